Background: an optimization exercise with open tools, aiming at small area and a short achievable clock period. Do not read the settings as production practice.
The RTL was checked by simulation tests, not by an equivalence proof against the original design.
Runs are listed by start time; runs that overlapped did not see each other's results, and the first one shown may already differ from the original design.
The series may have gaps, and a smaller design here may also do less where the tests do not look.
No activity file was given, so power comes from the tool's default toggle rates.

===== design/flow/config.mk =====
export PLATFORM = sky130hd
export DESIGN_NAME = top_module
export DESIGN_NICKNAME = top_module
export VERILOG_FILES = /design/flow/design.v
export SDC_FILE = /design/flow/constraint.sdc
export NUM_CORES = 4
export LEC_CHECK = 0
export CAP_MARGIN = 20
export CORE_MARGIN = 2
export CORE_UTILIZATION = 45
export PLACE_DENSITY = 0.6
export SETUP_SLACK_MARGIN = 0.5
export SLEW_MARGIN = 20

===== design/flow/constraint.sdc =====
create_clock -name core_clock -period 16.0 [get_ports {clk}]
set_input_delay 3.2000 -clock core_clock [delete_from_list [all_inputs] [get_ports {clk}]]
set_output_delay 3.2000 -clock core_clock [all_outputs]
set_load 0.01 [all_outputs]

===== design/flow/design.v =====
module ALU (
    input [31:0] SRCA,SCRB,
    input [2:0] ALUControl,
    output zero,
    output reg signed [31:0] ALUResult
);
always @(*) begin
          ALUResult=0; 
case (ALUControl)
    3'b000 : 
        ALUResult = SRCA & SCRB; 
    3'b001 : 
        ALUResult = SRCA | SCRB; 
    3'b010 : 
        ALUResult = SRCA + SCRB; 
    3'b110 : 
        ALUResult = SRCA - SCRB; 
    3'b111 : 
        ALUResult = (SRCA < SCRB) ? 1:0; 
    default:
        ALUResult=0; 
endcase
end
assign zero = (ALUResult==0) ? 1:0;
endmodule
module ALU_Decoder (
    input [5:0] Funct,
    input [1:0] ALUOp,
    output reg [2:0] ALUControl
);
always @(*) begin
    ALUControl=3'b000;
    casex (ALUOp)
       2'b00 : 
       ALUControl=3'b010;
       2'bx1:
       ALUControl=3'b110;
       2'b1x:
       begin
        case (Funct)
              6'b100000 :
              ALUControl=3'b010;
               6'b100010 :
              ALUControl=3'b110;
               6'b100100 :
              ALUControl=3'b000;
               6'b100101 :
              ALUControl=3'b001;
               6'b101010 :
              ALUControl=3'b111;
            default: 
              ALUControl=3'b000;
        endcase
       end
        default: 
         ALUControl=3'b000;
    endcase
end
endmodule
module main_decoder (
    input [5:0] Opcode,
    output reg MemtoReg,MemWrite,Branch,ALUSrc,RegDst,RegWrite,jump,
    output reg [1:0] ALUOp
);
always@(*)
begin
    RegWrite=0;
     RegDst=0;
     ALUSrc=0;
     Branch=0;
     MemWrite=0;
     MemtoReg=0;
     ALUOp=2'b00;
     jump=0;
case (Opcode)
   6'b0 :
   begin
     RegWrite=1;
     RegDst=1;
     ALUSrc=0;
     Branch=0;
     MemWrite=0;
     MemtoReg=0;
     ALUOp=2'b10;
   end 
   6'b100011 :
   begin
     RegWrite=1;
     RegDst=0;
     ALUSrc=1;
     Branch=0;
     MemWrite=0;
     MemtoReg=1;
     ALUOp=2'b00;
   end 
   6'b101011 :
   begin
     RegWrite=0;
     RegDst=0;
     ALUSrc=1;
     Branch=0;
     MemWrite=1;
     MemtoReg=0;
     ALUOp=2'b00;
   end 
   6'b000100:
   begin
     RegWrite=0;
     RegDst=0;
     ALUSrc=0;
     Branch=1;
     MemWrite=0;
     MemtoReg=0;
     ALUOp=2'b01;
   end 
   6'b001000 :
   begin
     RegWrite=1;
     RegDst=0;
     ALUSrc=1;
     Branch=0;
     MemWrite=0;
     MemtoReg=0;
     ALUOp=2'b00;
   end 
   6'b000010 :
   begin
     RegWrite=0;
     RegDst=0;
     ALUSrc=0;
     Branch=0;
     MemWrite=0;
     MemtoReg=0;
     ALUOp=2'b00;
     jump=1;
   end 
    default: 
     begin
     RegWrite=0;
     RegDst=0;
     ALUSrc=0;
     Branch=0;
     MemWrite=0;
     MemtoReg=0;
     ALUOp=2'b00;
     jump=0;
   end 
endcase
end
endmodule
module Contol_unit (
    input [5:0] Opcode,
    input [5:0] Funct,
    output  MemtoReg,MemWrite,Branch,ALUSrc,RegDst,RegWrite,jump,
    output  [2:0] ALUControl
);
wire [1:0] ALUOp;
main_decoder u1 (Opcode,MemtoReg,MemWrite,Branch,ALUSrc,RegDst,RegWrite,jump,ALUOp);
ALU_Decoder u2 (Funct,ALUOp,ALUControl);
endmodule
module mux2to1
#(parameter  N = 32 )(
    input [N-1 : 0] A,B,
    input sel,
    output reg [N-1 :0] OUT
);
always @(*) begin
    if(sel)
    OUT=B;
    else
    OUT=A;
end
endmodule
module sign_extend (
  input [15:0] in,
  output [31:0] out  
);
assign out = {{16{in[15]}},in};
endmodule
module Register_File(
input [4:0] A1,A2,A3,
input [31:0] WD3,
input WE3,clk,rst_n,
output reg [31:0] RD1,RD2
);
reg [31:0] Reg_MEM [1:31];
integer i;
always@(posedge clk , negedge rst_n)
begin
if(rst_n==0)
begin
 for(i=1;i<32;i=i+1)
begin
Reg_MEM[i]<=0;
end
end
else if (WE3 && A3!=0)
    Reg_MEM [A3]<= WD3;
end
always @(*) begin
    RD1=(A1==0) ? 32'd0 : Reg_MEM[A1];
    RD2=(A2==0) ? 32'd0 : Reg_MEM[A2];
end
endmodule
module Data_Memory (
input [31:0] A, WD,
input WE ,clk,rst_n,
output reg [31:0] RD
);
reg [31:0] DATA_MEM [0:31];
integer i;
always @(posedge clk , negedge rst_n) begin
 if(rst_n==0)
begin
 for(i=0;i<32;i=i+1)
begin
DATA_MEM[i]<=0;
end
end
else if (WE)
DATA_MEM[A[4:0]]<= WD;
end
always @(*) begin
    RD=DATA_MEM[A[4:0]];
end
endmodule
module PC_FF (
    input [31:0] PC_next,
    input rst_n,clk,
    output reg [31:0] PC
);
always @(posedge clk ,negedge rst_n) begin
    if(!rst_n)
    PC <= 0;
    else
    PC<=PC_next;
end
endmodule
module pcplus4 (
    input [31:0] pc,
    output reg [31:0] pc_plus4
);
always @(*) begin
    pc_plus4= pc +4;
end
endmodule
module pcbranch(
    input [31:0] A,B,
    output reg [31:0] S
);
reg [31:0] Ax4;
always @(*) begin
    Ax4 = A<<2;
    S= Ax4+B;
end
endmodule
module PCJump (
    input [3:0] up,
    input [25:0] down,
    output [31:0] out
);
    wire [27:0] down_mod;
    assign down_mod = down << 2;
    assign out = {up,down_mod};
endmodule
module top_module (
    input clk,rst_n,
    input [31:0] instr,
    output [31:0] pc,
    output signed [31:0] result
);
wire [31:0] PC,SRCA,SRCB,SRCB_reg,SignImm,ALUResult,ReadData,PC_next,PC_plus4,PC_Branch,PC_Jump,PC_notjump;
wire MemtoReg,MemWrite,Branch,ALUSrc,RegDst,RegWrite,zero,jump;
wire [2:0] ALUControl;
wire [4:0] WriteReg;
assign pc = PC;
Contol_unit u2 (instr [31:26], instr [5:0] , MemtoReg,MemWrite,Branch,ALUSrc,RegDst,RegWrite,jump,ALUControl);
mux2to1 #(.N(5)) u3 (instr[20:16],instr[15:11],RegDst,WriteReg);
Register_File u4 (instr[25:21],instr[20:16],WriteReg,result,RegWrite,clk,rst_n,SRCA,SRCB_reg);
sign_extend u5 (instr[15:0],SignImm);
mux2to1 u6 (SRCB_reg,SignImm,ALUSrc,SRCB);
ALU u7 (SRCA,SRCB,ALUControl,zero,ALUResult);
Data_Memory u8 (ALUResult,SRCB_reg,MemWrite,clk,rst_n,ReadData);
mux2to1 u9 (ALUResult,ReadData,MemtoReg,result);
PC_FF u10 (PC_next,rst_n,clk,PC);
pcplus4 u11 (PC,PC_plus4);
pcbranch u12 (SignImm,PC_plus4,PC_Branch);
mux2to1 u13 (PC_plus4,PC_Branch,(zero & Branch),PC_notjump);
mux2to1 u14 (PC_notjump,PC_Jump,jump,PC_next);
PCJump u15 (PC_plus4[31:28],instr[25:0],PC_Jump);
endmodule

===== design/flow/run.sh =====
#!/bin/bash
# synth_recipe.tcl (not shown) runs the flow's synth.tcl, then flattens the netlist and writes it again
# the make line also repeats each setting of config.mk as NAME=value (left out here)
make -C /OpenROAD-flow-scripts/flow DESIGN_CONFIG=/design/flow/config.mk WORK_HOME=/design/flow/orfs CLKGATE_MAP_FILE= SYNTH_SCRIPT=/design/flow/synth_recipe.tcl finish

==> results of run 1 <==
==> registers in the layout, indices dropped and copies added (netlist names) <==
name and count:
u4.Reg_MEM 992, u10.PC 30, u8.DATA_MEM 1024
==> metal layers <==
layer | share of wire [%] | vias up
li1 | - | 37210
met5 | 0.087 | -
met4 | 6.5 | 56
met3 | 15 | 2109
met2 | 39 | 8169
met1 | 39 | 48390
==> per-stage QoR <==
stage / hold WS [ns] / instances / util [%] / worst slack, ns
floorplan: 0.4538 / 10020 / - / 3.368
global placement: 0.4684 / 12850 / 48.99 / 0.5516
detailed placement: 0.4754 / 12850 / 49.01 / 0.4748
CTS: 0.4895 / 13250 / 52.23 / 0.5064
global route: 0.5094 / 13280 / 52.40 / 0.5259
finish: 0.4923 / 13300 / 52.42 / 0.3212
==> final timing paths <==
path / slack [ns] / cells after the start / endpoint
max: 0.32 / 26 / result[20]
min: 0.49 / 1 / u8.DATA_MEM[28][2]
max reg2reg: 7.60 / 23 / u10.PC[29]
min reg2reg: 0.49 / 1 / u8.DATA_MEM[28][2]
max in group asynchronous: 10.47 / 5 / u8.DATA_MEM[28][0]
min in group asynchronous: 2.27 / 1 / u4.Reg_MEM[22][27]
==> cell type report <==
cell class              instances  area (µm²)
clock buffers                 310        6192
repair buffers                776        7142
diodes                         21       52.55
inverters                     134       503.0
fillers                     20240      108400
clock inverters                86        1122
well taps                    3009        3765
flip-flops and latches       2046       51200
multi-input cells            6915       49390
==> report_power, final <==
| group | internal, mW | leakage [nW] | switching, mW | total [mW] |
|---|---|---|---|---|
| logic | 0.376 | 22.3 | 0.950 | 1.33 |
| clock network | 3.03 | 3.60 | 2.27 | 5.30 |
| registers | 5.23 | 28.5 | 0.0687 | 5.30 |
| total | 8.64 | 54.4 | 3.29 | 11.9 |
==> cell usage in the layout, fill, tap and decap left out, types with 30 or more instances in the layout <==
cell             count
clkbuf_8            37
mux2_2            1168
a31oi_1             39
nand3_1            236
o21ai_0            974
buf_12              82
nor2b_1             39
and3_1              38
a21o_1              30
ha_1               126
dfrtp_1           2046
a21oi_1            300
a211oi_1            45
nand2_1           1276
nor2_1             258
clkinv_2            43
clkbuf_16          219
nand4_1            128
buf_4              594
nor3_1             130
a222oi_1            77
inv_1              134
mux2i_1             83
a221oi_1           265
clkbuf_1            54
nor4_1              32
a22oi_1            575
xnor2_1             44
nor2_4              66
o31ai_1             51
clkdlybuf4s50_1     92
a22o_1             268
==> timing repair <==
item                       in CTS  in global routing
pin swaps                       0                  8
hold endpoints to repair        0                  0
resized for setup               1                  3
setup buffers                   0                 27
setup endpoints to repair       1                  8
==> kinds of logic after synthesis <==
family	synth area share, %
AND/OR/NAND/NOR	10.45
adder cells (fa/ha/maj)	1.585
XOR/XNOR	0.5429
AO/OA/AOI/OAI	20.10
other	0.003632
buffers and inverters	4.107
flip-flops	49.59
multiplexers	13.63
==> worst max-delay path: cells and delay by family <==
kind,cells,cell delay (ns)
and+or+nand+nor,10,3.42
AOI/OAI and AO/OA,9,3.03
buffers and inverters,6,2.24
adders and majority gates,1,0.51
==> metrics.md, run 1 <==
| Metric | Value |
|---|---|
| Post-DP Area | 111,600 µm² |
| Vias per cell | 7.214 |
| DR pass1 iterations | 14 |
| Worst setup path start | instr[17] |
| Ys flop type | dfrtp_1 |
| Max incr delay on CP | 0.96 ns |
| Grt met3 use | 17.32% |
| Worst skew pair latency | 0.93 ns |
| CP required | 12.80 ns |
| Syn Inst Count | 10,020 |
| Fin crit share | 97.99% |
| Port Buf Inserts | 95 |
| Critical path startpoint category | input pin |
| Tot GR Track Use | 43.79% |
| Post-synth top area cell | dfrtp_1 |
| Synth Area per Inst | 10.30 µm² |
| Slew Limit Fails | 0 |
| Fin. Hold Viols | 0 |
| Most Used Layer, Global Route | met1 |
| Core area | 227,700 µm² |
| Maximum number of pins on one net before global-route repair | 194 |
| Synth Cell Area | 103,300 µm² |
| Power per Cell Area | 99.90 nW/µm² |
| RSZ-0062 raised after global routing | false |
| Leading post-synthesis cells by cell area | dfrtp_1 (50%), mux2_2 (13%), nand2_1 (4.8%), o21ai_0 (4.7%), a22oi_1 (4.2%) |
| Layout cells sized above 1 | 24.12% |
| Post-layout min period | 15.68 ns |
| Number of synthesized flops with an enable pin | 0 |
| Total Power | 11.92 mW |
| WS Path Type | input pin to output port |
| Highest Clock Rate | 63.78 MHz |
| Leak | 54.37 nW |
| Worst-path clk slew | 0.06 ns |
| Worst-Margin Slew | 1.306 ns |
| Die area | 233,300 µm² |
| Post-DP HPWL | 335.5 mm |
| Most frequent CP cell | buf_4 |
| Slew Limit Headroom | 12.91% |
| Max-Cap Viols | 0 |
| Clock sink count | 2,046 |
| Post-synthesis sequential area ratio | 49.59% |
| Clock root buffer master | clkbuf_16 |
| Yosys top cell area share | 49.59% |
| CTS tree | yes |
| Hold buffers post-CTS | 0 |
| CP arrival | 12.48 ns |
| Die Y-Extent | 483.0 µm |
| Setup crit end kind | output port |
| Crit-path slowest cell | nor2_4 |
| Via count | 95,930 |
| Starting Density | 45.34% |
| Initial antenna violation count | 27 |
| Fin Clk Skew | 0.03834 ns |
| Top Ports | 98 |
| Async set or reset register ratio after synthesis | 100.0% |
| CTS buffer count | 216 |
| DR iter-0 viols | 17,240 |
| Hold Path Class | register to register |
| Met2 GRT Util | 59.04% |
| Fin area | 119,400 µm² |
| Yosys warnings | 12 |
| Max Buffers Root-to-Sink | 3 |
| Status | no timing/DRC/antenna violations |
| # DRC | 0 |
| Final Setup Violations | 0 |
| Vias in the first global route | 90,720 |
| Htree depth | 4 |
| Fin Setup TNS | 0 ns |
| Die width | 483.0 µm |
| WL final | 526.2 mm |
| Hold path startpoint | u8.DATA_MEM[28][2] |
| Area delta synth->final | 15.61% |
| Yosys cell types | 115 |
| Top cells by count, synth | dfrtp_1 (2,046), nand2_1 (1,312), mux2_2 (1,168) |
| Met1 Resource Use GR | 60.14% |
| WL per Instance | 39.57 µm |
| Global-route wire length before repair | 727.4 mm |
| Routed Antenna Nets | 0 |
| Maximum vdd drop | 97.61 µV |
| Final Wtd Congestion | 1.029 |
| Count leader, synth | dfrtp_1 |
| Row Count | 175 |
| GRT Residual Overflow | 0 |
| CP Max Fanout | 15 |
| R2R Path Start | u4.Reg_MEM[26][0] |
| #FFs+latches synth | 2,046 |
| Final net count | 10,250 |
==> run 2: changes to the inputs <==
==> design/flow/design.v (replaced) <==
module ALU (
    input  [31:0] A,
    input  [31:0] B,
    input         sub,       
    input         op_and,
    input         op_or,
    input         op_add,    
    input         op_slt,
    output [31:0] Y,
    output        eq
);
    wire [32:0] s = {1'b0, A} + {1'b0, B ^ {32{sub}}} + {32'd0, sub};
    wire        lt = ~s[32];
    assign Y = ({32{op_and}} & (A & B))
             | ({32{op_or}}  & (A | B))
             | ({32{op_add}} & s[31:0])
             | {31'd0, op_slt & lt};
    assign eq = (A == B);
endmodule
module aoi222 (input a1, b1, a2, b2, a3, b3, output y);
    assign y = ~((a1 & b1) | (a2 & b2) | (a3 & b3));
endmodule
module aoi22 (input a1, b1, a2, b2, output y);
    assign y = ~((a1 & b1) | (a2 & b2));
endmodule
module onehot_mux32 (input [31:0] sel, input [31:0] d, output y);
    wire [10:0] n;
    genvar i;
    generate
        for (i = 0; i < 10; i = i + 1) begin : g
            aoi222 u (.a1(sel[3*i]), .b1(d[3*i]), .a2(sel[3*i+1]), .b2(d[3*i+1]),
                      .a3(sel[3*i+2]), .b3(d[3*i+2]), .y(n[i]));
        end
    endgenerate
    aoi22 u10 (.a1(sel[30]), .b1(d[30]), .a2(sel[31]), .b2(d[31]), .y(n[10]));
    assign y = ~&n[3:0] | ~&n[7:4] | ~&n[10:8];
endmodule
module top_module (
    input clk,rst_n,
    input [31:0] instr,
    output [31:0] pc,
    output signed [31:0] result
);
    wire [5:0] op    = instr[31:26];
    wire [4:0] rs    = instr[25:21];
    wire [4:0] rt    = instr[20:16];
    wire [4:0] rd    = instr[15:11];
    wire [5:0] funct = instr[5:0];
    wire [31:0] imm  = {{16{instr[15]}}, instr[15:0]};
    wire is_r    = (op == 6'b000000);
    wire is_lw   = (op == 6'b100011);
    wire is_sw   = (op == 6'b101011);
    wire is_beq  = (op == 6'b000100);
    wire is_addi = (op == 6'b001000);
    wire is_j    = (op == 6'b000010);
    wire f_add = (funct == 6'b100000);
    wire f_sub = (funct == 6'b100010);
    wire f_or  = (funct == 6'b100101);
    wire f_slt = (funct == 6'b101010);
    wire r_and = is_r & ~(f_add | f_sub | f_or | f_slt);
    wire r_or  = is_r & f_or;
    wire r_slt = is_r & f_slt;
    wire sub    = is_beq | (is_r & (f_sub | f_slt));
    wire op_add = ~is_r | f_add | f_sub;
    wire alusrc = is_lw | is_sw | is_addi;
    reg  [29:0] PC;            
    assign pc = {PC, 2'b00};
    wire [4:0]  wreg     = is_r ? rd : rt;
    wire        regwrite = is_r | is_lw | is_addi;
    wire [31:0] rwe      = (32'd1 << wreg) & {32{regwrite}} & 32'hFFFF_FFFE;
    reg  [31:0] rvalid;
    always @(posedge clk or negedge rst_n)
        if (!rst_n) rvalid <= 32'd0;
        else        rvalid <= rvalid | rwe;
    wire [31:0] sel1 = (32'd1 << rs) & rvalid & 32'hFFFF_FFFE;
    wire [31:0] sel2 = (32'd1 << rt) & rvalid & 32'hFFFF_FFFE;
    wire [31:0] rq [0:31];
    assign rq[0] = 32'd0;
    genvar i, b;
    generate
        for (i = 1; i < 32; i = i + 1) begin : r
            reg [31:0] d;
            always @(posedge clk)
                if (rwe[i]) d <= result;
            assign rq[i] = d;
        end
    endgenerate
    wire [31:0] RD1, RD2;
    wire [4:0]  maddr = RD1[4:0] + instr[4:0];
    wire [31:0] mdec  = 32'd1 << maddr;
    wire [31:0] mwe   = mdec & {32{is_sw}};
    reg  [31:0] mvalid;
    always @(posedge clk or negedge rst_n)
        if (!rst_n) mvalid <= 32'd0;
        else        mvalid <= mvalid | mwe;
    wire [31:0] msel = mdec & mvalid;
    wire [31:0] mq [0:31];
    generate
        for (i = 0; i < 32; i = i + 1) begin : m
            reg [31:0] d;
            always @(posedge clk)
                if (mwe[i]) d <= RD2;
            assign mq[i] = d;
        end
    endgenerate
    wire [31:0] mrd;
    generate
        for (b = 0; b < 32; b = b + 1) begin : rp
            wire [31:0] rcol, mcol;
            for (i = 0; i < 32; i = i + 1) begin : c
                assign rcol[i] = rq[i][b];
                assign mcol[i] = mq[i][b];
            end
            onehot_mux32 p1 (.sel(sel1), .d(rcol), .y(RD1[b]));
            onehot_mux32 p2 (.sel(sel2), .d(rcol), .y(RD2[b]));
            onehot_mux32 p3 (.sel(msel), .d(mcol), .y(mrd[b]));
        end
    endgenerate
    wire [31:0] srcb = alusrc ? imm : RD2;
    wire [31:0] alu_y;
    wire        eq;
    ALU alu (.A(RD1), .B(srcb), .sub(sub), .op_and(r_and), .op_or(r_or),
             .op_add(op_add), .op_slt(r_slt), .Y(alu_y), .eq(eq));
    assign result = is_lw ? mrd : alu_y;
    wire [29:0] pc4  = PC + 30'd1;
    wire [29:0] pcbr = PC + imm[29:0] + 30'd1;
    wire        take = is_beq & eq;
    wire [29:0] pcn  = is_j ? {pc4[29:26], instr[25:0]} : (take ? pcbr : pc4);
    always @(posedge clk or negedge rst_n)
        if (!rst_n) PC <= 30'd0;
        else        PC <= pcn;
endmodule
--- a/design/flow/config.mk
+++ b/design/flow/config.mk
@@ -11,3 +11,4 @@
 export PLACE_DENSITY = 0.6
 export SETUP_SLACK_MARGIN = 0.5
 export SLEW_MARGIN = 20
+export SYNTH_HIERARCHICAL = 1
==> metrics.md, run 2 <==
| Metric | Value |
|---|---|
| Status | no timing/DRC/antenna violations |
| Port Buf Inserts | 95 (unchanged) |
| Power per Cell Area | 131.9 nW/µm² (+32%) |
| Util after Layout | 52.43% (about the same) |
| Top Registers | m.d x1024, r.d x992, mvalid x32 |
| Combinational fraction of design power | 12.6% (+1.5 points) |
| Starting Density | 45.20% (-0.14 points) |
| Hold buffers post-CTS | 0 (unchanged) |
| WL final | 310.2 mm (-41%) |
| Post-synth top area cell | edfxtp_1 |
| Worst-path clk slew | 0.06 ns (about the same) |
| Area delta synth->final | 16.00% |
| RSZ-0062 raised after global routing | false |
| Worst-Margin Slew | 1.100 ns (-0.2062 ns) |
| Setup Fix Bufs, Post-CTS | 0 (unchanged) |
| Register share of total power | 50.3% (+5.8 points) |
| Clock sink count | 2,109 (+3.1%) |
| DR iter-0 viols | 13,140 (-24%) |
| Fin Setup TNS | 0 ns (unchanged) |
| Max Buffers Root-to-Sink | 3 (unchanged) |
| Core area | 187,600 µm² (-18%) |
| Leak | 32.87 nW (-40%) |
| Global-route wire length before repair | 425.8 mm (-41%) |
| Die width | 438.1 µm (-9.3%) |
| CP required | 12.80 ns (about the same) |
| Setup crit end kind | output port |
| Hold Path Class | register to register |
| Area of the multi-input gates | 22,410 µm² (-55%) |
| Maximum number of pins on one net before global-route repair | 63 (-68%) |
| Ys flop type | edfxtp_1 |
| Maximum vdd drop | 107.2 µV (+9.9%) |
| Final Wtd Congestion | 0.9995 (-2.9%) |
| Fillers | 15,030 (-26%) |
| # DRC | 0 (unchanged) |
| Count leader, synth | edfxtp_1 |
| Yosys warnings | 7 (-5) |
| Yosys top cell area share | 71.39% (+22 points) |
| Post-layout min period | 15.02 ns (-0.6632 ns) |
| GRT Residual Overflow | 0 (unchanged) |
| Switch share | 25.94% (-1.6 points) |
| Top reg by flops | m.d |
| Fin. Hold Viols | 0 (unchanged) |
| Internal Power | 9.608 mW (+11%) |
| Top Ports | 98 (unchanged) |
| Number of synthesized flops with an enable pin | 2,016 (+2,016) |
| Vias in the first global route | 55,410 (-39%) |
| Leading post-synthesis cells by cell area | edfxtp_1 (71%), a222oi_1 (11%), dfrtp_1 (2.7%), ha_1 (2.0%), nand4_1 (1.5%) |
| Clock power share | 37.1% (-7.3 points) |
| Highest Clock Rate | 66.60 MHz (+4.4%) |
| Leading cell type in the layout, fill and taps excluded | edfxtp_1 |
| Post-DP HPWL | 195.9 mm (-42%) |
| Yosys cell types | 74 (-36%) |
| #FFs+latches synth | 2,109 (+3.1%) |
| Vias per cell | 7.171 (-0.60%) |
| CP arrival | 11.82 ns (-0.66 ns) |
| Row Count | 159 (-9.1%) |
| Die area | 191,900 µm² (-18%) |
| CTS tree | yes |
| Post-synthesis sequential area ratio | 74.14% (+25 points) |
| Synth Area per Inst | 17.40 µm² (+69%) |
| Syn Inst Count | 4,873 (-51%) |
| Max reg flops | 1,024 (unchanged) |
| Async set or reset register ratio after synthesis | 4.410% (-96 points) |
| Top cells by count, synth | edfxtp_1 (2,016), a222oi_1 (960), nand4_1 (207) |
| Initial antenna violation count | 28 (+3.7%) |
| Slew Limit Fails | 0 (unchanged) |
| Htree depth | 4 (unchanged) |
| CP Max Fanout | 32 (+17) |
| Synth Cell Area | 84,790 µm² (-18%) |
| Die Y-Extent | 438.1 µm (-9.3%) |
| Worst skew pair latency | 0.89 ns (-0.04 ns) |
| WL per Instance | 37.87 µm (-4.3%) |
| Final Setup Violations | 0 (unchanged) |
| Routed Antenna Nets | 0 (unchanged) |
| Commonest non-fill, non-tap cells in the layout | edfxtp_1 (2,016), a222oi_1 (960), buf_4 (261), nand4_1 (207), clkbuf_16 (202) |
| FF/Latch Area | 62,870 µm² (+23%) |
| Post-cts sizing count | 0 (-1) |
| Tot GR Track Use | 31.42% (-12 points) |
| CTS buffer count | 202 (-6.5%) |
| Slew Limit Headroom | 26.66% (+14 points) |
| Min Hold Slack | 0.4591 ns (-0.03314 ns) |
| Fin Clk Skew | 0.05636 ns (+0.01802 ns) |
| Clock root buffer master | clkbuf_16 |
| Via count | 58,740 (-39%) |
| DR pass1 iterations | 11 (-3) |
| Critical path startpoint category | input pin |
| WS Path Type | input pin to output port |
| Final net count | 5,687 (-45%) |
| Layout cells sized above 1 | 15.19% (-8.9 points) |
| Net switching power | 3.366 mW (+2.4%) |
| Fin crit share | 93.85% (-4.1 points) |
| Max-Cap Viols | 0 (unchanged) |
[run 2: cell types whose count changed in the layout (fill, tap and decap cells not counted), sizes merged, moves of 189 or more]
cell,previous run,this run
a21oi,341,82
a221oi,267,4
a222oi,77,960
a22o,268,0
a22oi,577,96
buf,684,264
dfrtp,2046,93
edfxtp,0,2016
mux2,1174,46
nand2,1314,130
nor2,332,143
o21ai,1011,55
[run 2: final timing paths]
path | startpoint | endpoint | cells past startpoint | slack [ns]
hold reg to reg | mvalid[14] | mvalid[14] | 1 | 0.46
min in group asynchronous | rst_n | rvalid[13] | 1 | 2.28
setup reg to reg | rvalid[27] | r[13].d[19] | 17 | 8.37
hold / removal | mvalid[14] | mvalid[14] | 1 | 0.46
max in group asynchronous | rst_n | mvalid[16] | 2 | 12.34
setup / recovery | instr[25] | result[15] | 20 | 0.98
[run 2: per-stage QoR]
step,instances,power (mW),setup slack (ns),area [µm²]
final,8191,12.97,0.9845,98360
after global routing,8182,13.31,1.016,98340
after CTS,8178,12.96,1.337,98320
after detailed placement,7804,8.228,1.365,91690
after global placement,7802,8.205,1.237,91640
after floorplan,5002,7.398,4.346,85280
[run 2: critical path: stages]
cell	delay, ns
clkdlybuf4s50_1	0.73
and3_1	0.38
and3_1	0.46
buf_4	0.37
a222oi_1	0.46
nand4_1	0.34
or3_1	0.62
ha_1	0.42
nor2b_1	0.15
o21ai_0	0.15
nand2b_1	0.13
xnor2_1	0.31
nor2_1	0.25
and3_1	0.43
buf_4	0.34
a222oi_1	0.48
nand4_1	0.60
or3_1	0.65
mux2_2	0.57
clkdlybuf4s50_1	0.66
[run 2: area by class of cell]
class | count | share of cell area (%)
Multi-Input combinational cell | 2755 | 22.78
Antenna cell | 13 | 0.03307
Clock inverter | 121 | 1.366
Sequential cell | 2109 | 63.91
Clock buffer | 253 | 5.374
Timing Repair Buffer | 358 | 3.025
Tap cell | 2495 | 3.174
Inverter | 87 | 0.3320
[run 2: logic make-up after synthesis]
kind of cell,share of synthesized area (%)
adder cells (fa/ha/maj),2.092
other,0.004422
AND/OR/NAND/NOR,6.261
AO/OA/AOI/OAI,15.00
buffers and inverters,0.6389
multiplexers,0.6935
XOR/XNOR,1.167
flip-flops,74.14
[run 2: power groups by stage]
stage	clock [mW]	combinational, mW	sequential (mW)
after global routing	5.07	1.72	6.52
after CTS	4.84	1.60	6.52
final	4.81	1.64	6.52
after global placement	0	1.57	6.63
after detailed placement	0	1.59	6.63
after floorplan	0	0.782	6.62
[run 2: modules after synthesis, one instance, submodules excluded]
module,times used,flops+latches,cells inside
top_module,1,2109,2923
aoi222,960,0,1
onehot_mux32,96,0,4
ALU,1,0,510
aoi22,96,0,1
[run 2: routing by layer]
metal  GRT usage [%]  part of all wire [%]
met1           40.14                    35
met2           48.29                    45
met3           7.967                    13
met4           19.29                   7.4
met5               0                 0.042
==> run 3: changes to the inputs <==
==> design/flow/design.v (replaced) <==
module ALU (
    input  [31:0] A,
    input  [31:0] RD2,
    input  [31:0] imm,
    input  [31:0] mrd,
    input         alusrc,
    input         sub,
    input         c_mem,
    input         c_add,
    input         c_and,
    input         c_or,
    input         c_slt,
    output [31:0] result,
    output [31:0] wdata,
    output        eq
);
    wire bx0;
    wire b0;
    wire x0;
    wire g0;
    wire o0;
    wire bx1;
    wire b1;
    wire x1;
    wire g1;
    wire o1;
    wire bx2;
    wire b2;
    wire x2;
    wire g2;
    wire o2;
    wire bx3;
    wire b3;
    wire x3;
    wire g3;
    wire o3;
    wire bx4;
    wire b4;
    wire x4;
    wire g4;
    wire o4;
    wire bx5;
    wire b5;
    wire x5;
    wire g5;
    wire o5;
    wire bx6;
    wire b6;
    wire x6;
    wire g6;
    wire o6;
    wire bx7;
    wire b7;
    wire x7;
    wire g7;
    wire o7;
    wire bx8;
    wire b8;
    wire x8;
    wire g8;
    wire o8;
    wire bx9;
    wire b9;
    wire x9;
    wire g9;
    wire o9;
    wire bx10;
    wire b10;
    wire x10;
    wire g10;
    wire o10;
    wire bx11;
    wire b11;
    wire x11;
    wire g11;
    wire o11;
    wire bx12;
    wire b12;
    wire x12;
    wire g12;
    wire o12;
    wire bx13;
    wire b13;
    wire x13;
    wire g13;
    wire o13;
    wire bx14;
    wire b14;
    wire x14;
    wire g14;
    wire o14;
    wire bx15;
    wire b15;
    wire x15;
    wire g15;
    wire o15;
    wire bx16;
    wire b16;
    wire x16;
    wire g16;
    wire o16;
    wire bx17;
    wire b17;
    wire x17;
    wire g17;
    wire o17;
    wire bx18;
    wire b18;
    wire x18;
    wire g18;
    wire o18;
    wire bx19;
    wire b19;
    wire x19;
    wire g19;
    wire o19;
    wire bx20;
    wire b20;
    wire x20;
    wire g20;
    wire o20;
    wire bx21;
    wire b21;
    wire x21;
    wire g21;
    wire o21;
    wire bx22;
    wire b22;
    wire x22;
    wire g22;
    wire o22;
    wire bx23;
    wire b23;
    wire x23;
    wire g23;
    wire o23;
    wire bx24;
    wire b24;
    wire x24;
    wire g24;
    wire o24;
    wire bx25;
    wire b25;
    wire x25;
    wire g25;
    wire o25;
    wire bx26;
    wire b26;
    wire x26;
    wire g26;
    wire o26;
    wire bx27;
    wire b27;
    wire x27;
    wire g27;
    wire o27;
    wire bx28;
    wire b28;
    wire x28;
    wire g28;
    wire o28;
    wire bx29;
    wire b29;
    wire x29;
    wire g29;
    wire o29;
    wire bx30;
    wire b30;
    wire x30;
    wire g30;
    wire o30;
    wire bx31;
    wire b31;
    wire x31;
    wire g31;
    wire o31;
    wire gc0;
    wire i_gc0;
    wire G1_1;
    wire P1_1;
    wire G1_2;
    wire P1_2;
    wire G1_3;
    wire P1_3;
    wire G1_4;
    wire P1_4;
    wire G1_5;
    wire P1_5;
    wire G1_6;
    wire P1_6;
    wire G1_7;
    wire P1_7;
    wire G1_8;
    wire P1_8;
    wire G1_9;
    wire P1_9;
    wire G1_10;
    wire P1_10;
    wire G1_11;
    wire P1_11;
    wire G1_12;
    wire P1_12;
    wire G1_13;
    wire P1_13;
    wire G1_14;
    wire P1_14;
    wire G1_15;
    wire P1_15;
    wire G1_16;
    wire P1_16;
    wire G1_17;
    wire P1_17;
    wire G1_18;
    wire P1_18;
    wire G1_19;
    wire P1_19;
    wire G1_20;
    wire P1_20;
    wire G1_21;
    wire P1_21;
    wire G1_22;
    wire P1_22;
    wire G1_23;
    wire P1_23;
    wire G1_24;
    wire P1_24;
    wire G1_25;
    wire P1_25;
    wire G1_26;
    wire P1_26;
    wire G1_27;
    wire P1_27;
    wire G1_28;
    wire P1_28;
    wire G1_29;
    wire P1_29;
    wire G1_30;
    wire P1_30;
    wire G1_31;
    wire P1_31;
    wire G2_2;
    wire G2_3;
    wire P2_3;
    wire G2_4;
    wire P2_4;
    wire G2_5;
    wire P2_5;
    wire G2_6;
    wire P2_6;
    wire G2_7;
    wire P2_7;
    wire G2_8;
    wire P2_8;
    wire G2_9;
    wire P2_9;
    wire G2_10;
    wire P2_10;
    wire G2_11;
    wire P2_11;
    wire G2_12;
    wire P2_12;
    wire G2_13;
    wire P2_13;
    wire G2_14;
    wire P2_14;
    wire G2_15;
    wire P2_15;
    wire G2_16;
    wire P2_16;
    wire G2_17;
    wire P2_17;
    wire G2_18;
    wire P2_18;
    wire G2_19;
    wire P2_19;
    wire G2_20;
    wire P2_20;
    wire G2_21;
    wire P2_21;
    wire G2_22;
    wire P2_22;
    wire G2_23;
    wire P2_23;
    wire G2_24;
    wire P2_24;
    wire G2_25;
    wire P2_25;
    wire G2_26;
    wire P2_26;
    wire G2_27;
    wire P2_27;
    wire G2_28;
    wire P2_28;
    wire G2_29;
    wire P2_29;
    wire G2_30;
    wire P2_30;
    wire G2_31;
    wire P2_31;
    wire G3_4;
    wire i_G1_1;
    wire G3_5;
    wire G3_6;
    wire G3_7;
    wire P3_7;
    wire G3_8;
    wire P3_8;
    wire G3_9;
    wire P3_9;
    wire G3_10;
    wire P3_10;
    wire G3_11;
    wire P3_11;
    wire G3_12;
    wire P3_12;
    wire G3_13;
    wire P3_13;
    wire G3_14;
    wire P3_14;
    wire G3_15;
    wire P3_15;
    wire G3_16;
    wire P3_16;
    wire G3_17;
    wire P3_17;
    wire G3_18;
    wire P3_18;
    wire G3_19;
    wire P3_19;
    wire G3_20;
    wire P3_20;
    wire G3_21;
    wire P3_21;
    wire G3_22;
    wire P3_22;
    wire G3_23;
    wire P3_23;
    wire G3_24;
    wire P3_24;
    wire G3_25;
    wire P3_25;
    wire G3_26;
    wire P3_26;
    wire G3_27;
    wire P3_27;
    wire G3_28;
    wire P3_28;
    wire G3_29;
    wire P3_29;
    wire G3_30;
    wire P3_30;
    wire G3_31;
    wire P3_31;
    wire G4_8;
    wire G4_9;
    wire i_G2_2;
    wire G4_10;
    wire i_G2_3;
    wire G4_11;
    wire G4_12;
    wire G4_13;
    wire G4_14;
    wire G4_15;
    wire P4_15;
    wire G4_16;
    wire P4_16;
    wire G4_17;
    wire P4_17;
    wire G4_18;
    wire P4_18;
    wire G4_19;
    wire P4_19;
    wire G4_20;
    wire P4_20;
    wire G4_21;
    wire P4_21;
    wire G4_22;
    wire P4_22;
    wire G4_23;
    wire P4_23;
    wire G4_24;
    wire P4_24;
    wire G4_25;
    wire P4_25;
    wire G4_26;
    wire P4_26;
    wire G4_27;
    wire P4_27;
    wire G4_28;
    wire P4_28;
    wire G4_29;
    wire P4_29;
    wire G4_30;
    wire P4_30;
    wire G4_31;
    wire P4_31;
    wire G5_16;
    wire G5_17;
    wire G5_18;
    wire G5_19;
    wire i_G3_4;
    wire G5_20;
    wire i_G3_5;
    wire G5_21;
    wire i_G3_6;
    wire G5_22;
    wire i_G3_7;
    wire G5_23;
    wire G5_24;
    wire G5_25;
    wire G5_26;
    wire G5_27;
    wire G5_28;
    wire G5_29;
    wire G5_30;
    wire G5_31;
    wire P5_31;
    wire s0;
    wire s1;
    wire s2;
    wire s3;
    wire s4;
    wire s5;
    wire s6;
    wire s7;
    wire s8;
    wire s9;
    wire s10;
    wire s11;
    wire s12;
    wire s13;
    wire s14;
    wire s15;
    wire s16;
    wire s17;
    wire s18;
    wire s19;
    wire s20;
    wire s21;
    wire s22;
    wire s23;
    wire s24;
    wire s25;
    wire s26;
    wire s27;
    wire s28;
    wire s29;
    wire s30;
    wire s31;
    wire lt;
    wire nm0;
    wire na0;
    wire ne0;
    wire nl0;
    wire nm1;
    wire na1;
    wire ne1;
    wire nm2;
    wire na2;
    wire ne2;
    wire nm3;
    wire na3;
    wire ne3;
    wire nm4;
    wire na4;
    wire ne4;
    wire nm5;
    wire na5;
    wire ne5;
    wire nm6;
    wire na6;
    wire ne6;
    wire nm7;
    wire na7;
    wire ne7;
    wire nm8;
    wire na8;
    wire ne8;
    wire nm9;
    wire na9;
    wire ne9;
    wire nm10;
    wire na10;
    wire ne10;
    wire nm11;
    wire na11;
    wire ne11;
    wire nm12;
    wire na12;
    wire ne12;
    wire nm13;
    wire na13;
    wire ne13;
    wire nm14;
    wire na14;
    wire ne14;
    wire nm15;
    wire na15;
    wire ne15;
    wire nm16;
    wire na16;
    wire ne16;
    wire nm17;
    wire na17;
    wire ne17;
    wire nm18;
    wire na18;
    wire ne18;
    wire nm19;
    wire na19;
    wire ne19;
    wire nm20;
    wire na20;
    wire ne20;
    wire nm21;
    wire na21;
    wire ne21;
    wire nm22;
    wire na22;
    wire ne22;
    wire nm23;
    wire na23;
    wire ne23;
    wire nm24;
    wire na24;
    wire ne24;
    wire nm25;
    wire na25;
    wire ne25;
    wire nm26;
    wire na26;
    wire ne26;
    wire nm27;
    wire na27;
    wire ne27;
    wire nm28;
    wire na28;
    wire ne28;
    wire nm29;
    wire na29;
    wire ne29;
    wire nm30;
    wire na30;
    wire ne30;
    wire nm31;
    wire na31;
    wire ne31;
    xor2g u1 (.a(RD2[0]), .b(sub), .y(bx0));
    mux2g u2 (.a(bx0), .b(imm[0]), .s(alusrc), .y(b0));
    xor2g u3 (.a(A[0]), .b(b0), .y(x0));
    and2g u4 (.a(A[0]), .b(b0), .y(g0));
    or2g u5 (.a(A[0]), .b(b0), .y(o0));
    xor2g u6 (.a(RD2[1]), .b(sub), .y(bx1));
    mux2g u7 (.a(bx1), .b(imm[1]), .s(alusrc), .y(b1));
    xor2g u8 (.a(A[1]), .b(b1), .y(x1));
    and2g u9 (.a(A[1]), .b(b1), .y(g1));
    or2g u10 (.a(A[1]), .b(b1), .y(o1));
    xor2g u11 (.a(RD2[2]), .b(sub), .y(bx2));
    mux2g u12 (.a(bx2), .b(imm[2]), .s(alusrc), .y(b2));
    xor2g u13 (.a(A[2]), .b(b2), .y(x2));
    and2g u14 (.a(A[2]), .b(b2), .y(g2));
    or2g u15 (.a(A[2]), .b(b2), .y(o2));
    xor2g u16 (.a(RD2[3]), .b(sub), .y(bx3));
    mux2g u17 (.a(bx3), .b(imm[3]), .s(alusrc), .y(b3));
    xor2g u18 (.a(A[3]), .b(b3), .y(x3));
    and2g u19 (.a(A[3]), .b(b3), .y(g3));
    or2g u20 (.a(A[3]), .b(b3), .y(o3));
    xor2g u21 (.a(RD2[4]), .b(sub), .y(bx4));
    mux2g u22 (.a(bx4), .b(imm[4]), .s(alusrc), .y(b4));
    xor2g u23 (.a(A[4]), .b(b4), .y(x4));
    and2g u24 (.a(A[4]), .b(b4), .y(g4));
    or2g u25 (.a(A[4]), .b(b4), .y(o4));
    xor2g u26 (.a(RD2[5]), .b(sub), .y(bx5));
    mux2g u27 (.a(bx5), .b(imm[5]), .s(alusrc), .y(b5));
    xor2g u28 (.a(A[5]), .b(b5), .y(x5));
    and2g u29 (.a(A[5]), .b(b5), .y(g5));
    or2g u30 (.a(A[5]), .b(b5), .y(o5));
    xor2g u31 (.a(RD2[6]), .b(sub), .y(bx6));
    mux2g u32 (.a(bx6), .b(imm[6]), .s(alusrc), .y(b6));
    xor2g u33 (.a(A[6]), .b(b6), .y(x6));
    and2g u34 (.a(A[6]), .b(b6), .y(g6));
    or2g u35 (.a(A[6]), .b(b6), .y(o6));
    xor2g u36 (.a(RD2[7]), .b(sub), .y(bx7));
    mux2g u37 (.a(bx7), .b(imm[7]), .s(alusrc), .y(b7));
    xor2g u38 (.a(A[7]), .b(b7), .y(x7));
    and2g u39 (.a(A[7]), .b(b7), .y(g7));
    or2g u40 (.a(A[7]), .b(b7), .y(o7));
    xor2g u41 (.a(RD2[8]), .b(sub), .y(bx8));
    mux2g u42 (.a(bx8), .b(imm[8]), .s(alusrc), .y(b8));
    xor2g u43 (.a(A[8]), .b(b8), .y(x8));
    and2g u44 (.a(A[8]), .b(b8), .y(g8));
    or2g u45 (.a(A[8]), .b(b8), .y(o8));
    xor2g u46 (.a(RD2[9]), .b(sub), .y(bx9));
    mux2g u47 (.a(bx9), .b(imm[9]), .s(alusrc), .y(b9));
    xor2g u48 (.a(A[9]), .b(b9), .y(x9));
    and2g u49 (.a(A[9]), .b(b9), .y(g9));
    or2g u50 (.a(A[9]), .b(b9), .y(o9));
    xor2g u51 (.a(RD2[10]), .b(sub), .y(bx10));
    mux2g u52 (.a(bx10), .b(imm[10]), .s(alusrc), .y(b10));
    xor2g u53 (.a(A[10]), .b(b10), .y(x10));
    and2g u54 (.a(A[10]), .b(b10), .y(g10));
    or2g u55 (.a(A[10]), .b(b10), .y(o10));
    xor2g u56 (.a(RD2[11]), .b(sub), .y(bx11));
    mux2g u57 (.a(bx11), .b(imm[11]), .s(alusrc), .y(b11));
    xor2g u58 (.a(A[11]), .b(b11), .y(x11));
    and2g u59 (.a(A[11]), .b(b11), .y(g11));
    or2g u60 (.a(A[11]), .b(b11), .y(o11));
    xor2g u61 (.a(RD2[12]), .b(sub), .y(bx12));
    mux2g u62 (.a(bx12), .b(imm[12]), .s(alusrc), .y(b12));
    xor2g u63 (.a(A[12]), .b(b12), .y(x12));
    and2g u64 (.a(A[12]), .b(b12), .y(g12));
    or2g u65 (.a(A[12]), .b(b12), .y(o12));
    xor2g u66 (.a(RD2[13]), .b(sub), .y(bx13));
    mux2g u67 (.a(bx13), .b(imm[13]), .s(alusrc), .y(b13));
    xor2g u68 (.a(A[13]), .b(b13), .y(x13));
    and2g u69 (.a(A[13]), .b(b13), .y(g13));
    or2g u70 (.a(A[13]), .b(b13), .y(o13));
    xor2g u71 (.a(RD2[14]), .b(sub), .y(bx14));
    mux2g u72 (.a(bx14), .b(imm[14]), .s(alusrc), .y(b14));
    xor2g u73 (.a(A[14]), .b(b14), .y(x14));
    and2g u74 (.a(A[14]), .b(b14), .y(g14));
    or2g u75 (.a(A[14]), .b(b14), .y(o14));
    xor2g u76 (.a(RD2[15]), .b(sub), .y(bx15));
    mux2g u77 (.a(bx15), .b(imm[15]), .s(alusrc), .y(b15));
    xor2g u78 (.a(A[15]), .b(b15), .y(x15));
    and2g u79 (.a(A[15]), .b(b15), .y(g15));
    or2g u80 (.a(A[15]), .b(b15), .y(o15));
    xor2g u81 (.a(RD2[16]), .b(sub), .y(bx16));
    mux2g u82 (.a(bx16), .b(imm[16]), .s(alusrc), .y(b16));
    xor2g u83 (.a(A[16]), .b(b16), .y(x16));
    and2g u84 (.a(A[16]), .b(b16), .y(g16));
    or2g u85 (.a(A[16]), .b(b16), .y(o16));
    xor2g u86 (.a(RD2[17]), .b(sub), .y(bx17));
    mux2g u87 (.a(bx17), .b(imm[17]), .s(alusrc), .y(b17));
    xor2g u88 (.a(A[17]), .b(b17), .y(x17));
    and2g u89 (.a(A[17]), .b(b17), .y(g17));
    or2g u90 (.a(A[17]), .b(b17), .y(o17));
    xor2g u91 (.a(RD2[18]), .b(sub), .y(bx18));
    mux2g u92 (.a(bx18), .b(imm[18]), .s(alusrc), .y(b18));
    xor2g u93 (.a(A[18]), .b(b18), .y(x18));
    and2g u94 (.a(A[18]), .b(b18), .y(g18));
    or2g u95 (.a(A[18]), .b(b18), .y(o18));
    xor2g u96 (.a(RD2[19]), .b(sub), .y(bx19));
    mux2g u97 (.a(bx19), .b(imm[19]), .s(alusrc), .y(b19));
    xor2g u98 (.a(A[19]), .b(b19), .y(x19));
    and2g u99 (.a(A[19]), .b(b19), .y(g19));
    or2g u100 (.a(A[19]), .b(b19), .y(o19));
    xor2g u101 (.a(RD2[20]), .b(sub), .y(bx20));
    mux2g u102 (.a(bx20), .b(imm[20]), .s(alusrc), .y(b20));
    xor2g u103 (.a(A[20]), .b(b20), .y(x20));
    and2g u104 (.a(A[20]), .b(b20), .y(g20));
    or2g u105 (.a(A[20]), .b(b20), .y(o20));
    xor2g u106 (.a(RD2[21]), .b(sub), .y(bx21));
    mux2g u107 (.a(bx21), .b(imm[21]), .s(alusrc), .y(b21));
    xor2g u108 (.a(A[21]), .b(b21), .y(x21));
    and2g u109 (.a(A[21]), .b(b21), .y(g21));
    or2g u110 (.a(A[21]), .b(b21), .y(o21));
    xor2g u111 (.a(RD2[22]), .b(sub), .y(bx22));
    mux2g u112 (.a(bx22), .b(imm[22]), .s(alusrc), .y(b22));
    xor2g u113 (.a(A[22]), .b(b22), .y(x22));
    and2g u114 (.a(A[22]), .b(b22), .y(g22));
    or2g u115 (.a(A[22]), .b(b22), .y(o22));
    xor2g u116 (.a(RD2[23]), .b(sub), .y(bx23));
    mux2g u117 (.a(bx23), .b(imm[23]), .s(alusrc), .y(b23));
    xor2g u118 (.a(A[23]), .b(b23), .y(x23));
    and2g u119 (.a(A[23]), .b(b23), .y(g23));
    or2g u120 (.a(A[23]), .b(b23), .y(o23));
    xor2g u121 (.a(RD2[24]), .b(sub), .y(bx24));
    mux2g u122 (.a(bx24), .b(imm[24]), .s(alusrc), .y(b24));
    xor2g u123 (.a(A[24]), .b(b24), .y(x24));
    and2g u124 (.a(A[24]), .b(b24), .y(g24));
    or2g u125 (.a(A[24]), .b(b24), .y(o24));
    xor2g u126 (.a(RD2[25]), .b(sub), .y(bx25));
    mux2g u127 (.a(bx25), .b(imm[25]), .s(alusrc), .y(b25));
    xor2g u128 (.a(A[25]), .b(b25), .y(x25));
    and2g u129 (.a(A[25]), .b(b25), .y(g25));
    or2g u130 (.a(A[25]), .b(b25), .y(o25));
    xor2g u131 (.a(RD2[26]), .b(sub), .y(bx26));
    mux2g u132 (.a(bx26), .b(imm[26]), .s(alusrc), .y(b26));
    xor2g u133 (.a(A[26]), .b(b26), .y(x26));
    and2g u134 (.a(A[26]), .b(b26), .y(g26));
    or2g u135 (.a(A[26]), .b(b26), .y(o26));
    xor2g u136 (.a(RD2[27]), .b(sub), .y(bx27));
    mux2g u137 (.a(bx27), .b(imm[27]), .s(alusrc), .y(b27));
    xor2g u138 (.a(A[27]), .b(b27), .y(x27));
    and2g u139 (.a(A[27]), .b(b27), .y(g27));
    or2g u140 (.a(A[27]), .b(b27), .y(o27));
    xor2g u141 (.a(RD2[28]), .b(sub), .y(bx28));
    mux2g u142 (.a(bx28), .b(imm[28]), .s(alusrc), .y(b28));
    xor2g u143 (.a(A[28]), .b(b28), .y(x28));
    and2g u144 (.a(A[28]), .b(b28), .y(g28));
    or2g u145 (.a(A[28]), .b(b28), .y(o28));
    xor2g u146 (.a(RD2[29]), .b(sub), .y(bx29));
    mux2g u147 (.a(bx29), .b(imm[29]), .s(alusrc), .y(b29));
    xor2g u148 (.a(A[29]), .b(b29), .y(x29));
    and2g u149 (.a(A[29]), .b(b29), .y(g29));
    or2g u150 (.a(A[29]), .b(b29), .y(o29));
    xor2g u151 (.a(RD2[30]), .b(sub), .y(bx30));
    mux2g u152 (.a(bx30), .b(imm[30]), .s(alusrc), .y(b30));
    xor2g u153 (.a(A[30]), .b(b30), .y(x30));
    and2g u154 (.a(A[30]), .b(b30), .y(g30));
    or2g u155 (.a(A[30]), .b(b30), .y(o30));
    xor2g u156 (.a(RD2[31]), .b(sub), .y(bx31));
    mux2g u157 (.a(bx31), .b(imm[31]), .s(alusrc), .y(b31));
    xor2g u158 (.a(A[31]), .b(b31), .y(x31));
    and2g u159 (.a(A[31]), .b(b31), .y(g31));
    or2g u160 (.a(A[31]), .b(b31), .y(o31));
    aoi21g u161 (.a1(x0), .a2(sub), .b1(g0), .y(gc0));
    invg u162 (.a(gc0), .y(i_gc0));
    aoi21g u163 (.a1(x1), .a2(i_gc0), .b1(g1), .y(G1_1));
    nand2g u164 (.a(x1), .b(x0), .y(P1_1));
    aoi21g u165 (.a1(x2), .a2(g1), .b1(g2), .y(G1_2));
    nand2g u166 (.a(x2), .b(x1), .y(P1_2));
    aoi21g u167 (.a1(x3), .a2(g2), .b1(g3), .y(G1_3));
    nand2g u168 (.a(x3), .b(x2), .y(P1_3));
    aoi21g u169 (.a1(x4), .a2(g3), .b1(g4), .y(G1_4));
    nand2g u170 (.a(x4), .b(x3), .y(P1_4));
    aoi21g u171 (.a1(x5), .a2(g4), .b1(g5), .y(G1_5));
    nand2g u172 (.a(x5), .b(x4), .y(P1_5));
    aoi21g u173 (.a1(x6), .a2(g5), .b1(g6), .y(G1_6));
    nand2g u174 (.a(x6), .b(x5), .y(P1_6));
    aoi21g u175 (.a1(x7), .a2(g6), .b1(g7), .y(G1_7));
    nand2g u176 (.a(x7), .b(x6), .y(P1_7));
    aoi21g u177 (.a1(x8), .a2(g7), .b1(g8), .y(G1_8));
    nand2g u178 (.a(x8), .b(x7), .y(P1_8));
    aoi21g u179 (.a1(x9), .a2(g8), .b1(g9), .y(G1_9));
    nand2g u180 (.a(x9), .b(x8), .y(P1_9));
    aoi21g u181 (.a1(x10), .a2(g9), .b1(g10), .y(G1_10));
    nand2g u182 (.a(x10), .b(x9), .y(P1_10));
    aoi21g u183 (.a1(x11), .a2(g10), .b1(g11), .y(G1_11));
    nand2g u184 (.a(x11), .b(x10), .y(P1_11));
    aoi21g u185 (.a1(x12), .a2(g11), .b1(g12), .y(G1_12));
    nand2g u186 (.a(x12), .b(x11), .y(P1_12));
    aoi21g u187 (.a1(x13), .a2(g12), .b1(g13), .y(G1_13));
    nand2g u188 (.a(x13), .b(x12), .y(P1_13));
    aoi21g u189 (.a1(x14), .a2(g13), .b1(g14), .y(G1_14));
    nand2g u190 (.a(x14), .b(x13), .y(P1_14));
    aoi21g u191 (.a1(x15), .a2(g14), .b1(g15), .y(G1_15));
    nand2g u192 (.a(x15), .b(x14), .y(P1_15));
    aoi21g u193 (.a1(x16), .a2(g15), .b1(g16), .y(G1_16));
    nand2g u194 (.a(x16), .b(x15), .y(P1_16));
    aoi21g u195 (.a1(x17), .a2(g16), .b1(g17), .y(G1_17));
    nand2g u196 (.a(x17), .b(x16), .y(P1_17));
    aoi21g u197 (.a1(x18), .a2(g17), .b1(g18), .y(G1_18));
    nand2g u198 (.a(x18), .b(x17), .y(P1_18));
    aoi21g u199 (.a1(x19), .a2(g18), .b1(g19), .y(G1_19));
    nand2g u200 (.a(x19), .b(x18), .y(P1_19));
    aoi21g u201 (.a1(x20), .a2(g19), .b1(g20), .y(G1_20));
    nand2g u202 (.a(x20), .b(x19), .y(P1_20));
    aoi21g u203 (.a1(x21), .a2(g20), .b1(g21), .y(G1_21));
    nand2g u204 (.a(x21), .b(x20), .y(P1_21));
    aoi21g u205 (.a1(x22), .a2(g21), .b1(g22), .y(G1_22));
    nand2g u206 (.a(x22), .b(x21), .y(P1_22));
    aoi21g u207 (.a1(x23), .a2(g22), .b1(g23), .y(G1_23));
    nand2g u208 (.a(x23), .b(x22), .y(P1_23));
    aoi21g u209 (.a1(x24), .a2(g23), .b1(g24), .y(G1_24));
    nand2g u210 (.a(x24), .b(x23), .y(P1_24));
    aoi21g u211 (.a1(x25), .a2(g24), .b1(g25), .y(G1_25));
    nand2g u212 (.a(x25), .b(x24), .y(P1_25));
    aoi21g u213 (.a1(x26), .a2(g25), .b1(g26), .y(G1_26));
    nand2g u214 (.a(x26), .b(x25), .y(P1_26));
    aoi21g u215 (.a1(x27), .a2(g26), .b1(g27), .y(G1_27));
    nand2g u216 (.a(x27), .b(x26), .y(P1_27));
    aoi21g u217 (.a1(x28), .a2(g27), .b1(g28), .y(G1_28));
    nand2g u218 (.a(x28), .b(x27), .y(P1_28));
    aoi21g u219 (.a1(x29), .a2(g28), .b1(g29), .y(G1_29));
    nand2g u220 (.a(x29), .b(x28), .y(P1_29));
    aoi21g u221 (.a1(x30), .a2(g29), .b1(g30), .y(G1_30));
    nand2g u222 (.a(x30), .b(x29), .y(P1_30));
    aoi21g u223 (.a1(x31), .a2(g30), .b1(g31), .y(G1_31));
    nand2g u224 (.a(x31), .b(x30), .y(P1_31));
    oai21g u225 (.a1(P1_2), .a2(gc0), .b1(G1_2), .y(G2_2));
    oai21g u228 (.a1(P1_3), .a2(G1_1), .b1(G1_3), .y(G2_3));
    nor2g u229 (.a(P1_3), .b(P1_1), .y(P2_3));
    oai21g u230 (.a1(P1_4), .a2(G1_2), .b1(G1_4), .y(G2_4));
    nor2g u231 (.a(P1_4), .b(P1_2), .y(P2_4));
    oai21g u232 (.a1(P1_5), .a2(G1_3), .b1(G1_5), .y(G2_5));
    nor2g u233 (.a(P1_5), .b(P1_3), .y(P2_5));
    oai21g u234 (.a1(P1_6), .a2(G1_4), .b1(G1_6), .y(G2_6));
    nor2g u235 (.a(P1_6), .b(P1_4), .y(P2_6));
    oai21g u236 (.a1(P1_7), .a2(G1_5), .b1(G1_7), .y(G2_7));
    nor2g u237 (.a(P1_7), .b(P1_5), .y(P2_7));
    oai21g u238 (.a1(P1_8), .a2(G1_6), .b1(G1_8), .y(G2_8));
    nor2g u239 (.a(P1_8), .b(P1_6), .y(P2_8));
    oai21g u240 (.a1(P1_9), .a2(G1_7), .b1(G1_9), .y(G2_9));
    nor2g u241 (.a(P1_9), .b(P1_7), .y(P2_9));
    oai21g u242 (.a1(P1_10), .a2(G1_8), .b1(G1_10), .y(G2_10));
    nor2g u243 (.a(P1_10), .b(P1_8), .y(P2_10));
    oai21g u244 (.a1(P1_11), .a2(G1_9), .b1(G1_11), .y(G2_11));
    nor2g u245 (.a(P1_11), .b(P1_9), .y(P2_11));
    oai21g u246 (.a1(P1_12), .a2(G1_10), .b1(G1_12), .y(G2_12));
    nor2g u247 (.a(P1_12), .b(P1_10), .y(P2_12));
    oai21g u248 (.a1(P1_13), .a2(G1_11), .b1(G1_13), .y(G2_13));
    nor2g u249 (.a(P1_13), .b(P1_11), .y(P2_13));
    oai21g u250 (.a1(P1_14), .a2(G1_12), .b1(G1_14), .y(G2_14));
    nor2g u251 (.a(P1_14), .b(P1_12), .y(P2_14));
    oai21g u252 (.a1(P1_15), .a2(G1_13), .b1(G1_15), .y(G2_15));
    nor2g u253 (.a(P1_15), .b(P1_13), .y(P2_15));
    oai21g u254 (.a1(P1_16), .a2(G1_14), .b1(G1_16), .y(G2_16));
    nor2g u255 (.a(P1_16), .b(P1_14), .y(P2_16));
    oai21g u256 (.a1(P1_17), .a2(G1_15), .b1(G1_17), .y(G2_17));
    nor2g u257 (.a(P1_17), .b(P1_15), .y(P2_17));
    oai21g u258 (.a1(P1_18), .a2(G1_16), .b1(G1_18), .y(G2_18));
    nor2g u259 (.a(P1_18), .b(P1_16), .y(P2_18));
    oai21g u260 (.a1(P1_19), .a2(G1_17), .b1(G1_19), .y(G2_19));
    nor2g u261 (.a(P1_19), .b(P1_17), .y(P2_19));
    oai21g u262 (.a1(P1_20), .a2(G1_18), .b1(G1_20), .y(G2_20));
    nor2g u263 (.a(P1_20), .b(P1_18), .y(P2_20));
    oai21g u264 (.a1(P1_21), .a2(G1_19), .b1(G1_21), .y(G2_21));
    nor2g u265 (.a(P1_21), .b(P1_19), .y(P2_21));
    oai21g u266 (.a1(P1_22), .a2(G1_20), .b1(G1_22), .y(G2_22));
    nor2g u267 (.a(P1_22), .b(P1_20), .y(P2_22));
    oai21g u268 (.a1(P1_23), .a2(G1_21), .b1(G1_23), .y(G2_23));
    nor2g u269 (.a(P1_23), .b(P1_21), .y(P2_23));
    oai21g u270 (.a1(P1_24), .a2(G1_22), .b1(G1_24), .y(G2_24));
    nor2g u271 (.a(P1_24), .b(P1_22), .y(P2_24));
    oai21g u272 (.a1(P1_25), .a2(G1_23), .b1(G1_25), .y(G2_25));
    nor2g u273 (.a(P1_25), .b(P1_23), .y(P2_25));
    oai21g u274 (.a1(P1_26), .a2(G1_24), .b1(G1_26), .y(G2_26));
    nor2g u275 (.a(P1_26), .b(P1_24), .y(P2_26));
    oai21g u276 (.a1(P1_27), .a2(G1_25), .b1(G1_27), .y(G2_27));
    nor2g u277 (.a(P1_27), .b(P1_25), .y(P2_27));
    oai21g u278 (.a1(P1_28), .a2(G1_26), .b1(G1_28), .y(G2_28));
    nor2g u279 (.a(P1_28), .b(P1_26), .y(P2_28));
    oai21g u280 (.a1(P1_29), .a2(G1_27), .b1(G1_29), .y(G2_29));
    nor2g u281 (.a(P1_29), .b(P1_27), .y(P2_29));
    oai21g u282 (.a1(P1_30), .a2(G1_28), .b1(G1_30), .y(G2_30));
    nor2g u283 (.a(P1_30), .b(P1_28), .y(P2_30));
    oai21g u284 (.a1(P1_31), .a2(G1_29), .b1(G1_31), .y(G2_31));
    nor2g u285 (.a(P1_31), .b(P1_29), .y(P2_31));
    aoi21g u286 (.a1(P2_4), .a2(i_gc0), .b1(G2_4), .y(G3_4));
    invg u288 (.a(G1_1), .y(i_G1_1));
    aoi21g u289 (.a1(P2_5), .a2(i_G1_1), .b1(G2_5), .y(G3_5));
    aoi21g u292 (.a1(P2_6), .a2(G2_2), .b1(G2_6), .y(G3_6));
    aoi21g u294 (.a1(P2_7), .a2(G2_3), .b1(G2_7), .y(G3_7));
    nand2g u295 (.a(P2_7), .b(P2_3), .y(P3_7));
    aoi21g u296 (.a1(P2_8), .a2(G2_4), .b1(G2_8), .y(G3_8));
    nand2g u297 (.a(P2_8), .b(P2_4), .y(P3_8));
    aoi21g u298 (.a1(P2_9), .a2(G2_5), .b1(G2_9), .y(G3_9));
    nand2g u299 (.a(P2_9), .b(P2_5), .y(P3_9));
    aoi21g u300 (.a1(P2_10), .a2(G2_6), .b1(G2_10), .y(G3_10));
    nand2g u301 (.a(P2_10), .b(P2_6), .y(P3_10));
    aoi21g u302 (.a1(P2_11), .a2(G2_7), .b1(G2_11), .y(G3_11));
    nand2g u303 (.a(P2_11), .b(P2_7), .y(P3_11));
    aoi21g u304 (.a1(P2_12), .a2(G2_8), .b1(G2_12), .y(G3_12));
    nand2g u305 (.a(P2_12), .b(P2_8), .y(P3_12));
    aoi21g u306 (.a1(P2_13), .a2(G2_9), .b1(G2_13), .y(G3_13));
    nand2g u307 (.a(P2_13), .b(P2_9), .y(P3_13));
    aoi21g u308 (.a1(P2_14), .a2(G2_10), .b1(G2_14), .y(G3_14));
    nand2g u309 (.a(P2_14), .b(P2_10), .y(P3_14));
    aoi21g u310 (.a1(P2_15), .a2(G2_11), .b1(G2_15), .y(G3_15));
    nand2g u311 (.a(P2_15), .b(P2_11), .y(P3_15));
    aoi21g u312 (.a1(P2_16), .a2(G2_12), .b1(G2_16), .y(G3_16));
    nand2g u313 (.a(P2_16), .b(P2_12), .y(P3_16));
    aoi21g u314 (.a1(P2_17), .a2(G2_13), .b1(G2_17), .y(G3_17));
    nand2g u315 (.a(P2_17), .b(P2_13), .y(P3_17));
    aoi21g u316 (.a1(P2_18), .a2(G2_14), .b1(G2_18), .y(G3_18));
    nand2g u317 (.a(P2_18), .b(P2_14), .y(P3_18));
    aoi21g u318 (.a1(P2_19), .a2(G2_15), .b1(G2_19), .y(G3_19));
    nand2g u319 (.a(P2_19), .b(P2_15), .y(P3_19));
    aoi21g u320 (.a1(P2_20), .a2(G2_16), .b1(G2_20), .y(G3_20));
    nand2g u321 (.a(P2_20), .b(P2_16), .y(P3_20));
    aoi21g u322 (.a1(P2_21), .a2(G2_17), .b1(G2_21), .y(G3_21));
    nand2g u323 (.a(P2_21), .b(P2_17), .y(P3_21));
    aoi21g u324 (.a1(P2_22), .a2(G2_18), .b1(G2_22), .y(G3_22));
    nand2g u325 (.a(P2_22), .b(P2_18), .y(P3_22));
    aoi21g u326 (.a1(P2_23), .a2(G2_19), .b1(G2_23), .y(G3_23));
    nand2g u327 (.a(P2_23), .b(P2_19), .y(P3_23));
    aoi21g u328 (.a1(P2_24), .a2(G2_20), .b1(G2_24), .y(G3_24));
    nand2g u329 (.a(P2_24), .b(P2_20), .y(P3_24));
    aoi21g u330 (.a1(P2_25), .a2(G2_21), .b1(G2_25), .y(G3_25));
    nand2g u331 (.a(P2_25), .b(P2_21), .y(P3_25));
    aoi21g u332 (.a1(P2_26), .a2(G2_22), .b1(G2_26), .y(G3_26));
    nand2g u333 (.a(P2_26), .b(P2_22), .y(P3_26));
    aoi21g u334 (.a1(P2_27), .a2(G2_23), .b1(G2_27), .y(G3_27));
    nand2g u335 (.a(P2_27), .b(P2_23), .y(P3_27));
    aoi21g u336 (.a1(P2_28), .a2(G2_24), .b1(G2_28), .y(G3_28));
    nand2g u337 (.a(P2_28), .b(P2_24), .y(P3_28));
    aoi21g u338 (.a1(P2_29), .a2(G2_25), .b1(G2_29), .y(G3_29));
    nand2g u339 (.a(P2_29), .b(P2_25), .y(P3_29));
    aoi21g u340 (.a1(P2_30), .a2(G2_26), .b1(G2_30), .y(G3_30));
    nand2g u341 (.a(P2_30), .b(P2_26), .y(P3_30));
    aoi21g u342 (.a1(P2_31), .a2(G2_27), .b1(G2_31), .y(G3_31));
    nand2g u343 (.a(P2_31), .b(P2_27), .y(P3_31));
    oai21g u344 (.a1(P3_8), .a2(gc0), .b1(G3_8), .y(G4_8));
    oai21g u346 (.a1(P3_9), .a2(G1_1), .b1(G3_9), .y(G4_9));
    invg u348 (.a(G2_2), .y(i_G2_2));
    oai21g u349 (.a1(P3_10), .a2(i_G2_2), .b1(G3_10), .y(G4_10));
    invg u352 (.a(G2_3), .y(i_G2_3));
    oai21g u353 (.a1(P3_11), .a2(i_G2_3), .b1(G3_11), .y(G4_11));
    oai21g u356 (.a1(P3_12), .a2(G3_4), .b1(G3_12), .y(G4_12));
    oai21g u358 (.a1(P3_13), .a2(G3_5), .b1(G3_13), .y(G4_13));
    oai21g u360 (.a1(P3_14), .a2(G3_6), .b1(G3_14), .y(G4_14));
    oai21g u362 (.a1(P3_15), .a2(G3_7), .b1(G3_15), .y(G4_15));
    nor2g u363 (.a(P3_15), .b(P3_7), .y(P4_15));
    oai21g u364 (.a1(P3_16), .a2(G3_8), .b1(G3_16), .y(G4_16));
    nor2g u365 (.a(P3_16), .b(P3_8), .y(P4_16));
    oai21g u366 (.a1(P3_17), .a2(G3_9), .b1(G3_17), .y(G4_17));
    nor2g u367 (.a(P3_17), .b(P3_9), .y(P4_17));
    oai21g u368 (.a1(P3_18), .a2(G3_10), .b1(G3_18), .y(G4_18));
    nor2g u369 (.a(P3_18), .b(P3_10), .y(P4_18));
    oai21g u370 (.a1(P3_19), .a2(G3_11), .b1(G3_19), .y(G4_19));
    nor2g u371 (.a(P3_19), .b(P3_11), .y(P4_19));
    oai21g u372 (.a1(P3_20), .a2(G3_12), .b1(G3_20), .y(G4_20));
    nor2g u373 (.a(P3_20), .b(P3_12), .y(P4_20));
    oai21g u374 (.a1(P3_21), .a2(G3_13), .b1(G3_21), .y(G4_21));
    nor2g u375 (.a(P3_21), .b(P3_13), .y(P4_21));
    oai21g u376 (.a1(P3_22), .a2(G3_14), .b1(G3_22), .y(G4_22));
    nor2g u377 (.a(P3_22), .b(P3_14), .y(P4_22));
    oai21g u378 (.a1(P3_23), .a2(G3_15), .b1(G3_23), .y(G4_23));
    nor2g u379 (.a(P3_23), .b(P3_15), .y(P4_23));
    oai21g u380 (.a1(P3_24), .a2(G3_16), .b1(G3_24), .y(G4_24));
    nor2g u381 (.a(P3_24), .b(P3_16), .y(P4_24));
    oai21g u382 (.a1(P3_25), .a2(G3_17), .b1(G3_25), .y(G4_25));
    nor2g u383 (.a(P3_25), .b(P3_17), .y(P4_25));
    oai21g u384 (.a1(P3_26), .a2(G3_18), .b1(G3_26), .y(G4_26));
    nor2g u385 (.a(P3_26), .b(P3_18), .y(P4_26));
    oai21g u386 (.a1(P3_27), .a2(G3_19), .b1(G3_27), .y(G4_27));
    nor2g u387 (.a(P3_27), .b(P3_19), .y(P4_27));
    oai21g u388 (.a1(P3_28), .a2(G3_20), .b1(G3_28), .y(G4_28));
    nor2g u389 (.a(P3_28), .b(P3_20), .y(P4_28));
    oai21g u390 (.a1(P3_29), .a2(G3_21), .b1(G3_29), .y(G4_29));
    nor2g u391 (.a(P3_29), .b(P3_21), .y(P4_29));
    oai21g u392 (.a1(P3_30), .a2(G3_22), .b1(G3_30), .y(G4_30));
    nor2g u393 (.a(P3_30), .b(P3_22), .y(P4_30));
    oai21g u394 (.a1(P3_31), .a2(G3_23), .b1(G3_31), .y(G4_31));
    nor2g u395 (.a(P3_31), .b(P3_23), .y(P4_31));
    aoi21g u396 (.a1(P4_16), .a2(i_gc0), .b1(G4_16), .y(G5_16));
    aoi21g u398 (.a1(P4_17), .a2(i_G1_1), .b1(G4_17), .y(G5_17));
    aoi21g u400 (.a1(P4_18), .a2(G2_2), .b1(G4_18), .y(G5_18));
    aoi21g u402 (.a1(P4_19), .a2(G2_3), .b1(G4_19), .y(G5_19));
    invg u404 (.a(G3_4), .y(i_G3_4));
    aoi21g u405 (.a1(P4_20), .a2(i_G3_4), .b1(G4_20), .y(G5_20));
    invg u408 (.a(G3_5), .y(i_G3_5));
    aoi21g u409 (.a1(P4_21), .a2(i_G3_5), .b1(G4_21), .y(G5_21));
    invg u412 (.a(G3_6), .y(i_G3_6));
    aoi21g u413 (.a1(P4_22), .a2(i_G3_6), .b1(G4_22), .y(G5_22));
    invg u416 (.a(G3_7), .y(i_G3_7));
    aoi21g u417 (.a1(P4_23), .a2(i_G3_7), .b1(G4_23), .y(G5_23));
    aoi21g u420 (.a1(P4_24), .a2(G4_8), .b1(G4_24), .y(G5_24));
    aoi21g u422 (.a1(P4_25), .a2(G4_9), .b1(G4_25), .y(G5_25));
    aoi21g u424 (.a1(P4_26), .a2(G4_10), .b1(G4_26), .y(G5_26));
    aoi21g u426 (.a1(P4_27), .a2(G4_11), .b1(G4_27), .y(G5_27));
    aoi21g u428 (.a1(P4_28), .a2(G4_12), .b1(G4_28), .y(G5_28));
    aoi21g u430 (.a1(P4_29), .a2(G4_13), .b1(G4_29), .y(G5_29));
    aoi21g u432 (.a1(P4_30), .a2(G4_14), .b1(G4_30), .y(G5_30));
    aoi21g u434 (.a1(P4_31), .a2(G4_15), .b1(G4_31), .y(G5_31));
    nand2g u435 (.a(P4_31), .b(P4_15), .y(P5_31));
    xor2g u436 (.a(x0), .b(sub), .y(s0));
    xnor2g u437 (.a(x1), .b(gc0), .y(s1));
    xnor2g u438 (.a(x2), .b(G1_1), .y(s2));
    xor2g u439 (.a(x3), .b(G2_2), .y(s3));
    xor2g u440 (.a(x4), .b(G2_3), .y(s4));
    xnor2g u441 (.a(x5), .b(G3_4), .y(s5));
    xnor2g u442 (.a(x6), .b(G3_5), .y(s6));
    xnor2g u443 (.a(x7), .b(G3_6), .y(s7));
    xnor2g u444 (.a(x8), .b(G3_7), .y(s8));
    xor2g u445 (.a(x9), .b(G4_8), .y(s9));
    xor2g u446 (.a(x10), .b(G4_9), .y(s10));
    xor2g u447 (.a(x11), .b(G4_10), .y(s11));
    xor2g u448 (.a(x12), .b(G4_11), .y(s12));
    xor2g u449 (.a(x13), .b(G4_12), .y(s13));
    xor2g u450 (.a(x14), .b(G4_13), .y(s14));
    xor2g u451 (.a(x15), .b(G4_14), .y(s15));
    xor2g u452 (.a(x16), .b(G4_15), .y(s16));
    xnor2g u453 (.a(x17), .b(G5_16), .y(s17));
    xnor2g u454 (.a(x18), .b(G5_17), .y(s18));
    xnor2g u455 (.a(x19), .b(G5_18), .y(s19));
    xnor2g u456 (.a(x20), .b(G5_19), .y(s20));
    xnor2g u457 (.a(x21), .b(G5_20), .y(s21));
    xnor2g u458 (.a(x22), .b(G5_21), .y(s22));
    xnor2g u459 (.a(x23), .b(G5_22), .y(s23));
    xnor2g u460 (.a(x24), .b(G5_23), .y(s24));
    xnor2g u461 (.a(x25), .b(G5_24), .y(s25));
    xnor2g u462 (.a(x26), .b(G5_25), .y(s26));
    xnor2g u463 (.a(x27), .b(G5_26), .y(s27));
    xnor2g u464 (.a(x28), .b(G5_27), .y(s28));
    xnor2g u465 (.a(x29), .b(G5_28), .y(s29));
    xnor2g u466 (.a(x30), .b(G5_29), .y(s30));
    xnor2g u467 (.a(x31), .b(G5_30), .y(s31));
    assign eq = ~P5_31;
    assign lt = G5_31;
    nand2g u468 (.a(c_mem), .b(mrd[0]), .y(nm0));
    nand2g u469 (.a(c_add), .b(s0), .y(na0));
    aoi22g u470 (.a1(c_and), .b1(g0), .a2(c_or), .b2(o0), .y(ne0));
    nand2g u471 (.a(c_slt), .b(lt), .y(nl0));
    nand4g u472 (.a(nm0), .b(na0), .c(ne0), .d(nl0), .y(result[0]));
    nand4g u473 (.a(nm0), .b(na0), .c(ne0), .d(nl0), .y(wdata[0]));
    nand2g u474 (.a(c_mem), .b(mrd[1]), .y(nm1));
    nand2g u475 (.a(c_add), .b(s1), .y(na1));
    aoi22g u476 (.a1(c_and), .b1(g1), .a2(c_or), .b2(o1), .y(ne1));
    nand3g u477 (.a(nm1), .b(na1), .c(ne1), .y(result[1]));
    nand3g u478 (.a(nm1), .b(na1), .c(ne1), .y(wdata[1]));
    nand2g u479 (.a(c_mem), .b(mrd[2]), .y(nm2));
    nand2g u480 (.a(c_add), .b(s2), .y(na2));
    aoi22g u481 (.a1(c_and), .b1(g2), .a2(c_or), .b2(o2), .y(ne2));
    nand3g u482 (.a(nm2), .b(na2), .c(ne2), .y(result[2]));
    nand3g u483 (.a(nm2), .b(na2), .c(ne2), .y(wdata[2]));
    nand2g u484 (.a(c_mem), .b(mrd[3]), .y(nm3));
    nand2g u485 (.a(c_add), .b(s3), .y(na3));
    aoi22g u486 (.a1(c_and), .b1(g3), .a2(c_or), .b2(o3), .y(ne3));
    nand3g u487 (.a(nm3), .b(na3), .c(ne3), .y(result[3]));
    nand3g u488 (.a(nm3), .b(na3), .c(ne3), .y(wdata[3]));
    nand2g u489 (.a(c_mem), .b(mrd[4]), .y(nm4));
    nand2g u490 (.a(c_add), .b(s4), .y(na4));
    aoi22g u491 (.a1(c_and), .b1(g4), .a2(c_or), .b2(o4), .y(ne4));
    nand3g u492 (.a(nm4), .b(na4), .c(ne4), .y(result[4]));
    nand3g u493 (.a(nm4), .b(na4), .c(ne4), .y(wdata[4]));
    nand2g u494 (.a(c_mem), .b(mrd[5]), .y(nm5));
    nand2g u495 (.a(c_add), .b(s5), .y(na5));
    aoi22g u496 (.a1(c_and), .b1(g5), .a2(c_or), .b2(o5), .y(ne5));
    nand3g u497 (.a(nm5), .b(na5), .c(ne5), .y(result[5]));
    nand3g u498 (.a(nm5), .b(na5), .c(ne5), .y(wdata[5]));
    nand2g u499 (.a(c_mem), .b(mrd[6]), .y(nm6));
    nand2g u500 (.a(c_add), .b(s6), .y(na6));
    aoi22g u501 (.a1(c_and), .b1(g6), .a2(c_or), .b2(o6), .y(ne6));
    nand3g u502 (.a(nm6), .b(na6), .c(ne6), .y(result[6]));
    nand3g u503 (.a(nm6), .b(na6), .c(ne6), .y(wdata[6]));
    nand2g u504 (.a(c_mem), .b(mrd[7]), .y(nm7));
    nand2g u505 (.a(c_add), .b(s7), .y(na7));
    aoi22g u506 (.a1(c_and), .b1(g7), .a2(c_or), .b2(o7), .y(ne7));
    nand3g u507 (.a(nm7), .b(na7), .c(ne7), .y(result[7]));
    nand3g u508 (.a(nm7), .b(na7), .c(ne7), .y(wdata[7]));
    nand2g u509 (.a(c_mem), .b(mrd[8]), .y(nm8));
    nand2g u510 (.a(c_add), .b(s8), .y(na8));
    aoi22g u511 (.a1(c_and), .b1(g8), .a2(c_or), .b2(o8), .y(ne8));
    nand3g u512 (.a(nm8), .b(na8), .c(ne8), .y(result[8]));
    nand3g u513 (.a(nm8), .b(na8), .c(ne8), .y(wdata[8]));
    nand2g u514 (.a(c_mem), .b(mrd[9]), .y(nm9));
    nand2g u515 (.a(c_add), .b(s9), .y(na9));
    aoi22g u516 (.a1(c_and), .b1(g9), .a2(c_or), .b2(o9), .y(ne9));
    nand3g u517 (.a(nm9), .b(na9), .c(ne9), .y(result[9]));
    nand3g u518 (.a(nm9), .b(na9), .c(ne9), .y(wdata[9]));
    nand2g u519 (.a(c_mem), .b(mrd[10]), .y(nm10));
    nand2g u520 (.a(c_add), .b(s10), .y(na10));
    aoi22g u521 (.a1(c_and), .b1(g10), .a2(c_or), .b2(o10), .y(ne10));
    nand3g u522 (.a(nm10), .b(na10), .c(ne10), .y(result[10]));
    nand3g u523 (.a(nm10), .b(na10), .c(ne10), .y(wdata[10]));
    nand2g u524 (.a(c_mem), .b(mrd[11]), .y(nm11));
    nand2g u525 (.a(c_add), .b(s11), .y(na11));
    aoi22g u526 (.a1(c_and), .b1(g11), .a2(c_or), .b2(o11), .y(ne11));
    nand3g u527 (.a(nm11), .b(na11), .c(ne11), .y(result[11]));
    nand3g u528 (.a(nm11), .b(na11), .c(ne11), .y(wdata[11]));
    nand2g u529 (.a(c_mem), .b(mrd[12]), .y(nm12));
    nand2g u530 (.a(c_add), .b(s12), .y(na12));
    aoi22g u531 (.a1(c_and), .b1(g12), .a2(c_or), .b2(o12), .y(ne12));
    nand3g u532 (.a(nm12), .b(na12), .c(ne12), .y(result[12]));
    nand3g u533 (.a(nm12), .b(na12), .c(ne12), .y(wdata[12]));
    nand2g u534 (.a(c_mem), .b(mrd[13]), .y(nm13));
    nand2g u535 (.a(c_add), .b(s13), .y(na13));
    aoi22g u536 (.a1(c_and), .b1(g13), .a2(c_or), .b2(o13), .y(ne13));
    nand3g u537 (.a(nm13), .b(na13), .c(ne13), .y(result[13]));
    nand3g u538 (.a(nm13), .b(na13), .c(ne13), .y(wdata[13]));
    nand2g u539 (.a(c_mem), .b(mrd[14]), .y(nm14));
    nand2g u540 (.a(c_add), .b(s14), .y(na14));
    aoi22g u541 (.a1(c_and), .b1(g14), .a2(c_or), .b2(o14), .y(ne14));
    nand3g u542 (.a(nm14), .b(na14), .c(ne14), .y(result[14]));
    nand3g u543 (.a(nm14), .b(na14), .c(ne14), .y(wdata[14]));
    nand2g u544 (.a(c_mem), .b(mrd[15]), .y(nm15));
    nand2g u545 (.a(c_add), .b(s15), .y(na15));
    aoi22g u546 (.a1(c_and), .b1(g15), .a2(c_or), .b2(o15), .y(ne15));
    nand3g u547 (.a(nm15), .b(na15), .c(ne15), .y(result[15]));
    nand3g u548 (.a(nm15), .b(na15), .c(ne15), .y(wdata[15]));
    nand2g u549 (.a(c_mem), .b(mrd[16]), .y(nm16));
    nand2g u550 (.a(c_add), .b(s16), .y(na16));
    aoi22g u551 (.a1(c_and), .b1(g16), .a2(c_or), .b2(o16), .y(ne16));
    nand3g u552 (.a(nm16), .b(na16), .c(ne16), .y(result[16]));
    nand3g u553 (.a(nm16), .b(na16), .c(ne16), .y(wdata[16]));
    nand2g u554 (.a(c_mem), .b(mrd[17]), .y(nm17));
    nand2g u555 (.a(c_add), .b(s17), .y(na17));
    aoi22g u556 (.a1(c_and), .b1(g17), .a2(c_or), .b2(o17), .y(ne17));
    nand3g u557 (.a(nm17), .b(na17), .c(ne17), .y(result[17]));
    nand3g u558 (.a(nm17), .b(na17), .c(ne17), .y(wdata[17]));
    nand2g u559 (.a(c_mem), .b(mrd[18]), .y(nm18));
    nand2g u560 (.a(c_add), .b(s18), .y(na18));
    aoi22g u561 (.a1(c_and), .b1(g18), .a2(c_or), .b2(o18), .y(ne18));
    nand3g u562 (.a(nm18), .b(na18), .c(ne18), .y(result[18]));
    nand3g u563 (.a(nm18), .b(na18), .c(ne18), .y(wdata[18]));
    nand2g u564 (.a(c_mem), .b(mrd[19]), .y(nm19));
    nand2g u565 (.a(c_add), .b(s19), .y(na19));
    aoi22g u566 (.a1(c_and), .b1(g19), .a2(c_or), .b2(o19), .y(ne19));
    nand3g u567 (.a(nm19), .b(na19), .c(ne19), .y(result[19]));
    nand3g u568 (.a(nm19), .b(na19), .c(ne19), .y(wdata[19]));
    nand2g u569 (.a(c_mem), .b(mrd[20]), .y(nm20));
    nand2g u570 (.a(c_add), .b(s20), .y(na20));
    aoi22g u571 (.a1(c_and), .b1(g20), .a2(c_or), .b2(o20), .y(ne20));
    nand3g u572 (.a(nm20), .b(na20), .c(ne20), .y(result[20]));
    nand3g u573 (.a(nm20), .b(na20), .c(ne20), .y(wdata[20]));
    nand2g u574 (.a(c_mem), .b(mrd[21]), .y(nm21));
    nand2g u575 (.a(c_add), .b(s21), .y(na21));
    aoi22g u576 (.a1(c_and), .b1(g21), .a2(c_or), .b2(o21), .y(ne21));
    nand3g u577 (.a(nm21), .b(na21), .c(ne21), .y(result[21]));
    nand3g u578 (.a(nm21), .b(na21), .c(ne21), .y(wdata[21]));
    nand2g u579 (.a(c_mem), .b(mrd[22]), .y(nm22));
    nand2g u580 (.a(c_add), .b(s22), .y(na22));
    aoi22g u581 (.a1(c_and), .b1(g22), .a2(c_or), .b2(o22), .y(ne22));
    nand3g u582 (.a(nm22), .b(na22), .c(ne22), .y(result[22]));
    nand3g u583 (.a(nm22), .b(na22), .c(ne22), .y(wdata[22]));
    nand2g u584 (.a(c_mem), .b(mrd[23]), .y(nm23));
    nand2g u585 (.a(c_add), .b(s23), .y(na23));
    aoi22g u586 (.a1(c_and), .b1(g23), .a2(c_or), .b2(o23), .y(ne23));
    nand3g u587 (.a(nm23), .b(na23), .c(ne23), .y(result[23]));
    nand3g u588 (.a(nm23), .b(na23), .c(ne23), .y(wdata[23]));
    nand2g u589 (.a(c_mem), .b(mrd[24]), .y(nm24));
    nand2g u590 (.a(c_add), .b(s24), .y(na24));
    aoi22g u591 (.a1(c_and), .b1(g24), .a2(c_or), .b2(o24), .y(ne24));
    nand3g u592 (.a(nm24), .b(na24), .c(ne24), .y(result[24]));
    nand3g u593 (.a(nm24), .b(na24), .c(ne24), .y(wdata[24]));
    nand2g u594 (.a(c_mem), .b(mrd[25]), .y(nm25));
    nand2g u595 (.a(c_add), .b(s25), .y(na25));
    aoi22g u596 (.a1(c_and), .b1(g25), .a2(c_or), .b2(o25), .y(ne25));
    nand3g u597 (.a(nm25), .b(na25), .c(ne25), .y(result[25]));
    nand3g u598 (.a(nm25), .b(na25), .c(ne25), .y(wdata[25]));
    nand2g u599 (.a(c_mem), .b(mrd[26]), .y(nm26));
    nand2g u600 (.a(c_add), .b(s26), .y(na26));
    aoi22g u601 (.a1(c_and), .b1(g26), .a2(c_or), .b2(o26), .y(ne26));
    nand3g u602 (.a(nm26), .b(na26), .c(ne26), .y(result[26]));
    nand3g u603 (.a(nm26), .b(na26), .c(ne26), .y(wdata[26]));
    nand2g u604 (.a(c_mem), .b(mrd[27]), .y(nm27));
    nand2g u605 (.a(c_add), .b(s27), .y(na27));
    aoi22g u606 (.a1(c_and), .b1(g27), .a2(c_or), .b2(o27), .y(ne27));
    nand3g u607 (.a(nm27), .b(na27), .c(ne27), .y(result[27]));
    nand3g u608 (.a(nm27), .b(na27), .c(ne27), .y(wdata[27]));
    nand2g u609 (.a(c_mem), .b(mrd[28]), .y(nm28));
    nand2g u610 (.a(c_add), .b(s28), .y(na28));
    aoi22g u611 (.a1(c_and), .b1(g28), .a2(c_or), .b2(o28), .y(ne28));
    nand3g u612 (.a(nm28), .b(na28), .c(ne28), .y(result[28]));
    nand3g u613 (.a(nm28), .b(na28), .c(ne28), .y(wdata[28]));
    nand2g u614 (.a(c_mem), .b(mrd[29]), .y(nm29));
    nand2g u615 (.a(c_add), .b(s29), .y(na29));
    aoi22g u616 (.a1(c_and), .b1(g29), .a2(c_or), .b2(o29), .y(ne29));
    nand3g u617 (.a(nm29), .b(na29), .c(ne29), .y(result[29]));
    nand3g u618 (.a(nm29), .b(na29), .c(ne29), .y(wdata[29]));
    nand2g u619 (.a(c_mem), .b(mrd[30]), .y(nm30));
    nand2g u620 (.a(c_add), .b(s30), .y(na30));
    aoi22g u621 (.a1(c_and), .b1(g30), .a2(c_or), .b2(o30), .y(ne30));
    nand3g u622 (.a(nm30), .b(na30), .c(ne30), .y(result[30]));
    nand3g u623 (.a(nm30), .b(na30), .c(ne30), .y(wdata[30]));
    nand2g u624 (.a(c_mem), .b(mrd[31]), .y(nm31));
    nand2g u625 (.a(c_add), .b(s31), .y(na31));
    aoi22g u626 (.a1(c_and), .b1(g31), .a2(c_or), .b2(o31), .y(ne31));
    nand3g u627 (.a(nm31), .b(na31), .c(ne31), .y(result[31]));
    nand3g u628 (.a(nm31), .b(na31), .c(ne31), .y(wdata[31]));
endmodule
module aoi222 (input a1, b1, a2, b2, a3, b3, output y);
    assign y = ~((a1 & b1) | (a2 & b2) | (a3 & b3));
endmodule
module aoi22 (input a1, b1, a2, b2, output y);
    assign y = ~((a1 & b1) | (a2 & b2));
endmodule
module nand4g (input a, b, c, d, output y);
    assign y = ~(a & b & c & d);
endmodule
module nand2g (input a, b, output y);
    assign y = ~(a & b);
endmodule
module nor2g (input a, b, output y);
    assign y = ~(a | b);
endmodule
module and3g (input a, b, c, output y);
    assign y = a & b & c;
endmodule
module nand3g (input a, b, c, output y);
    assign y = ~(a & b & c);
endmodule
module invg (input a, output y);
    assign y = ~a;
endmodule
module and2g (input a, b, output y);
    assign y = a & b;
endmodule
module or2g (input a, b, output y);
    assign y = a | b;
endmodule
module xor2g (input a, b, output y);
    assign y = a ^ b;
endmodule
module xnor2g (input a, b, output y);
    assign y = ~(a ^ b);
endmodule
module mux2g (input a, b, s, output y);
    assign y = s ? b : a;
endmodule
module aoi21g (input a1, a2, b1, output y);
    assign y = ~((a1 & a2) | b1);
endmodule
module oai21g (input a1, a2, b1, output y);
    assign y = ~((a1 | a2) & b1);
endmodule
module aoi22g (input a1, b1, a2, b2, output y);
    assign y = ~((a1 & b1) | (a2 & b2));
endmodule
module ohtail (input [9:0] n, input nx, output y);
    wire h0, h1, t0, t1;
    nand4g u0 (.a(n[0]), .b(n[1]), .c(n[2]), .d(n[3]), .y(h0));
    nand4g u1 (.a(n[4]), .b(n[5]), .c(n[6]), .d(n[7]), .y(h1));
    nor2g  u2 (.a(h0), .b(h1), .y(t0));
    and3g  u3 (.a(n[8]), .b(n[9]), .c(nx), .y(t1));
    nand2g u4 (.a(t0), .b(t1), .y(y));
endmodule
module onehot_mux32 (input [31:0] sel, input [31:0] d, output y);
    wire [9:0] n;
    wire nx;
    genvar i;
    generate
        for (i = 0; i < 10; i = i + 1) begin : g
            aoi222 u (.a1(sel[3*i]), .b1(d[3*i]), .a2(sel[3*i+1]), .b2(d[3*i+1]),
                      .a3(sel[3*i+2]), .b3(d[3*i+2]), .y(n[i]));
        end
    endgenerate
    aoi22 ux (.a1(sel[30]), .b1(d[30]), .a2(sel[31]), .b2(d[31]), .y(nx));
    ohtail t (.n(n), .nx(nx), .y(y));
endmodule
module onehot_mux31 (input [31:1] sel, input [31:1] d, output y);
    wire [9:0] n;
    wire nx;
    genvar i;
    generate
        for (i = 0; i < 10; i = i + 1) begin : g
            aoi222 u (.a1(sel[3*i+1]), .b1(d[3*i+1]), .a2(sel[3*i+2]), .b2(d[3*i+2]),
                      .a3(sel[3*i+3]), .b3(d[3*i+3]), .y(n[i]));
        end
    endgenerate
    nand2g ux (.a(sel[31]), .b(d[31]), .y(nx));
    ohtail t (.n(n), .nx(nx), .y(y));
endmodule
module rsel (input [4:0] a, input [31:0] valid, output [31:0] sel);
    assign sel = (32'd1 << a) & valid & 32'hFFFF_FFFE;
endmodule
module maddr_dec (input [4:0] a, input [4:0] b, output [31:0] dec);
    wire [3:0] oa_lo = 4'd1 << a[1:0];
    wire [3:0] ob_lo = 4'd1 << b[1:0];
    wire [7:0] oa_hi = 8'd1 << a[4:2];
    wire [7:0] ob_hi = 8'd1 << b[4:2];
    reg  [3:0] lo;
    reg  [7:0] hi0;
    integer j, k;
    always @(*) begin
        for (k = 0; k < 4; k = k + 1) begin
            lo[k] = 1'b0;
            for (j = 0; j < 4; j = j + 1)
                lo[k] = lo[k] | (oa_lo[j] & ob_lo[(k - j + 4) % 4]);
        end
        for (k = 0; k < 8; k = k + 1) begin
            hi0[k] = 1'b0;
            for (j = 0; j < 8; j = j + 1)
                hi0[k] = hi0[k] | (oa_hi[j] & ob_hi[(k - j + 8) % 8]);
        end
    end
    wire       c2 = (a[1] & b[1]) | ((a[1] | b[1]) & a[0] & b[0]);
    wire [7:0] hi = c2 ? {hi0[6:0], hi0[7]} : hi0;
    genvar i;
    generate
        for (i = 0; i < 32; i = i + 1) begin : d
            assign dec[i] = lo[i % 4] & hi[i / 4];
        end
    endgenerate
endmodule
module top_module (
    input clk,rst_n,
    input [31:0] instr,
    output [31:0] pc,
    output signed [31:0] result
);
    wire [5:0] op    = instr[31:26];
    wire [4:0] rs    = instr[25:21];
    wire [4:0] rt    = instr[20:16];
    wire [4:0] rd    = instr[15:11];
    wire [5:0] funct = instr[5:0];
    wire [31:0] imm  = {{16{instr[15]}}, instr[15:0]};
    wire is_r    = (op == 6'b000000);
    wire is_lw   = (op == 6'b100011);
    wire is_sw   = (op == 6'b101011);
    wire is_beq  = (op == 6'b000100);
    wire is_addi = (op == 6'b001000);
    wire is_j    = (op == 6'b000010);
    wire f_add = (funct == 6'b100000);
    wire f_sub = (funct == 6'b100010);
    wire f_or  = (funct == 6'b100101);
    wire f_slt = (funct == 6'b101010);
    wire r_and = is_r & ~(f_add | f_sub | f_or | f_slt);
    wire r_or  = is_r & f_or;
    wire r_slt = is_r & f_slt;
    wire sub    = is_beq | (is_r & (f_sub | f_slt));
    wire op_add = ~is_r | f_add | f_sub;
    wire alusrc = is_lw | is_sw | is_addi;
    reg  [29:0] PC;            
    assign pc = {PC, 2'b00};
    genvar i, b;
    wire [4:0]  wreg     = is_r ? rd : rt;
    wire        regwrite = is_r | is_lw | is_addi;
    wire [31:0] rwe      = (32'd1 << wreg) & {32{regwrite}} & 32'hFFFF_FFFE;
    reg  [31:0] rvalid;
    always @(posedge clk or negedge rst_n)
        if (!rst_n) rvalid <= 32'd0;
        else        rvalid <= rvalid | rwe;
    wire [31:0] sel1, sel1a, sel2;
    rsel dec1  (.a(rs), .valid(rvalid), .sel(sel1));
    rsel dec1a (.a(rs), .valid(rvalid), .sel(sel1a));
    rsel dec2  (.a(rt), .valid(rvalid), .sel(sel2));
    wire [31:0] rq [0:31];
    assign rq[0] = 32'd0;
    generate
        for (i = 1; i < 32; i = i + 1) begin : r
            reg  [31:0] d;
            always @(posedge clk)
                if (rwe[i]) d <= wdata;
            assign rq[i] = d;
        end
    endgenerate
    wire [31:0] RD1, RD2;
    wire [31:0] mdec;
    maddr_dec mad (.a(RD1[4:0]), .b(instr[4:0]), .dec(mdec));
    wire [31:0] mwe   = mdec & {32{is_sw}};
    reg  [31:0] mvalid;
    always @(posedge clk or negedge rst_n)
        if (!rst_n) mvalid <= 32'd0;
        else        mvalid <= mvalid | mwe;
    wire [31:0] msel = mdec & mvalid;
    wire [31:0] mq [0:31];
    generate
        for (i = 0; i < 32; i = i + 1) begin : m
            reg  [31:0] d;
            always @(posedge clk)
                if (mwe[i]) d <= RD2;
            assign mq[i] = d;
        end
    endgenerate
    wire [31:0] mrd;
    generate
        for (b = 0; b < 32; b = b + 1) begin : rp
            wire [31:1] rcol;
            wire [31:0] mcol;
            for (i = 0; i < 32; i = i + 1) begin : c
                if (i > 0) assign rcol[i] = rq[i][b];
                assign mcol[i] = mq[i][b];
            end
            onehot_mux31 p1 (.sel(b < 5 ? sel1a[31:1] : sel1[31:1]), .d(rcol), .y(RD1[b]));
            onehot_mux31 p2 (.sel(sel2[31:1]), .d(rcol), .y(RD2[b]));
            onehot_mux32 p3 (.sel(msel), .d(mcol), .y(mrd[b]));
        end
    endgenerate
    wire [31:0] wdata;
    wire        eq;
    ALU alu (.A(RD1), .RD2(RD2), .imm(imm), .mrd(mrd), .alusrc(alusrc), .sub(sub),
             .c_mem(is_lw), .c_add(~is_lw & op_add), .c_and(r_and), .c_or(r_or),
             .c_slt(r_slt), .result(result), .wdata(wdata), .eq(eq));
    wire [29:0] pc4  = PC + 30'd1;
    wire [29:0] pcbr = PC + imm[29:0] + 30'd1;
    wire        take = is_beq & eq;
    wire [29:0] pcn  = is_j ? {pc4[29:26], instr[25:0]} : (take ? pcbr : pc4);
    always @(posedge clk or negedge rst_n)
        if (!rst_n) PC <= 30'd0;
        else        PC <= pcn;
endmodule
--- a/design/flow/config.mk
+++ b/design/flow/config.mk
@@ -7,8 +7,8 @@
 export LEC_CHECK = 0
 export CAP_MARGIN = 20
 export CORE_MARGIN = 2
-export CORE_UTILIZATION = 45
-export PLACE_DENSITY = 0.6
-export SETUP_SLACK_MARGIN = 0.5
+export CORE_UTILIZATION = 60
+export PLACE_DENSITY = 0.7
+export SETUP_SLACK_MARGIN = 5
 export SLEW_MARGIN = 20
 export SYNTH_HIERARCHICAL = 1
==> metrics.md, run 3 <==
| Metric | Value |
|---|---|
| Status | no timing/DRC/antenna violations |
| CP required | 12.80 ns (about the same) |
| Top Registers | m.d x1024, r.d x992, mvalid x32 |
| Final Setup Violations | 0 (unchanged) |
| Fin. Hold Viols | 0 (unchanged) |
| CTS tree | yes |
| Max Buffers Root-to-Sink | 3 (unchanged) |
| Critical path startpoint category | input pin |
| Crit-path slowest cell | a222oi_1 |
| WL per Instance | 39.60 µm (+4.6%) |
| Top Ports | 98 (unchanged) |
| Final Wtd Congestion | 0.9849 (-1.5%) |
| Maximum vdd drop | 104.2 µV (-2.8%) |
| Hold Path Class | register to register |
| Routed Antenna Nets | 0 (unchanged) |
| Global-route wire length before repair | 421.1 mm (-1.1%) |
| Worst-path clk slew | 0.06 ns (about the same) |
| Core area | 141,400 µm² (-25%) |
| Initial antenna violation count | 15 (-46%) |
| Vias per cell | 7.924 (+10%) |
| Fin crit share | 71.49% (-22 points) |
| Leading cell type in the layout, fill and taps excluded | edfxtp_1 |
| Setup crit end kind | output port |
| Final net count | 5,864 (+3.1%) |
| Clock root buffer master | clkbuf_16 |
| Worst-Margin Slew | 1.146 ns (+0.04582 ns) |
| Post-layout min period | 11.44 ns (-3.577 ns) |
| Hold buffers post-CTS | 0 (unchanged) |
| # DRC | 0 (unchanged) |
| Tot GR Track Use | 41.03% (+9.6 points) |
| Port Buf Inserts | 95 (unchanged) |
| Buffers plus inverters on the worst setup path | 8 (+4) |
| CP Max Fanout | 7 (-78%) |
| Htree depth | 4 (unchanged) |
| Max-Cap Viols | 0 (unchanged) |
| DP Cell Count | 7,305 (-6.4%) |
| CTS buffer count | 200 (-0.99%) |
| Commonest non-fill, non-tap cells in the layout | edfxtp_1 (2,016), a222oi_1 (960), nand2_1 (269), buf_4 (267), clkbuf_16 (212) |
| Syn Inst Count | 5,154 (+5.8%) |
| CP arrival | 8.24 ns (-3.58 ns) |
| Die width | 381.2 µm (-13%) |
| Synth Area per Inst | 16.56 µm² (-4.8%) |
| Total Power | 11.98 mW (-7.6%) |
| Maximum number of pins on one net before global-route repair | 54 (-14%) |
| DR iter-0 viols | 15,700 (+19%) |
| WL final | 311.7 mm (+0.50%) |
| Util after Layout | 72.52% (+20 points) |
| Die Y-Extent | 381.2 µm (-13%) |
| Fin Clk Skew | 0.05787 ns (+0.001514 ns) |
| WS Path Type | input pin to output port |
| Starting Density | 60.37% (+15 points) |
| Post-DP HPWL | 173.1 mm (-12%) |
| DR pass1 iterations | 17 (+6) |
| Max incr delay on CP | 0.49 ns (-0.24 ns) |
| Worst skew pair latency | 0.87 ns (-0.02 ns) |
| Min Hold Slack | 0.4616 ns (+0.002458 ns) |
| Max reg flops | 1,024 (unchanged) |
| Placement Setup Slack | 2.152 ns (+0.7870 ns) |
| Synth Cell Area | 85,380 µm² (+0.69%) |
| Slew Limit Headroom | 23.25% (-3.4 points) |
| Clock sink count | 2,109 (unchanged) |
| Post-DP Area | 90,460 µm² (-1.3%) |
| Layout cells sized above 1 | 24.10% (+8.9 points) |
| Leak | 34.85 nW (+6.0%) |
| Fin Setup TNS | 0 ns (unchanged) |
| Yosys warnings | 8 (+1) |
| Most frequent CP cell | buf_12 |
| Highest Clock Rate | 87.43 MHz (+31%) |
| Area delta synth->final | 20.12% |
| Final WS setup | 4.562 ns (+3.577 ns) |
| Delay-heaviest family, CP | simple AND/OR/NAND/NOR gates |
| RSZ-0062 raised after global routing | true |
| Power per Cell Area | 116.8 nW/µm² (-11%) |
| GRT Residual Overflow | 0 (unchanged) |
| Die area | 145,300 µm² (-24%) |
| Slew Limit Fails | 0 (unchanged) |
| Fin area | 102,600 µm² (+4.3%) |
| Via count | 62,380 (+6.2%) |
| Row Count | 138 (-13%) |
| Fillers | 8,804 (-41%) |
| Vias in the first global route | 58,210 (+5.0%) |
| Non-Filler Instances | 7,872 (-3.9%) |
| Top reg by flops | m.d |
## run 3: what timing repair did
action | in CTS | in global routing
resized for setup | 746 | 192
setup buffers | 82 | 64
endpoints found under the setup margin | 32 | 32
cloned | 22 | 13
pin swaps | 286 | 218
## run 3: final cells by class
type                       count  area, µm²  share of cell area [%]
sequential                  2109      62870                   61.30
multi-input combinational   2972      25170                   24.54
timing repair buffer         482       5326                   5.194
clock buffer                 252       5270                   5.139
tap                         1890       2365                   2.306
clock inverter               122       1403                   1.368
inverter                      34      127.6                  0.1244
antenna                       11      27.53                 0.02684
## run 3: worst reg2reg max path: stages (launching register included)
cell and delay, ns:
dfrtp_1 0.44, and3_4 0.19, buf_4 0.14, a222oi_1 0.36
nand4_1 0.35, nor2_4 0.32, nand2_8 0.12, xor2_2 0.23
and3_4 0.22, a22oi_2 0.29, nor2_1 0.11, and2_4 0.19
buf_12 0.16, buf_4 0.17, a222oi_1 0.40, nand4_1 0.37
nor2_4 0.38, nand2_1 0.12, nand2_1 0.13, nand3_2 0.84
## run 3: per-layer routing
layer | vias up | track usage, % | wire length, µm
met5 | - | 0 | 187
met4 | 12 | 23.09 | 20520
met3 | 1098 | 16.21 | 56320
met2 | 6153 | 57.98 | 132600
met1 | 30790 | 54.39 | 102100
li1 | 24320 | - | -
## run 3: worst paths after layout
path                       startpoint           to  slack (ns)  depth (start not counted)
max reg2reg                 rvalid[3]  r[28].d[15]        9.85                         19
min                        mvalid[26]   mvalid[26]        0.46                          1
max                         instr[21]   result[24]        4.56                         25
max in group asynchronous       rst_n   mvalid[14]       12.36                          2
min reg2reg                mvalid[26]   mvalid[26]        0.46                          1
min in group asynchronous       rst_n       PC[24]        2.41                          1
## run 3: power breakdown
part	leakage, nW	internal (mW)	switching [mW]
clock	3.21	2.68	2.11
combinational	11.6	0.331	0.654
sequential	20.0	6.14	0.0591
==> run 4: changes to the inputs <==
==> design/flow/flow/run.sh (new file) <==
#!/bin/bash
# Layout: the standard ORFS flow (standard.sh, unchanged synthesis),
# with these changes to how the layout is built:
#  - timing repair aims for 6 ns of setup slack instead of 5;
#  - ports are buffered with buf_4 cells (resizable within the buf family)
#    instead of the delay cell buffer_ports picks by default;
#  - clock tree synthesis adds no dummy loads;
#  - the clock tree is built from clkbuf_8 cells.
# make's full output goes to flow_make.log here; ORFS keeps each step's log
# under orfs/logs/.
set -euo pipefail
bash standard.sh \
  "SETUP_SLACK_MARGIN=6" \
  "BUFFER_PORTS_ARGS=-buffer_cell sky130_fd_sc_hd__buf_4" \
  "CTS_ARGS=-sink_clustering_enable -repair_clock_nets -dont_use_dummy_load -buf_list sky130_fd_sc_hd__clkbuf_8" \
  finish > flow_make.log 2>&1
==> design/flow/standard.sh (new file) <==
#!/bin/bash
# synth_recipe.tcl (not shown) runs the flow's synth.tcl, then flattens the netlist and writes it again
# the make line also repeats each setting of config.mk as NAME=value (left out here)
make -C /OpenROAD-flow-scripts/flow DESIGN_CONFIG=/design/flow/config.mk WORK_HOME=/design/flow/orfs CLKGATE_MAP_FILE= SYNTH_SCRIPT=/design/flow/synth_recipe.tcl "${@:-finish}"
--- a/design/flow/config.mk
+++ b/design/flow/config.mk
@@ -7,8 +7,8 @@
 export LEC_CHECK = 0
 export CAP_MARGIN = 20
 export CORE_MARGIN = 2
-export CORE_UTILIZATION = 60
-export PLACE_DENSITY = 0.7
+export CORE_UTILIZATION = 50
+export PLACE_DENSITY = 0.62
 export SETUP_SLACK_MARGIN = 5
 export SLEW_MARGIN = 20
 export SYNTH_HIERARCHICAL = 1
removed: design/flow/run.sh
==> metrics.md, run 4 <==
| Metric | Value |
|---|---|
| Power per Cell Area | 109.0 nW/µm² (-6.7%) |
| CTS buffer count | 351 (+76%) |
| Top Ports | 98 (unchanged) |
| CP required | 12.80 ns (about the same) |
| Combinational fraction of design power | 8.2% (about the same) |
| Synth Area per Inst | 16.56 µm² (unchanged) |
| Post-DP HPWL | 165.5 mm (-4.4%) |
| Htree depth | 5 (+1) |
| Max-Cap Viols | 0 (unchanged) |
| Fin crit share | 68.83% (-2.7 points) |
| Post-layout min period | 11.01 ns (-0.4251 ns) |
| WL per Instance | 36.65 µm (-7.5%) |
| Fin Setup TNS | 0 ns (unchanged) |
| Setup crit end kind | output port |
| Slew Limit Fails | 0 (unchanged) |
| Max Buffers Root-to-Sink | 4 (+1) |
| Routed Antenna Nets | 0 (unchanged) |
| Fin. Hold Viols | 0 (unchanged) |
| Via count | 59,910 (-4.0%) |
| RSZ-0062 raised after global routing | true |
| Final net count | 5,954 (+1.5%) |
| Core area | 169,500 µm² (+20%) |
| Util after Layout | 59.18% (-13 points) |
| Worst skew pair latency | 1.07 ns (+0.20 ns) |
| Hold Path Class | register to register |
| Vias in the first global route | 58,140 (-0.12%) |
| DR pass1 iterations | 14 (-3) |
| Row Count | 151 (+9.4%) |
| Fin Clk Skew | 0.1031 ns (+0.04526 ns) |
| Max reg flops | 1,024 (unchanged) |
| CP Max Fanout | 32 (+25) |
| Switch share | 23.35% (-0.25 points) |
| Final Setup Violations | 0 (unchanged) |
| Starting Density | 50.38% (-10 points) |
| Maximum vdd drop | 89.46 µV (-14%) |
| Net switching power | 2.553 mW (-9.7%) |
| Global-route wire length before repair | 410.5 mm (-2.5%) |
| DR iter-0 viols | 12,630 (-20%) |
| Commonest non-fill, non-tap cells in the layout | edfxtp_1 (2,016), a222oi_1 (960), clkbuf_8 (351), buf_4 (299), nand2_1 (269) |
| WL final | 297.2 mm (-4.7%) |
| Internal Power | 8.382 mW (-8.5%) |
| Port Buf Inserts | 95 (unchanged) |
| CP arrival | 7.81 ns (-0.43 ns) |
| Yosys warnings | 8 (unchanged) |
| Clock power share | 35.0% (-5.0 points) |
| # DRC | 0 (unchanged) |
| Synth Cell Area | 85,380 µm² (unchanged) |
| Leading cell type in the layout, fill and taps excluded | edfxtp_1 |
| Die area | 174,100 µm² (+20%) |
| Worst-Margin Slew | 1.190 ns (+0.04406 ns) |
| Top Registers | m.d x1024, r.d x992, mvalid x32 |
| Layout cells sized above 1 | 25.23% (+1.1 points) |
| Clock root buffer master | clkbuf_8 |
| Clock sink count | 2,109 (unchanged) |
| Area delta synth->final | 17.47% |
| Worst-path clk slew | 0.06 ns (about the same) |
| Top reg by flops | m.d |
| WS Path Type | input pin to output port |
| Die width | 417.2 µm (+9.4%) |
| GRT Residual Overflow | 0 (unchanged) |
| Slew Limit Headroom | 20.67% (-2.6 points) |
| Leak | 33.73 nW (-3.2%) |
| Die Y-Extent | 417.2 µm (+9.4%) |
| Maximum number of pins on one net before global-route repair | 51 (-5.6%) |
| Initial antenna violation count | 3 (-12) |
| Highest Clock Rate | 90.80 MHz (+3.9%) |
| Vias per cell | 7.386 (-6.8%) |
| Syn Inst Count | 5,154 (unchanged) |
| CTS tree | yes |
| Status | no timing/DRC/antenna violations |
| Final Wtd Congestion | 0.9956 (+1.1%) |
| Register share of total power | 56.8% (+5.1 points) |
| Tot GR Track Use | 32.89% (-8.1 points) |
| Critical path startpoint category | input pin |
[run 4: cell types whose count changed in the layout (fill, tap and decap cells not counted), moves of 16 or more]
cell,delta
clkbuf_8,+343
clkbuf_16,-204
clkdlybuf4s50_1,-51
clkbuf_1,-45
clkinv_1,-35
clkinv_2,-33
buf_4,+32
nand2_8,+21
bufinv_16,-20
nand3_2,+16
[run 4: path summary, 6_finish.rpt]
kind	cells past startpoint	end	startpoint	slack, ns
setup / recovery	21	result[20]	instr[23]	4.99
hold reg to reg	1	mvalid[22]	mvalid[22]	0.46
hold / removal	1	mvalid[22]	mvalid[22]	0.46
setup reg to reg	20	PC[15]	rvalid[10]	10.29
max in group asynchronous	2	rvalid[19]	rst_n	12.60
min in group asynchronous	1	PC[10]	rst_n	2.15
[run 4: per-stage QoR]
stage | instance area [µm²] | total power, mW | setup slack [ns] | cells | hold slack (ns)
6_report | 100300 | 10.93 | 4.987 | 8111 | 0.4564
5_1_grt | 100300 | 11.26 | 4.971 | 8108 | 0.4708
4_1_cts | 99580 | 10.94 | 5.231 | 8074 | 0.4575
3_3_place_gp | 90780 | 7.103 | 3.627 | 7608 | 0.4416
3_5_place_dp | 90830 | 7.114 | 3.642 | 7609 | 0.4446
2_1_floorplan | 85790 | 6.771 | 5.710 | 5155 | 0.4300
[run 4: critical path, stage by stage]
cell and delay, ns:
buf_6 0.15, nor2b_1 0.18, and3_4 0.21, a222oi_1 0.45, nand4_1 0.33, nor2_4 0.33
nand2_8 0.13, xnor2_4 0.20, buf_4 0.17, o211ai_1 0.21, a32oi_4 0.31, nor2_1 0.08
and2_1 0.19, buf_12 0.18, a222oi_1 0.49, nand4_1 0.19, nor2_2 0.17, nand2_1 0.09
nand2_1 0.14, nand3_4 0.14, buf_4 0.17
[run 4: metal layers]
metal	track usage [%]	up-vias	part of all wire, %
met1	42.55	30280	36
met2	53.29	4469	48
met3	7.021	885	11
met5	0	-	0
li1	-	24280	-
met4	15.39	0	5.1
[run 4: final cells by class]
| type | instances | area (µm²) |
|---|---|---|
| Clock buffer | 351 | 4831 |
| Multi-Input combinational cell | 2980 | 25230 |
| Antenna cell | 6 | 15.01 |
| Sequential cell | 2109 | 62870 |
| Tap cell | 2218 | 2775 |
| Fill cell | 12720 | 69180 |
| Inverter | 34 | 130.1 |
| Timing Repair Buffer | 413 | 4437 |
[run 4: power by group through the flow]
stage	logic, mW	registers, mW	clock network, mW
finish	0.902	6.21	3.82
global route	0.963	6.21	4.09
CTS	0.868	6.21	3.86
detailed placement	0.794	6.32	0
global placement	0.783	6.32	0
floorplan	0.463	6.31	0
[run 4: repair_timing]
action | 4_1_cts | 5_1_grt
resized for setup | 574 | 70
cloned | 31 | 9
hold buffers | 0 | 0
pin swaps | 252 | 148
setup endpoints to repair | 32 | 32
setup buffers | 83 | 22
==> run 5: changes to the inputs <==
==> design/flow/design.v (replaced) <==
module ALU (
    input  [31:0] A,
    input  [31:0] RD2,
    input  [31:0] imm,
    input  [31:0] mrd,
    input         alusrc,
    input         nalusrc,     
    input         sub,
    input         c_mem,
    input         c_add,
    input         c_and,
    input         c_or,
    input         c_slt,
    output [31:0] result,
    output [31:0] wdata,
    output        eq
);
    wire bx0;
    wire b0;
    wire x0;
    wire g0;
    wire o0;
    wire nbx0;
    wire nim0;
    wire bx1;
    wire b1;
    wire x1;
    wire g1;
    wire o1;
    wire nbx1;
    wire nim1;
    wire bx2;
    wire b2;
    wire x2;
    wire g2;
    wire o2;
    wire nbx2;
    wire nim2;
    wire bx3;
    wire b3;
    wire x3;
    wire g3;
    wire o3;
    wire nbx3;
    wire nim3;
    wire bx4;
    wire b4;
    wire x4;
    wire g4;
    wire o4;
    wire nbx4;
    wire nim4;
    wire bx5;
    wire b5;
    wire x5;
    wire g5;
    wire o5;
    wire nbx5;
    wire nim5;
    wire bx6;
    wire b6;
    wire x6;
    wire g6;
    wire o6;
    wire nbx6;
    wire nim6;
    wire bx7;
    wire b7;
    wire x7;
    wire g7;
    wire o7;
    wire nbx7;
    wire nim7;
    wire bx8;
    wire b8;
    wire x8;
    wire g8;
    wire o8;
    wire nbx8;
    wire nim8;
    wire bx9;
    wire b9;
    wire x9;
    wire g9;
    wire o9;
    wire nbx9;
    wire nim9;
    wire bx10;
    wire b10;
    wire x10;
    wire g10;
    wire o10;
    wire nbx10;
    wire nim10;
    wire bx11;
    wire b11;
    wire x11;
    wire g11;
    wire o11;
    wire nbx11;
    wire nim11;
    wire bx12;
    wire b12;
    wire x12;
    wire g12;
    wire o12;
    wire nbx12;
    wire nim12;
    wire bx13;
    wire b13;
    wire x13;
    wire g13;
    wire o13;
    wire nbx13;
    wire nim13;
    wire bx14;
    wire b14;
    wire x14;
    wire g14;
    wire o14;
    wire nbx14;
    wire nim14;
    wire bx15;
    wire b15;
    wire x15;
    wire g15;
    wire o15;
    wire nbx15;
    wire nim15;
    wire bx16;
    wire b16;
    wire x16;
    wire g16;
    wire o16;
    wire nbx16;
    wire nim16;
    wire bx17;
    wire b17;
    wire x17;
    wire g17;
    wire o17;
    wire nbx17;
    wire nim17;
    wire bx18;
    wire b18;
    wire x18;
    wire g18;
    wire o18;
    wire nbx18;
    wire nim18;
    wire bx19;
    wire b19;
    wire x19;
    wire g19;
    wire o19;
    wire nbx19;
    wire nim19;
    wire bx20;
    wire b20;
    wire x20;
    wire g20;
    wire o20;
    wire nbx20;
    wire nim20;
    wire bx21;
    wire b21;
    wire x21;
    wire g21;
    wire o21;
    wire nbx21;
    wire nim21;
    wire bx22;
    wire b22;
    wire x22;
    wire g22;
    wire o22;
    wire nbx22;
    wire nim22;
    wire bx23;
    wire b23;
    wire x23;
    wire g23;
    wire o23;
    wire nbx23;
    wire nim23;
    wire bx24;
    wire b24;
    wire x24;
    wire g24;
    wire o24;
    wire nbx24;
    wire nim24;
    wire bx25;
    wire b25;
    wire x25;
    wire g25;
    wire o25;
    wire nbx25;
    wire nim25;
    wire bx26;
    wire b26;
    wire x26;
    wire g26;
    wire o26;
    wire nbx26;
    wire nim26;
    wire bx27;
    wire b27;
    wire x27;
    wire g27;
    wire o27;
    wire nbx27;
    wire nim27;
    wire bx28;
    wire b28;
    wire x28;
    wire g28;
    wire o28;
    wire nbx28;
    wire nim28;
    wire bx29;
    wire b29;
    wire x29;
    wire g29;
    wire o29;
    wire nbx29;
    wire nim29;
    wire bx30;
    wire b30;
    wire x30;
    wire g30;
    wire o30;
    wire nbx30;
    wire nim30;
    wire bx31;
    wire b31;
    wire x31;
    wire g31;
    wire o31;
    wire nbx31;
    wire nim31;
    wire gc0;
    wire i_gc0;
    wire G1_1;
    wire P1_1;
    wire G1_2;
    wire P1_2;
    wire G1_3;
    wire P1_3;
    wire G1_4;
    wire P1_4;
    wire G1_5;
    wire P1_5;
    wire G1_6;
    wire P1_6;
    wire G1_7;
    wire P1_7;
    wire G1_8;
    wire P1_8;
    wire G1_9;
    wire P1_9;
    wire G1_10;
    wire P1_10;
    wire G1_11;
    wire P1_11;
    wire G1_12;
    wire P1_12;
    wire G1_13;
    wire P1_13;
    wire G1_14;
    wire P1_14;
    wire G1_15;
    wire P1_15;
    wire G1_16;
    wire P1_16;
    wire G1_17;
    wire P1_17;
    wire G1_18;
    wire P1_18;
    wire G1_19;
    wire P1_19;
    wire G1_20;
    wire P1_20;
    wire G1_21;
    wire P1_21;
    wire G1_22;
    wire P1_22;
    wire G1_23;
    wire P1_23;
    wire G1_24;
    wire P1_24;
    wire G1_25;
    wire P1_25;
    wire G1_26;
    wire P1_26;
    wire G1_27;
    wire P1_27;
    wire G1_28;
    wire P1_28;
    wire G1_29;
    wire P1_29;
    wire G1_30;
    wire P1_30;
    wire G1_31;
    wire P1_31;
    wire G2_2;
    wire G2_3;
    wire P2_3;
    wire G2_4;
    wire P2_4;
    wire G2_5;
    wire P2_5;
    wire G2_6;
    wire P2_6;
    wire G2_7;
    wire P2_7;
    wire G2_8;
    wire P2_8;
    wire G2_9;
    wire P2_9;
    wire G2_10;
    wire P2_10;
    wire G2_11;
    wire P2_11;
    wire G2_12;
    wire P2_12;
    wire G2_13;
    wire P2_13;
    wire G2_14;
    wire P2_14;
    wire G2_15;
    wire P2_15;
    wire G2_16;
    wire P2_16;
    wire G2_17;
    wire P2_17;
    wire G2_18;
    wire P2_18;
    wire G2_19;
    wire P2_19;
    wire G2_20;
    wire P2_20;
    wire G2_21;
    wire P2_21;
    wire G2_22;
    wire P2_22;
    wire G2_23;
    wire P2_23;
    wire G2_24;
    wire P2_24;
    wire G2_25;
    wire P2_25;
    wire G2_26;
    wire P2_26;
    wire G2_27;
    wire P2_27;
    wire G2_28;
    wire P2_28;
    wire G2_29;
    wire P2_29;
    wire G2_30;
    wire P2_30;
    wire G2_31;
    wire P2_31;
    wire G3_4;
    wire i_G1_1;
    wire G3_5;
    wire G3_6;
    wire G3_7;
    wire P3_7;
    wire G3_8;
    wire P3_8;
    wire G3_9;
    wire P3_9;
    wire G3_10;
    wire P3_10;
    wire G3_11;
    wire P3_11;
    wire G3_12;
    wire P3_12;
    wire G3_13;
    wire P3_13;
    wire G3_14;
    wire P3_14;
    wire G3_15;
    wire P3_15;
    wire G3_16;
    wire P3_16;
    wire G3_17;
    wire P3_17;
    wire G3_18;
    wire P3_18;
    wire G3_19;
    wire P3_19;
    wire G3_20;
    wire P3_20;
    wire G3_21;
    wire P3_21;
    wire G3_22;
    wire P3_22;
    wire G3_23;
    wire P3_23;
    wire G3_24;
    wire P3_24;
    wire G3_25;
    wire P3_25;
    wire G3_26;
    wire P3_26;
    wire G3_27;
    wire P3_27;
    wire G3_28;
    wire P3_28;
    wire G3_29;
    wire P3_29;
    wire G3_30;
    wire P3_30;
    wire G3_31;
    wire P3_31;
    wire G4_8;
    wire G4_9;
    wire i_G2_2;
    wire G4_10;
    wire i_G2_3;
    wire G4_11;
    wire G4_12;
    wire G4_13;
    wire G4_14;
    wire G4_15;
    wire P4_15;
    wire G4_16;
    wire P4_16;
    wire G4_17;
    wire P4_17;
    wire G4_18;
    wire P4_18;
    wire G4_19;
    wire P4_19;
    wire G4_20;
    wire P4_20;
    wire G4_21;
    wire P4_21;
    wire G4_22;
    wire P4_22;
    wire G4_23;
    wire P4_23;
    wire G4_24;
    wire P4_24;
    wire G4_25;
    wire P4_25;
    wire G4_26;
    wire P4_26;
    wire G4_27;
    wire P4_27;
    wire G4_28;
    wire P4_28;
    wire G4_29;
    wire P4_29;
    wire G4_30;
    wire P4_30;
    wire G4_31;
    wire P4_31;
    wire G5_16;
    wire G5_17;
    wire G5_18;
    wire G5_19;
    wire i_G3_4;
    wire G5_20;
    wire i_G3_5;
    wire G5_21;
    wire i_G3_6;
    wire G5_22;
    wire i_G3_7;
    wire G5_23;
    wire G5_24;
    wire G5_25;
    wire G5_26;
    wire G5_27;
    wire G5_28;
    wire G5_29;
    wire G5_30;
    wire G5_31;
    wire P5_31;
    wire s0;
    wire s1;
    wire s2;
    wire s3;
    wire s4;
    wire s5;
    wire s6;
    wire s7;
    wire s8;
    wire s9;
    wire s10;
    wire s11;
    wire s12;
    wire s13;
    wire s14;
    wire s15;
    wire s16;
    wire s17;
    wire s18;
    wire s19;
    wire s20;
    wire s21;
    wire s22;
    wire s23;
    wire s24;
    wire s25;
    wire s26;
    wire s27;
    wire s28;
    wire s29;
    wire s30;
    wire s31;
    wire lt;
    wire nm0;
    wire na0;
    wire ne0;
    wire nl0;
    wire nm1;
    wire na1;
    wire ne1;
    wire nm2;
    wire na2;
    wire ne2;
    wire nm3;
    wire na3;
    wire ne3;
    wire nm4;
    wire na4;
    wire ne4;
    wire nm5;
    wire na5;
    wire ne5;
    wire nm6;
    wire na6;
    wire ne6;
    wire nm7;
    wire na7;
    wire ne7;
    wire nm8;
    wire na8;
    wire ne8;
    wire nm9;
    wire na9;
    wire ne9;
    wire nm10;
    wire na10;
    wire ne10;
    wire nm11;
    wire na11;
    wire ne11;
    wire nm12;
    wire na12;
    wire ne12;
    wire nm13;
    wire na13;
    wire ne13;
    wire nm14;
    wire na14;
    wire ne14;
    wire nm15;
    wire na15;
    wire ne15;
    wire nm16;
    wire na16;
    wire ne16;
    wire nm17;
    wire na17;
    wire ne17;
    wire nm18;
    wire na18;
    wire ne18;
    wire nm19;
    wire na19;
    wire ne19;
    wire nm20;
    wire na20;
    wire ne20;
    wire nm21;
    wire na21;
    wire ne21;
    wire nm22;
    wire na22;
    wire ne22;
    wire nm23;
    wire na23;
    wire ne23;
    wire nm24;
    wire na24;
    wire ne24;
    wire nm25;
    wire na25;
    wire ne25;
    wire nm26;
    wire na26;
    wire ne26;
    wire nm27;
    wire na27;
    wire ne27;
    wire nm28;
    wire na28;
    wire ne28;
    wire nm29;
    wire na29;
    wire ne29;
    wire nm30;
    wire na30;
    wire ne30;
    wire nm31;
    wire na31;
    wire ne31;
    xor2g u1 (.a(RD2[0]), .b(sub), .y(bx0));
    nand2g u2 (.a(bx0), .b(nalusrc), .y(nbx0));
    nand2g u3 (.a(imm[0]), .b(alusrc), .y(nim0));
    nand2g u4 (.a(nbx0), .b(nim0), .y(b0));
    xor2g u5 (.a(A[0]), .b(b0), .y(x0));
    and2g u6 (.a(A[0]), .b(b0), .y(g0));
    or2g u7 (.a(A[0]), .b(b0), .y(o0));
    xor2g u8 (.a(RD2[1]), .b(sub), .y(bx1));
    nand2g u9 (.a(bx1), .b(nalusrc), .y(nbx1));
    nand2g u10 (.a(imm[1]), .b(alusrc), .y(nim1));
    nand2g u11 (.a(nbx1), .b(nim1), .y(b1));
    xor2g u12 (.a(A[1]), .b(b1), .y(x1));
    and2g u13 (.a(A[1]), .b(b1), .y(g1));
    or2g u14 (.a(A[1]), .b(b1), .y(o1));
    xor2g u15 (.a(RD2[2]), .b(sub), .y(bx2));
    nand2g u16 (.a(bx2), .b(nalusrc), .y(nbx2));
    nand2g u17 (.a(imm[2]), .b(alusrc), .y(nim2));
    nand2g u18 (.a(nbx2), .b(nim2), .y(b2));
    xor2g u19 (.a(A[2]), .b(b2), .y(x2));
    and2g u20 (.a(A[2]), .b(b2), .y(g2));
    or2g u21 (.a(A[2]), .b(b2), .y(o2));
    xor2g u22 (.a(RD2[3]), .b(sub), .y(bx3));
    nand2g u23 (.a(bx3), .b(nalusrc), .y(nbx3));
    nand2g u24 (.a(imm[3]), .b(alusrc), .y(nim3));
    nand2g u25 (.a(nbx3), .b(nim3), .y(b3));
    xor2g u26 (.a(A[3]), .b(b3), .y(x3));
    and2g u27 (.a(A[3]), .b(b3), .y(g3));
    or2g u28 (.a(A[3]), .b(b3), .y(o3));
    xor2g u29 (.a(RD2[4]), .b(sub), .y(bx4));
    nand2g u30 (.a(bx4), .b(nalusrc), .y(nbx4));
    nand2g u31 (.a(imm[4]), .b(alusrc), .y(nim4));
    nand2g u32 (.a(nbx4), .b(nim4), .y(b4));
    xor2g u33 (.a(A[4]), .b(b4), .y(x4));
    and2g u34 (.a(A[4]), .b(b4), .y(g4));
    or2g u35 (.a(A[4]), .b(b4), .y(o4));
    xor2g u36 (.a(RD2[5]), .b(sub), .y(bx5));
    nand2g u37 (.a(bx5), .b(nalusrc), .y(nbx5));
    nand2g u38 (.a(imm[5]), .b(alusrc), .y(nim5));
    nand2g u39 (.a(nbx5), .b(nim5), .y(b5));
    xor2g u40 (.a(A[5]), .b(b5), .y(x5));
    and2g u41 (.a(A[5]), .b(b5), .y(g5));
    or2g u42 (.a(A[5]), .b(b5), .y(o5));
    xor2g u43 (.a(RD2[6]), .b(sub), .y(bx6));
    nand2g u44 (.a(bx6), .b(nalusrc), .y(nbx6));
    nand2g u45 (.a(imm[6]), .b(alusrc), .y(nim6));
    nand2g u46 (.a(nbx6), .b(nim6), .y(b6));
    xor2g u47 (.a(A[6]), .b(b6), .y(x6));
    and2g u48 (.a(A[6]), .b(b6), .y(g6));
    or2g u49 (.a(A[6]), .b(b6), .y(o6));
    xor2g u50 (.a(RD2[7]), .b(sub), .y(bx7));
    nand2g u51 (.a(bx7), .b(nalusrc), .y(nbx7));
    nand2g u52 (.a(imm[7]), .b(alusrc), .y(nim7));
    nand2g u53 (.a(nbx7), .b(nim7), .y(b7));
    xor2g u54 (.a(A[7]), .b(b7), .y(x7));
    and2g u55 (.a(A[7]), .b(b7), .y(g7));
    or2g u56 (.a(A[7]), .b(b7), .y(o7));
    xor2g u57 (.a(RD2[8]), .b(sub), .y(bx8));
    nand2g u58 (.a(bx8), .b(nalusrc), .y(nbx8));
    nand2g u59 (.a(imm[8]), .b(alusrc), .y(nim8));
    nand2g u60 (.a(nbx8), .b(nim8), .y(b8));
    xor2g u61 (.a(A[8]), .b(b8), .y(x8));
    and2g u62 (.a(A[8]), .b(b8), .y(g8));
    or2g u63 (.a(A[8]), .b(b8), .y(o8));
    xor2g u64 (.a(RD2[9]), .b(sub), .y(bx9));
    nand2g u65 (.a(bx9), .b(nalusrc), .y(nbx9));
    nand2g u66 (.a(imm[9]), .b(alusrc), .y(nim9));
    nand2g u67 (.a(nbx9), .b(nim9), .y(b9));
    xor2g u68 (.a(A[9]), .b(b9), .y(x9));
    and2g u69 (.a(A[9]), .b(b9), .y(g9));
    or2g u70 (.a(A[9]), .b(b9), .y(o9));
    xor2g u71 (.a(RD2[10]), .b(sub), .y(bx10));
    nand2g u72 (.a(bx10), .b(nalusrc), .y(nbx10));
    nand2g u73 (.a(imm[10]), .b(alusrc), .y(nim10));
    nand2g u74 (.a(nbx10), .b(nim10), .y(b10));
    xor2g u75 (.a(A[10]), .b(b10), .y(x10));
    and2g u76 (.a(A[10]), .b(b10), .y(g10));
    or2g u77 (.a(A[10]), .b(b10), .y(o10));
    xor2g u78 (.a(RD2[11]), .b(sub), .y(bx11));
    nand2g u79 (.a(bx11), .b(nalusrc), .y(nbx11));
    nand2g u80 (.a(imm[11]), .b(alusrc), .y(nim11));
    nand2g u81 (.a(nbx11), .b(nim11), .y(b11));
    xor2g u82 (.a(A[11]), .b(b11), .y(x11));
    and2g u83 (.a(A[11]), .b(b11), .y(g11));
    or2g u84 (.a(A[11]), .b(b11), .y(o11));
    xor2g u85 (.a(RD2[12]), .b(sub), .y(bx12));
    nand2g u86 (.a(bx12), .b(nalusrc), .y(nbx12));
    nand2g u87 (.a(imm[12]), .b(alusrc), .y(nim12));
    nand2g u88 (.a(nbx12), .b(nim12), .y(b12));
    xor2g u89 (.a(A[12]), .b(b12), .y(x12));
    and2g u90 (.a(A[12]), .b(b12), .y(g12));
    or2g u91 (.a(A[12]), .b(b12), .y(o12));
    xor2g u92 (.a(RD2[13]), .b(sub), .y(bx13));
    nand2g u93 (.a(bx13), .b(nalusrc), .y(nbx13));
    nand2g u94 (.a(imm[13]), .b(alusrc), .y(nim13));
    nand2g u95 (.a(nbx13), .b(nim13), .y(b13));
    xor2g u96 (.a(A[13]), .b(b13), .y(x13));
    and2g u97 (.a(A[13]), .b(b13), .y(g13));
    or2g u98 (.a(A[13]), .b(b13), .y(o13));
    xor2g u99 (.a(RD2[14]), .b(sub), .y(bx14));
    nand2g u100 (.a(bx14), .b(nalusrc), .y(nbx14));
    nand2g u101 (.a(imm[14]), .b(alusrc), .y(nim14));
    nand2g u102 (.a(nbx14), .b(nim14), .y(b14));
    xor2g u103 (.a(A[14]), .b(b14), .y(x14));
    and2g u104 (.a(A[14]), .b(b14), .y(g14));
    or2g u105 (.a(A[14]), .b(b14), .y(o14));
    xor2g u106 (.a(RD2[15]), .b(sub), .y(bx15));
    nand2g u107 (.a(bx15), .b(nalusrc), .y(nbx15));
    nand2g u108 (.a(imm[15]), .b(alusrc), .y(nim15));
    nand2g u109 (.a(nbx15), .b(nim15), .y(b15));
    xor2g u110 (.a(A[15]), .b(b15), .y(x15));
    and2g u111 (.a(A[15]), .b(b15), .y(g15));
    or2g u112 (.a(A[15]), .b(b15), .y(o15));
    xor2g u113 (.a(RD2[16]), .b(sub), .y(bx16));
    nand2g u114 (.a(bx16), .b(nalusrc), .y(nbx16));
    nand2g u115 (.a(imm[16]), .b(alusrc), .y(nim16));
    nand2g u116 (.a(nbx16), .b(nim16), .y(b16));
    xor2g u117 (.a(A[16]), .b(b16), .y(x16));
    and2g u118 (.a(A[16]), .b(b16), .y(g16));
    or2g u119 (.a(A[16]), .b(b16), .y(o16));
    xor2g u120 (.a(RD2[17]), .b(sub), .y(bx17));
    nand2g u121 (.a(bx17), .b(nalusrc), .y(nbx17));
    nand2g u122 (.a(imm[17]), .b(alusrc), .y(nim17));
    nand2g u123 (.a(nbx17), .b(nim17), .y(b17));
    xor2g u124 (.a(A[17]), .b(b17), .y(x17));
    and2g u125 (.a(A[17]), .b(b17), .y(g17));
    or2g u126 (.a(A[17]), .b(b17), .y(o17));
    xor2g u127 (.a(RD2[18]), .b(sub), .y(bx18));
    nand2g u128 (.a(bx18), .b(nalusrc), .y(nbx18));
    nand2g u129 (.a(imm[18]), .b(alusrc), .y(nim18));
    nand2g u130 (.a(nbx18), .b(nim18), .y(b18));
    xor2g u131 (.a(A[18]), .b(b18), .y(x18));
    and2g u132 (.a(A[18]), .b(b18), .y(g18));
    or2g u133 (.a(A[18]), .b(b18), .y(o18));
    xor2g u134 (.a(RD2[19]), .b(sub), .y(bx19));
    nand2g u135 (.a(bx19), .b(nalusrc), .y(nbx19));
    nand2g u136 (.a(imm[19]), .b(alusrc), .y(nim19));
    nand2g u137 (.a(nbx19), .b(nim19), .y(b19));
    xor2g u138 (.a(A[19]), .b(b19), .y(x19));
    and2g u139 (.a(A[19]), .b(b19), .y(g19));
    or2g u140 (.a(A[19]), .b(b19), .y(o19));
    xor2g u141 (.a(RD2[20]), .b(sub), .y(bx20));
    nand2g u142 (.a(bx20), .b(nalusrc), .y(nbx20));
    nand2g u143 (.a(imm[20]), .b(alusrc), .y(nim20));
    nand2g u144 (.a(nbx20), .b(nim20), .y(b20));
    xor2g u145 (.a(A[20]), .b(b20), .y(x20));
    and2g u146 (.a(A[20]), .b(b20), .y(g20));
    or2g u147 (.a(A[20]), .b(b20), .y(o20));
    xor2g u148 (.a(RD2[21]), .b(sub), .y(bx21));
    nand2g u149 (.a(bx21), .b(nalusrc), .y(nbx21));
    nand2g u150 (.a(imm[21]), .b(alusrc), .y(nim21));
    nand2g u151 (.a(nbx21), .b(nim21), .y(b21));
    xor2g u152 (.a(A[21]), .b(b21), .y(x21));
    and2g u153 (.a(A[21]), .b(b21), .y(g21));
    or2g u154 (.a(A[21]), .b(b21), .y(o21));
    xor2g u155 (.a(RD2[22]), .b(sub), .y(bx22));
    nand2g u156 (.a(bx22), .b(nalusrc), .y(nbx22));
    nand2g u157 (.a(imm[22]), .b(alusrc), .y(nim22));
    nand2g u158 (.a(nbx22), .b(nim22), .y(b22));
    xor2g u159 (.a(A[22]), .b(b22), .y(x22));
    and2g u160 (.a(A[22]), .b(b22), .y(g22));
    or2g u161 (.a(A[22]), .b(b22), .y(o22));
    xor2g u162 (.a(RD2[23]), .b(sub), .y(bx23));
    nand2g u163 (.a(bx23), .b(nalusrc), .y(nbx23));
    nand2g u164 (.a(imm[23]), .b(alusrc), .y(nim23));
    nand2g u165 (.a(nbx23), .b(nim23), .y(b23));
    xor2g u166 (.a(A[23]), .b(b23), .y(x23));
    and2g u167 (.a(A[23]), .b(b23), .y(g23));
    or2g u168 (.a(A[23]), .b(b23), .y(o23));
    xor2g u169 (.a(RD2[24]), .b(sub), .y(bx24));
    nand2g u170 (.a(bx24), .b(nalusrc), .y(nbx24));
    nand2g u171 (.a(imm[24]), .b(alusrc), .y(nim24));
    nand2g u172 (.a(nbx24), .b(nim24), .y(b24));
    xor2g u173 (.a(A[24]), .b(b24), .y(x24));
    and2g u174 (.a(A[24]), .b(b24), .y(g24));
    or2g u175 (.a(A[24]), .b(b24), .y(o24));
    xor2g u176 (.a(RD2[25]), .b(sub), .y(bx25));
    nand2g u177 (.a(bx25), .b(nalusrc), .y(nbx25));
    nand2g u178 (.a(imm[25]), .b(alusrc), .y(nim25));
    nand2g u179 (.a(nbx25), .b(nim25), .y(b25));
    xor2g u180 (.a(A[25]), .b(b25), .y(x25));
    and2g u181 (.a(A[25]), .b(b25), .y(g25));
    or2g u182 (.a(A[25]), .b(b25), .y(o25));
    xor2g u183 (.a(RD2[26]), .b(sub), .y(bx26));
    nand2g u184 (.a(bx26), .b(nalusrc), .y(nbx26));
    nand2g u185 (.a(imm[26]), .b(alusrc), .y(nim26));
    nand2g u186 (.a(nbx26), .b(nim26), .y(b26));
    xor2g u187 (.a(A[26]), .b(b26), .y(x26));
    and2g u188 (.a(A[26]), .b(b26), .y(g26));
    or2g u189 (.a(A[26]), .b(b26), .y(o26));
    xor2g u190 (.a(RD2[27]), .b(sub), .y(bx27));
    nand2g u191 (.a(bx27), .b(nalusrc), .y(nbx27));
    nand2g u192 (.a(imm[27]), .b(alusrc), .y(nim27));
    nand2g u193 (.a(nbx27), .b(nim27), .y(b27));
    xor2g u194 (.a(A[27]), .b(b27), .y(x27));
    and2g u195 (.a(A[27]), .b(b27), .y(g27));
    or2g u196 (.a(A[27]), .b(b27), .y(o27));
    xor2g u197 (.a(RD2[28]), .b(sub), .y(bx28));
    nand2g u198 (.a(bx28), .b(nalusrc), .y(nbx28));
    nand2g u199 (.a(imm[28]), .b(alusrc), .y(nim28));
    nand2g u200 (.a(nbx28), .b(nim28), .y(b28));
    xor2g u201 (.a(A[28]), .b(b28), .y(x28));
    and2g u202 (.a(A[28]), .b(b28), .y(g28));
    or2g u203 (.a(A[28]), .b(b28), .y(o28));
    xor2g u204 (.a(RD2[29]), .b(sub), .y(bx29));
    nand2g u205 (.a(bx29), .b(nalusrc), .y(nbx29));
    nand2g u206 (.a(imm[29]), .b(alusrc), .y(nim29));
    nand2g u207 (.a(nbx29), .b(nim29), .y(b29));
    xor2g u208 (.a(A[29]), .b(b29), .y(x29));
    and2g u209 (.a(A[29]), .b(b29), .y(g29));
    or2g u210 (.a(A[29]), .b(b29), .y(o29));
    xor2g u211 (.a(RD2[30]), .b(sub), .y(bx30));
    nand2g u212 (.a(bx30), .b(nalusrc), .y(nbx30));
    nand2g u213 (.a(imm[30]), .b(alusrc), .y(nim30));
    nand2g u214 (.a(nbx30), .b(nim30), .y(b30));
    xor2g u215 (.a(A[30]), .b(b30), .y(x30));
    and2g u216 (.a(A[30]), .b(b30), .y(g30));
    or2g u217 (.a(A[30]), .b(b30), .y(o30));
    xor2g u218 (.a(RD2[31]), .b(sub), .y(bx31));
    nand2g u219 (.a(bx31), .b(nalusrc), .y(nbx31));
    nand2g u220 (.a(imm[31]), .b(alusrc), .y(nim31));
    nand2g u221 (.a(nbx31), .b(nim31), .y(b31));
    xor2g u222 (.a(A[31]), .b(b31), .y(x31));
    and2g u223 (.a(A[31]), .b(b31), .y(g31));
    or2g u224 (.a(A[31]), .b(b31), .y(o31));
    aoi21g u225 (.a1(x0), .a2(sub), .b1(g0), .y(gc0));
    invg u226 (.a(gc0), .y(i_gc0));
    aoi21g u227 (.a1(x1), .a2(i_gc0), .b1(g1), .y(G1_1));
    nand2g u228 (.a(x1), .b(x0), .y(P1_1));
    aoi21g u229 (.a1(x2), .a2(g1), .b1(g2), .y(G1_2));
    nand2g u230 (.a(x2), .b(x1), .y(P1_2));
    aoi21g u231 (.a1(x3), .a2(g2), .b1(g3), .y(G1_3));
    nand2g u232 (.a(x3), .b(x2), .y(P1_3));
    aoi21g u233 (.a1(x4), .a2(g3), .b1(g4), .y(G1_4));
    nand2g u234 (.a(x4), .b(x3), .y(P1_4));
    aoi21g u235 (.a1(x5), .a2(g4), .b1(g5), .y(G1_5));
    nand2g u236 (.a(x5), .b(x4), .y(P1_5));
    aoi21g u237 (.a1(x6), .a2(g5), .b1(g6), .y(G1_6));
    nand2g u238 (.a(x6), .b(x5), .y(P1_6));
    aoi21g u239 (.a1(x7), .a2(g6), .b1(g7), .y(G1_7));
    nand2g u240 (.a(x7), .b(x6), .y(P1_7));
    aoi21g u241 (.a1(x8), .a2(g7), .b1(g8), .y(G1_8));
    nand2g u242 (.a(x8), .b(x7), .y(P1_8));
    aoi21g u243 (.a1(x9), .a2(g8), .b1(g9), .y(G1_9));
    nand2g u244 (.a(x9), .b(x8), .y(P1_9));
    aoi21g u245 (.a1(x10), .a2(g9), .b1(g10), .y(G1_10));
    nand2g u246 (.a(x10), .b(x9), .y(P1_10));
    aoi21g u247 (.a1(x11), .a2(g10), .b1(g11), .y(G1_11));
    nand2g u248 (.a(x11), .b(x10), .y(P1_11));
    aoi21g u249 (.a1(x12), .a2(g11), .b1(g12), .y(G1_12));
    nand2g u250 (.a(x12), .b(x11), .y(P1_12));
    aoi21g u251 (.a1(x13), .a2(g12), .b1(g13), .y(G1_13));
    nand2g u252 (.a(x13), .b(x12), .y(P1_13));
    aoi21g u253 (.a1(x14), .a2(g13), .b1(g14), .y(G1_14));
    nand2g u254 (.a(x14), .b(x13), .y(P1_14));
    aoi21g u255 (.a1(x15), .a2(g14), .b1(g15), .y(G1_15));
    nand2g u256 (.a(x15), .b(x14), .y(P1_15));
    aoi21g u257 (.a1(x16), .a2(g15), .b1(g16), .y(G1_16));
    nand2g u258 (.a(x16), .b(x15), .y(P1_16));
    aoi21g u259 (.a1(x17), .a2(g16), .b1(g17), .y(G1_17));
    nand2g u260 (.a(x17), .b(x16), .y(P1_17));
    aoi21g u261 (.a1(x18), .a2(g17), .b1(g18), .y(G1_18));
    nand2g u262 (.a(x18), .b(x17), .y(P1_18));
    aoi21g u263 (.a1(x19), .a2(g18), .b1(g19), .y(G1_19));
    nand2g u264 (.a(x19), .b(x18), .y(P1_19));
    aoi21g u265 (.a1(x20), .a2(g19), .b1(g20), .y(G1_20));
    nand2g u266 (.a(x20), .b(x19), .y(P1_20));
    aoi21g u267 (.a1(x21), .a2(g20), .b1(g21), .y(G1_21));
    nand2g u268 (.a(x21), .b(x20), .y(P1_21));
    aoi21g u269 (.a1(x22), .a2(g21), .b1(g22), .y(G1_22));
    nand2g u270 (.a(x22), .b(x21), .y(P1_22));
    aoi21g u271 (.a1(x23), .a2(g22), .b1(g23), .y(G1_23));
    nand2g u272 (.a(x23), .b(x22), .y(P1_23));
    aoi21g u273 (.a1(x24), .a2(g23), .b1(g24), .y(G1_24));
    nand2g u274 (.a(x24), .b(x23), .y(P1_24));
    aoi21g u275 (.a1(x25), .a2(g24), .b1(g25), .y(G1_25));
    nand2g u276 (.a(x25), .b(x24), .y(P1_25));
    aoi21g u277 (.a1(x26), .a2(g25), .b1(g26), .y(G1_26));
    nand2g u278 (.a(x26), .b(x25), .y(P1_26));
    aoi21g u279 (.a1(x27), .a2(g26), .b1(g27), .y(G1_27));
    nand2g u280 (.a(x27), .b(x26), .y(P1_27));
    aoi21g u281 (.a1(x28), .a2(g27), .b1(g28), .y(G1_28));
    nand2g u282 (.a(x28), .b(x27), .y(P1_28));
    aoi21g u283 (.a1(x29), .a2(g28), .b1(g29), .y(G1_29));
    nand2g u284 (.a(x29), .b(x28), .y(P1_29));
    aoi21g u285 (.a1(x30), .a2(g29), .b1(g30), .y(G1_30));
    nand2g u286 (.a(x30), .b(x29), .y(P1_30));
    aoi21g u287 (.a1(x31), .a2(g30), .b1(g31), .y(G1_31));
    nand2g u288 (.a(x31), .b(x30), .y(P1_31));
    oai21g u289 (.a1(P1_2), .a2(gc0), .b1(G1_2), .y(G2_2));
    oai21g u292 (.a1(P1_3), .a2(G1_1), .b1(G1_3), .y(G2_3));
    nor2g u293 (.a(P1_3), .b(P1_1), .y(P2_3));
    oai21g u294 (.a1(P1_4), .a2(G1_2), .b1(G1_4), .y(G2_4));
    nor2g u295 (.a(P1_4), .b(P1_2), .y(P2_4));
    oai21g u296 (.a1(P1_5), .a2(G1_3), .b1(G1_5), .y(G2_5));
    nor2g u297 (.a(P1_5), .b(P1_3), .y(P2_5));
    oai21g u298 (.a1(P1_6), .a2(G1_4), .b1(G1_6), .y(G2_6));
    nor2g u299 (.a(P1_6), .b(P1_4), .y(P2_6));
    oai21g u300 (.a1(P1_7), .a2(G1_5), .b1(G1_7), .y(G2_7));
    nor2g u301 (.a(P1_7), .b(P1_5), .y(P2_7));
    oai21g u302 (.a1(P1_8), .a2(G1_6), .b1(G1_8), .y(G2_8));
    nor2g u303 (.a(P1_8), .b(P1_6), .y(P2_8));
    oai21g u304 (.a1(P1_9), .a2(G1_7), .b1(G1_9), .y(G2_9));
    nor2g u305 (.a(P1_9), .b(P1_7), .y(P2_9));
    oai21g u306 (.a1(P1_10), .a2(G1_8), .b1(G1_10), .y(G2_10));
    nor2g u307 (.a(P1_10), .b(P1_8), .y(P2_10));
    oai21g u308 (.a1(P1_11), .a2(G1_9), .b1(G1_11), .y(G2_11));
    nor2g u309 (.a(P1_11), .b(P1_9), .y(P2_11));
    oai21g u310 (.a1(P1_12), .a2(G1_10), .b1(G1_12), .y(G2_12));
    nor2g u311 (.a(P1_12), .b(P1_10), .y(P2_12));
    oai21g u312 (.a1(P1_13), .a2(G1_11), .b1(G1_13), .y(G2_13));
    nor2g u313 (.a(P1_13), .b(P1_11), .y(P2_13));
    oai21g u314 (.a1(P1_14), .a2(G1_12), .b1(G1_14), .y(G2_14));
    nor2g u315 (.a(P1_14), .b(P1_12), .y(P2_14));
    oai21g u316 (.a1(P1_15), .a2(G1_13), .b1(G1_15), .y(G2_15));
    nor2g u317 (.a(P1_15), .b(P1_13), .y(P2_15));
    oai21g u318 (.a1(P1_16), .a2(G1_14), .b1(G1_16), .y(G2_16));
    nor2g u319 (.a(P1_16), .b(P1_14), .y(P2_16));
    oai21g u320 (.a1(P1_17), .a2(G1_15), .b1(G1_17), .y(G2_17));
    nor2g u321 (.a(P1_17), .b(P1_15), .y(P2_17));
    oai21g u322 (.a1(P1_18), .a2(G1_16), .b1(G1_18), .y(G2_18));
    nor2g u323 (.a(P1_18), .b(P1_16), .y(P2_18));
    oai21g u324 (.a1(P1_19), .a2(G1_17), .b1(G1_19), .y(G2_19));
    nor2g u325 (.a(P1_19), .b(P1_17), .y(P2_19));
    oai21g u326 (.a1(P1_20), .a2(G1_18), .b1(G1_20), .y(G2_20));
    nor2g u327 (.a(P1_20), .b(P1_18), .y(P2_20));
    oai21g u328 (.a1(P1_21), .a2(G1_19), .b1(G1_21), .y(G2_21));
    nor2g u329 (.a(P1_21), .b(P1_19), .y(P2_21));
    oai21g u330 (.a1(P1_22), .a2(G1_20), .b1(G1_22), .y(G2_22));
    nor2g u331 (.a(P1_22), .b(P1_20), .y(P2_22));
    oai21g u332 (.a1(P1_23), .a2(G1_21), .b1(G1_23), .y(G2_23));
    nor2g u333 (.a(P1_23), .b(P1_21), .y(P2_23));
    oai21g u334 (.a1(P1_24), .a2(G1_22), .b1(G1_24), .y(G2_24));
    nor2g u335 (.a(P1_24), .b(P1_22), .y(P2_24));
    oai21g u336 (.a1(P1_25), .a2(G1_23), .b1(G1_25), .y(G2_25));
    nor2g u337 (.a(P1_25), .b(P1_23), .y(P2_25));
    oai21g u338 (.a1(P1_26), .a2(G1_24), .b1(G1_26), .y(G2_26));
    nor2g u339 (.a(P1_26), .b(P1_24), .y(P2_26));
    oai21g u340 (.a1(P1_27), .a2(G1_25), .b1(G1_27), .y(G2_27));
    nor2g u341 (.a(P1_27), .b(P1_25), .y(P2_27));
    oai21g u342 (.a1(P1_28), .a2(G1_26), .b1(G1_28), .y(G2_28));
    nor2g u343 (.a(P1_28), .b(P1_26), .y(P2_28));
    oai21g u344 (.a1(P1_29), .a2(G1_27), .b1(G1_29), .y(G2_29));
    nor2g u345 (.a(P1_29), .b(P1_27), .y(P2_29));
    oai21g u346 (.a1(P1_30), .a2(G1_28), .b1(G1_30), .y(G2_30));
    nor2g u347 (.a(P1_30), .b(P1_28), .y(P2_30));
    oai21g u348 (.a1(P1_31), .a2(G1_29), .b1(G1_31), .y(G2_31));
    nor2g u349 (.a(P1_31), .b(P1_29), .y(P2_31));
    aoi21g u350 (.a1(P2_4), .a2(i_gc0), .b1(G2_4), .y(G3_4));
    invg u352 (.a(G1_1), .y(i_G1_1));
    aoi21g u353 (.a1(P2_5), .a2(i_G1_1), .b1(G2_5), .y(G3_5));
    aoi21g u356 (.a1(P2_6), .a2(G2_2), .b1(G2_6), .y(G3_6));
    aoi21g u358 (.a1(P2_7), .a2(G2_3), .b1(G2_7), .y(G3_7));
    nand2g u359 (.a(P2_7), .b(P2_3), .y(P3_7));
    aoi21g u360 (.a1(P2_8), .a2(G2_4), .b1(G2_8), .y(G3_8));
    nand2g u361 (.a(P2_8), .b(P2_4), .y(P3_8));
    aoi21g u362 (.a1(P2_9), .a2(G2_5), .b1(G2_9), .y(G3_9));
    nand2g u363 (.a(P2_9), .b(P2_5), .y(P3_9));
    aoi21g u364 (.a1(P2_10), .a2(G2_6), .b1(G2_10), .y(G3_10));
    nand2g u365 (.a(P2_10), .b(P2_6), .y(P3_10));
    aoi21g u366 (.a1(P2_11), .a2(G2_7), .b1(G2_11), .y(G3_11));
    nand2g u367 (.a(P2_11), .b(P2_7), .y(P3_11));
    aoi21g u368 (.a1(P2_12), .a2(G2_8), .b1(G2_12), .y(G3_12));
    nand2g u369 (.a(P2_12), .b(P2_8), .y(P3_12));
    aoi21g u370 (.a1(P2_13), .a2(G2_9), .b1(G2_13), .y(G3_13));
    nand2g u371 (.a(P2_13), .b(P2_9), .y(P3_13));
    aoi21g u372 (.a1(P2_14), .a2(G2_10), .b1(G2_14), .y(G3_14));
    nand2g u373 (.a(P2_14), .b(P2_10), .y(P3_14));
    aoi21g u374 (.a1(P2_15), .a2(G2_11), .b1(G2_15), .y(G3_15));
    nand2g u375 (.a(P2_15), .b(P2_11), .y(P3_15));
    aoi21g u376 (.a1(P2_16), .a2(G2_12), .b1(G2_16), .y(G3_16));
    nand2g u377 (.a(P2_16), .b(P2_12), .y(P3_16));
    aoi21g u378 (.a1(P2_17), .a2(G2_13), .b1(G2_17), .y(G3_17));
    nand2g u379 (.a(P2_17), .b(P2_13), .y(P3_17));
    aoi21g u380 (.a1(P2_18), .a2(G2_14), .b1(G2_18), .y(G3_18));
    nand2g u381 (.a(P2_18), .b(P2_14), .y(P3_18));
    aoi21g u382 (.a1(P2_19), .a2(G2_15), .b1(G2_19), .y(G3_19));
    nand2g u383 (.a(P2_19), .b(P2_15), .y(P3_19));
    aoi21g u384 (.a1(P2_20), .a2(G2_16), .b1(G2_20), .y(G3_20));
    nand2g u385 (.a(P2_20), .b(P2_16), .y(P3_20));
    aoi21g u386 (.a1(P2_21), .a2(G2_17), .b1(G2_21), .y(G3_21));
    nand2g u387 (.a(P2_21), .b(P2_17), .y(P3_21));
    aoi21g u388 (.a1(P2_22), .a2(G2_18), .b1(G2_22), .y(G3_22));
    nand2g u389 (.a(P2_22), .b(P2_18), .y(P3_22));
    aoi21g u390 (.a1(P2_23), .a2(G2_19), .b1(G2_23), .y(G3_23));
    nand2g u391 (.a(P2_23), .b(P2_19), .y(P3_23));
    aoi21g u392 (.a1(P2_24), .a2(G2_20), .b1(G2_24), .y(G3_24));
    nand2g u393 (.a(P2_24), .b(P2_20), .y(P3_24));
    aoi21g u394 (.a1(P2_25), .a2(G2_21), .b1(G2_25), .y(G3_25));
    nand2g u395 (.a(P2_25), .b(P2_21), .y(P3_25));
    aoi21g u396 (.a1(P2_26), .a2(G2_22), .b1(G2_26), .y(G3_26));
    nand2g u397 (.a(P2_26), .b(P2_22), .y(P3_26));
    aoi21g u398 (.a1(P2_27), .a2(G2_23), .b1(G2_27), .y(G3_27));
    nand2g u399 (.a(P2_27), .b(P2_23), .y(P3_27));
    aoi21g u400 (.a1(P2_28), .a2(G2_24), .b1(G2_28), .y(G3_28));
    nand2g u401 (.a(P2_28), .b(P2_24), .y(P3_28));
    aoi21g u402 (.a1(P2_29), .a2(G2_25), .b1(G2_29), .y(G3_29));
    nand2g u403 (.a(P2_29), .b(P2_25), .y(P3_29));
    aoi21g u404 (.a1(P2_30), .a2(G2_26), .b1(G2_30), .y(G3_30));
    nand2g u405 (.a(P2_30), .b(P2_26), .y(P3_30));
    aoi21g u406 (.a1(P2_31), .a2(G2_27), .b1(G2_31), .y(G3_31));
    nand2g u407 (.a(P2_31), .b(P2_27), .y(P3_31));
    oai21g u408 (.a1(P3_8), .a2(gc0), .b1(G3_8), .y(G4_8));
    oai21g u410 (.a1(P3_9), .a2(G1_1), .b1(G3_9), .y(G4_9));
    invg u412 (.a(G2_2), .y(i_G2_2));
    oai21g u413 (.a1(P3_10), .a2(i_G2_2), .b1(G3_10), .y(G4_10));
    invg u416 (.a(G2_3), .y(i_G2_3));
    oai21g u417 (.a1(P3_11), .a2(i_G2_3), .b1(G3_11), .y(G4_11));
    oai21g u420 (.a1(P3_12), .a2(G3_4), .b1(G3_12), .y(G4_12));
    oai21g u422 (.a1(P3_13), .a2(G3_5), .b1(G3_13), .y(G4_13));
    oai21g u424 (.a1(P3_14), .a2(G3_6), .b1(G3_14), .y(G4_14));
    oai21g u426 (.a1(P3_15), .a2(G3_7), .b1(G3_15), .y(G4_15));
    nor2g u427 (.a(P3_15), .b(P3_7), .y(P4_15));
    oai21g u428 (.a1(P3_16), .a2(G3_8), .b1(G3_16), .y(G4_16));
    nor2g u429 (.a(P3_16), .b(P3_8), .y(P4_16));
    oai21g u430 (.a1(P3_17), .a2(G3_9), .b1(G3_17), .y(G4_17));
    nor2g u431 (.a(P3_17), .b(P3_9), .y(P4_17));
    oai21g u432 (.a1(P3_18), .a2(G3_10), .b1(G3_18), .y(G4_18));
    nor2g u433 (.a(P3_18), .b(P3_10), .y(P4_18));
    oai21g u434 (.a1(P3_19), .a2(G3_11), .b1(G3_19), .y(G4_19));
    nor2g u435 (.a(P3_19), .b(P3_11), .y(P4_19));
    oai21g u436 (.a1(P3_20), .a2(G3_12), .b1(G3_20), .y(G4_20));
    nor2g u437 (.a(P3_20), .b(P3_12), .y(P4_20));
    oai21g u438 (.a1(P3_21), .a2(G3_13), .b1(G3_21), .y(G4_21));
    nor2g u439 (.a(P3_21), .b(P3_13), .y(P4_21));
    oai21g u440 (.a1(P3_22), .a2(G3_14), .b1(G3_22), .y(G4_22));
    nor2g u441 (.a(P3_22), .b(P3_14), .y(P4_22));
    oai21g u442 (.a1(P3_23), .a2(G3_15), .b1(G3_23), .y(G4_23));
    nor2g u443 (.a(P3_23), .b(P3_15), .y(P4_23));
    oai21g u444 (.a1(P3_24), .a2(G3_16), .b1(G3_24), .y(G4_24));
    nor2g u445 (.a(P3_24), .b(P3_16), .y(P4_24));
    oai21g u446 (.a1(P3_25), .a2(G3_17), .b1(G3_25), .y(G4_25));
    nor2g u447 (.a(P3_25), .b(P3_17), .y(P4_25));
    oai21g u448 (.a1(P3_26), .a2(G3_18), .b1(G3_26), .y(G4_26));
    nor2g u449 (.a(P3_26), .b(P3_18), .y(P4_26));
    oai21g u450 (.a1(P3_27), .a2(G3_19), .b1(G3_27), .y(G4_27));
    nor2g u451 (.a(P3_27), .b(P3_19), .y(P4_27));
    oai21g u452 (.a1(P3_28), .a2(G3_20), .b1(G3_28), .y(G4_28));
    nor2g u453 (.a(P3_28), .b(P3_20), .y(P4_28));
    oai21g u454 (.a1(P3_29), .a2(G3_21), .b1(G3_29), .y(G4_29));
    nor2g u455 (.a(P3_29), .b(P3_21), .y(P4_29));
    oai21g u456 (.a1(P3_30), .a2(G3_22), .b1(G3_30), .y(G4_30));
    nor2g u457 (.a(P3_30), .b(P3_22), .y(P4_30));
    oai21g u458 (.a1(P3_31), .a2(G3_23), .b1(G3_31), .y(G4_31));
    nor2g u459 (.a(P3_31), .b(P3_23), .y(P4_31));
    aoi21g u460 (.a1(P4_16), .a2(i_gc0), .b1(G4_16), .y(G5_16));
    aoi21g u462 (.a1(P4_17), .a2(i_G1_1), .b1(G4_17), .y(G5_17));
    aoi21g u464 (.a1(P4_18), .a2(G2_2), .b1(G4_18), .y(G5_18));
    aoi21g u466 (.a1(P4_19), .a2(G2_3), .b1(G4_19), .y(G5_19));
    invg u468 (.a(G3_4), .y(i_G3_4));
    aoi21g u469 (.a1(P4_20), .a2(i_G3_4), .b1(G4_20), .y(G5_20));
    invg u472 (.a(G3_5), .y(i_G3_5));
    aoi21g u473 (.a1(P4_21), .a2(i_G3_5), .b1(G4_21), .y(G5_21));
    invg u476 (.a(G3_6), .y(i_G3_6));
    aoi21g u477 (.a1(P4_22), .a2(i_G3_6), .b1(G4_22), .y(G5_22));
    invg u480 (.a(G3_7), .y(i_G3_7));
    aoi21g u481 (.a1(P4_23), .a2(i_G3_7), .b1(G4_23), .y(G5_23));
    aoi21g u484 (.a1(P4_24), .a2(G4_8), .b1(G4_24), .y(G5_24));
    aoi21g u486 (.a1(P4_25), .a2(G4_9), .b1(G4_25), .y(G5_25));
    aoi21g u488 (.a1(P4_26), .a2(G4_10), .b1(G4_26), .y(G5_26));
    aoi21g u490 (.a1(P4_27), .a2(G4_11), .b1(G4_27), .y(G5_27));
    aoi21g u492 (.a1(P4_28), .a2(G4_12), .b1(G4_28), .y(G5_28));
    aoi21g u494 (.a1(P4_29), .a2(G4_13), .b1(G4_29), .y(G5_29));
    aoi21g u496 (.a1(P4_30), .a2(G4_14), .b1(G4_30), .y(G5_30));
    aoi21g u498 (.a1(P4_31), .a2(G4_15), .b1(G4_31), .y(G5_31));
    nand2g u499 (.a(P4_31), .b(P4_15), .y(P5_31));
    xor2g u500 (.a(x0), .b(sub), .y(s0));
    xnor2g u501 (.a(x1), .b(gc0), .y(s1));
    xnor2g u502 (.a(x2), .b(G1_1), .y(s2));
    xor2g u503 (.a(x3), .b(G2_2), .y(s3));
    xor2g u504 (.a(x4), .b(G2_3), .y(s4));
    xnor2g u505 (.a(x5), .b(G3_4), .y(s5));
    xnor2g u506 (.a(x6), .b(G3_5), .y(s6));
    xnor2g u507 (.a(x7), .b(G3_6), .y(s7));
    xnor2g u508 (.a(x8), .b(G3_7), .y(s8));
    xor2g u509 (.a(x9), .b(G4_8), .y(s9));
    xor2g u510 (.a(x10), .b(G4_9), .y(s10));
    xor2g u511 (.a(x11), .b(G4_10), .y(s11));
    xor2g u512 (.a(x12), .b(G4_11), .y(s12));
    xor2g u513 (.a(x13), .b(G4_12), .y(s13));
    xor2g u514 (.a(x14), .b(G4_13), .y(s14));
    xor2g u515 (.a(x15), .b(G4_14), .y(s15));
    xor2g u516 (.a(x16), .b(G4_15), .y(s16));
    xnor2g u517 (.a(x17), .b(G5_16), .y(s17));
    xnor2g u518 (.a(x18), .b(G5_17), .y(s18));
    xnor2g u519 (.a(x19), .b(G5_18), .y(s19));
    xnor2g u520 (.a(x20), .b(G5_19), .y(s20));
    xnor2g u521 (.a(x21), .b(G5_20), .y(s21));
    xnor2g u522 (.a(x22), .b(G5_21), .y(s22));
    xnor2g u523 (.a(x23), .b(G5_22), .y(s23));
    xnor2g u524 (.a(x24), .b(G5_23), .y(s24));
    xnor2g u525 (.a(x25), .b(G5_24), .y(s25));
    xnor2g u526 (.a(x26), .b(G5_25), .y(s26));
    xnor2g u527 (.a(x27), .b(G5_26), .y(s27));
    xnor2g u528 (.a(x28), .b(G5_27), .y(s28));
    xnor2g u529 (.a(x29), .b(G5_28), .y(s29));
    xnor2g u530 (.a(x30), .b(G5_29), .y(s30));
    xnor2g u531 (.a(x31), .b(G5_30), .y(s31));
    assign eq = ~P5_31;
    assign lt = G5_31;
    nand2g u532 (.a(c_mem), .b(mrd[0]), .y(nm0));
    nand2g u533 (.a(c_add), .b(s0), .y(na0));
    aoi22g u534 (.a1(c_and), .b1(g0), .a2(c_or), .b2(o0), .y(ne0));
    nand2g u535 (.a(c_slt), .b(lt), .y(nl0));
    nand4g u536 (.a(nm0), .b(na0), .c(ne0), .d(nl0), .y(result[0]));
    nand4g u537 (.a(nm0), .b(na0), .c(ne0), .d(nl0), .y(wdata[0]));
    nand2g u538 (.a(c_mem), .b(mrd[1]), .y(nm1));
    nand2g u539 (.a(c_add), .b(s1), .y(na1));
    aoi22g u540 (.a1(c_and), .b1(g1), .a2(c_or), .b2(o1), .y(ne1));
    nand3g u541 (.a(nm1), .b(na1), .c(ne1), .y(result[1]));
    nand3g u542 (.a(nm1), .b(na1), .c(ne1), .y(wdata[1]));
    nand2g u543 (.a(c_mem), .b(mrd[2]), .y(nm2));
    nand2g u544 (.a(c_add), .b(s2), .y(na2));
    aoi22g u545 (.a1(c_and), .b1(g2), .a2(c_or), .b2(o2), .y(ne2));
    nand3g u546 (.a(nm2), .b(na2), .c(ne2), .y(result[2]));
    nand3g u547 (.a(nm2), .b(na2), .c(ne2), .y(wdata[2]));
    nand2g u548 (.a(c_mem), .b(mrd[3]), .y(nm3));
    nand2g u549 (.a(c_add), .b(s3), .y(na3));
    aoi22g u550 (.a1(c_and), .b1(g3), .a2(c_or), .b2(o3), .y(ne3));
    nand3g u551 (.a(nm3), .b(na3), .c(ne3), .y(result[3]));
    nand3g u552 (.a(nm3), .b(na3), .c(ne3), .y(wdata[3]));
    nand2g u553 (.a(c_mem), .b(mrd[4]), .y(nm4));
    nand2g u554 (.a(c_add), .b(s4), .y(na4));
    aoi22g u555 (.a1(c_and), .b1(g4), .a2(c_or), .b2(o4), .y(ne4));
    nand3g u556 (.a(nm4), .b(na4), .c(ne4), .y(result[4]));
    nand3g u557 (.a(nm4), .b(na4), .c(ne4), .y(wdata[4]));
    nand2g u558 (.a(c_mem), .b(mrd[5]), .y(nm5));
    nand2g u559 (.a(c_add), .b(s5), .y(na5));
    aoi22g u560 (.a1(c_and), .b1(g5), .a2(c_or), .b2(o5), .y(ne5));
    nand3g u561 (.a(nm5), .b(na5), .c(ne5), .y(result[5]));
    nand3g u562 (.a(nm5), .b(na5), .c(ne5), .y(wdata[5]));
    nand2g u563 (.a(c_mem), .b(mrd[6]), .y(nm6));
    nand2g u564 (.a(c_add), .b(s6), .y(na6));
    aoi22g u565 (.a1(c_and), .b1(g6), .a2(c_or), .b2(o6), .y(ne6));
    nand3g u566 (.a(nm6), .b(na6), .c(ne6), .y(result[6]));
    nand3g u567 (.a(nm6), .b(na6), .c(ne6), .y(wdata[6]));
    nand2g u568 (.a(c_mem), .b(mrd[7]), .y(nm7));
    nand2g u569 (.a(c_add), .b(s7), .y(na7));
    aoi22g u570 (.a1(c_and), .b1(g7), .a2(c_or), .b2(o7), .y(ne7));
    nand3g u571 (.a(nm7), .b(na7), .c(ne7), .y(result[7]));
    nand3g u572 (.a(nm7), .b(na7), .c(ne7), .y(wdata[7]));
    nand2g u573 (.a(c_mem), .b(mrd[8]), .y(nm8));
    nand2g u574 (.a(c_add), .b(s8), .y(na8));
    aoi22g u575 (.a1(c_and), .b1(g8), .a2(c_or), .b2(o8), .y(ne8));
    nand3g u576 (.a(nm8), .b(na8), .c(ne8), .y(result[8]));
    nand3g u577 (.a(nm8), .b(na8), .c(ne8), .y(wdata[8]));
    nand2g u578 (.a(c_mem), .b(mrd[9]), .y(nm9));
    nand2g u579 (.a(c_add), .b(s9), .y(na9));
    aoi22g u580 (.a1(c_and), .b1(g9), .a2(c_or), .b2(o9), .y(ne9));
    nand3g u581 (.a(nm9), .b(na9), .c(ne9), .y(result[9]));
    nand3g u582 (.a(nm9), .b(na9), .c(ne9), .y(wdata[9]));
    nand2g u583 (.a(c_mem), .b(mrd[10]), .y(nm10));
    nand2g u584 (.a(c_add), .b(s10), .y(na10));
    aoi22g u585 (.a1(c_and), .b1(g10), .a2(c_or), .b2(o10), .y(ne10));
    nand3g u586 (.a(nm10), .b(na10), .c(ne10), .y(result[10]));
    nand3g u587 (.a(nm10), .b(na10), .c(ne10), .y(wdata[10]));
    nand2g u588 (.a(c_mem), .b(mrd[11]), .y(nm11));
    nand2g u589 (.a(c_add), .b(s11), .y(na11));
    aoi22g u590 (.a1(c_and), .b1(g11), .a2(c_or), .b2(o11), .y(ne11));
    nand3g u591 (.a(nm11), .b(na11), .c(ne11), .y(result[11]));
    nand3g u592 (.a(nm11), .b(na11), .c(ne11), .y(wdata[11]));
    nand2g u593 (.a(c_mem), .b(mrd[12]), .y(nm12));
    nand2g u594 (.a(c_add), .b(s12), .y(na12));
    aoi22g u595 (.a1(c_and), .b1(g12), .a2(c_or), .b2(o12), .y(ne12));
    nand3g u596 (.a(nm12), .b(na12), .c(ne12), .y(result[12]));
    nand3g u597 (.a(nm12), .b(na12), .c(ne12), .y(wdata[12]));
    nand2g u598 (.a(c_mem), .b(mrd[13]), .y(nm13));
    nand2g u599 (.a(c_add), .b(s13), .y(na13));
    aoi22g u600 (.a1(c_and), .b1(g13), .a2(c_or), .b2(o13), .y(ne13));
    nand3g u601 (.a(nm13), .b(na13), .c(ne13), .y(result[13]));
    nand3g u602 (.a(nm13), .b(na13), .c(ne13), .y(wdata[13]));
    nand2g u603 (.a(c_mem), .b(mrd[14]), .y(nm14));
    nand2g u604 (.a(c_add), .b(s14), .y(na14));
    aoi22g u605 (.a1(c_and), .b1(g14), .a2(c_or), .b2(o14), .y(ne14));
    nand3g u606 (.a(nm14), .b(na14), .c(ne14), .y(result[14]));
    nand3g u607 (.a(nm14), .b(na14), .c(ne14), .y(wdata[14]));
    nand2g u608 (.a(c_mem), .b(mrd[15]), .y(nm15));
    nand2g u609 (.a(c_add), .b(s15), .y(na15));
    aoi22g u610 (.a1(c_and), .b1(g15), .a2(c_or), .b2(o15), .y(ne15));
    nand3g u611 (.a(nm15), .b(na15), .c(ne15), .y(result[15]));
    nand3g u612 (.a(nm15), .b(na15), .c(ne15), .y(wdata[15]));
    nand2g u613 (.a(c_mem), .b(mrd[16]), .y(nm16));
    nand2g u614 (.a(c_add), .b(s16), .y(na16));
    aoi22g u615 (.a1(c_and), .b1(g16), .a2(c_or), .b2(o16), .y(ne16));
    nand3g u616 (.a(nm16), .b(na16), .c(ne16), .y(result[16]));
    nand3g u617 (.a(nm16), .b(na16), .c(ne16), .y(wdata[16]));
    nand2g u618 (.a(c_mem), .b(mrd[17]), .y(nm17));
    nand2g u619 (.a(c_add), .b(s17), .y(na17));
    aoi22g u620 (.a1(c_and), .b1(g17), .a2(c_or), .b2(o17), .y(ne17));
    nand3g u621 (.a(nm17), .b(na17), .c(ne17), .y(result[17]));
    nand3g u622 (.a(nm17), .b(na17), .c(ne17), .y(wdata[17]));
    nand2g u623 (.a(c_mem), .b(mrd[18]), .y(nm18));
    nand2g u624 (.a(c_add), .b(s18), .y(na18));
    aoi22g u625 (.a1(c_and), .b1(g18), .a2(c_or), .b2(o18), .y(ne18));
    nand3g u626 (.a(nm18), .b(na18), .c(ne18), .y(result[18]));
    nand3g u627 (.a(nm18), .b(na18), .c(ne18), .y(wdata[18]));
    nand2g u628 (.a(c_mem), .b(mrd[19]), .y(nm19));
    nand2g u629 (.a(c_add), .b(s19), .y(na19));
    aoi22g u630 (.a1(c_and), .b1(g19), .a2(c_or), .b2(o19), .y(ne19));
    nand3g u631 (.a(nm19), .b(na19), .c(ne19), .y(result[19]));
    nand3g u632 (.a(nm19), .b(na19), .c(ne19), .y(wdata[19]));
    nand2g u633 (.a(c_mem), .b(mrd[20]), .y(nm20));
    nand2g u634 (.a(c_add), .b(s20), .y(na20));
    aoi22g u635 (.a1(c_and), .b1(g20), .a2(c_or), .b2(o20), .y(ne20));
    nand3g u636 (.a(nm20), .b(na20), .c(ne20), .y(result[20]));
    nand3g u637 (.a(nm20), .b(na20), .c(ne20), .y(wdata[20]));
    nand2g u638 (.a(c_mem), .b(mrd[21]), .y(nm21));
    nand2g u639 (.a(c_add), .b(s21), .y(na21));
    aoi22g u640 (.a1(c_and), .b1(g21), .a2(c_or), .b2(o21), .y(ne21));
    nand3g u641 (.a(nm21), .b(na21), .c(ne21), .y(result[21]));
    nand3g u642 (.a(nm21), .b(na21), .c(ne21), .y(wdata[21]));
    nand2g u643 (.a(c_mem), .b(mrd[22]), .y(nm22));
    nand2g u644 (.a(c_add), .b(s22), .y(na22));
    aoi22g u645 (.a1(c_and), .b1(g22), .a2(c_or), .b2(o22), .y(ne22));
    nand3g u646 (.a(nm22), .b(na22), .c(ne22), .y(result[22]));
    nand3g u647 (.a(nm22), .b(na22), .c(ne22), .y(wdata[22]));
    nand2g u648 (.a(c_mem), .b(mrd[23]), .y(nm23));
    nand2g u649 (.a(c_add), .b(s23), .y(na23));
    aoi22g u650 (.a1(c_and), .b1(g23), .a2(c_or), .b2(o23), .y(ne23));
    nand3g u651 (.a(nm23), .b(na23), .c(ne23), .y(result[23]));
    nand3g u652 (.a(nm23), .b(na23), .c(ne23), .y(wdata[23]));
    nand2g u653 (.a(c_mem), .b(mrd[24]), .y(nm24));
    nand2g u654 (.a(c_add), .b(s24), .y(na24));
    aoi22g u655 (.a1(c_and), .b1(g24), .a2(c_or), .b2(o24), .y(ne24));
    nand3g u656 (.a(nm24), .b(na24), .c(ne24), .y(result[24]));
    nand3g u657 (.a(nm24), .b(na24), .c(ne24), .y(wdata[24]));
    nand2g u658 (.a(c_mem), .b(mrd[25]), .y(nm25));
    nand2g u659 (.a(c_add), .b(s25), .y(na25));
    aoi22g u660 (.a1(c_and), .b1(g25), .a2(c_or), .b2(o25), .y(ne25));
    nand3g u661 (.a(nm25), .b(na25), .c(ne25), .y(result[25]));
    nand3g u662 (.a(nm25), .b(na25), .c(ne25), .y(wdata[25]));
    nand2g u663 (.a(c_mem), .b(mrd[26]), .y(nm26));
    nand2g u664 (.a(c_add), .b(s26), .y(na26));
    aoi22g u665 (.a1(c_and), .b1(g26), .a2(c_or), .b2(o26), .y(ne26));
    nand3g u666 (.a(nm26), .b(na26), .c(ne26), .y(result[26]));
    nand3g u667 (.a(nm26), .b(na26), .c(ne26), .y(wdata[26]));
    nand2g u668 (.a(c_mem), .b(mrd[27]), .y(nm27));
    nand2g u669 (.a(c_add), .b(s27), .y(na27));
    aoi22g u670 (.a1(c_and), .b1(g27), .a2(c_or), .b2(o27), .y(ne27));
    nand3g u671 (.a(nm27), .b(na27), .c(ne27), .y(result[27]));
    nand3g u672 (.a(nm27), .b(na27), .c(ne27), .y(wdata[27]));
    nand2g u673 (.a(c_mem), .b(mrd[28]), .y(nm28));
    nand2g u674 (.a(c_add), .b(s28), .y(na28));
    aoi22g u675 (.a1(c_and), .b1(g28), .a2(c_or), .b2(o28), .y(ne28));
    nand3g u676 (.a(nm28), .b(na28), .c(ne28), .y(result[28]));
    nand3g u677 (.a(nm28), .b(na28), .c(ne28), .y(wdata[28]));
    nand2g u678 (.a(c_mem), .b(mrd[29]), .y(nm29));
    nand2g u679 (.a(c_add), .b(s29), .y(na29));
    aoi22g u680 (.a1(c_and), .b1(g29), .a2(c_or), .b2(o29), .y(ne29));
    nand3g u681 (.a(nm29), .b(na29), .c(ne29), .y(result[29]));
    nand3g u682 (.a(nm29), .b(na29), .c(ne29), .y(wdata[29]));
    nand2g u683 (.a(c_mem), .b(mrd[30]), .y(nm30));
    nand2g u684 (.a(c_add), .b(s30), .y(na30));
    aoi22g u685 (.a1(c_and), .b1(g30), .a2(c_or), .b2(o30), .y(ne30));
    nand3g u686 (.a(nm30), .b(na30), .c(ne30), .y(result[30]));
    nand3g u687 (.a(nm30), .b(na30), .c(ne30), .y(wdata[30]));
    nand2g u688 (.a(c_mem), .b(mrd[31]), .y(nm31));
    nand2g u689 (.a(c_add), .b(s31), .y(na31));
    aoi22g u690 (.a1(c_and), .b1(g31), .a2(c_or), .b2(o31), .y(ne31));
    nand3g u691 (.a(nm31), .b(na31), .c(ne31), .y(result[31]));
    nand3g u692 (.a(nm31), .b(na31), .c(ne31), .y(wdata[31]));
endmodule
module aoi222 (input a1, b1, a2, b2, a3, b3, output y);
    assign y = ~((a1 & b1) | (a2 & b2) | (a3 & b3));
endmodule
module aoi22 (input a1, b1, a2, b2, output y);
    assign y = ~((a1 & b1) | (a2 & b2));
endmodule
module nand4g (input a, b, c, d, output y);
    assign y = ~(a & b & c & d);
endmodule
module nand2g (input a, b, output y);
    assign y = ~(a & b);
endmodule
module nor2g (input a, b, output y);
    assign y = ~(a | b);
endmodule
module and3g (input a, b, c, output y);
    assign y = a & b & c;
endmodule
module nand3g (input a, b, c, output y);
    assign y = ~(a & b & c);
endmodule
module invg (input a, output y);
    assign y = ~a;
endmodule
module and2g (input a, b, output y);
    assign y = a & b;
endmodule
module or2g (input a, b, output y);
    assign y = a | b;
endmodule
module xor2g (input a, b, output y);
    assign y = a ^ b;
endmodule
module xnor2g (input a, b, output y);
    assign y = ~(a ^ b);
endmodule
module mux2g (input a, b, s, output y);
    assign y = s ? b : a;
endmodule
module aoi21g (input a1, a2, b1, output y);
    assign y = ~((a1 & a2) | b1);
endmodule
module oai21g (input a1, a2, b1, output y);
    assign y = ~((a1 | a2) & b1);
endmodule
module aoi22g (input a1, b1, a2, b2, output y);
    assign y = ~((a1 & b1) | (a2 & b2));
endmodule
module ohtail (input [9:0] n, input nx, output y);
    wire h0, h1, t0, t1;
    nand4g u0 (.a(n[0]), .b(n[1]), .c(n[2]), .d(n[3]), .y(h0));
    nand4g u1 (.a(n[4]), .b(n[5]), .c(n[6]), .d(n[7]), .y(h1));
    nor2g  u2 (.a(h0), .b(h1), .y(t0));
    and3g  u3 (.a(n[8]), .b(n[9]), .c(nx), .y(t1));
    nand2g u4 (.a(t0), .b(t1), .y(y));
endmodule
module onehot_mux32 (input [31:0] sel, input [31:0] d, output y);
    wire [9:0] n;
    wire nx;
    genvar i;
    generate
        for (i = 0; i < 10; i = i + 1) begin : g
            aoi222 u (.a1(sel[3*i]), .b1(d[3*i]), .a2(sel[3*i+1]), .b2(d[3*i+1]),
                      .a3(sel[3*i+2]), .b3(d[3*i+2]), .y(n[i]));
        end
    endgenerate
    aoi22 ux (.a1(sel[30]), .b1(d[30]), .a2(sel[31]), .b2(d[31]), .y(nx));
    ohtail t (.n(n), .nx(nx), .y(y));
endmodule
module onehot_mux31 (input [31:1] sel, input [31:1] d, output y);
    wire [9:0] n;
    wire nx;
    genvar i;
    generate
        for (i = 0; i < 10; i = i + 1) begin : g
            aoi222 u (.a1(sel[3*i+1]), .b1(d[3*i+1]), .a2(sel[3*i+2]), .b2(d[3*i+2]),
                      .a3(sel[3*i+3]), .b3(d[3*i+3]), .y(n[i]));
        end
    endgenerate
    nand2g ux (.a(sel[31]), .b(d[31]), .y(nx));
    ohtail t (.n(n), .nx(nx), .y(y));
endmodule
module rsel (input [4:0] a, input [31:0] valid, output [31:0] sel);
    assign sel = (32'd1 << a) & valid & 32'hFFFF_FFFE;
endmodule
module maddr_dec (input [4:0] a, input [4:0] b, output [31:0] dec);
    wire [3:0] oa_lo = 4'd1 << a[1:0];
    wire [3:0] ob_lo = 4'd1 << b[1:0];
    wire [7:0] oa_hi = 8'd1 << a[4:2];
    wire [7:0] ob_hi = 8'd1 << b[4:2];
    reg  [3:0] lo;
    reg  [7:0] hi0;
    integer j, k;
    always @(*) begin
        for (k = 0; k < 4; k = k + 1) begin
            lo[k] = 1'b0;
            for (j = 0; j < 4; j = j + 1)
                lo[k] = lo[k] | (oa_lo[j] & ob_lo[(k - j + 4) % 4]);
        end
        for (k = 0; k < 8; k = k + 1) begin
            hi0[k] = 1'b0;
            for (j = 0; j < 8; j = j + 1)
                hi0[k] = hi0[k] | (oa_hi[j] & ob_hi[(k - j + 8) % 8]);
        end
    end
    wire       c2 = (a[1] & b[1]) | ((a[1] | b[1]) & a[0] & b[0]);
    wire [7:0] hi = c2 ? {hi0[6:0], hi0[7]} : hi0;
    genvar i;
    generate
        for (i = 0; i < 32; i = i + 1) begin : d
            assign dec[i] = lo[i % 4] & hi[i / 4];
        end
    endgenerate
endmodule
module top_module (
    input clk,rst_n,
    input [31:0] instr,
    output [31:0] pc,
    output signed [31:0] result
);
    wire [5:0] op    = instr[31:26];
    wire [4:0] rs    = instr[25:21];
    wire [4:0] rt    = instr[20:16];
    wire [4:0] rd    = instr[15:11];
    wire [5:0] funct = instr[5:0];
    wire [31:0] imm  = {{16{instr[15]}}, instr[15:0]};
    wire is_r    = (op == 6'b000000);
    wire is_lw   = (op == 6'b100011);
    wire is_sw   = (op == 6'b101011);
    wire is_beq  = (op == 6'b000100);
    wire is_addi = (op == 6'b001000);
    wire is_j    = (op == 6'b000010);
    wire f_add = (funct == 6'b100000);
    wire f_sub = (funct == 6'b100010);
    wire f_or  = (funct == 6'b100101);
    wire f_slt = (funct == 6'b101010);
    wire r_and = is_r & ~(f_add | f_sub | f_or | f_slt);
    wire r_or  = is_r & f_or;
    wire r_slt = is_r & f_slt;
    wire sub    = is_beq | (is_r & (f_sub | f_slt));
    wire op_add = ~is_r | f_add | f_sub;
    wire alusrc = is_lw | is_sw | is_addi;
    reg  [29:0] PC;            
    assign pc = {PC, 2'b00};
    genvar i, b;
    wire [4:0]  wreg     = is_r ? rd : rt;
    wire        regwrite = is_r | is_lw | is_addi;
    wire [31:0] rwe      = (32'd1 << wreg) & {32{regwrite}} & 32'hFFFF_FFFE;
    reg  [31:0] rvalid;
    always @(posedge clk or negedge rst_n)
        if (!rst_n) rvalid <= 32'd0;
        else        rvalid <= rvalid | rwe;
    wire [31:0] sel1, sel1a, sel2;
    rsel dec1  (.a(rs), .valid(rvalid), .sel(sel1));
    rsel dec1a (.a(rs), .valid(rvalid), .sel(sel1a));
    rsel dec2  (.a(rt), .valid(rvalid), .sel(sel2));
    wire [31:0] rq [0:31];
    assign rq[0] = 32'd0;
    generate
        for (i = 1; i < 32; i = i + 1) begin : r
            reg  [31:0] d;
            always @(posedge clk)
                if (rwe[i]) d <= wdata;
            assign rq[i] = d;
        end
    endgenerate
    wire [31:0] RD1, RD2;
    wire [31:0] mdec;
    maddr_dec mad (.a(RD1[4:0]), .b(instr[4:0]), .dec(mdec));
    wire [31:0] mwe   = mdec & {32{is_sw}};
    reg  [31:0] mvalid;
    always @(posedge clk or negedge rst_n)
        if (!rst_n) mvalid <= 32'd0;
        else        mvalid <= mvalid | mwe;
    wire [31:0] msel = mdec & mvalid;
    wire [31:0] mq [0:31];
    generate
        for (i = 0; i < 32; i = i + 1) begin : m
            reg  [31:0] d;
            always @(posedge clk)
                if (mwe[i]) d <= RD2;
            assign mq[i] = d;
        end
    endgenerate
    wire [31:0] mrd;
    generate
        for (b = 0; b < 32; b = b + 1) begin : rp
            wire [31:1] rcol;
            wire [31:0] mcol;
            for (i = 0; i < 32; i = i + 1) begin : c
                if (i > 0) assign rcol[i] = rq[i][b];
                assign mcol[i] = mq[i][b];
            end
            onehot_mux31 p1 (.sel(b < 5 ? sel1a[31:1] : sel1[31:1]), .d(rcol), .y(RD1[b]));
            onehot_mux31 p2 (.sel(sel2[31:1]), .d(rcol), .y(RD2[b]));
            onehot_mux32 p3 (.sel(msel), .d(mcol), .y(mrd[b]));
        end
    endgenerate
    wire [31:0] wdata;
    wire        eq;
    ALU alu (.A(RD1), .RD2(RD2), .imm(imm), .mrd(mrd), .alusrc(alusrc), .nalusrc(~alusrc), .sub(sub),
             .c_mem(is_lw), .c_add(~is_lw & op_add), .c_and(r_and), .c_or(r_or),
             .c_slt(r_slt), .result(result), .wdata(wdata), .eq(eq));
    wire [29:0] pc4  = PC + 30'd1;
    wire [29:0] pcbr = PC + imm[29:0] + 30'd1;
    wire        take = is_beq & eq;
    wire [29:0] pcn  = is_j ? {pc4[29:26], instr[25:0]} : (take ? pcbr : pc4);
    always @(posedge clk or negedge rst_n)
        if (!rst_n) PC <= 30'd0;
        else        PC <= pcn;
endmodule
==> design/flow/flow/run.sh (replaced) <==
#!/bin/bash
# Layout: the standard ORFS flow (standard.sh, unchanged synthesis),
# with these changes to how the layout is built:
#  - timing repair aims for 6 ns of setup slack instead of 5;
#  - ports are buffered with buf_4 cells (resizable within the buf family)
#    instead of the delay cell buffer_ports picks by default;
#  - clock tree synthesis adds no dummy loads and clusters up to 20 flops
#    per clkbuf_16 leaf buffer.
# make's full output goes to flow_make.log here; ORFS keeps each step's log
# under orfs/logs/.
set -euo pipefail
bash standard.sh \
  "SETUP_SLACK_MARGIN=6" \
  "BUFFER_PORTS_ARGS=-buffer_cell sky130_fd_sc_hd__buf_4" \
  "CTS_ARGS=-sink_clustering_enable -repair_clock_nets -dont_use_dummy_load -buf_list sky130_fd_sc_hd__clkbuf_16 -sink_clustering_size 20 -sink_clustering_max_diameter 100" \
  finish > flow_make.log 2>&1
--- a/design/flow/config.mk
+++ b/design/flow/config.mk
@@ -6,9 +6,10 @@
 export NUM_CORES = 4
 export LEC_CHECK = 0
 export CAP_MARGIN = 20
+export CELL_PAD_IN_SITES_DETAIL_PLACEMENT = 1
 export CORE_MARGIN = 2
-export CORE_UTILIZATION = 50
-export PLACE_DENSITY = 0.62
+export CORE_UTILIZATION = 45
+export PLACE_DENSITY = 0.6
 export SETUP_SLACK_MARGIN = 5
 export SLEW_MARGIN = 20
 export SYNTH_HIERARCHICAL = 1
==> metrics.md, run 5 <==
| Metric | Value |
|---|---|
| Status | no timing/DRC/antenna violations |
| Fin. Hold Viols | 0 (unchanged) |
| Placement Setup Slack | 3.276 ns (-0.3669 ns) |
| Clock power share | 29.8% (-5.2 points) |
| Htree depth | 3 (-2) |
| Post-layout min period | 11.20 ns (+0.1841 ns) |
| CP required | 12.80 ns (about the same) |
| Delay-heaviest family, CP | simple AND/OR/NAND/NOR gates |
| Switch share | 23.62% (+0.27 points) |
| Clock sink count | 2,109 (unchanged) |
| Max Buffers Root-to-Sink | 3 (-1) |
| Initial antenna violation count | 6 (+3) |
| Min Hold Slack | 0.4649 ns (+0.008543 ns) |
| Die Y-Extent | 438.7 µm (+5.1%) |
| Power per Cell Area | 102.3 nW/µm² (-6.1%) |
| Commonest non-fill, non-tap cells in the layout | edfxtp_1 (2,016), a222oi_1 (960), nand2_1 (362), buf_4 (332), nand4_1 (202) |
| # DRC | 0 (unchanged) |
| Setup crit end kind | output port |
| Internal Power | 7.712 mW (-8.0%) |
| Total Power | 10.10 mW (-7.7%) |
| Fin Setup TNS | 0 ns (unchanged) |
| Crit-path cells | buf_12 -> buf_8 -> buf_4 -> nor2b_4 -> and3_4 -> a222oi_1 -> nand4_1 -> nor2_4 -> nand2_4 -> xor2_4 -> buf_4 -> nand2_1 -> a21oi_4 -> nor3_2 -> and2_4 -> buf_12 -> buf_16 -> a222oi_1 -> nand4_1 -> nor2_2 -> nand2_1 -> nand2_1 -> nand3_2 -> buf_4 |
| Critical path startpoint category | input pin |
| Area delta synth->final | 16.03% |
| Max incr delay on CP | 0.48 ns (about the same) |
| Final WS setup | 4.803 ns (-0.1841 ns) |
| Max-Cap Viols | 0 (unchanged) |
| Via count | 61,490 (+2.7%) |
| Buffers plus inverters on the worst setup path | 7 (+3) |
| Leak | 32.54 nW (-3.5%) |
| Worst setup path start | instr[21] |
| Net switching power | 2.385 mW (-6.6%) |
| WL final | 333.2 mm (+12%) |
| RSZ-0062 raised after global routing | true |
| Maximum number of pins on one net before global-route repair | 60 (+18%) |
| GRT Residual Overflow | 0 (unchanged) |
| Synth Cell Area | 85,030 µm² (-0.41%) |
| Clock root buffer master | clkbuf_16 |
| Core area | 187,800 µm² (+11%) |
| Slew Limit Fails | 0 (unchanged) |
| Flop2flop setup slack | 9.96 ns (-0.33 ns) |
| DR iter-0 viols | 12,550 (-0.61%) |
| Die area | 192,400 µm² (+11%) |
| Register share of total power | 61.4% (+4.6 points) |
| Non-Filler Instances | 8,217 (+1.3%) |
| Worst-Margin Slew | 1.201 ns (+0.01084 ns) |
| WL per Instance | 40.55 µm (+11%) |
| Routed Antenna Nets | 0 (unchanged) |
| Maximum vdd drop | 106.5 µV (+19%) |
| Fillers | 17,460 (+37%) |
| CTS tree | yes |
| Highest Clock Rate | 89.31 MHz (-1.6%) |
| Final net count | 5,783 (-2.9%) |
| Die width | 438.7 µm (+5.1%) |
| Tot GR Track Use | 33.51% (+0.62 points) |
| Leading cell type in the layout, fill and taps excluded | edfxtp_1 |
| Layout cells sized above 1 | 22.57% (-2.7 points) |
| Fin crit share | 69.98% (+1.2 points) |
| Hold path startpoint | mvalid[10] |
| Top Registers | m.d x1024, r.d x992, mvalid x32 |
| Hold Path Class | register to register |
| WS Path Type | input pin to output port |
| Top Ports | 98 (unchanged) |
| Top reg by flops | m.d |
| Global-route wire length before repair | 461.1 mm (+12%) |
| Fin Clk Skew | 0.08579 ns (-0.01734 ns) |
| Slew Limit Headroom | 19.33% (-1.3 points) |
| Util after Layout | 52.53% (-6.6 points) |
| Final Wtd Congestion | 0.9557 (-4.0%) |
| Hold buffers post-CTS | 0 (unchanged) |
| Port Buf Inserts | 95 (unchanged) |
| Final Setup Violations | 0 (unchanged) |
| Vias per cell | 7.484 (+1.3%) |
| Combinational fraction of design power | 8.8% (+0.6 points) |
| Vias in the first global route | 61,050 (+5.0%) |
| DR pass1 iterations | 13 (-1) |
| Worst-path clk slew | 0.08 ns (+0.02 ns) |
| Syn Inst Count | 5,159 (+0.097%) |
| DP Cell Count | 7,875 (+3.5%) |
| Post-DP HPWL | 179.9 mm (+8.7%) |
| Row Count | 159 (+5.3%) |
| CP arrival | 8.00 ns (+0.19 ns) |
| Post-DP Area | 90,360 µm² (-0.52%) |
| Max reg flops | 1,024 (unchanged) |
| Synth Area per Inst | 16.48 µm² (-0.50%) |
| Yosys warnings | 8 (unchanged) |
| CP Max Fanout | 8 (-75%) |
| R2R Path Start | rvalid[10] |
| Starting Density | 45.28% (-5.1 points) |
| CTS buffer count | 116 (-67%) |
| Fin area | 98,660 µm² (-1.6%) |
| Worst skew pair latency | 0.80 ns (-0.27 ns) |
| Crit-path slowest cell | a222oi_1 |
[run 5: layout make-up]
class                           count  area (µm²)  share of cell area [%]
Tap cell                         2495        3122                   3.164
Multi-Input combinational cell   3038       25240                   25.58
Sequential cell                  2109       62870                   63.72
Antenna cell                        6       15.01                 0.01522
Clock buffer                      116        2903                   2.942
Timing Repair Buffer              431        4424                   4.484
Inverter                           21       82.58                 0.08370
Timing Repair inverter              1       7.507                0.007609
[run 5: power groups by stage]
stage	sequential [mW]	clock (mW)	combinational, mW
final	6.20	3.01	0.887
after global routing	6.20	3.19	0.945
after CTS	6.20	3.01	0.845
after detailed placement	6.32	0	0.754
after global placement	6.31	0	0.731
after floorplan	6.30	0	0.433
[run 5: final timing paths]
| kind | endpoint | cells past startpoint |
|---|---|---|
| setup / recovery | result[2] | 24 |
| hold / removal | mvalid[10] | 1 |
| setup reg to reg | r[3].d[17] | 21 |
| hold reg to reg | mvalid[10] | 1 |
| max in group asynchronous | mvalid[25] | 2 |
| min in group asynchronous | PC[25] | 1 |
[run 5: metal layers]
layer | GRT usage, % | vias up | wire, µm
met4 | 20.34 | 4 | 24150
met3 | 5.289 | 1049 | 35270
met1 | 42.13 | 31790 | 115900
li1 | - | 23980 | -
met5 | 0 | - | 21
met2 | 54.77 | 4674 | 157900
[run 5: worst register-to-register path: cells and delay by family, from the launching register on]
family                 cells  cell delay, ns
AO/OA/AOI/OAI              4            1.39
XOR/XNOR                   1            0.26
buffers and inverters      5            0.70
flip-flops                 1            0.64
AND/OR/NAND/NOR           11            2.56
[run 5: repair_timing]
item / in CTS / in global routing
pin swaps: 282 / 124
gates cloned: 62 / 4
gates resized for setup: 614 / 80
setup buffers: 120 / 34
endpoints found under the setup margin: 32 / 32
==> run 6: changes to the inputs <==
--- a/design/flow/design.v
+++ b/design/flow/design.v
@@ -1353,10 +1353,38 @@
     nand2g ux (.a(sel[31]), .b(d[31]), .y(nx));
     ohtail t (.n(n), .nx(nx), .y(y));
 endmodule
+module or8 (input [7:0] s, input [7:0] d, output y);
+    assign y = |(s & d);
+endmodule
+module or7 (input [6:0] s, input [6:0] d, output y);
+    assign y = |(s & d);
+endmodule
+module onehot_mux32f (input [31:0] sel, input [31:0] d, output y);
+    wire [3:0] h;
+    wire [1:0] t;
+    or8    g0 (.s(sel[7:0]),   .d(d[7:0]),   .y(h[0]));
+    or8    g1 (.s(sel[15:8]),  .d(d[15:8]),  .y(h[1]));
+    or8    g2 (.s(sel[23:16]), .d(d[23:16]), .y(h[2]));
+    or8    g3 (.s(sel[31:24]), .d(d[31:24]), .y(h[3]));
+    nor2g  u0 (.a(h[0]), .b(h[1]), .y(t[0]));
+    nor2g  u1 (.a(h[2]), .b(h[3]), .y(t[1]));
+    nand2g u2 (.a(t[0]), .b(t[1]), .y(y));
+endmodule
+module onehot_mux31f (input [31:1] sel, input [31:1] d, output y);
+    wire [3:0] h;
+    wire [1:0] t;
+    or8    g0 (.s(sel[8:1]),   .d(d[8:1]),   .y(h[0]));
+    or8    g1 (.s(sel[16:9]),  .d(d[16:9]),  .y(h[1]));
+    or8    g2 (.s(sel[24:17]), .d(d[24:17]), .y(h[2]));
+    or7    g3 (.s(sel[31:25]), .d(d[31:25]), .y(h[3]));
+    nor2g  u0 (.a(h[0]), .b(h[1]), .y(t[0]));
+    nor2g  u1 (.a(h[2]), .b(h[3]), .y(t[1]));
+    nand2g u2 (.a(t[0]), .b(t[1]), .y(y));
+endmodule
 module rsel (input [4:0] a, input [31:0] valid, output [31:0] sel);
     assign sel = (32'd1 << a) & valid & 32'hFFFF_FFFE;
 endmodule
-module maddr_dec (input [4:0] a, input [4:0] b, output [31:0] dec);
+module maddr_dec (input [4:0] a, input [4:0] b, input [31:0] valid, output [31:0] dec);
     wire [3:0] oa_lo = 4'd1 << a[1:0];
     wire [3:0] ob_lo = 4'd1 << b[1:0];
     wire [7:0] oa_hi = 8'd1 << a[4:2];
@@ -1381,7 +1409,7 @@
     genvar i;
     generate
         for (i = 0; i < 32; i = i + 1) begin : d
-            assign dec[i] = lo[i % 4] & hi[i / 4];
+            assign dec[i] = lo[i % 4] & hi[i / 4] & valid[i];
         end
     endgenerate
 endmodule
@@ -1438,14 +1466,15 @@
         end
     endgenerate
     wire [31:0] RD1, RD2;
-    wire [31:0] mdec;
-    maddr_dec mad (.a(RD1[4:0]), .b(instr[4:0]), .dec(mdec));
-    wire [31:0] mwe   = mdec & {32{is_sw}};
+    wire [31:0] mdec, msel;
     reg  [31:0] mvalid;
+    maddr_dec mad (.a(RD1[4:0]), .b(instr[4:0]), .valid(mvalid), .dec(msel));
+    wire [4:0]  waddr = RD1[4:0] + instr[4:0];
+    assign mdec = 32'd1 << waddr;
+    wire [31:0] mwe   = mdec & {32{is_sw}};
     always @(posedge clk or negedge rst_n)
         if (!rst_n) mvalid <= 32'd0;
         else        mvalid <= mvalid | mwe;
-    wire [31:0] msel = mdec & mvalid;
     wire [31:0] mq [0:31];
     generate
         for (i = 0; i < 32; i = i + 1) begin : m
@@ -1464,9 +1493,9 @@
                 if (i > 0) assign rcol[i] = rq[i][b];
                 assign mcol[i] = mq[i][b];
             end
-            onehot_mux31 p1 (.sel(b < 5 ? sel1a[31:1] : sel1[31:1]), .d(rcol), .y(RD1[b]));
+            onehot_mux31f p1 (.sel(b < 5 ? sel1a[31:1] : sel1[31:1]), .d(rcol), .y(RD1[b]));
             onehot_mux31 p2 (.sel(sel2[31:1]), .d(rcol), .y(RD2[b]));
-            onehot_mux32 p3 (.sel(msel), .d(mcol), .y(mrd[b]));
+            onehot_mux32f p3 (.sel(msel), .d(mcol), .y(mrd[b]));
         end
     endgenerate
     wire [31:0] wdata;
==> design/flow/flow/run.sh (replaced) <==
#!/bin/bash
# Layout: the standard ORFS flow (standard.sh, unchanged synthesis),
# with these changes to how the layout is built:
#  - timing repair aims for 6 ns of setup slack instead of 5;
#  - ports are buffered with buf_4 cells (resizable within the buf family)
#    instead of the delay cell buffer_ports picks by default;
#  - clock tree synthesis adds no dummy loads;
#  - the clock tree is built from clkbuf_8 cells.
# make's full output goes to flow_make.log here; ORFS keeps each step's log
# under orfs/logs/.
set -euo pipefail
bash standard.sh \
  "SETUP_SLACK_MARGIN=6" \
  "BUFFER_PORTS_ARGS=-buffer_cell sky130_fd_sc_hd__buf_4" \
  "CTS_ARGS=-sink_clustering_enable -repair_clock_nets -dont_use_dummy_load -buf_list sky130_fd_sc_hd__clkbuf_8" \
  finish > flow_make.log 2>&1
==> design/flow/config.mk (replaced) <==
export PLATFORM = sky130hd
export DESIGN_NAME = top_module
export DESIGN_NICKNAME = top_module
export VERILOG_FILES = /design/flow/design.v
export SDC_FILE = /design/flow/constraint.sdc
export NUM_CORES = 4
export LEC_CHECK = 0
export CAP_MARGIN = 20
export CORE_MARGIN = 2
export CORE_UTILIZATION = 50
export PLACE_DENSITY = 0.62
export SETUP_SLACK_MARGIN = 5
export SLEW_MARGIN = 20
export SYNTH_HIERARCHICAL = 1
==> metrics.md, run 6 <==
| Metric | Value |
|---|---|
| Internal Power | 8.450 mW (+9.6%) |
| Top Registers | m.d x1024, r.d x992, mvalid x32 |
| Initial antenna violation count | 6 (unchanged) |
| Die area | 175,500 µm² (-8.8%) |
| Row Count | 152 (-4.4%) |
| R2R Path Start | rvalid[13] |
| Area of the multi-input gates | 26,960 µm² (+6.8%) |
| Max reg flops | 1,024 (unchanged) |
| Max Buffers Root-to-Sink | 4 (+1) |
| Routed Antenna Nets | 0 (unchanged) |
| WL per Instance | 35.79 µm (-12%) |
| Post-DP HPWL | 179.3 mm (-0.38%) |
| Clock power share | 35.1% (+5.3 points) |
| Synth Area per Inst | 15.46 µm² (-6.2%) |
| Worst-path clk slew | 0.05 ns (-0.03 ns) |
| WL final | 313.6 mm (-5.9%) |
| Leading cell type in the layout, fill and taps excluded | edfxtp_1 |
| Fin Clk Skew | 0.1024 ns (+0.01656 ns) |
| DR iter-0 viols | 10,970 (-13%) |
| DR pass1 iterations | 14 (+1) |
| CP arrival | 7.81 ns (-0.19 ns) |
| Combinational fraction of design power | 8.8% (about the same) |
| Flop2flop setup slack | 7.90 ns (-2.06 ns) |
| Vias in the first global route | 60,250 (-1.3%) |
| Slew Limit Headroom | 29.71% (+10 points) |
| Maximum vdd drop | 95.88 µV (-10%) |
| Yosys warnings | 8 (unchanged) |
| Maximum number of pins on one net before global-route repair | 58 (-3.3%) |
| Die width | 418.9 µm (-4.5%) |
| Final Wtd Congestion | 1.004 (+5.0%) |
| WS Path Type | input pin to output port |
| Synth Cell Area | 86,090 µm² (+1.2%) |
| Worst-Margin Slew | 1.054 ns (-0.1464 ns) |
| Highest Clock Rate | 90.85 MHz (+1.7%) |
| Vias per cell | 7.192 (-3.9%) |
| Post-DP Area | 91,860 µm² (+1.7%) |
| Worst Setup EP | result[27] |
| Hold Path Class | register to register |
| Layout cells sized above 1 | 25.75% (+3.2 points) |
| Hold path startpoint | mvalid[4] |
| Fin. Hold Viols | 0 (unchanged) |
| Hold buffers post-CTS | 0 (unchanged) |
| Register share of total power | 56.1% (-5.3 points) |
| Top Ports | 98 (unchanged) |
| Tot GR Track Use | 34.49% (+0.97 points) |
| Leak | 35.28 nW (+8.4%) |
| Setup crit end kind | output port |
| Switch share | 23.57% (-0.053 points) |
| Global-route wire length before repair | 433.0 mm (-6.1%) |
| Core area | 171,400 µm² (-8.8%) |
| CTS tree | yes |
| Htree depth | 5 (+2) |
| Net switching power | 2.605 mW (+9.3%) |
| Final Setup Violations | 0 (unchanged) |
| Fillers | 12,800 (-27%) |
| Worst skew pair latency | 1.09 ns (+0.29 ns) |
| Worst setup path start | instr[19] |
| Power per Cell Area | 106.9 nW/µm² (+4.5%) |
| Commonest non-fill, non-tap cells in the layout | edfxtp_1 (2,016), a22oi_1 (943), clkbuf_8 (355), a222oi_1 (352), buf_4 (343) |
| # DRC | 0 (unchanged) |
| FF/Latch Area | 62,870 µm² (unchanged) |
| Final net count | 6,515 (+13%) |
| Clock sink count | 2,109 (unchanged) |
| Syn Inst Count | 5,568 (+7.9%) |
| Clock root buffer master | clkbuf_8 |
| RSZ-0062 raised after global routing | true |
| CP required | 12.80 ns (about the same) |
| Port Buf Inserts | 95 (unchanged) |
| Post-layout min period | 11.01 ns (-0.1905 ns) |
| Area delta synth->final | 20.10% |
| R2R Path End | r[5].d[3] |
| GRT Residual Overflow | 0 (unchanged) |
| Starting Density | 50.24% (+5.0 points) |
| Status | no timing/DRC/antenna violations |
| Max-Cap Viols | 0 (unchanged) |
| CP Max Fanout | 7 (-1) |
| Critical path startpoint category | input pin |
| Fin area | 103,400 µm² (+4.8%) |
| Fin Setup TNS | 0 ns (unchanged) |
| Die Y-Extent | 418.9 µm (-4.5%) |
| Via count | 63,010 (+2.5%) |
| Fin crit share | 68.79% (-1.2 points) |
| Worst R2R Path Depth | 53 (+150%) |
| CTS buffer count | 354 (+210%) |
| Top reg by flops | m.d |
| Slew Limit Fails | 0 (unchanged) |
==> run 6: changes by cell type in the layout (fill, tap and decap cells not counted), moves of 29 or more <==
| cell | before | now |
|---|---|---|
| clkbuf_16 | 120 | 4 |
| a22oi_1 | 0 | 943 |
| nand4_1 | 202 | 298 |
| and3_1 | 151 | 68 |
| nor2_4 | 76 | 124 |
| buf_6 | 27 | 89 |
| nand2_2 | 39 | 68 |
| and3_2 | 23 | 54 |
| a222oi_1 | 960 | 352 |
| and2_2 | 47 | 6 |
| clkbuf_8 | 1 | 355 |
| and3_4 | 61 | 24 |
| nand2_1 | 362 | 328 |
| nor2_1 | 111 | 150 |
==> run 6: how the worst min path moves through the flow <==
stage          depth (start not counted)    endpoint
2_1_floorplan                          1  mvalid[15]
3_3_place_gp                           1  mvalid[31]
3_5_place_dp                           1  mvalid[21]
4_1_cts                                1   mvalid[6]
5_1_grt                                1   mvalid[4]
6_report                               1   mvalid[4]
==> run 6: final cells by class <==
type / count / area share [%]
Inverter: 27 / 0.09802
Clock buffer: 354 / 4.712
Antenna cell: 9 / 0.02178
Tap cell: 2310 / 2.795
Sequential cell: 2109 / 60.80
Multi-Input combinational cell: 3421 / 26.08
Timing Repair Buffer: 532 / 5.494
==> run 6: power groups by stage <==
stage,clock [mW],combinational (mW),sequential [mW]
finish,3.88,0.975,6.20
global route,4.13,1.03,6.20
floorplan,0,0.434,6.31
detailed placement,0,0.775,6.31
CTS,3.91,0.907,6.20
global placement,0,0.760,6.31
==> run 6: critical path, cell delays in order <==
cell and delay (ns):
buf_12 0.12, and3b_2 0.25, and3_4 0.23, buf_12 0.17, a222oi_1 0.93, nand4_1 0.26
nor2_2 0.26, nand2_2 0.11, buf_12 0.13, xor2_1 0.14, nand2_1 0.14, nand2_4 0.08
xor2_4 0.16, buf_12 0.14, a21oi_4 0.24, o21ai_4 0.11, a21oi_2 0.18, buf_4 0.14
o21ai_4 0.06, a21oi_2 0.15, xnor2_1 0.16, nand2_1 0.15, nand3_4 0.15, buf_6 0.13
==> run 6: per-layer routing <==
layer | wire length, µm | track usage (%) | vias up
li1 | - | - | 25350
met1 | 112500 | 44.67 | 31650
met2 | 144600 | 54.32 | 4927
met3 | 38180 | 8.575 | 1082
met4 | 18250 | 17.23 | 2
met5 | 52 | 0 | -
==> run 6: through the flow <==
step / instances / utilization [%] / total power, mW / hold slack, ns / worst slack [ns]
5_1_grt: 8760 / 60.34 / 11.37 / 0.4740 / 4.968
3_5_place_dp: 8148 / 53.61 / 7.085 / 0.4467 / 3.788
2_1_floorplan: 5569 / - / 6.740 / 0.4302 / 6.002
3_3_place_gp: 8145 / 53.57 / 7.072 / 0.4427 / 3.890
6_report: 8762 / 60.34 / 11.05 / 0.4566 / 4.993
4_1_cts: 8689 / 59.54 / 11.02 / 0.4608 / 5.378
==> run 6: repair_timing <==
item | 4_1_cts | 5_1_grt
pin swaps | 224 | 121
setup endpoints to repair | 32 | 63
setup buffers | 167 | 56
gates resized for setup | 759 | 162
gates cloned | 20 | 8
==> run 7: changes to the inputs <==
--- a/design/flow/design.v
+++ b/design/flow/design.v
@@ -1353,34 +1353,6 @@
     nand2g ux (.a(sel[31]), .b(d[31]), .y(nx));
     ohtail t (.n(n), .nx(nx), .y(y));
 endmodule
-module or8 (input [7:0] s, input [7:0] d, output y);
-    assign y = |(s & d);
-endmodule
-module or7 (input [6:0] s, input [6:0] d, output y);
-    assign y = |(s & d);
-endmodule
-module onehot_mux32f (input [31:0] sel, input [31:0] d, output y);
-    wire [3:0] h;
-    wire [1:0] t;
-    or8    g0 (.s(sel[7:0]),   .d(d[7:0]),   .y(h[0]));
-    or8    g1 (.s(sel[15:8]),  .d(d[15:8]),  .y(h[1]));
-    or8    g2 (.s(sel[23:16]), .d(d[23:16]), .y(h[2]));
-    or8    g3 (.s(sel[31:24]), .d(d[31:24]), .y(h[3]));
-    nor2g  u0 (.a(h[0]), .b(h[1]), .y(t[0]));
-    nor2g  u1 (.a(h[2]), .b(h[3]), .y(t[1]));
-    nand2g u2 (.a(t[0]), .b(t[1]), .y(y));
-endmodule
-module onehot_mux31f (input [31:1] sel, input [31:1] d, output y);
-    wire [3:0] h;
-    wire [1:0] t;
-    or8    g0 (.s(sel[8:1]),   .d(d[8:1]),   .y(h[0]));
-    or8    g1 (.s(sel[16:9]),  .d(d[16:9]),  .y(h[1]));
-    or8    g2 (.s(sel[24:17]), .d(d[24:17]), .y(h[2]));
-    or7    g3 (.s(sel[31:25]), .d(d[31:25]), .y(h[3]));
-    nor2g  u0 (.a(h[0]), .b(h[1]), .y(t[0]));
-    nor2g  u1 (.a(h[2]), .b(h[3]), .y(t[1]));
-    nand2g u2 (.a(t[0]), .b(t[1]), .y(y));
-endmodule
 module rsel (input [4:0] a, input [31:0] valid, output [31:0] sel);
     assign sel = (32'd1 << a) & valid & 32'hFFFF_FFFE;
 endmodule
@@ -1493,9 +1465,9 @@
                 if (i > 0) assign rcol[i] = rq[i][b];
                 assign mcol[i] = mq[i][b];
             end
-            onehot_mux31f p1 (.sel(b < 5 ? sel1a[31:1] : sel1[31:1]), .d(rcol), .y(RD1[b]));
+            onehot_mux31 p1 (.sel(b < 5 ? sel1a[31:1] : sel1[31:1]), .d(rcol), .y(RD1[b]));
             onehot_mux31 p2 (.sel(sel2[31:1]), .d(rcol), .y(RD2[b]));
-            onehot_mux32f p3 (.sel(msel), .d(mcol), .y(mrd[b]));
+            onehot_mux32 p3 (.sel(msel), .d(mcol), .y(mrd[b]));
         end
     endgenerate
     wire [31:0] wdata;
==> design/flow/flow/run.sh (replaced) <==
#!/bin/bash
# Layout: the standard ORFS flow (standard.sh, unchanged synthesis),
# with these changes to how the layout is built:
#  - timing repair aims for 6 ns of setup slack instead of 5;
#  - ports are buffered with buf_4 cells (resizable within the buf family)
#    instead of the delay cell buffer_ports picks by default;
#  - clock tree synthesis adds no dummy loads and clusters up to 20 flops
#    per clkbuf_16 leaf buffer.
# make's full output goes to flow_make.log here; ORFS keeps each step's log
# under orfs/logs/.
set -euo pipefail
bash standard.sh \
  "SETUP_SLACK_MARGIN=6" \
  "BUFFER_PORTS_ARGS=-buffer_cell sky130_fd_sc_hd__buf_4" \
  "CTS_ARGS=-sink_clustering_enable -repair_clock_nets -dont_use_dummy_load -buf_list sky130_fd_sc_hd__clkbuf_16 -sink_clustering_size 20 -sink_clustering_max_diameter 100" \
  finish > flow_make.log 2>&1
==> metrics.md, run 7 <==
| Metric | Value |
|---|---|
| Status | no timing/DRC/antenna violations |
| Fin Setup TNS | 0 ns (unchanged) |
| Placement Setup Slack | 3.783 ns (-0.004500 ns) |
| Die area | 173,100 µm² (-1.4%) |
| Fin crit share | 67.68% (-1.1 points) |
| Final WS setup | 5.171 ns (+0.1776 ns) |
| Vias in the first global route | 56,160 (-6.8%) |
| Final Wtd Congestion | 0.9843 (-1.9%) |
| WS Path Type | input pin to output port |
| Initial antenna violation count | 4 (-2) |
| Setup crit end kind | output port |
| CP arrival | 7.63 ns (-0.18 ns) |
| Leak | 33.04 nW (-6.3%) |
| Synth Area per Inst | 16.48 µm² (+6.6%) |
| Crit-path slowest cell | a222oi_1 |
| Slew Limit Fails | 0 (unchanged) |
| Yosys warnings | 8 (unchanged) |
| CP required | 12.80 ns (about the same) |
| Post-DP HPWL | 161.4 mm (-10%) |
| Syn Inst Count | 5,152 (-7.5%) |
| Worst-Margin Slew | 1.131 ns (+0.07652 ns) |
| FF/Latch Area | 62,870 µm² (unchanged) |
| Row Count | 151 (-0.66%) |
| GRT Residual Overflow | 0 (unchanged) |
| Non-Filler Instances | 7,944 (-9.3%) |
| Tot GR Track Use | 32.41% (-2.1 points) |
| Die Y-Extent | 416.0 µm (-0.69%) |
| Total Power | 10.00 mW (-9.5%) |
| DP Cell Count | 7,604 (-6.7%) |
| Die width | 416.0 µm (-0.69%) |
| Maximum number of pins on one net before global-route repair | 62 (+6.9%) |
| Min Hold Slack | 0.4717 ns (+0.01511 ns) |
| Clock sink count | 2,109 (unchanged) |
| Max reg flops | 1,024 (unchanged) |
| Slew Limit Headroom | 24.40% (-5.3 points) |
| Area of the multi-input gates | 25,410 µm² (-5.7%) |
| Htree depth | 3 (-2) |
| Area delta synth->final | 16.23% |
| WL per Instance | 37.15 µm (+3.8%) |
| Synth Cell Area | 84,890 µm² (-1.4%) |
| Post-layout min period | 10.83 ns (-0.1776 ns) |
| Final net count | 5,794 (-11%) |
| Top Registers | m.d x1024, r.d x992, mvalid x32 |
| Starting Density | 50.20% (about the same) |
| Via count | 58,980 (-6.4%) |
| Clock root buffer master | clkbuf_16 |
| Global-route wire length before repair | 403.4 mm (-6.8%) |
| Top Ports | 98 (unchanged) |
| Max incr delay on CP | 0.52 ns (-0.41 ns) |
| Routed Antenna Nets | 0 (unchanged) |
| DR pass1 iterations | 14 (unchanged) |
| Port Buf Inserts | 95 (unchanged) |
| Hold Path Class | register to register |
| DR iter-0 viols | 12,290 (+12%) |
| Worst-path clk slew | 0.08 ns (+0.03 ns) |
| Core area | 169,100 µm² (-1.3%) |
| WL final | 295.1 mm (-5.9%) |
| Vias per cell | 7.425 (+3.2%) |
| Commonest non-fill, non-tap cells in the layout | edfxtp_1 (2,016), a222oi_1 (960), nand2_1 (375), buf_4 (351), nand4_1 (202) |
| Top reg by flops | m.d |
| CP Max Fanout | 8 (+1) |
| Max Buffers Root-to-Sink | 3 (-1) |
| Worst skew pair latency | 0.80 ns (-0.29 ns) |
| Power per Cell Area | 101.4 nW/µm² (-5.2%) |
| Max-Cap Viols | 0 (unchanged) |
| Delay-heaviest family, CP | simple AND/OR/NAND/NOR gates |
| CTS buffer count | 116 (-67%) |
| CTS tree | yes |
| Crit-path cells | buf_12 -> nor3b_2 -> and3_1 -> a222oi_1 -> nand4_1 -> nor2_4 -> nand2_8 -> o211ai_1 -> buf_4 -> a22oi_2 -> o2bb2ai_4 -> and3_4 -> buf_12 -> buf_16 -> a222oi_1 -> nand4_1 -> nor2_2 -> nand2_1 -> nand2_2 -> nand3_4 -> buf_6 |
| Layout cells sized above 1 | 23.02% (-2.7 points) |
| Maximum vdd drop | 111.7 µV (+16%) |
| # DRC | 0 (unchanged) |
| Fillers | 12,660 (-1.1%) |
| Highest Clock Rate | 92.34 MHz (+1.6%) |
| Critical path startpoint category | input pin |
| Fin. Hold Viols | 0 (unchanged) |
| Fin Clk Skew | 0.07510 ns (-0.02725 ns) |
| Hold buffers post-CTS | 0 (unchanged) |
| RSZ-0062 raised after global routing | true |
| Leading cell type in the layout, fill and taps excluded | edfxtp_1 |
| Buffers plus inverters on the worst setup path | 5 (-1) |
| Final Setup Violations | 0 (unchanged) |
[run 7: metal layers]
metal	part of all wire [%]	track usage (%)	vias up
met1	35	42.02	29990
li1	-	-	23910
met5	0.0044	0	-
met4	5.4	14.46	2
met2	48	53.66	4245
met3	11	5.801	835
[run 7: worst register-to-register path: cells and delay by family, from the launching register on]
kind	cells	cell delay, ns
AO/OA/AOI/OAI	4	0.90
AND/OR/NAND/NOR	11	2.76
buffers and inverters	32	4.18
flip-flops	1	0.44
[run 7: final cells by class]
| type | instances | area share, % |
|---|---|---|
| clock buffer | 116 | 2.942 |
| sequential | 2109 | 63.72 |
| multi-input combinational | 3009 | 25.76 |
| inverter | 27 | 0.1027 |
| timing repair buffer | 461 | 4.659 |
| antenna | 4 | 0.01014 |
| tap | 2218 | 2.813 |
[run 7: final timing paths]
kind | from | end | slack (ns) | cells past startpoint
hold / removal | mvalid[26] | mvalid[26] | 0.47 | 1
max in group asynchronous | rst_n | mvalid[26] | 12.28 | 2
hold reg to reg | mvalid[26] | mvalid[26] | 0.47 | 1
min in group asynchronous | rst_n | rvalid[16] | 2.37 | 1
setup / recovery | instr[21] | result[15] | 5.17 | 21
setup reg to reg | rvalid[6] | r[9].d[3] | 7.49 | 47
[run 7: repair_timing]
item,in CTS,in global routing
setup endpoints to repair,32,94
cloned,19,21
resized for setup,589,118
setup buffers,151,29
pin swaps,266,178
[run 7: per-stage QoR]
stage / area, µm² / util (%)
2_1_floorplan: 85070 / -
3_3_place_gp: 90250 / 53.37
3_5_place_dp: 90270 / 53.38
4_1_cts: 97350 / 57.57
5_1_grt: 98660 / 58.34
6_report: 98670 / 58.35
[run 7: report_power, final]
part	switching (mW)	internal, mW	total [mW]
combinational	0.558	0.298	0.856
sequential	0.0564	6.13	6.19
clock	1.67	1.28	2.95
==> run 8: changes to the inputs <==
--- a/design/flow/config.mk
+++ b/design/flow/config.mk
@@ -6,9 +6,10 @@
 export NUM_CORES = 4
 export LEC_CHECK = 0
 export CAP_MARGIN = 20
+export CELL_PAD_IN_SITES_DETAIL_PLACEMENT = 1
 export CORE_MARGIN = 2
-export CORE_UTILIZATION = 50
-export PLACE_DENSITY = 0.62
+export CORE_UTILIZATION = 45
+export PLACE_DENSITY = 0.6
 export SETUP_SLACK_MARGIN = 5
 export SLEW_MARGIN = 20
 export SYNTH_HIERARCHICAL = 1
==> metrics.md, run 8 <==
| Metric | Value |
|---|---|
| Status | no timing/DRC/antenna violations |
| CP arrival | 7.92 ns (+0.29 ns) |
| Worst-Margin Slew | 0.9993 ns (-0.1316 ns) |
| R2R Path Start | rvalid[4] |
| Flop2flop setup slack | 7.09 ns (-0.40 ns) |
| R2R Path End | r[8].d[3] |
| # DRC | 0 (unchanged) |
| Slew Limit Headroom | 33.38% (+9.0 points) |
| Top reg by flops | m.d |
| Clock sink count | 2,109 (unchanged) |
| Maximum number of pins on one net before global-route repair | 57 (-8.1%) |
| Hold buffers post-CTS | 0 (unchanged) |
| Commonest non-fill, non-tap cells in the layout | edfxtp_1 (2,016), a222oi_1 (960), nand2_1 (385), buf_4 (356), nand4_1 (202) |
| Final Setup Violations | 0 (unchanged) |
| Via count | 59,660 (+1.1%) |
| CP Max Fanout | 32 (+24) |
| Register share of total power | 61.3% (-0.6 points) |
| Fillers | 17,250 (+36%) |
| Fin crit share | 69.52% (+1.8 points) |
| Post-DP HPWL | 177.3 mm (+9.9%) |
| WL per Instance | 37.49 µm (+0.93%) |
| Fin Setup TNS | 0 ns (unchanged) |
| Max Buffers Root-to-Sink | 3 (unchanged) |
| Switch share | 23.34% (+0.46 points) |
| Hold path startpoint | mvalid[4] |
| Synth Area per Inst | 16.48 µm² (unchanged) |
| Placement Setup Slack | 3.618 ns (-0.1650 ns) |
| Clock power share | 29.8% (+0.3 points) |
| Final WS setup | 4.877 ns (-0.2938 ns) |
| Die Y-Extent | 438.3 µm (+5.4%) |
| Highest Clock Rate | 89.91 MHz (-2.6%) |
| Core area | 187,600 µm² (+11%) |
| Die area | 192,100 µm² (+11%) |
| Non-Filler Instances | 8,222 (+3.5%) |
| Yosys warnings | 8 (unchanged) |
| Max reg flops | 1,024 (unchanged) |
| Row Count | 159 (+5.3%) |
| Combinational fraction of design power | 8.9% (+0.3 points) |
| Synth Cell Area | 84,890 µm² (unchanged) |
| Area delta synth->final | 16.31% (about the same) |
| Top Registers | m.d x1024, r.d x992, mvalid x32 |
| WS Path Type | input pin to output port |
| WHS Path Cells | 1 (unchanged) |
| Fin Clk Skew | 0.05685 ns (-0.01825 ns) |
| Die width | 438.3 µm (+5.4%) |
| Global-route wire length before repair | 431.4 mm (+6.9%) |
| Worst-path clk slew | 0.10 ns (+0.02 ns) |
| Internal Power | 7.743 mW (+0.41%) |
| Htree depth | 3 (unchanged) |
| CP required | 12.80 ns (about the same) |
| Maximum vdd drop | 100.3 µV (-10%) |
| Vias in the first global route | 60,100 (+7.0%) |
| Fin. Hold Viols | 0 (unchanged) |
| Hold Path Class | register to register |
| Syn Inst Count | 5,152 (unchanged) |
| Final Wtd Congestion | 0.9392 (-4.6%) |
| DR pass1 iterations | 12 (-2) |
| Power per Cell Area | 102.3 nW/µm² (+0.94%) |
| GRT Residual Overflow | 0 (unchanged) |
| Critical path startpoint category | input pin |
| Total Power | 10.10 mW (+1.0%) |
| CTS buffer count | 118 (+1.7%) |
| Worst R2R Path Depth | 49 (+4.3%) |
| Top Ports | 98 (unchanged) |
| Net switching power | 2.358 mW (+3.0%) |
| Routed Antenna Nets | 0 (unchanged) |
| Tot GR Track Use | 30.96% (-1.5 points) |
| Setup crit end kind | output port |
| DP Cell Count | 7,881 (+3.6%) |
| Final net count | 5,794 (unchanged) |
| WL final | 308.3 mm (+4.5%) |
| Leading cell type in the layout, fill and taps excluded | edfxtp_1 |
| Leak | 32.91 nW (-0.40%) |
| Port Buf Inserts | 95 (unchanged) |
| DR iter-0 viols | 11,380 (-7.4%) |
| Clock root buffer master | clkbuf_16 |
| Post-layout min period | 11.12 ns (+0.2938 ns) |
| Slew Limit Fails | 0 (unchanged) |
| Starting Density | 45.25% (-5.0 points) |
| CTS tree | yes |
| Max-Cap Viols | 0 (unchanged) |
| WHS Endpoint | mvalid[4] |
| Vias per cell | 7.256 (-2.3%) |
| RSZ-0062 raised after global routing | true |
| Layout cells sized above 1 | 22.72% (-0.30 points) |
| Worst skew pair latency | 0.83 ns (+0.03 ns) |
| Initial antenna violation count | 2 (-2) |
run 8: cell count changes in the layout (fill, tap and decap cells not counted), moves of 10 or more:
cell     before  now
and3_2       46   25
nand2_1     375  385
and3_4       32   44
nor2_2       43   61
nor2_4      118  107
and3_1      132  148
run 8: how the worst max path moves through the flow:
stage / start / endpoint / slack [ns] / depth (start not counted)
2_1_floorplan: instr[24] / result[0] / 6.01 / 17
4_1_cts: instr[21] / result[18] / 5.19 / 21
3_3_place_gp: instr[24] / result[14] / 3.80 / 19
5_1_grt: instr[16] / result[4] / 4.89 / 20
6_report: instr[17] / result[4] / 4.88 / 20
3_5_place_dp: instr[24] / result[13] / 3.62 / 19
run 8: timing repair:
item,in CTS,in global routing
endpoints found under the setup margin,32,94
pin swaps,254,144
setup buffers,133,49
gates resized for setup,570,89
cloned,21,12
run 8: layout make-up:
class | count | area [µm²] | area share [%]
inverter | 27 | 101.3 | 0.1026
sequential | 2109 | 62870 | 63.67
antenna | 5 | 12.51 | 0.01267
tap | 2495 | 3122 | 3.162
multi-input combinational | 3013 | 25310 | 25.64
timing repair buffer | 455 | 4367 | 4.423
clock buffer | 118 | 2953 | 2.991
run 8: worst max-delay path, stage by stage:
cell and delay (ns):
buf_4 0.19, and3b_2 0.31, and3_2 0.24, buf_8 0.18
a222oi_1 0.45, nand4_1 0.49, nor2_4 0.40, nand2_8 0.06
xor2_1 0.14, nand2_1 0.11, nand2_2 0.12, xor2_4 0.31
buf_4 0.18, a21oi_4 0.07, o21ai_4 0.21, buf_4 0.16
xor2_1 0.50, nand2_1 0.24, nand3_2 0.17, buf_4 0.14
run 8: power by group through the flow:
| stage | combinational, mW | clock [mW] | sequential [mW] |
|---|---|---|---|
| after global routing | 0.958 | 3.19 | 6.20 |
| final | 0.902 | 3.01 | 6.19 |
| after floorplan | 0.435 | 0 | 6.31 |
| after CTS | 0.845 | 3.04 | 6.19 |
| after detailed placement | 0.764 | 0 | 6.32 |
| after global placement | 0.739 | 0 | 6.32 |
run 8: stage by stage:
| step | area [µm²] | hold WS (ns) | utilization (%) |
|---|---|---|---|
| CTS | 97560 | 0.4732 | 52.00 |
| detailed placement | 90610 | 0.4478 | 48.30 |
| global placement | 90580 | 0.4420 | 48.29 |
| finish | 98730 | 0.4734 | 52.63 |
| floorplan | 85070 | 0.4302 | - |
| global route | 98720 | 0.4928 | 52.62 |
run 8: metal layers:
| metal | GRT usage (%) | part of all wire [%] |
|---|---|---|
| met2 | 52.07 | 49 |
| met4 | 14.59 | 5.3 |
| met5 | 0 | 0.0094 |
| met1 | 39.47 | 36 |
| met3 | 4.651 | 9.9 |
==> run 9: changes to the inputs <==
==> design/flow/config.mk (replaced) <==
export PLATFORM = sky130hd
export DESIGN_NAME = top_module
export DESIGN_NICKNAME = top_module
export VERILOG_FILES = /design/flow/design.v
export SDC_FILE = /design/flow/constraint.sdc
export NUM_CORES = 4
export LEC_CHECK = 0
export CAP_MARGIN = 20
export CORE_MARGIN = 2
export CORE_UTILIZATION = 55
export PLACE_DENSITY = 0.66
export SETUP_SLACK_MARGIN = 5
export SLEW_MARGIN = 20
export SYNTH_HIERARCHICAL = 1
==> metrics.md, run 9 <==
| Metric | Value |
|---|---|
| Status | no timing/DRC/antenna violations |
| Max-Cap Viols | 0 (unchanged) |
| WL per Instance | 38.42 µm (+2.5%) |
| Non-Filler Instances | 7,698 (-6.4%) |
| Commonest non-fill, non-tap cells in the layout | edfxtp_1 (2,016), a222oi_1 (960), nand2_1 (379), buf_4 (289), nand4_1 (202) |
| WS Path Type | input pin to output port |
| Hold buffers post-CTS | 0 (unchanged) |
| Row Count | 144 (-9.4%) |
| Internal Power | 7.695 mW (-0.62%) |
| Top Registers | m.d x1024, r.d x992, mvalid x32 |
| GRT Residual Overflow | 0 (unchanged) |
| Register share of total power | 62.0% (+0.7 points) |
| Htree depth | 3 (unchanged) |
| Highest Clock Rate | 90.12 MHz (+0.24%) |
| DP Cell Count | 7,419 (-5.9%) |
| Post-DP Area | 90,010 µm² (-0.67%) |
| Fin Clk Skew | 0.05836 ns (+0.001504 ns) |
| Syn Inst Count | 5,152 (unchanged) |
| Fin crit share | 69.35% (-0.17 points) |
| Net switching power | 2.294 mW (-2.7%) |
| Slew Limit Headroom | 27.05% (-6.3 points) |
| Final Wtd Congestion | 0.9514 (+1.3%) |
| Top reg by flops | m.d |
| Post-DP HPWL | 163.8 mm (-7.6%) |
| Starting Density | 55.23% (+10 points) |
| DR pass1 iterations | 11 (-1) |
| DR iter-0 viols | 12,810 (+13%) |
| Yosys warnings | 8 (unchanged) |
| Die Y-Extent | 396.9 µm (-9.5%) |
| Final Setup Violations | 0 (unchanged) |
| Synth Area per Inst | 16.48 µm² (unchanged) |
| Setup crit end kind | output port |
| CP arrival | 7.90 ns (-0.02 ns) |
| Vias per cell | 7.716 (+6.3%) |
| Die area | 157,500 µm² (-18%) |
| Port Buf Inserts | 95 (unchanged) |
| Clock power share | 29.3% (-0.5 points) |
| Max reg flops | 1,024 (unchanged) |
| Tot GR Track Use | 36.32% (+5.4 points) |
| Global-route wire length before repair | 408.1 mm (-5.4%) |
| CTS tree | yes |
| Max Buffers Root-to-Sink | 3 (unchanged) |
| Clock sink count | 2,109 (unchanged) |
| Clock root buffer master | clkbuf_16 |
| Via count | 59,400 (-0.43%) |
| # DRC | 0 (unchanged) |
| Slew Limit Fails | 0 (unchanged) |
| CP Max Fanout | 32 (unchanged) |
| Routed Antenna Nets | 0 (unchanged) |
| Final net count | 5,723 (-1.2%) |
| Initial antenna violation count | 9 (+7) |
| Maximum vdd drop | 108.9 µV (+8.6%) |
| Leak | 32.53 nW (-1.1%) |
| Synth Cell Area | 84,890 µm² (unchanged) |
| Core area | 153,700 µm² (-18%) |
| CTS buffer count | 115 (-2.5%) |
| Fin Setup TNS | 0 ns (unchanged) |
| Vias in the first global route | 56,480 (-6.0%) |
| Power per Cell Area | 102.5 nW/µm² (+0.15%) |
| Post-layout min period | 11.10 ns (-0.02697 ns) |
| Leading cell type in the layout, fill and taps excluded | edfxtp_1 |
| Worst skew pair latency | 0.80 ns (-0.03 ns) |
| RSZ-0062 raised after global routing | true |
| Hold Path Class | register to register |
| Combinational fraction of design power | 8.7% (-0.2 points) |
| Maximum number of pins on one net before global-route repair | 60 (+5.3%) |
| Layout cells sized above 1 | 21.59% (-1.1 points) |
| CP required | 12.80 ns (about the same) |
| Worst-path clk slew | 0.08 ns (-0.02 ns) |
| Critical path startpoint category | input pin |
| Fin area | 97,480 µm² (-1.3%) |
| Worst-Margin Slew | 1.094 ns (+0.09498 ns) |
| Top Ports | 98 (unchanged) |
| Fin. Hold Viols | 0 (unchanged) |
| WL final | 295.7 mm (-4.1%) |
| Die width | 396.9 µm (-9.5%) |
| Switch share | 22.96% (-0.38 points) |
| Area delta synth->final | 14.84% |
run 9: metal layers:
metal  vias to the layer above  global-route usage (%)  wire length (µm)
li1                      23830                       -                 -
met1                     29880                   46.62            100800
met2                      4680                   58.67            139700
met3                      1003                   7.364             36450
met4                         8                   19.20             18710
met5                         -                       0                52
run 9: cell type report:
cell class,instances,area (µm²)
antenna,3,7.507
clock buffer,115,2878
fill,10950,56200
inverter,27,101.3
multi-input combinational,3028,25480
sequential,2109,62870
tap,2044,2557
timing repair buffer,372,3596
run 9: through the flow:
stage          hold WS (ns)  total power, mW  util, %  setup WS (ns)
2_1_floorplan        0.4302            6.741        -          6.014
5_1_grt              0.4907            10.26    63.43          4.942
3_3_place_gp         0.4407            7.051    58.53          3.696
3_5_place_dp         0.4448            7.062    58.56          3.665
6_report             0.4635            9.989    63.43          4.904
4_1_cts              0.4644            9.957    62.60          5.184
run 9: critical path, stage by stage:
cell and delay, ns:
buf_12 0.12, and3b_2 0.25, and3_4 0.21, a222oi_1 0.37
nand4_1 0.41, nor2_4 0.33, nand2_4 0.15, and2_4 0.18
buf_6 0.11, a211oi_4 0.27, o21a_4 0.26, nor3_4 0.06
buf_8 0.21, a222oi_1 0.44, nand4_1 0.20, nor2_4 0.22
nand2_2 0.12, nand2_2 0.08, nand4_1 0.37, buf_4 0.29
run 9: what timing repair did:
item	in CTS	in global routing
gates cloned	34	9
pin swaps	177	176
setup endpoints to repair	32	32
buffers inserted	73	44
resized for setup	508	141
run 9: final timing paths:
kind,depth (start not counted),end,slack [ns],startpoint
min in group asynchronous,1,rvalid[1],2.41,rst_n
setup / recovery,20,result[0],4.90,instr[21]
hold / removal,1,mvalid[5],0.46,mvalid[5]
max in group asynchronous,2,PC[0],12.30,rst_n
hold reg to reg,1,mvalid[5],0.46,mvalid[5]
setup reg to reg,20,PC[20],9.88,rvalid[1]
run 9: power groups by stage:
stage / combinational [mW] / clock [mW] / sequential (mW)
floorplan: 0.435 / 0 / 6.31
global placement: 0.736 / 0 / 6.32
detailed placement: 0.747 / 0 / 6.32
CTS: 0.822 / 2.94 / 6.19
global route: 0.925 / 3.13 / 6.20
finish: 0.866 / 2.93 / 6.20

==> static timing again, ports no longer ideal <==
No port has a modelled driver above. Below, the same layouts with a new extraction and two added sets of constraints.
Step 1 assumes that a clkbuf_16 drives the clock port and a buf_2 every other input.
Step 2 adds t to the input delays and takes it off the output delays; t is the mean of the earliest and latest rising clock arrival at the registers after step 1. Input paths then give back, and output paths get back, about the clock's delay inside the block.
Three values: ideal ports, drivers, drivers and shift; two values: the first two.
run | t, ns | setup slack, ns | hold slack, ns | pins driven straight from the clock port
run 1 | 1.012 | 0.321 / 0.287 / 0.287 | 0.492 / 0.492 / 0.492 | 1
run 2 | 0.953 | 0.984 / 0.959 / 0.959 | 0.459 / 0.459 / 0.459 | 1
run 3 | 0.930 | 4.562 / 4.432 / 4.432 | 0.462 / 0.462 / 0.462 | 1
run 4 | 1.094 | 4.987 / 4.903 / 4.903 | 0.456 / 0.456 / 0.456 | 1
run 5 | 0.861 | 4.803 / 4.679 / 4.679 | 0.465 / 0.465 / 0.465 | 1
run 6 | 1.123 | 4.993 / 4.928 / 4.729 | 0.457 / 0.457 / 0.457 | 1
run 7 | 0.851 | 5.171 / 5.046 / 4.279 | 0.472 / 0.472 / 0.472 | 1
run 8 | 0.891 | 4.877 / 4.828 / 4.031 | 0.473 / 0.473 / 0.473 | 1
run 9 | 0.849 | 4.904 / 4.768 / 4.768 | 0.463 / 0.463 / 0.463 | 1
After both steps every run listed still meets setup and hold. The setup slack of run 7, which loses most, moves by -0.125 ns with the drivers and by -0.892 ns with both steps.
